This design comes from an exercise in tuning for small area on the open sky130 flow, not from production work.
In this exercise RTL edits were held to simulation tests only and were not proved equivalent to the original.
Runs are listed by start time; runs that overlapped did not see each other's results, and the first one shown may already differ from the original design.
Not every run is shown, and edits may drop behaviour that the tests do not exercise.
No driver is modelled on the clock port, so clocking that relies on it looks cheaper here than on a real chip.
Power is estimated from default activity; no workload was simulated.

<file path="design/flow/config.mk">
export PLATFORM = sky130hd
export DESIGN_NAME = cpu
export DESIGN_NICKNAME = cpu
export VERILOG_FILES = /design/flow/design.v
export SDC_FILE = /design/flow/constraint.sdc
export NUM_CORES = 8
export LEC_CHECK = 0
export ABC_CLOCK_PERIOD_IN_PS = 10000
export CAP_MARGIN = 20
export CORE_MARGIN = 2
export CORE_UTILIZATION = 40
export SLEW_MARGIN = 20
</file>
<file path="design/flow/constraint.sdc">
create_clock -name core_clock -period 20.0 [get_ports {clk}]
set_input_delay 4.0000 -clock core_clock [delete_from_list [all_inputs] [get_ports {clk}]]
set_output_delay 4.0000 -clock core_clock [all_outputs]
set_load 0.01 [all_outputs]
</file>
<file path="design/flow/design.v">
module gnrl_dfflrs #(
    parameter DW = 32 
) (
    input lden,
    input [DW-1:0] dnxt,
    output [DW-1:0] qout,
    input clk,
    input rst_n
);
reg [DW-1: 0] qout_r;
always @(posedge clk or negedge rst_n) begin
    if (rst_n == 1'b0) begin
        qout_r <= {DW{1'b1}};
    end
    else if (lden == 1'b1) begin
        qout_r  <= dnxt;
    end
end
assign qout = qout_r;
endmodule
module gnrl_dfflr #(
    parameter DW = 32 
) (
    input lden,
    input [DW-1:0] dnxt,
    output [DW-1:0] qout,
    input clk,
    input rst_n
);
reg [DW-1: 0] qout_r;
always @(posedge clk or negedge rst_n) begin
    if (rst_n == 1'b0) begin
        qout_r <= {DW{1'b0}};
    end
    else if (lden == 1'b1) begin
        qout_r  <= dnxt;
    end
end
assign qout = qout_r;
endmodule
module gnrl_dffl #(
    parameter DW = 32 
) (
    input lden,
    input [DW-1:0] dnxt,
    output [DW-1:0] qout,
    input clk
);
reg [DW-1: 0] qout_r;
always @(posedge clk) begin
    if (lden == 1'b1) begin
        qout_r  <= dnxt;
    end
end
assign qout = qout_r;
endmodule
module gnrl_dffrs #(
    parameter DW = 32 
) (
    input [DW-1:0] dnxt,
    output [DW-1:0] qout,
    input clk,
    input rst_n
);
reg [DW-1: 0] qout_r;
always @(posedge clk or negedge rst_n) begin
    if (rst_n == 1'b0) begin
        qout_r <= {DW{1'b1}};
    end
    else begin
        qout_r  <= dnxt;
    end
end
assign qout = qout_r;
endmodule
module gnrl_dffr #(
    parameter DW = 32 
) (
    input [DW-1:0] dnxt,
    output [DW-1:0] qout,
    input clk,
    input rst_n
);
reg [DW-1: 0] qout_r;
always @(posedge clk or negedge rst_n) begin
    if (rst_n == 1'b0) begin
        qout_r <= {DW{1'b0}};
    end
    else begin
        qout_r  <= dnxt;
    end
end
assign qout = qout_r;
endmodule
module gnrl_pipe_stage #(
    parameter DP = 1,
    parameter DW = 32
)(
    input           i_vld, 
    output          i_rdy, 
    input  [DW-1:0] i_dat,
    output          o_vld, 
    input           o_rdy, 
    output [DW-1:0] o_dat,
    input           clk,
    input           rst_n
);
    wire vld_set;
    wire vld_clr;
    wire vld_ena;
    wire vld_r;
    wire vld_nxt;
    assign vld_set = i_vld & i_rdy;
    assign vld_clr = o_vld & o_rdy;
    assign vld_ena = vld_set | vld_clr;
    assign vld_nxt = vld_set | (~ vld_clr);
    gnrl_dfflr #(1) vld_dfflr(vld_ena, vld_nxt, vld_r, clk, rst_n);
    gnrl_dfflr #(DW) dat_dfflr(vld_set, i_dat, o_dat, clk, rst_n);
    assign o_vld = vld_r;
    assign i_rdy = (~vld_r) | vld_clr;
endmodule
module exu_decode (
    input[32-1: 0] i_instr,
    input[32-1:0] i_pc,
    input i_prdt_taken,
    output dec_rs1en,
    output dec_rs2en,
    output dec_rdwen,
    output [5-1:0] dec_rs1idx,
    output [5-1:0] dec_rs2idx,
    output [5-1:0] dec_rdidx,
    output [0+2 - 1+1+1+1+1+1+1+1+1+1+1+1+1+1+1+1-1:0] dec_info,
    output [32-1:0] dec_imm,
    output [32-1:0] dec_pc,
    output dec_illegal,
    output dec_bjp,
    output dec_jal,
    output dec_jalr,
    output dec_bxx,
    output [5-1:0] dec_jalr_rs1idx,
    output [32-1:0] dec_bjp_imm
);
wire opcode_1_0_00 = i_instr[1:0] == 2'b00;
wire opcode_1_0_11 = i_instr[1:0] == 2'b11;
wire opcode_4_2_000 = i_instr[4:2] == 3'b000;
wire opcode_4_2_001 = i_instr[4:2] == 3'b001;
wire opcode_4_2_011 = i_instr[4:2] == 3'b011;
wire opcode_4_2_100 = i_instr[4:2] == 3'b100;
wire opcode_4_2_101 = i_instr[4:2] == 3'b101;
wire opcode_4_2_111 = i_instr[4:2] == 3'b111;
wire opcode_6_5_00 = i_instr[6:5] == 2'b00;
wire opcode_6_5_01 = i_instr[6:5] == 2'b01;
wire opcode_6_5_11 = i_instr[6:5] == 2'b11;
wire func3_000 = i_instr[14:12] == 3'b000;
wire func3_001 = i_instr[14:12] == 3'b001;
wire func3_010 = i_instr[14:12] == 3'b010;
wire func3_011 = i_instr[14:12] == 3'b011;
wire func3_100 = i_instr[14:12] == 3'b100;
wire func3_101 = i_instr[14:12] == 3'b101;
wire func3_110 = i_instr[14:12] == 3'b110;
wire func3_111 = i_instr[14:12] == 3'b111;
wire func7_0000000 = i_instr[31:25] == 7'b000_0000;
wire func7_0000001 = i_instr[31:25] == 7'b000_0001;
wire func7_0100000 = i_instr[31:25] == 7'b010_0000;
wire func7_1111111 = i_instr[31:25] == 7'b111_1111;
wire rv32_lui = opcode_4_2_101 & opcode_6_5_01;
wire rv32_auipc = opcode_4_2_101 & opcode_6_5_00;
wire rv32_jal = opcode_4_2_011 & opcode_6_5_11;
wire rv32_jalr = opcode_4_2_001 & opcode_6_5_11;
wire rv32_branch = opcode_4_2_000 & opcode_6_5_11;
wire rv32_load = opcode_4_2_000 & opcode_6_5_00 & opcode_1_0_11;
wire rv32_store = opcode_4_2_000 & opcode_6_5_01;
wire rv32_op_imm = opcode_4_2_100 & opcode_6_5_00;
wire rv32_op = opcode_4_2_100 & opcode_6_5_01; 
wire need_rs1 = ~(rv32_lui | rv32_auipc | rv32_jal) ;
wire need_rs2 = rv32_branch | rv32_store | rv32_op;
wire need_rd = ~(rv32_branch | rv32_store);
wire[5-1:0] rs1_idx = i_instr[19:15];
wire[5-1:0] rs2_idx = i_instr[24:20];
wire[5-1:0] rd_idx = i_instr[11:7];
wire rs1_x0 = rs1_idx == {5{1'b0}};
wire rd_x0 = rd_idx == {5{1'b0}};
wire rs1_x31 = rs1_idx == {5{1'b1}};
wire rs2_x31 = rs1_idx == {5{1'b1}};
wire rd_x31 = rd_idx == {5{1'b1}};
wire rv32_beq = rv32_branch & func3_000;
wire rv32_bne = rv32_branch & func3_001;
wire rv32_blt = rv32_branch & func3_100;
wire rv32_bge = rv32_branch & func3_101;
wire rv32_bltu = rv32_branch & func3_110;
wire rv32_bgeu = rv32_branch & func3_111;
wire bjp_op = rv32_branch | rv32_jal | rv32_jalr;
wire [0+2 - 1+1+1+1+1+1+1+1+1+1+1-1:0] bjp_info_bus;
assign bjp_info_bus[0+2 - 1:0] = 2'd1;  
assign bjp_info_bus[0+2 - 1+1] = rv32_jal | rv32_jalr;
assign bjp_info_bus[0+2 - 1+1+1] = i_prdt_taken;
assign bjp_info_bus[0+2 - 1+1+1+1] = rv32_beq;
assign bjp_info_bus[0+2 - 1+1+1+1+1] = rv32_bne;
assign bjp_info_bus[0+2 - 1+1+1+1+1+1] = rv32_blt;
assign bjp_info_bus[0+2 - 1+1+1+1+1+1+1] = rv32_bge;
assign bjp_info_bus[0+2 - 1+1+1+1+1+1+1+1] = rv32_bltu;
assign bjp_info_bus[0+2 - 1+1+1+1+1+1+1+1+1] = rv32_bgeu;
assign bjp_info_bus[0+2 - 1+1+1+1+1+1+1+1+1+1] = rv32_branch;
wire rv32_addi = rv32_op_imm & func3_000;
wire rv32_slti = rv32_op_imm & func3_010;
wire rv32_sltiu = rv32_op_imm & func3_011;
wire rv32_xori = rv32_op_imm & func3_100;
wire rv32_ori = rv32_op_imm & func3_110;
wire rv32_andi = rv32_op_imm & func3_111;
wire rv32_slli = rv32_op_imm & func3_001 & func7_0000000;
wire rv32_srli = rv32_op_imm & func3_101 & func7_0000000;
wire rv32_srai = rv32_op_imm & func3_101 &func7_0100000;
wire rv32_op_imm_sxxi  = rv32_slli | rv32_srli | rv32_srai;
wire rv32_nop = rv32_addi & rs1_x0 & rd_x0 & (~(|i_instr[31:20])); 
wire rv32_add = rv32_op & func3_000 & func7_0000000;
wire rv32_sub = rv32_op & func3_000 & func7_0100000;
wire rv32_sll = rv32_op & func3_001 & func7_0000000;
wire rv32_slt = rv32_op & func3_010 & func7_0000000;
wire rv32_sltu = rv32_op & func3_011 & func7_0000000;
wire rv32_xor = rv32_op & func3_100 & func7_0000000;
wire rv32_srl = rv32_op & func3_101 & func7_0000000;
wire rv32_sra = rv32_op & func3_101 & func7_0100000;
wire rv32_or = rv32_op & func3_110 & func7_0000000;
wire rv32_and = rv32_op & func3_111 & func7_0000000;
wire rv32_mul = rv32_op & func3_000 & func7_0000001;
wire rv32_mulh = rv32_op & func3_001 & func7_0000001;
wire rv32_mulhsu = rv32_op & func3_010 & func7_0000001;
wire rv32_mulhu = rv32_op & func3_011 & func7_0000001;
wire rv32_div = rv32_op & func3_100 & func7_0000001;
wire rv32_divu = rv32_op & func3_101 & func7_0000001;
wire rv32_rem = rv32_op & func3_110 & func7_0000001;
wire rv32_remu = rv32_op & func3_111 & func7_0000001;
wire alu_op =  
                (rv32_lui
                | rv32_auipc
                | rv32_op_imm
                | (rv32_op & ~func7_0000001)  
                );
wire need_imm;
wire [0+2 - 1+1+1+1+1+1+1+1+1+1+1+1+1+1+1+1-1:0] alu_info_bus;
assign alu_info_bus[0+2 - 1:0] = 2'd0;
assign alu_info_bus[0+2 - 1+1] = rv32_add | rv32_addi | rv32_auipc;
assign alu_info_bus[0+2 - 1+1+1] = rv32_sub; 
assign alu_info_bus[0+2 - 1+1+1+1] = rv32_slt | rv32_slti;
assign alu_info_bus[0+2 - 1+1+1+1+1] = rv32_sltu | rv32_sltiu;
assign alu_info_bus[0+2 - 1+1+1+1+1+1] = rv32_xor | rv32_xori;
assign alu_info_bus[0+2 - 1+1+1+1+1+1+1] = rv32_or | rv32_ori;
assign alu_info_bus[0+2 - 1+1+1+1+1+1+1+1] = rv32_and | rv32_andi;
assign alu_info_bus[0+2 - 1+1+1+1+1+1+1+1+1] = rv32_sll | rv32_slli;
assign alu_info_bus[0+2 - 1+1+1+1+1+1+1+1+1+1] = rv32_srl | rv32_srli;
assign alu_info_bus[0+2 - 1+1+1+1+1+1+1+1+1+1+1] = rv32_sra | rv32_srai;
assign alu_info_bus[0+2 - 1+1+1+1+1+1+1+1+1+1+1+1] = rv32_lui;
assign alu_info_bus[0+2 - 1+1+1+1+1+1+1+1+1+1+1+1+1] = need_imm;
assign alu_info_bus[0+2 - 1+1+1+1+1+1+1+1+1+1+1+1+1+1] =rv32_auipc;
assign alu_info_bus[0+2 - 1+1+1+1+1+1+1+1+1+1+1+1+1+1+1] = rv32_nop;
wire muldiv_op = rv32_op & func7_0000001;
wire [0+2 - 1+1+1+1+1+1+1+1+1+1-1:0] muldiv_info_bus;
assign muldiv_info_bus[0+2 - 1:0] = 2'd2;
assign muldiv_info_bus[0+2 - 1+1] = rv32_mul;
assign muldiv_info_bus[0+2 - 1+1+1] = rv32_mulh;
assign muldiv_info_bus[0+2 - 1+1+1+1] = rv32_mulhsu;
assign muldiv_info_bus[0+2 - 1+1+1+1+1] = rv32_mulhu;
assign muldiv_info_bus[0+2 - 1+1+1+1+1+1] = rv32_div;
assign muldiv_info_bus[0+2 - 1+1+1+1+1+1+1] = rv32_divu;
assign muldiv_info_bus[0+2 - 1+1+1+1+1+1+1+1] = rv32_rem;
assign muldiv_info_bus[0+2 - 1+1+1+1+1+1+1+1+1] = rv32_remu;
wire rv32_lb = rv32_load & func3_000;
wire rv32_lh = rv32_load & func3_001;
wire rv32_lw = rv32_load & func3_010;
wire rv32_lbu = rv32_load & func3_100;
wire rv32_lhu = rv32_load & func3_101;
wire rv32_sb = rv32_store & func3_000;
wire rv32_sh = rv32_store & func3_001;
wire rv32_sw = rv32_store & func3_010;
wire ls_op = rv32_load | rv32_store;
wire [1:0] lsu_info_size = i_instr[13:12];
wire lsu_info_usign = i_instr[14];
wire [0+2 - 1+1+1+2+1+1+1-1:0] agu_info_bus;
assign agu_info_bus[0+2 - 1:0] = 2'd3;
assign agu_info_bus[0+2 - 1+1] = rv32_load;
assign agu_info_bus[0+2 - 1+1+1] = rv32_store;
assign agu_info_bus[0+2 - 1+1+1+2:0+2 - 1+1+1+1] = lsu_info_size; 
assign agu_info_bus[0+2 - 1+1+1+2+1] = lsu_info_usign;
assign agu_info_bus[0+2 - 1+1+1+2+1+1] = need_imm;
wire rv32_imm_sel_i = rv32_jalr | rv32_op_imm | rv32_load;
wire rv32_imm_sel_s = rv32_store;
wire rv32_imm_sel_b = rv32_branch;
wire rv32_imm_sel_u = rv32_lui | rv32_auipc;
wire rv32_imm_sel_j = rv32_jal;
assign need_imm = ~rv32_op;
wire[32-1:0] rv32_i_imm =  {{20{i_instr[31]}},i_instr[31:20]};
wire[32-1:0] rv32_s_imm = {{20{i_instr[31]}},i_instr[31], i_instr[30:25],i_instr[11:8], i_instr[7]};
wire[32-1:0] rv32_b_imm = {{20{i_instr[31]}},
                                                 i_instr[7], 
                                                 i_instr[30:25], 
                                                 i_instr[11:8], 
                                                 1'b0};
wire[32-1:0] rv32_u_imm ={i_instr[31:12],
                                                12'b0};
wire[32-1:0] rv32_j_imm = {{11{i_instr[31]}},
                                                i_instr[31],
                                                i_instr[19:12],
                                                i_instr[20],
                                                i_instr[30:25],
                                                i_instr[24:21],
                                                1'b0};
wire all_zeros_illegal = opcode_1_0_00 
                                    & opcode_4_2_000 
                                    & opcode_6_5_00
                                    & rd_x0
                                    & func3_000
                                    & i_instr[15] == 1'b0;
wire all_ones_illegal = opcode_1_0_11
                                    & opcode_4_2_111
                                    & opcode_6_5_11
                                    & rd_x31
                                    & func3_111
                                    & rs1_x31
                                    & rs2_x31
                                    & func7_1111111;
wire rv32_legal_ops = alu_op | muldiv_op | ls_op | bjp_op;
assign dec_rs1idx = rs1_idx;
assign dec_rs2idx = rs2_idx;
assign dec_rs1en = need_rs1;
assign dec_rs2en = need_rs2;
assign dec_rdidx = rd_idx;
assign dec_rdwen = need_rd & (~dec_illegal);
assign dec_jalr_rs1idx = rs1_idx;
assign dec_pc = i_pc;
assign dec_imm = ({32{rv32_imm_sel_i}} & rv32_i_imm)
                            | ({32{rv32_imm_sel_s}} & rv32_s_imm)
                            | ({32{rv32_imm_sel_b}} & rv32_b_imm)
                            | ({32{rv32_imm_sel_u}} & rv32_u_imm)
                            | ({32{rv32_imm_sel_j}} & rv32_j_imm);
assign dec_illegal = all_ones_illegal
                                | all_zeros_illegal
                                | ~rv32_legal_ops;
assign dec_jal = rv32_jal;
assign dec_jalr = rv32_jalr;
assign dec_bjp = bjp_op;
assign dec_bjp_imm =({32{rv32_jalr}} & rv32_i_imm)
                            | ({32{rv32_branch}} & rv32_b_imm)
                            | ({32{rv32_jal}} & rv32_j_imm);
assign dec_bxx = rv32_branch;
assign dec_info = {{0+2 - 1+1+1+1+1+1+1+1+1+1+1+1+1+1+1+1{bjp_op}}&
                            {{0+2 - 1+1+1+1+1+1+1+1+1+1+1+1+1+1+1+1-0+2 - 1+1+1+1+1+1+1+1+1+1+1{1'b0}},bjp_info_bus}}
                            | ({0+2 - 1+1+1+1+1+1+1+1+1+1+1+1+1+1+1+1{alu_op}} & 
                            {{0+2 - 1+1+1+1+1+1+1+1+1+1+1+1+1+1+1+1-0+2 - 1+1+1+1+1+1+1+1+1+1+1+1+1+1+1+1{1'b0}},
                            alu_info_bus})
                            | ({0+2 - 1+1+1+1+1+1+1+1+1+1+1+1+1+1+1+1{muldiv_op}} & 
                            {{0+2 - 1+1+1+1+1+1+1+1+1+1+1+1+1+1+1+1-0+2 - 1+1+1+1+1+1+1+1+1+1{1'b0}},
                            muldiv_info_bus})
                            |({0+2 - 1+1+1+1+1+1+1+1+1+1+1+1+1+1+1+1{ls_op}} & 
                            {{0+2 - 1+1+1+1+1+1+1+1+1+1+1+1+1+1+1+1-0+2 - 1+1+1+2+1+1+1{1'b0}},
                            agu_info_bus});
endmodule
module ifu_minidec(
  input  [32-1:0] instr,
  output dec_rs1en,
  output dec_rs2en,
  output [5-1:0] dec_rs1idx,
  output [5-1:0] dec_rs2idx,
  output dec_bjp,  
  output dec_jal,
  output dec_jalr,
  output dec_bxx,  
  output [5-1:0] dec_jalr_rs1idx,
  output [32-1:0] dec_bjp_imm 
  );
  exu_decode u_exu_decode(
  .i_instr(instr),
  .i_pc(32'b0),
  .i_prdt_taken(1'b0), 
  .dec_illegal(),
  .dec_rs1en(dec_rs1en),
  .dec_rs2en(dec_rs2en),
  .dec_rdwen(),
  .dec_rs1idx(dec_rs1idx),
  .dec_rs2idx(dec_rs2idx),
  .dec_rdidx(),
  .dec_info(),  
  .dec_imm(),
  .dec_pc(),
  .dec_bjp (dec_bjp ),
  .dec_jal (dec_jal ),
  .dec_jalr(dec_jalr),
  .dec_bxx (dec_bxx ),
  .dec_jalr_rs1idx(dec_jalr_rs1idx),
  .dec_bjp_imm    (dec_bjp_imm    )  
  );
endmodule
module ifu_bpu(
  input  [32-1:0] pc,
  input  dec_jal,  
  input  dec_jalr,
  input  dec_bxx,   
  input  [32-1:0] dec_bjp_imm,  
  input  [5-1:0] dec_jalr_rs1idx,
  input  oitf_empty,  
  input  ir_rs1en,
  input  jalr_rs1idx_match_irrdidx,
  output bpu_wait,  
  output prdt_taken,   
  output [32-1:0] prdt_pc_add_op1,  
  output [32-1:0] prdt_pc_add_op2,
  input  dec_i_valid,
  input  ir_nop_instr,
  input  [32-1:0] rf2bpu_x1,
  input  [32-1:0] rf2bpu_rs1,
  input  clk,
  input  rst_n
);
  assign prdt_taken   = (dec_jal | dec_jalr | (dec_bxx & dec_bjp_imm[32-1]));  
  wire dec_jalr_rs1x0 = (dec_jalr_rs1idx == 5'd0);     
  wire dec_jalr_rs1x1 = (dec_jalr_rs1idx == 5'd1);     
  wire dec_jalr_rs1xn = (~dec_jalr_rs1x0) & (~dec_jalr_rs1x1);    
  wire jalr_rs1x1_dep = dec_i_valid & dec_jalr & dec_jalr_rs1x1 & ((~oitf_empty) | (jalr_rs1idx_match_irrdidx));
  wire jalr_rs1xn_dep = dec_i_valid & dec_jalr & dec_jalr_rs1xn & ((~oitf_empty) | (~ir_nop_instr));
  assign bpu_wait = jalr_rs1x1_dep | jalr_rs1xn_dep;
  assign prdt_pc_add_op1 = (dec_bxx | dec_jal) ? pc[32-1:0]                        
                         : (dec_jalr & dec_jalr_rs1x0) ? 32'b0                     
                         : (dec_jalr & dec_jalr_rs1x1) ? rf2bpu_x1[32-1:0]         
                         : rf2bpu_rs1[32-1:0];                                     
  assign prdt_pc_add_op2 = dec_bjp_imm[32-1:0];  
endmodule
module ifu_ifetch(
   input  [32-1:0] pc_rtvec,               
   output ifu_req_valid, 
   input  ifu_req_ready,
   output [32-1:0] ifu_req_pc,
   input  ifu_rsp_valid, 
   output ifu_rsp_ready, 
   input  [32-1:0] ifu_rsp_instr, 
   output [32-1:0] ifu_o_ir,            
   output [32-1:0] ifu_o_pc,
   output [5-1:0] ifu_o_rs1idx,
   output [5-1:0] ifu_o_rs2idx,
   output ifu_o_prdt_taken,                      
   output ifu_o_valid,                           
   input  ifu_o_ready,
   output  pipe_flush_ack,                       
   input   pipe_flush_req,                       
   input   [32-1:0] pipe_flush_add_op1,  
   input   [32-1:0] pipe_flush_add_op2,
   input  oitf_empty,
   input  [32-1:0] rf2ifu_x1,
   input  [32-1:0] rf2ifu_rs1,
   input  dec2ifu_rs1en,
   input  dec2ifu_rden,
   input  [5-1:0] dec2ifu_rdidx,
   input  clk,
   input  rst_n
);
   wire [32-1:0] pc_r;
   wire prdt_taken;
   wire ir_nop_instr_r;
   wire minidec_bjp;
   wire minidec_jal;
   wire minidec_jalr;
   wire minidec_bxx;
   wire [32-1:0] minidec_bjp_imm;
   wire [5-1:0] minidec_jalr_rs1idx;
   wire minidec_rs1en;  
   wire minidec_rs2en;
   wire [5-1:0] minidec_rs1idx;
   wire [5-1:0] minidec_rs2idx;
   ifu_minidec u_ifu_minidec (
      .instr       (ifu_rsp_instr         ),
      .dec_rs1en   (minidec_rs1en      ),
      .dec_rs2en   (minidec_rs2en      ),
      .dec_rs1idx  (minidec_rs1idx     ),
      .dec_rs2idx  (minidec_rs2idx     ),
      .dec_bjp     (minidec_bjp        ),
      .dec_jal     (minidec_jal        ),
      .dec_jalr    (minidec_jalr       ),
      .dec_bxx     (minidec_bxx        ),
      .dec_jalr_rs1idx (minidec_jalr_rs1idx),
      .dec_bjp_imm (minidec_bjp_imm)
   );
   wire bpu_wait;
   wire [32-1:0] prdt_pc_add_op1;  
   wire [32-1:0] prdt_pc_add_op2;
   wire jalr_rs1idx_match_irrdidx = dec2ifu_rden & (minidec_jalr_rs1idx == dec2ifu_rdidx);
   ifu_bpu u_ifu_bpu(
      .pc                           (pc_r),
      .dec_jal                      (minidec_jal  ),
      .dec_jalr                     (minidec_jalr ),
      .dec_bxx                      (minidec_bxx  ),
      .dec_bjp_imm                  (minidec_bjp_imm  ),
      .dec_jalr_rs1idx              (minidec_jalr_rs1idx  ),
      .dec_i_valid                  (ifu_rsp_valid),
      .oitf_empty                   (oitf_empty),
      .ir_rs1en                     (dec2ifu_rs1en  ),
      .jalr_rs1idx_match_irrdidx    (jalr_rs1idx_match_irrdidx),
      .bpu_wait                     (bpu_wait       ),  
      .prdt_taken                   (prdt_taken     ),  
      .prdt_pc_add_op1              (prdt_pc_add_op1),  
      .prdt_pc_add_op2              (prdt_pc_add_op2),
      .ir_nop_instr                 (ir_nop_instr_r),
      .rf2bpu_x1                    (rf2ifu_x1    ),
      .rf2bpu_rs1                   (rf2ifu_rs1   ),
      .clk                          (clk  ) ,
      .rst_n                        (rst_n )                 
   );
   wire reset_flag_r;
   wire ifu_o_hsked = (ifu_o_valid & ifu_o_ready);              
   assign ifu_req_valid = ~reset_flag_r;
   wire ifu_req_hsked  = (ifu_req_valid & ifu_req_ready);
   wire ifu_rsp_hsked  = (ifu_rsp_valid & ifu_rsp_ready);
   assign pipe_flush_ack = 1'b1;                                
  gnrl_dffrs #(1) reset_flag_dffrs (1'b0, reset_flag_r, clk, rst_n);
  wire reset_req_r;
  wire reset_req_set = (~reset_req_r) & reset_flag_r;
  wire reset_req_clr = reset_req_r & ifu_req_hsked;
  wire reset_req_ena = reset_req_set | reset_req_clr;
  wire reset_req_nxt = reset_req_set | (~reset_req_clr);
  gnrl_dfflr #(1) reset_req_dfflr (reset_req_ena, reset_req_nxt, reset_req_r, clk, rst_n);
  wire ifu_reset_req = reset_req_r;
   wire pc_hold_req = (~ifu_o_hsked) | bpu_wait;                                 
   wire [32-1:0] ifu_ir_r;
   wire instr_nop_req = (bpu_wait & ifu_o_hsked) | pipe_flush_req;
   wire [32-1:0] ifu_ir_nxt = instr_nop_req ? 32'b0000000_00000_00000_000_00000_001_0011:ifu_rsp_instr; 
   wire [32-1:0] ifu_pc_nxt = pc_r;
   wire [32-1:0] ifu_pc_r;
   wire [5-1:0] ir_rs1idx_r;
   wire [5-1:0] ir_rs2idx_r;
   wire ifu_prdt_taken_r;
   wire ifu_exu_ena = ifu_o_hsked;
   gnrl_dfflr #(32) ifu_pc_dfflr (ifu_exu_ena, ifu_pc_nxt,  ifu_pc_r, clk, rst_n);
   gnrl_dfflr #(5) ifu_rs1idx_dfflr (ifu_exu_ena, minidec_rs1idx,  ir_rs1idx_r, clk, rst_n);
   gnrl_dfflr #(5) ifu_rs2idx_dfflr (ifu_exu_ena, minidec_rs2idx,  ir_rs2idx_r, clk, rst_n);
   gnrl_dfflr #(1) ifu_prdt_taken_dfflr (ifu_exu_ena, prdt_taken, ifu_prdt_taken_r, clk, rst_n);
   gnrl_dfflr #(32) ifu_ir_dfflr (ifu_exu_ena, ifu_ir_nxt, ifu_ir_r, clk, rst_n);
   assign ifu_o_ir  = ifu_ir_r;            
   assign ifu_o_pc  = ifu_pc_r;            
   wire ir_nop_instr_set = bpu_wait & ifu_o_hsked & (~pipe_flush_req);
   wire ir_nop_instr_clr = ir_nop_instr_r;
   wire ir_nop_instr_ena = ir_nop_instr_set | ir_nop_instr_clr;
   wire ir_nop_instr_nxt = ir_nop_instr_set | (~ir_nop_instr_clr);
   gnrl_dfflr #(1) ir_nop_instr_dfflr (ir_nop_instr_ena, ir_nop_instr_nxt, ir_nop_instr_r, clk, rst_n);
   assign ifu_o_rs1idx = ir_rs1idx_r;
   assign ifu_o_rs2idx = ir_rs2idx_r;
   assign ifu_o_prdt_taken = ifu_prdt_taken_r;
   assign ifu_o_valid  = ~reset_flag_r;
   wire bjp_req = minidec_bjp & prdt_taken;
   wire [32-1:0] pc_add_op1 = 
                                 reset_req_r ? pc_rtvec:
                                 pipe_flush_req  ? pipe_flush_add_op1 :
                                 pc_hold_req   ? pc_r :
                                 bjp_req ? prdt_pc_add_op1    :
                                                   pc_r;
   wire [32-1:0] pc_add_op2 =  
                                 reset_req_r ? 32'b0:
                                 pipe_flush_req  ? pipe_flush_add_op2 :
                                 pc_hold_req   ? 32'b0 :
                                 bjp_req ? prdt_pc_add_op2    :
                                  32'd4 ;
   wire [32-1:0] pc_nxt_pre = pc_add_op1 + pc_add_op2;
   wire [32-1:0] pc_nxt = {pc_nxt_pre[32-1:2],2'b00};
   gnrl_dfflr #(32) pc_dfflr (1'b1, pc_nxt, pc_r, clk, rst_n);
   assign ifu_rsp_ready = 1'b1;
   assign ifu_req_pc = pc_nxt;
   endmodule
module ifu_ifu2itcm(
  input  ifu_req_valid,  
  output ifu_req_ready,  
  input  [32-1:0] ifu_req_pc,  
  output ifu_rsp_valid,  
  input  ifu_rsp_ready,  
  output [32-1:0] ifu_rsp_instr,  
  output ifu2itcm_cmd_valid,  
  input  ifu2itcm_cmd_ready,  
  output [16-1:0]   ifu2itcm_cmd_addr,  
  input  ifu2itcm_rsp_valid,  
  output ifu2itcm_rsp_ready,  
  input  [32-1:0] ifu2itcm_rsp_rdata
);
  assign ifu2itcm_cmd_valid = ifu_req_valid;
  assign ifu_req_ready = ifu2itcm_cmd_ready;
  assign ifu2itcm_cmd_addr = ifu_req_pc[16-1:0]; 
  assign ifu_rsp_valid = ifu2itcm_rsp_valid;
  assign ifu2itcm_rsp_ready = ifu_rsp_ready;
  assign ifu_rsp_instr = ifu2itcm_rsp_rdata;
endmodule
module ifu (
   input [32-1:0] pc_rtvec,
  output [32-1:0] ifu_o_ir, 
  output [32-1:0] ifu_o_pc,    
  output [5-1:0] ifu_o_rs1idx,
  output [5-1:0] ifu_o_rs2idx,
  output ifu_o_prdt_taken,                
  output ifu_o_valid,  
  input  ifu_o_ready,
  output  pipe_flush_ack,
  input   pipe_flush_req,
  input   [32-1:0] pipe_flush_add_op1,  
  input   [32-1:0] pipe_flush_add_op2,
  output ifu2itcm_cmd_valid,  
  input  ifu2itcm_cmd_ready,  
  output [16-1:0]   ifu2itcm_cmd_addr,  
  input  ifu2itcm_rsp_valid,  
  output ifu2itcm_rsp_ready,  
  input  [32-1:0] ifu2itcm_rsp_rdata, 
  input  oitf_empty,
  input  [32-1:0] rf2ifu_x1,
  input  [32-1:0] rf2ifu_rs1,
  input  dec2ifu_rden,
  input  dec2ifu_rs1en,
  input  [5-1:0] dec2ifu_rdidx,
  input  clk,
  input  rst_n
);
  wire ifu_req_valid; 
  wire ifu_req_ready; 
  wire [32-1:0]   ifu_req_pc; 
  wire ifu_rsp_valid; 
  wire ifu_rsp_ready; 
  wire [32-1:0] ifu_rsp_instr; 
  ifu_ifetch u_ifu_ifetch(
    .pc_rtvec      (pc_rtvec),  
    .ifu_req_valid (ifu_req_valid),
    .ifu_req_ready (ifu_req_ready),
    .ifu_req_pc    (ifu_req_pc   ),
    .ifu_rsp_valid (ifu_rsp_valid),
    .ifu_rsp_ready (ifu_rsp_ready),
    .ifu_rsp_instr (ifu_rsp_instr),
    .ifu_o_ir      (ifu_o_ir     ),
    .ifu_o_pc      (ifu_o_pc     ),
    .ifu_o_rs1idx  (ifu_o_rs1idx),
    .ifu_o_rs2idx  (ifu_o_rs2idx),
    .ifu_o_prdt_taken(ifu_o_prdt_taken),
    .ifu_o_valid   (ifu_o_valid  ),
    .ifu_o_ready   (ifu_o_ready  ),
    .pipe_flush_ack (pipe_flush_ack),
    .pipe_flush_req     (pipe_flush_req),
    .pipe_flush_add_op1 (pipe_flush_add_op1),     
    .pipe_flush_add_op2 (pipe_flush_add_op2), 
    .oitf_empty    (oitf_empty   ),
    .rf2ifu_x1     (rf2ifu_x1    ),
    .rf2ifu_rs1    (rf2ifu_rs1   ),
    .dec2ifu_rden  (dec2ifu_rden ),
    .dec2ifu_rs1en (dec2ifu_rs1en),
    .dec2ifu_rdidx (dec2ifu_rdidx),
    .clk           (clk),
    .rst_n         (rst_n) 
  );
  ifu_ifu2itcm u_ifu_ifu2itcm (
    .ifu_req_valid (ifu_req_valid),
    .ifu_req_ready (ifu_req_ready),
    .ifu_req_pc    (ifu_req_pc),
    .ifu_rsp_valid (ifu_rsp_valid),
    .ifu_rsp_ready (ifu_rsp_ready),
    .ifu_rsp_instr (ifu_rsp_instr),
    .ifu2itcm_cmd_valid(ifu2itcm_cmd_valid),
    .ifu2itcm_cmd_ready(ifu2itcm_cmd_ready),
    .ifu2itcm_cmd_addr(ifu2itcm_cmd_addr),
    .ifu2itcm_rsp_valid(ifu2itcm_rsp_valid),
    .ifu2itcm_rsp_ready(ifu2itcm_rsp_ready),
    .ifu2itcm_rsp_rdata(ifu2itcm_rsp_rdata)
  );
endmodule
module exu_regfile (
    input [5-1:0] read_src1_idx,
    input [5-1:0] read_src2_idx,
    output [32-1:0] read_src1_data,
    output [32-1:0] read_src2_data,
    input [5-1:0] wbck_dest_idx,
    input [32-1:0] wbck_dest_data,
    input wbck_dest_ena,
    output [32-1:0] x1_data,
    input clk,
    input rst_n
);
wire [32-1:0] rf_r[32-1:0];
wire [32-1:0] rf_wen;
genvar i;
generate
    for(i=0; i<32; i=i+1) begin:regfile
        if(i==0) begin:x0
            assign rf_wen[i] = 1'b0;
            assign rf_r[i] = 32'b0;          
        end        
        else begin:not_x0
            assign rf_wen[i] = wbck_dest_ena & (wbck_dest_idx == i);
            gnrl_dfflr #(32) rf_dfflr(rf_wen[i], wbck_dest_data, rf_r[i], clk, rst_n);
        end
    end
endgenerate
assign read_src1_data = rf_r[read_src1_idx];
assign read_src2_data = rf_r[read_src2_idx];
assign x1_data = rf_r[1]; 
endmodule
module exu_disp (
    input oitf_empty,
    input disp_i_valid,          
    output disp_i_ready,      
    input disp_i_rs1en,
    input disp_i_rs2en,
    input disp_i_rdwen,
    input [5-1:0] disp_i_rs1idx,
    input [5-1:0] disp_i_rs2idx,
    input [5-1:0] disp_i_rdidx,
    input [32-1:0] disp_i_rs1,
    input [32-1:0] disp_i_rs2,
    input [0+2 - 1+1+1+1+1+1+1+1+1+1+1+1+1+1+1+1-1:0] disp_i_info,
    input [32-1:0] disp_i_imm,
    input [32-1:0] disp_i_pc,
    input disp_ilegl,
    output disp_o_alu_valid,
    input disp_o_alu_ready,
    input disp_o_alu_longpipe,  
    output [32-1:0] disp_o_alu_rs1,
    output [32-1:0] disp_o_alu_rs2,
    output disp_o_alu_rdwen,
    output [5-1:0] disp_o_alu_rdidx,
    output [0+2 - 1+1+1+1+1+1+1+1+1+1+1+1+1+1+1+1-1:0] disp_o_alu_info,
    output [32-1:0] disp_o_alu_imm,
    output [32-1:0] disp_o_alu_pc,
    output [1-1:0] disp_o_alu_itag,  
    output disp_o_alu_ilegl,
    input oitfrd_match_disprs1,  
    input oitfrd_match_disprs2,  
    input oitfrd_match_disprd,   
    input [1-1:0] disp_oitf_ptr, 
    output disp_oitf_ena,
    input disp_oitf_ready,
    output  disp_oitf_rs1en,
    output disp_oitf_rs2en,
    output disp_oitf_rdwen,
    output [5-1:0] disp_oitf_rs1idx,
    output [5-1:0] disp_oitf_rs2idx,
    output [5-1:0] disp_oitf_rdidx
);
wire raw_dep = oitfrd_match_disprs1 | oitfrd_match_disprs2;
wire waw_dep = oitfrd_match_disprd;
wire dep = raw_dep | waw_dep;
wire disp_condition = (~dep)
                                    & (disp_o_alu_longpipe ? disp_oitf_ready: 1'b1);
wire disp_i_valid_pos = disp_condition & disp_i_valid;
assign disp_i_ready = disp_condition & disp_o_alu_ready;
assign disp_o_alu_valid = disp_i_valid_pos;
assign disp_o_alu_rs1 = disp_i_rs1;
assign disp_o_alu_rs2 = disp_i_rs2;
assign disp_o_alu_rdwen = disp_i_rdwen;
assign disp_o_alu_rdidx = disp_i_rdidx;
assign disp_o_alu_info = disp_i_info;
assign disp_oitf_ena = disp_o_alu_valid & disp_o_alu_ready & disp_o_alu_longpipe;
assign disp_o_alu_imm = disp_i_imm;
assign disp_o_alu_pc = disp_i_pc;
assign disp_o_alu_itag = disp_oitf_ptr; 
assign disp_o_alu_ilegl = disp_ilegl;
assign disp_oitf_rs1en = disp_i_rs1en;
assign disp_oitf_rs2en = disp_i_rs2en;
assign disp_oitf_rdwen = disp_i_rdwen;
assign disp_oitf_rs1idx = disp_i_rs1idx;
assign disp_oitf_rs2idx = disp_i_rs2idx;
assign disp_oitf_rdidx = disp_i_rdidx;
endmodule
module exu_alu_dpath(
  input  alu_req_alu,
  input  alu_req_alu_add ,
  input  alu_req_alu_sub ,
  input  alu_req_alu_xor ,
  input  alu_req_alu_sll ,
  input  alu_req_alu_srl ,
  input  alu_req_alu_sra ,
  input  alu_req_alu_or  ,
  input  alu_req_alu_and ,
  input  alu_req_alu_slt ,
  input  alu_req_alu_sltu,
  input  alu_req_alu_lui ,
  input  [32-1:0] alu_req_alu_op1,
  input  [32-1:0] alu_req_alu_op2,
  output [32-1:0] alu_req_alu_res,
  input  bjp_req_alu,
  input  [32-1:0] bjp_req_alu_op1,
  input  [32-1:0] bjp_req_alu_op2,
  input  bjp_req_alu_cmp_eq ,
  input  bjp_req_alu_cmp_ne ,
  input  bjp_req_alu_cmp_lt ,
  input  bjp_req_alu_cmp_ge ,
  input  bjp_req_alu_cmp_ltu,
  input  bjp_req_alu_cmp_geu,
  input  bjp_req_alu_add,
  output bjp_req_alu_cmp_res,
  output [32-1:0] bjp_req_alu_add_res,
  input  agu_req_alu,
  input  [32-1:0] agu_req_alu_op1,
  input  [32-1:0] agu_req_alu_op2,
  input  agu_req_alu_swap,
  input  agu_req_alu_add ,
  input  agu_req_alu_and ,
  input  agu_req_alu_or  ,
  input  agu_req_alu_xor ,
  input  agu_req_alu_max ,
  input  agu_req_alu_min ,
  input  agu_req_alu_maxu,
  input  agu_req_alu_minu,
  output [32-1:0] agu_req_alu_res,
  input  agu_sbf_0_ena,
  input  [32-1:0] agu_sbf_0_nxt,
  output [32-1:0] agu_sbf_0_r,
  input  agu_sbf_1_ena,
  input  [32-1:0] agu_sbf_1_nxt,
  output [32-1:0] agu_sbf_1_r,
  input  muldiv_req_alu,
  input  [32+1-1:0] muldiv_req_alu_op1,
  input  [32+1-1:0] muldiv_req_alu_op2,
  input                         muldiv_req_alu_add,
  input                         muldiv_req_alu_sub,
  output [32+1-1:0] muldiv_req_alu_res,
  input           muldiv_sbf_0_ena,
  input  [33-1:0] muldiv_sbf_0_nxt,
  output [33-1:0] muldiv_sbf_0_r,
  input           muldiv_sbf_1_ena,
  input  [33-1:0] muldiv_sbf_1_nxt,
  output [33-1:0] muldiv_sbf_1_r,
  input  clk,
  input  rst_n
  );
  wire [32-1:0] mux_op1;
  wire [32-1:0] mux_op2;
  wire [32-1:0] misc_op1 = mux_op1[32-1:0];
  wire [32-1:0] misc_op2 = mux_op2[32-1:0];
  wire [32-1:0] shifter_op1 = alu_req_alu_op1[32-1:0];
  wire [32-1:0] shifter_op2 = alu_req_alu_op2[32-1:0];
  wire op_max;  
  wire op_min; 
  wire op_maxu;
  wire op_minu;
  wire op_add;
  wire op_sub;
  wire op_addsub = op_add | op_sub; 
  wire op_or;
  wire op_xor;
  wire op_and;
  wire op_sll;
  wire op_srl;
  wire op_sra;
  wire op_slt;
  wire op_sltu;
  wire op_mvop2;
  wire op_cmp_eq ;
  wire op_cmp_ne ;
  wire op_cmp_lt ;
  wire op_cmp_gt ;
  wire op_cmp_ltu;
  wire op_cmp_gtu;
  wire cmp_res;
  wire sbf_0_ena;
  wire [33-1:0] sbf_0_nxt;
  wire [33-1:0] sbf_0_r;
  wire sbf_1_ena;
  wire [33-1:0] sbf_1_nxt;
  wire [33-1:0] sbf_1_r;
  wire [32-1:0] shifter_in1;
  wire [4:0] shifter_in2;
  wire [32-1:0] shifter_res;
  wire op_shift = op_sra | op_sll | op_srl; 
  assign shifter_in1 = {32{op_shift}} &
           ((op_sra | op_srl) ? 
                 {
                    shifter_op1[00],shifter_op1[01],shifter_op1[02],shifter_op1[03],
                    shifter_op1[04],shifter_op1[05],shifter_op1[06],shifter_op1[07],
                    shifter_op1[08],shifter_op1[09],shifter_op1[10],shifter_op1[11],
                    shifter_op1[12],shifter_op1[13],shifter_op1[14],shifter_op1[15],
                    shifter_op1[16],shifter_op1[17],shifter_op1[18],shifter_op1[19],
                    shifter_op1[20],shifter_op1[21],shifter_op1[22],shifter_op1[23],
                    shifter_op1[24],shifter_op1[25],shifter_op1[26],shifter_op1[27],
                    shifter_op1[28],shifter_op1[29],shifter_op1[30],shifter_op1[31]
                 } : shifter_op1
           );
  assign shifter_in2 = {5{op_shift}} & shifter_op2[4:0];
  assign shifter_res = (shifter_in1 << shifter_in2);
  wire [32-1:0] sll_res = shifter_res;
  wire [32-1:0] srl_res =  
                 {
                    shifter_res[00],shifter_res[01],shifter_res[02],shifter_res[03],
                    shifter_res[04],shifter_res[05],shifter_res[06],shifter_res[07],
                    shifter_res[08],shifter_res[09],shifter_res[10],shifter_res[11],
                    shifter_res[12],shifter_res[13],shifter_res[14],shifter_res[15],
                    shifter_res[16],shifter_res[17],shifter_res[18],shifter_res[19],
                    shifter_res[20],shifter_res[21],shifter_res[22],shifter_res[23],
                    shifter_res[24],shifter_res[25],shifter_res[26],shifter_res[27],
                    shifter_res[28],shifter_res[29],shifter_res[30],shifter_res[31]
                 };
  wire [32-1:0] eff_mask = (~(32'b0)) >> shifter_in2;
  wire [32-1:0] sra_res = (srl_res & eff_mask) | ({32{shifter_op1[31]}} & (~eff_mask));
  wire op_unsigned = op_sltu | op_cmp_ltu | op_cmp_gtu | op_maxu | op_minu;
  wire [32+1-1:0] misc_adder_op1 =
      {{32+1-32{(~op_unsigned) & misc_op1[32-1]}},misc_op1};
  wire [32+1-1:0] misc_adder_op2 =
      {{32+1-32{(~op_unsigned) & misc_op2[32-1]}},misc_op2};
  wire [32+1-1:0] adder_op1 =  misc_adder_op1;
  wire [32+1-1:0] adder_op2 =  misc_adder_op2;
  wire adder_cin;
  wire [32+1-1:0] adder_in1;
  wire [32+1-1:0] adder_in2;
  wire [32+1-1:0] adder_res;
  wire adder_add;
  wire adder_sub;
  assign adder_add = op_add; 
  assign adder_sub = (
                      (op_sub) 
                    | (op_cmp_lt | op_cmp_gt  | 
                      op_cmp_ltu | op_cmp_gtu |
                      op_max     | op_maxu    |
                      op_min     | op_minu    |
                      op_slt     | op_sltu 
                    ));
  wire adder_addsub = adder_add | adder_sub; 
  assign adder_in1 = {32+1{adder_addsub}} & (adder_op1);
  assign adder_in2 = {32+1{adder_addsub}} & (adder_sub ? (~adder_op2) : adder_op2);
  assign adder_cin = adder_addsub & adder_sub;
  assign adder_res = adder_in1 + adder_in2 + adder_cin;
  wire [32-1:0] xorer_in1;
  wire [32-1:0] xorer_in2;
  wire xorer_op = op_xor | (op_cmp_eq | op_cmp_ne); 
  assign xorer_in1 = {32{xorer_op}} & misc_op1;
  assign xorer_in2 = {32{xorer_op}} & misc_op2;
  wire [32-1:0] xorer_res = xorer_in1 ^ xorer_in2;
  wire [32-1:0] orer_res  = misc_op1 | misc_op2; 
  wire [32-1:0] ander_res = misc_op1 & misc_op2; 
  wire neq  = (|xorer_res); 
  wire cmp_res_ne  = (op_cmp_ne & neq);
  wire cmp_res_eq  = op_cmp_eq  & (~neq);
  wire cmp_res_lt  = op_cmp_lt  & adder_res[32];
  wire cmp_res_ltu = op_cmp_ltu & adder_res[32];
  wire op1_gt_op2  = (~adder_res[32]);
  wire cmp_res_gt  = op_cmp_gt  & op1_gt_op2;
  wire cmp_res_gtu = op_cmp_gtu & op1_gt_op2;
  assign cmp_res = cmp_res_eq 
                 | cmp_res_ne 
                 | cmp_res_lt 
                 | cmp_res_gt  
                 | cmp_res_ltu 
                 | cmp_res_gtu; 
  wire [32-1:0] mvop2_res = misc_op2;
  wire op_slttu = (op_slt | op_sltu);
  wire slttu_cmp_lt = op_slttu & adder_res[32];
  wire [32-1:0] slttu_res = slttu_cmp_lt ? 32'b1 : 32'b0;
  wire maxmin_sel_op1 =  ((op_max | op_maxu) &   op1_gt_op2) 
                      |  ((op_min | op_minu) & (~op1_gt_op2));
  wire [32-1:0] maxmin_res  = maxmin_sel_op1 ? misc_op1 : misc_op2;  
  wire [32-1:0] alu_dpath_res = 
                                   ({32{op_or       }} & orer_res )
                                 | ({32{op_and      }} & ander_res)
                                 | ({32{op_xor      }} & xorer_res)
                                 | ({32{op_addsub   }} & adder_res[32-1:0])
                                 | ({32{op_srl      }} & srl_res)
                                 | ({32{op_sll      }} & sll_res)
                                 | ({32{op_sra      }} & sra_res)
                                 | ({32{op_mvop2    }} & mvop2_res)
                                 | ({32{op_slttu    }} & slttu_res)
                                 | ({32{op_max | op_maxu | op_min | op_minu}} & maxmin_res)
                                  ;
  gnrl_dffl #(33) sbf_0_dffl (sbf_0_ena, sbf_0_nxt, sbf_0_r, clk);
  gnrl_dffl #(33) sbf_1_dffl (sbf_1_ena, sbf_1_nxt, sbf_1_r, clk);
  localparam DPATH_MUX_WIDTH = ((32*2) + 21);
  assign  {
             mux_op1
            ,mux_op2
            ,op_max  
            ,op_min  
            ,op_maxu 
            ,op_minu 
            ,op_add
            ,op_sub
            ,op_or
            ,op_xor
            ,op_and
            ,op_sll
            ,op_srl
            ,op_sra
            ,op_slt
            ,op_sltu
            ,op_mvop2
            ,op_cmp_eq 
            ,op_cmp_ne 
            ,op_cmp_lt 
            ,op_cmp_gt 
            ,op_cmp_ltu
            ,op_cmp_gtu
            }
            = 
        ({DPATH_MUX_WIDTH{alu_req_alu}} & {
             alu_req_alu_op1
            ,alu_req_alu_op2
            ,1'b0
            ,1'b0
            ,1'b0
            ,1'b0
            ,alu_req_alu_add
            ,alu_req_alu_sub
            ,alu_req_alu_or
            ,alu_req_alu_xor
            ,alu_req_alu_and
            ,alu_req_alu_sll
            ,alu_req_alu_srl
            ,alu_req_alu_sra
            ,alu_req_alu_slt
            ,alu_req_alu_sltu
            ,alu_req_alu_lui 
            ,1'b0
            ,1'b0
            ,1'b0
            ,1'b0
            ,1'b0
            ,1'b0
        })
      | ({DPATH_MUX_WIDTH{bjp_req_alu}} & {
             bjp_req_alu_op1
            ,bjp_req_alu_op2
            ,1'b0
            ,1'b0
            ,1'b0
            ,1'b0
            ,bjp_req_alu_add
            ,1'b0
            ,1'b0
            ,1'b0
            ,1'b0
            ,1'b0
            ,1'b0
            ,1'b0
            ,1'b0
            ,1'b0
            ,1'b0
            ,bjp_req_alu_cmp_eq 
            ,bjp_req_alu_cmp_ne 
            ,bjp_req_alu_cmp_lt 
            ,bjp_req_alu_cmp_ge 
            ,bjp_req_alu_cmp_ltu
            ,bjp_req_alu_cmp_geu
        })
      | ({DPATH_MUX_WIDTH{agu_req_alu}} & {
             agu_req_alu_op1
            ,agu_req_alu_op2
            ,agu_req_alu_max  
            ,agu_req_alu_min  
            ,agu_req_alu_maxu 
            ,agu_req_alu_minu 
            ,agu_req_alu_add
            ,1'b0
            ,agu_req_alu_or
            ,agu_req_alu_xor
            ,agu_req_alu_and
            ,1'b0
            ,1'b0
            ,1'b0
            ,1'b0
            ,1'b0
            ,agu_req_alu_swap 
            ,1'b0
            ,1'b0
            ,1'b0
            ,1'b0
            ,1'b0
            ,1'b0
        })
        ;
  assign alu_req_alu_res     = alu_dpath_res[32-1:0];
  assign agu_req_alu_res     = alu_dpath_res[32-1:0];
  assign bjp_req_alu_add_res = alu_dpath_res[32-1:0];
  assign bjp_req_alu_cmp_res = cmp_res;
  assign muldiv_req_alu_res  = adder_res;
  assign sbf_0_ena = muldiv_req_alu ? muldiv_sbf_0_ena : agu_sbf_0_ena;
  assign sbf_1_ena = muldiv_req_alu ? muldiv_sbf_1_ena : agu_sbf_1_ena;
  assign sbf_0_nxt = muldiv_req_alu ? muldiv_sbf_0_nxt : {1'b0,agu_sbf_0_nxt};
  assign sbf_1_nxt = muldiv_req_alu ? muldiv_sbf_1_nxt : {1'b0,agu_sbf_1_nxt};
  assign agu_sbf_0_r = sbf_0_r[32-1:0];
  assign agu_sbf_1_r = sbf_1_r[32-1:0];
  assign muldiv_sbf_0_r = sbf_0_r;
  assign muldiv_sbf_1_r = sbf_1_r;
endmodule                                      
module exu_alu_rglr(
  input  alu_i_valid,  
  output alu_i_ready,  
  input  [32-1:0] alu_i_rs1,
  input  [32-1:0] alu_i_rs2,
  input  [32-1:0] alu_i_imm,
  input  [32-1:0] alu_i_pc,
  input  [0+2 - 1+1+1+1+1+1+1+1+1+1+1+1+1+1+1+1-1:0] alu_i_info,  
  output alu_o_valid,                          
  input  alu_o_ready,                          
  output [32-1:0] alu_o_wbck_wdat,
  output alu_req_alu_add ,
  output alu_req_alu_sub ,
  output alu_req_alu_xor ,
  output alu_req_alu_sll ,
  output alu_req_alu_srl ,
  output alu_req_alu_sra ,
  output alu_req_alu_or  ,
  output alu_req_alu_and ,
  output alu_req_alu_slt ,
  output alu_req_alu_sltu,
  output alu_req_alu_lui ,
  output [32-1:0] alu_req_alu_op1,
  output [32-1:0] alu_req_alu_op2,
  input  [32-1:0] alu_req_alu_res,
  input  clk,
  input  rst_n
  );
  wire op2imm  = alu_i_info [0+2 - 1+1+1+1+1+1+1+1+1+1+1+1+1];                   
  wire op1pc   = alu_i_info [0+2 - 1+1+1+1+1+1+1+1+1+1+1+1+1+1 ];                   
  assign alu_req_alu_op1  = op1pc  ? alu_i_pc  : alu_i_rs1;
  assign alu_req_alu_op2  = op2imm ? alu_i_imm : alu_i_rs2;  
  wire nop    = alu_i_info [0+2 - 1+1+1+1+1+1+1+1+1+1+1+1+1+1+1 ] ;                      
  assign alu_req_alu_add  = alu_i_info [0+2 - 1+1 ] & (~nop);  
  assign alu_req_alu_sub  = alu_i_info [0+2 - 1+1+1 ];           
  assign alu_req_alu_slt  = alu_i_info [0+2 - 1+1+1+1 ];           
  assign alu_req_alu_sltu = alu_i_info [0+2 - 1+1+1+1+1];           
  assign alu_req_alu_xor  = alu_i_info [0+2 - 1+1+1+1+1+1 ];           
  assign alu_req_alu_or   = alu_i_info [0+2 - 1+1+1+1+1+1+1  ];           
  assign alu_req_alu_and  = alu_i_info [0+2 - 1+1+1+1+1+1+1+1 ];           
  assign alu_req_alu_sll  = alu_i_info [0+2 - 1+1+1+1+1+1+1+1+1 ];           
  assign alu_req_alu_srl  = alu_i_info [0+2 - 1+1+1+1+1+1+1+1+1+1 ];           
  assign alu_req_alu_sra  = alu_i_info [0+2 - 1+1+1+1+1+1+1+1+1+1+1 ];           
  assign alu_req_alu_lui  = alu_i_info [0+2 - 1+1+1+1+1+1+1+1+1+1+1+1 ];           
  assign alu_o_valid = alu_i_valid;
  assign alu_i_ready = alu_o_ready;
  assign alu_o_wbck_wdat = alu_req_alu_res;
endmodule
module exu_alu_bjp(
  input  bjp_i_valid,        
  output bjp_i_ready,        
  input  [32-1:0] bjp_i_rs1,
  input  [32-1:0] bjp_i_rs2,
  input  [32-1:0] bjp_i_imm,
  input  [32-1:0] bjp_i_pc,
  input  [0+2 - 1+1+1+1+1+1+1+1+1+1+1-1:0] bjp_i_info,  
  output bjp_o_valid,        
  input  bjp_o_ready,        
  output [32-1:0] bjp_o_wbck_wdat,
  output bjp_o_wbck_err,
  output bjp_o_cmt_bjp,
  output bjp_o_cmt_prdt,     
  output bjp_o_cmt_rslv,     
  output [32-1:0] bjp_req_alu_op1,
  output [32-1:0] bjp_req_alu_op2,
  output bjp_req_alu_cmp_eq ,   
  output bjp_req_alu_cmp_ne ,  
  output bjp_req_alu_cmp_lt ,   
  output bjp_req_alu_cmp_ge ,    
  output bjp_req_alu_cmp_ltu,
  output bjp_req_alu_cmp_geu,
  output bjp_req_alu_add,
  input  bjp_req_alu_cmp_res,
  input  [32-1:0] bjp_req_alu_add_res,
  input  clk,
  input  rst_n
  );
  wire bxx   = bjp_i_info [0+2 - 1+1+1+1+1+1+1+1+1+1 ];    
  wire jump  = bjp_i_info [0+2 - 1+1 ];   
  wire wbck_link = jump;
  wire bjp_i_bprdt = bjp_i_info [0+2 - 1+1+1];
  assign bjp_req_alu_op1 = wbck_link ? bjp_i_pc : bjp_i_rs1;
  assign bjp_req_alu_op2 = wbck_link ? 32'd4 : bjp_i_rs2;
  assign bjp_o_cmt_bjp = bxx | jump;
  assign bjp_req_alu_cmp_eq  = bjp_i_info [0+2 - 1+1+1+1  ];   
  assign bjp_req_alu_cmp_ne  = bjp_i_info [0+2 - 1+1+1+1+1  ];   
  assign bjp_req_alu_cmp_lt  = bjp_i_info [0+2 - 1+1+1+1+1+1  ];   
  assign bjp_req_alu_cmp_ge  = bjp_i_info [0+2 - 1+1+1+1+1+1+1  ];   
  assign bjp_req_alu_cmp_ltu = bjp_i_info [0+2 - 1+1+1+1+1+1+1+1 ];   
  assign bjp_req_alu_cmp_geu = bjp_i_info [0+2 - 1+1+1+1+1+1+1+1+1 ];   
  assign bjp_req_alu_add  = wbck_link;
  assign bjp_o_valid     = bjp_i_valid;
  assign bjp_i_ready     = bjp_o_ready;
  assign bjp_o_cmt_prdt  = bjp_i_bprdt;
  assign bjp_o_cmt_rslv  = jump ? 1'b1 : bjp_req_alu_cmp_res;
  assign bjp_o_wbck_wdat  = bjp_req_alu_add_res;
  assign bjp_o_wbck_err   = 1'b0;
endmodule
module exu_alu_lsuagu(
  input  agu_i_valid,                                 
  output agu_i_ready,                                 
  input  [32-1:0] agu_i_rs1,
  input  [32-1:0] agu_i_rs2,
  input  [32-1:0] agu_i_imm,
  input  [0+2 - 1+1+1+2+1+1+1-1:0] agu_i_info,        
  input  [1-1:0] agu_i_itag,
  output agu_i_longpipe,
  output agu_o_valid,                                
  input  agu_o_ready,                                
  output [32-1:0] agu_o_wbck_wdat,
  output agu_cmd_usign,
  output [1:0] agu_cmd_size,
  output                  agu_cmd_valid,             
  input                   agu_cmd_ready,             
  output [16-1:0] agu_cmd_addr,              
  output                  agu_cmd_read,              
  output [32-1:0]      agu_cmd_wdata,
  output [32/8-1:0] agu_cmd_wmask,
  output [1-1:0]agu_cmd_itag,
  input                        agu_rsp_valid,        
  output                       agu_rsp_ready,        
  output [32-1:0] agu_req_alu_op1,
  output [32-1:0] agu_req_alu_op2,
  output agu_req_alu_swap,
  output agu_req_alu_add ,
  output agu_req_alu_and ,
  output agu_req_alu_or  ,
  output agu_req_alu_xor ,
  output agu_req_alu_max ,
  output agu_req_alu_min ,
  output agu_req_alu_maxu,
  output agu_req_alu_minu,
  input  [32-1:0] agu_req_alu_res,
  output agu_sbf_0_ena,
  output [32-1:0] agu_sbf_0_nxt,
  input  [32-1:0] agu_sbf_0_r,
  output agu_sbf_1_ena,
  output [32-1:0] agu_sbf_1_nxt,
  input  [32-1:0] agu_sbf_1_r,
  input  clk,
  input  rst_n
  );
  wire       sta_is_idle;                            
wire       agu_i_load    = agu_i_info [0+2 - 1+1   ];
wire       agu_i_store   = agu_i_info [0+2 - 1+1+1  ];
  wire [1:0] agu_i_size    = agu_i_info [0+2 - 1+1+1+2:0+2 - 1+1+1+1   ];
  wire       agu_i_usign   = agu_i_info [0+2 - 1+1+1+2+1  ];
  wire agu_i_size_b  = (agu_i_size == 2'b00);
  wire agu_i_size_hw = (agu_i_size == 2'b01);
  wire agu_i_size_w  = (agu_i_size == 2'b10);
  wire state_last_exit_ena;
  localparam STATE_WIDTH = 1;
  wire state_ena;
  wire [STATE_WIDTH-1:0] state_nxt;
  wire [STATE_WIDTH-1:0] state_r;
  localparam STATE_IDLE = 1'd0;
  assign sta_is_idle    = (state_r == STATE_IDLE);
  assign state_ena = 1'b0;
  assign state_nxt =({STATE_WIDTH{1'b0}});
  gnrl_dfflr #(STATE_WIDTH) state_dfflr (state_ena, state_nxt, state_r, clk, rst_n);
  wire  sta_is_last = 1'b0; 
  assign state_last_exit_ena = 1'b0;
  wire leftover_ena;
  wire [32-1:0] leftover_nxt;
  wire [32-1:0] leftover_r;
  wire leftover_err_nxt;
  wire leftover_err_r;
  wire [32-1:0] leftover_1_r;
  wire leftover_1_ena;
  wire [32-1:0] leftover_1_nxt;
  assign agu_sbf_0_ena = 1'b0;
  assign agu_sbf_0_nxt = {32{1'b0}};
  assign agu_sbf_1_ena = 1'b0;
  assign agu_sbf_1_nxt = {32{1'b0}};
  assign agu_req_alu_add  = 1'b0 | sta_is_idle;
  assign agu_req_alu_op1 =  sta_is_idle ? agu_i_rs1: 32'd0 ;
  wire [32-1:0] agu_addr_gen_op2 = agu_i_imm;
  assign agu_req_alu_op2 =  sta_is_idle   ? agu_addr_gen_op2 : 32'd0 ;
  assign agu_req_alu_swap = 1'b0;
  assign agu_req_alu_and  = 1'b0;
  assign agu_req_alu_or   = 1'b0;
  assign agu_req_alu_xor  = 1'b0;
  assign agu_req_alu_max  = 1'b0;
  assign agu_req_alu_min  = 1'b0;
  assign agu_req_alu_maxu = 1'b0;
  assign agu_req_alu_minu = 1'b0;
  assign agu_i_ready =( 1'b0) ? state_last_exit_ena : (agu_cmd_ready & agu_o_ready) ;
  assign agu_i_longpipe = agu_i_load | agu_i_store;
  assign agu_o_valid =   agu_i_valid & agu_cmd_ready;
  assign agu_o_wbck_wdat = {32{1'b0 }};
  assign agu_rsp_ready = 1'b1;
  assign agu_cmd_valid = agu_i_valid & agu_o_ready ;
  assign agu_cmd_addr = agu_req_alu_res[16-1:0];
  assign agu_cmd_read = agu_i_load;
  wire [32-1:0] algnst_wdata   = 
                                    ({32{agu_i_size_b }} & {4{agu_i_rs2[ 7:0]}})
                                  | ({32{agu_i_size_hw}} & {2{agu_i_rs2[15:0]}})
                                  | ({32{agu_i_size_w }} & {1{agu_i_rs2[31:0]}});
  assign agu_cmd_wmask =             ({32/8{agu_i_size_b }} & (4'b0001 << agu_cmd_addr[1:0]))
          | ({32/8{agu_i_size_hw}} & (4'b0011 << {agu_cmd_addr[1],1'b0}))
          | ({32/8{agu_i_size_w }} & (4'b1111));
  assign agu_cmd_wdata = algnst_wdata;
  assign agu_cmd_itag     = agu_i_itag;
  assign agu_cmd_usign    = agu_i_usign;
  assign agu_cmd_size     = agu_i_size;
endmodule       
module exu_alu(
  input  i_valid, 
  output i_ready, 
  output i_longpipe,                                 
  input  [1-1:0] i_itag,
  input  [32-1:0] i_rs1,
  input  [32-1:0] i_rs2,
  input  [32-1:0] i_imm,
  input  [0+2 - 1+1+1+1+1+1+1+1+1+1+1+1+1+1+1+1-1:0]  i_info,  
  input  [32-1:0] i_pc,
  input  i_pc_vld,
  input  [5-1:0] i_rdidx,
  input  i_rdwen,
  input  i_ilegl,
  output cmt_o_valid,                                
  input  cmt_o_ready,                                
  output cmt_o_pc_vld,  
  output [32-1:0] cmt_o_pc,  
  output [32-1:0]    cmt_o_imm,                  
  output cmt_o_bjp,
  output cmt_o_ifu_misalgn,
  output cmt_o_ifu_ilegl,
  output cmt_o_bjp_prdt,                             
  output cmt_o_bjp_rslv,                             
  output wbck_o_valid,                               
  input  wbck_o_ready,                               
  output [32-1:0] wbck_o_wdat,
  output [5-1:0] wbck_o_rdidx,
  input  mdv_nob2b,
  output                         agu_cmd_valid,      
  input                          agu_cmd_ready,     
  output [16-1:0]        agu_cmd_addr,            
  output                         agu_cmd_read,       
  output [32-1:0]             agu_cmd_wdata, 
  output [32/8-1:0] agu_cmd_wmask,
  output [1:0]                   agu_cmd_size,
  output                          agu_cmd_usign,
  output [1 -1:0]       agu_cmd_itag,
  input                          agu_rsp_valid,      
  output                         agu_rsp_ready,      
  input  [32-1:0]             agu_rsp_rdata,
  input  clk,
  input  rst_n
  );
  wire ifu_excp_op = i_ilegl;
  wire alu_op = (~ifu_excp_op) & (i_info[0+2 - 1:0] == 2'd0); 
  wire agu_op = (~ifu_excp_op) & (i_info[0+2 - 1:0] == 2'd3); 
  wire bjp_op = (~ifu_excp_op) & (i_info[0+2 - 1:0] == 2'd1); 
  wire mdv_op = (~ifu_excp_op) & (i_info[0+2 - 1:0] == 2'd2); 
  wire mdv_i_valid = i_valid & mdv_op;
  wire agu_i_valid = i_valid & agu_op;
  wire alu_i_valid = i_valid & alu_op;
  wire bjp_i_valid = i_valid & bjp_op;
  wire ifu_excp_i_valid = i_valid & ifu_excp_op;
  wire mdv_i_ready;
  wire agu_i_ready;
  wire alu_i_ready;
  wire bjp_i_ready;
  wire ifu_excp_i_ready;
  assign i_ready =   (agu_i_ready & agu_op)
                   | (mdv_i_ready & mdv_op)
                   | (alu_i_ready & alu_op)
                   | (ifu_excp_i_ready & ifu_excp_op)
                   | (bjp_i_ready & bjp_op)
                     ;
  wire agu_i_longpipe;
  assign i_longpipe = (agu_i_longpipe & agu_op)    
                   ;
  wire bjp_o_valid; 
  wire bjp_o_ready; 
  wire [32-1:0] bjp_o_wbck_wdat;
  wire bjp_o_wbck_err;
  wire bjp_o_cmt_bjp;
  wire bjp_o_cmt_prdt;
  wire bjp_o_cmt_rslv;
  wire [32-1:0] bjp_req_alu_op1;
  wire [32-1:0] bjp_req_alu_op2;
  wire bjp_req_alu_cmp_eq ;
  wire bjp_req_alu_cmp_ne ;
  wire bjp_req_alu_cmp_lt ;
  wire bjp_req_alu_cmp_ge ;
  wire bjp_req_alu_cmp_ltu;
  wire bjp_req_alu_cmp_geu;
  wire bjp_req_alu_add;
  wire bjp_req_alu_cmp_res;
  wire [32-1:0] bjp_req_alu_add_res;
  wire  [32-1:0]           bjp_i_rs1  = {32         {bjp_op}} & i_rs1;
  wire  [32-1:0]           bjp_i_rs2  = {32         {bjp_op}} & i_rs2;
  wire  [32-1:0]           bjp_i_imm  = {32         {bjp_op}} & i_imm;
  wire  [0+2 - 1+1+1+1+1+1+1+1+1+1+1+1+1+1+1+1-1:0]  bjp_i_info = {0+2 - 1+1+1+1+1+1+1+1+1+1+1+1+1+1+1+1{bjp_op}} & i_info;  
  wire  [32-1:0]        bjp_i_pc   = {32      {bjp_op}} & i_pc;  
  exu_alu_bjp u_exu_alu_bjp(
      .bjp_i_valid         (bjp_i_valid         ),
      .bjp_i_ready         (bjp_i_ready         ),
      .bjp_i_rs1           (bjp_i_rs1           ),
      .bjp_i_rs2           (bjp_i_rs2           ),
      .bjp_i_info          (bjp_i_info[0+2 - 1+1+1+1+1+1+1+1+1+1+1-1:0]),
      .bjp_i_imm           (bjp_i_imm           ),
      .bjp_i_pc            (bjp_i_pc            ),
      .bjp_o_valid         (bjp_o_valid      ),
      .bjp_o_ready         (bjp_o_ready      ),
      .bjp_o_wbck_wdat     (bjp_o_wbck_wdat  ),
      .bjp_o_wbck_err      (bjp_o_wbck_err   ),
      .bjp_o_cmt_bjp       (bjp_o_cmt_bjp    ),
      .bjp_o_cmt_prdt      (bjp_o_cmt_prdt   ),
      .bjp_o_cmt_rslv      (bjp_o_cmt_rslv   ),
      .bjp_req_alu_op1     (bjp_req_alu_op1       ),
      .bjp_req_alu_op2     (bjp_req_alu_op2       ),
      .bjp_req_alu_cmp_eq  (bjp_req_alu_cmp_eq    ),
      .bjp_req_alu_cmp_ne  (bjp_req_alu_cmp_ne    ),
      .bjp_req_alu_cmp_lt  (bjp_req_alu_cmp_lt    ),
      .bjp_req_alu_cmp_ge  (bjp_req_alu_cmp_ge    ),
      .bjp_req_alu_cmp_ltu (bjp_req_alu_cmp_ltu   ),
      .bjp_req_alu_cmp_geu (bjp_req_alu_cmp_geu   ),
      .bjp_req_alu_add     (bjp_req_alu_add       ),
      .bjp_req_alu_cmp_res (bjp_req_alu_cmp_res   ),
      .bjp_req_alu_add_res (bjp_req_alu_add_res   ),
      .clk                 (clk),
      .rst_n               (rst_n)
  );
  wire agu_o_valid; 
  wire agu_o_ready; 
  wire [32-1:0] agu_o_wbck_wdat;
  wire agu_o_wbck_err;   
  wire [32-1:0] agu_req_alu_op1;
  wire [32-1:0] agu_req_alu_op2;
  wire agu_req_alu_swap;
  wire agu_req_alu_add ;
  wire agu_req_alu_and ;
  wire agu_req_alu_or  ;
  wire agu_req_alu_xor ;
  wire agu_req_alu_max ;
  wire agu_req_alu_min ;
  wire agu_req_alu_maxu;
  wire agu_req_alu_minu;
  wire [32-1:0] agu_req_alu_res;
  wire agu_sbf_0_ena;
  wire [32-1:0] agu_sbf_0_nxt;
  wire [32-1:0] agu_sbf_0_r;
  wire agu_sbf_1_ena;
  wire [32-1:0] agu_sbf_1_nxt;
  wire [32-1:0] agu_sbf_1_r;
  wire  [32-1:0]           agu_i_rs1  = {32         {agu_op}} & i_rs1;
  wire  [32-1:0]           agu_i_rs2  = {32         {agu_op}} & i_rs2;
  wire  [32-1:0]           agu_i_imm  = {32         {agu_op}} & i_imm;
  wire  [0+2 - 1+1+1+1+1+1+1+1+1+1+1+1+1+1+1+1-1:0]  agu_i_info = {0+2 - 1+1+1+1+1+1+1+1+1+1+1+1+1+1+1+1{agu_op}} & i_info;  
  wire  [1-1:0]     agu_i_itag = {1   {agu_op}} & i_itag;  
  exu_alu_lsuagu u_exu_alu_lsuagu(
      .agu_i_valid         (agu_i_valid     ),
      .agu_i_ready         (agu_i_ready     ),
      .agu_i_rs1           (agu_i_rs1       ),
      .agu_i_rs2           (agu_i_rs2       ),
      .agu_i_imm           (agu_i_imm       ),
      .agu_i_info          (agu_i_info[0+2 - 1+1+1+2+1+1+1-1:0]),
      .agu_i_longpipe      (agu_i_longpipe  ),
      .agu_i_itag          (agu_i_itag      ),
      .agu_o_valid         (agu_o_valid         ),
      .agu_o_ready         (agu_o_ready         ),
      .agu_o_wbck_wdat     (agu_o_wbck_wdat     ),
      .agu_cmd_valid   (agu_cmd_valid   ),
      .agu_cmd_ready   (agu_cmd_ready   ),
      .agu_cmd_addr    (agu_cmd_addr    ),
      .agu_cmd_read    (agu_cmd_read    ),
      .agu_cmd_wdata   (agu_cmd_wdata   ),
      .agu_cmd_wmask (agu_cmd_wmask),
      .agu_cmd_size    (agu_cmd_size    ),
      .agu_cmd_usign   (agu_cmd_usign   ),
      .agu_cmd_itag    (agu_cmd_itag    ),
      .agu_rsp_valid   (agu_rsp_valid   ),
      .agu_rsp_ready   (agu_rsp_ready   ),
      .agu_req_alu_op1     (agu_req_alu_op1     ),
      .agu_req_alu_op2     (agu_req_alu_op2     ),
      .agu_req_alu_swap    (agu_req_alu_swap    ),
      .agu_req_alu_add     (agu_req_alu_add     ),
      .agu_req_alu_and     (agu_req_alu_and     ),
      .agu_req_alu_or      (agu_req_alu_or      ),
      .agu_req_alu_xor     (agu_req_alu_xor     ),
      .agu_req_alu_max     (agu_req_alu_max     ),
      .agu_req_alu_min     (agu_req_alu_min     ),
      .agu_req_alu_maxu    (agu_req_alu_maxu    ),
      .agu_req_alu_minu    (agu_req_alu_minu    ),
      .agu_req_alu_res     (agu_req_alu_res     ),
      .agu_sbf_0_ena       (agu_sbf_0_ena       ),
      .agu_sbf_0_nxt       (agu_sbf_0_nxt       ),
      .agu_sbf_0_r         (agu_sbf_0_r         ),
      .agu_sbf_1_ena       (agu_sbf_1_ena       ),
      .agu_sbf_1_nxt       (agu_sbf_1_nxt       ),
      .agu_sbf_1_r         (agu_sbf_1_r         ),
      .clk                 (clk),
      .rst_n               (rst_n)
  );
  wire alu_o_valid; 
  wire alu_o_ready; 
  wire [32-1:0] alu_o_wbck_wdat;
  wire alu_o_wbck_err;   
  wire alu_req_alu_add ;
  wire alu_req_alu_sub ;
  wire alu_req_alu_xor ;
  wire alu_req_alu_sll ;
  wire alu_req_alu_srl ;
  wire alu_req_alu_sra ;
  wire alu_req_alu_or  ;
  wire alu_req_alu_and ;
  wire alu_req_alu_slt ;
  wire alu_req_alu_sltu;
  wire alu_req_alu_lui ;
  wire [32-1:0] alu_req_alu_op1;
  wire [32-1:0] alu_req_alu_op2;
  wire [32-1:0] alu_req_alu_res;
  wire  [32-1:0]           alu_i_rs1  = {32         {alu_op}} & i_rs1;
  wire  [32-1:0]           alu_i_rs2  = {32         {alu_op}} & i_rs2;
  wire  [32-1:0]           alu_i_imm  = {32         {alu_op}} & i_imm;
  wire  [0+2 - 1+1+1+1+1+1+1+1+1+1+1+1+1+1+1+1-1:0]  alu_i_info = {0+2 - 1+1+1+1+1+1+1+1+1+1+1+1+1+1+1+1{alu_op}} & i_info;  
  wire  [32-1:0]        alu_i_pc   = {32      {alu_op}} & i_pc;  
  exu_alu_rglr u_exu_alu_rglr(
      .alu_i_valid         (alu_i_valid     ),
      .alu_i_ready         (alu_i_ready     ),
      .alu_i_rs1           (alu_i_rs1           ),
      .alu_i_rs2           (alu_i_rs2           ),
      .alu_i_info          (alu_i_info[0+2 - 1+1+1+1+1+1+1+1+1+1+1+1+1+1+1+1-1:0]),
      .alu_i_imm           (alu_i_imm           ),
      .alu_i_pc            (alu_i_pc            ),
      .alu_o_valid         (alu_o_valid         ),
      .alu_o_ready         (alu_o_ready         ),
      .alu_o_wbck_wdat     (alu_o_wbck_wdat     ),
      .alu_req_alu_add     (alu_req_alu_add       ),
      .alu_req_alu_sub     (alu_req_alu_sub       ),
      .alu_req_alu_xor     (alu_req_alu_xor       ),
      .alu_req_alu_sll     (alu_req_alu_sll       ),
      .alu_req_alu_srl     (alu_req_alu_srl       ),
      .alu_req_alu_sra     (alu_req_alu_sra       ),
      .alu_req_alu_or      (alu_req_alu_or        ),
      .alu_req_alu_and     (alu_req_alu_and       ),
      .alu_req_alu_slt     (alu_req_alu_slt       ),
      .alu_req_alu_sltu    (alu_req_alu_sltu      ),
      .alu_req_alu_lui     (alu_req_alu_lui       ),
      .alu_req_alu_op1     (alu_req_alu_op1       ),
      .alu_req_alu_op2     (alu_req_alu_op2       ),
      .alu_req_alu_res     (alu_req_alu_res       ),
      .clk                 (clk           ),
      .rst_n               (rst_n         ) 
  );
  wire [32-1:0]           mdv_i_rs1  = {32         {mdv_op}} & i_rs1;
  wire [32-1:0]           mdv_i_rs2  = {32         {mdv_op}} & i_rs2;
  wire [32-1:0]           mdv_i_imm  = {32         {mdv_op}} & i_imm;
  wire [0+2 - 1+1+1+1+1+1+1+1+1+1+1+1+1+1+1+1-1:0]  mdv_i_info = {0+2 - 1+1+1+1+1+1+1+1+1+1+1+1+1+1+1+1{mdv_op}} & i_info;  
  wire  [1-1:0]    mdv_i_itag = {1   {mdv_op}} & i_itag;  
  wire mdv_o_valid; 
  wire mdv_o_ready;
  wire [32-1:0] mdv_o_wbck_wdat;
  wire mdv_o_wbck_err;
  wire [32+1-1:0] muldiv_req_alu_op1;
  wire [32+1-1:0] muldiv_req_alu_op2;
  wire                             muldiv_req_alu_add ;
  wire                             muldiv_req_alu_sub ;
  wire [32+1-1:0] muldiv_req_alu_res;
  wire          muldiv_sbf_0_ena;
  wire [33-1:0] muldiv_sbf_0_nxt;
  wire [33-1:0] muldiv_sbf_0_r;
  wire          muldiv_sbf_1_ena;
  wire [33-1:0] muldiv_sbf_1_nxt;
  wire [33-1:0] muldiv_sbf_1_r;
  assign mdv_i_ready        = mdv_o_ready;
  assign mdv_o_valid        = mdv_i_valid;
  assign mdv_o_wbck_wdat    = 32'b0;
  assign mdv_o_wbck_err     = 1'b0;
  assign muldiv_req_alu_op1 = {32+1{1'b0}};
  assign muldiv_req_alu_op2 = {32+1{1'b0}};
  assign muldiv_req_alu_add = 1'b0;
  assign muldiv_req_alu_sub = 1'b0;
  assign muldiv_sbf_0_ena   = 1'b0;
  assign muldiv_sbf_0_nxt   = 33'b0;
  assign muldiv_sbf_1_ena   = 1'b0;
  assign muldiv_sbf_1_nxt   = 33'b0;
  wire alu_req_alu = alu_op & i_rdwen; 
  wire muldiv_req_alu = mdv_op; 
  wire bjp_req_alu = bjp_op; 
  wire agu_req_alu = agu_op; 
  exu_alu_dpath u_exu_alu_dpath(
      .alu_req_alu         (alu_req_alu           ),    
      .alu_req_alu_add     (alu_req_alu_add       ),
      .alu_req_alu_sub     (alu_req_alu_sub       ),
      .alu_req_alu_xor     (alu_req_alu_xor       ),
      .alu_req_alu_sll     (alu_req_alu_sll       ),
      .alu_req_alu_srl     (alu_req_alu_srl       ),
      .alu_req_alu_sra     (alu_req_alu_sra       ),
      .alu_req_alu_or      (alu_req_alu_or        ),
      .alu_req_alu_and     (alu_req_alu_and       ),
      .alu_req_alu_slt     (alu_req_alu_slt       ),
      .alu_req_alu_sltu    (alu_req_alu_sltu      ),
      .alu_req_alu_lui     (alu_req_alu_lui       ),
      .alu_req_alu_op1     (alu_req_alu_op1       ),
      .alu_req_alu_op2     (alu_req_alu_op2       ),
      .alu_req_alu_res     (alu_req_alu_res       ),
      .bjp_req_alu         (bjp_req_alu           ),
      .bjp_req_alu_op1     (bjp_req_alu_op1       ),
      .bjp_req_alu_op2     (bjp_req_alu_op2       ),
      .bjp_req_alu_cmp_eq  (bjp_req_alu_cmp_eq    ),
      .bjp_req_alu_cmp_ne  (bjp_req_alu_cmp_ne    ),
      .bjp_req_alu_cmp_lt  (bjp_req_alu_cmp_lt    ),
      .bjp_req_alu_cmp_ge  (bjp_req_alu_cmp_ge    ),
      .bjp_req_alu_cmp_ltu (bjp_req_alu_cmp_ltu   ),
      .bjp_req_alu_cmp_geu (bjp_req_alu_cmp_geu   ),
      .bjp_req_alu_add     (bjp_req_alu_add       ),
      .bjp_req_alu_cmp_res (bjp_req_alu_cmp_res   ),
      .bjp_req_alu_add_res (bjp_req_alu_add_res   ),
      .agu_req_alu         (agu_req_alu           ),
      .agu_req_alu_op1     (agu_req_alu_op1       ),
      .agu_req_alu_op2     (agu_req_alu_op2       ),
      .agu_req_alu_swap    (agu_req_alu_swap      ),
      .agu_req_alu_add     (agu_req_alu_add       ),
      .agu_req_alu_and     (agu_req_alu_and       ),
      .agu_req_alu_or      (agu_req_alu_or        ),
      .agu_req_alu_xor     (agu_req_alu_xor       ),
      .agu_req_alu_max     (agu_req_alu_max       ),
      .agu_req_alu_min     (agu_req_alu_min       ),
      .agu_req_alu_maxu    (agu_req_alu_maxu      ),
      .agu_req_alu_minu    (agu_req_alu_minu      ),
      .agu_req_alu_res     (agu_req_alu_res       ),
      .agu_sbf_0_ena       (agu_sbf_0_ena         ),
      .agu_sbf_0_nxt       (agu_sbf_0_nxt         ),
      .agu_sbf_0_r         (agu_sbf_0_r           ),
      .agu_sbf_1_ena       (agu_sbf_1_ena         ),
      .agu_sbf_1_nxt       (agu_sbf_1_nxt         ),
      .agu_sbf_1_r         (agu_sbf_1_r           ),      
      .muldiv_req_alu      (muldiv_req_alu    ),
      .muldiv_req_alu_op1  (muldiv_req_alu_op1),
      .muldiv_req_alu_op2  (muldiv_req_alu_op2),
      .muldiv_req_alu_add  (muldiv_req_alu_add),
      .muldiv_req_alu_sub  (muldiv_req_alu_sub),
      .muldiv_req_alu_res  (muldiv_req_alu_res),
      .muldiv_sbf_0_ena    (muldiv_sbf_0_ena  ),
      .muldiv_sbf_0_nxt    (muldiv_sbf_0_nxt  ),
      .muldiv_sbf_0_r      (muldiv_sbf_0_r    ),
      .muldiv_sbf_1_ena    (muldiv_sbf_1_ena  ),
      .muldiv_sbf_1_nxt    (muldiv_sbf_1_nxt  ),
      .muldiv_sbf_1_r      (muldiv_sbf_1_r    ),
      .clk                 (clk           ),
      .rst_n               (rst_n         ) 
    );
  wire ifu_excp_o_valid;
  wire ifu_excp_o_ready;
  wire [32-1:0] ifu_excp_o_wbck_wdat;
  wire ifu_excp_o_wbck_err;
  assign ifu_excp_i_ready = ifu_excp_o_ready;
  assign ifu_excp_o_valid = ifu_excp_i_valid;
  assign ifu_excp_o_wbck_wdat = 32'b0;
  assign ifu_excp_o_wbck_err  = 1'b1; 
  wire o_valid;
  wire o_ready;
  wire o_sel_ifu_excp = ifu_excp_op;
  wire o_sel_alu = alu_op;
  wire o_sel_bjp = bjp_op;
  wire o_sel_agu = agu_op;
  wire o_sel_mdv = mdv_op;
  assign o_valid =     (o_sel_alu      & alu_o_valid     )
                     | (o_sel_bjp      & bjp_o_valid     )
                     | (o_sel_agu      & agu_o_valid     )
                     | (o_sel_ifu_excp & ifu_excp_o_valid)
                     | (o_sel_mdv      & mdv_o_valid     )
                     ;
  assign ifu_excp_o_ready = o_sel_ifu_excp & o_ready;
  assign alu_o_ready      = o_sel_alu & o_ready;
  assign agu_o_ready      = o_sel_agu & o_ready;
  assign mdv_o_ready      = o_sel_mdv & o_ready;
  assign bjp_o_ready      = o_sel_bjp & o_ready;
  assign wbck_o_wdat = 
                    ({32{o_sel_alu}} & alu_o_wbck_wdat)
                  | ({32{o_sel_bjp}} & bjp_o_wbck_wdat)
                  | ({32{o_sel_agu}} & agu_o_wbck_wdat)
                  | ({32{o_sel_mdv}} & mdv_o_wbck_wdat)
                  | ({32{o_sel_ifu_excp}} & ifu_excp_o_wbck_wdat)
                  ;
  assign wbck_o_rdidx = i_rdidx; 
  wire wbck_o_rdwen = i_rdwen;                  
  wire o_need_wbck = wbck_o_rdwen & (~i_longpipe);
  wire o_need_cmt  = 1'b1;
  assign o_ready = 
           (o_need_cmt  ? cmt_o_ready  : 1'b1)  
         & (o_need_wbck ? wbck_o_ready : 1'b1); 
  assign wbck_o_valid = o_need_wbck & o_valid & (o_need_cmt  ? cmt_o_ready  : 1'b1);
  assign cmt_o_valid  = o_need_cmt  & o_valid & (o_need_wbck ? wbck_o_ready : 1'b1);
  assign cmt_o_pc   = i_pc;  
  assign cmt_o_imm  = i_imm;
  assign cmt_o_pc_vld      = i_pc_vld;
  assign cmt_o_bjp         = o_sel_bjp & bjp_o_cmt_bjp;
  assign cmt_o_bjp_prdt    = o_sel_bjp & bjp_o_cmt_prdt;
  assign cmt_o_bjp_rslv    = o_sel_bjp & bjp_o_cmt_rslv;
  assign cmt_o_ifu_ilegl   = i_ilegl;
  assign cmt_o_ifu_misalgn = 1'b0;
endmodule                                      
module exu_branchslv (
    input cmt_i_valid,
    output cmt_i_ready,
    input cmt_i_bjp,
    input cmt_i_bjp_prdt,  
    input cmt_i_bjp_rslv, 
    input [32-1:0] cmt_i_pc,
    input [32-1:0] cmt_i_imm,
    input brchmis_flush_ack, 
    output brchmis_flush_req,
    output [32-1:0] brchmis_flush_add_op1,
    output [32-1:0] brchmis_flush_add_op2
);
wire brchmis_need_flush = cmt_i_bjp
                                            & (cmt_i_bjp_prdt ^ cmt_i_bjp_rslv);  
assign brchmis_flush_req = cmt_i_valid & brchmis_need_flush;
assign cmt_i_ready = (~cmt_i_bjp) | 
                                   (brchmis_need_flush? brchmis_flush_ack:1'b1);
assign brchmis_flush_add_op1    = cmt_i_pc;
assign brchmis_flush_add_op2 = cmt_i_bjp_prdt? 32'd4:cmt_i_imm[32-1:0];
endmodule 
module exu_commit (
    output nonflush_cmt_ena,
    input alu_cmt_i_valid,
    output alu_cmt_i_ready,
    input [32-1:0] alu_cmt_i_imm,
    input alu_cmt_i_bjp,
    input alu_cmt_i_bjp_prdt, 
    input alu_cmt_i_bjp_rslv, 
    input [32-1:0] alu_cmt_i_pc,
    input alu_cmt_i_ilegl,
    output flush_pulse,
    input pipe_flush_ack,
    output pipe_flush_req,
    output [32-1:0] pipe_flush_add_op1,
    output [32-1:0] pipe_flush_add_op2
);
    wire alu_brchmis_flush_ack = pipe_flush_ack;
    wire [32-1:0] alu_brchmis_add_op1;
    wire [32-1:0] alu_brchmis_add_op2;
    assign pipe_flush_add_op1 = alu_brchmis_add_op1;
    assign pipe_flush_add_op2 = alu_brchmis_add_op2;
    exu_branchslv u_exu_branchslv (
        .cmt_i_valid(alu_cmt_i_valid),
        .cmt_i_ready(alu_cmt_i_ready),
        .cmt_i_bjp(alu_cmt_i_bjp),
        .cmt_i_bjp_prdt(alu_cmt_i_bjp_prdt),
        .cmt_i_bjp_rslv(alu_cmt_i_bjp_rslv),
        .cmt_i_pc(alu_cmt_i_pc),
        .cmt_i_imm(alu_cmt_i_imm),
        .brchmis_flush_ack(alu_brchmis_flush_ack),
        .brchmis_flush_req(pipe_flush_req),
        .brchmis_flush_add_op1(alu_brchmis_add_op1),
        .brchmis_flush_add_op2(alu_brchmis_add_op2)
    );
    assign flush_pulse = pipe_flush_ack & pipe_flush_req;  
    wire cmt_ena = alu_cmt_i_valid & alu_cmt_i_ready;
    assign nonflush_cmt_ena = (~pipe_flush_req) & cmt_ena;
endmodule
module exu_oitf (
    output disp_ready,
    input disp_ena,  
    input ret_ena,       
    output [1-1:0] dis_ptr,
    output [1-1:0] ret_ptr,
    output [5-1:0] ret_rdidx,
    output ret_rdwen,
    input disp_i_rs1en,
    input disp_i_rs2en,
    input disp_i_rdwen,
    input [5-1:0] disp_i_rs1idx,
    input [5-1:0] disp_i_rs2idx,
    input [5-1:0] disp_i_rdidx,
    output oitfrd_match_disprs1,
    output oitfrd_match_disprs2,
    output oitfrd_match_disprd,
    output oitf_empty,
    input clk,
    input rst_n
);
    wire [1-1:0] vld_set;
    wire [1-1:0] vld_clr;
    wire [1-1:0] vld_ena;
    wire [1-1:0] vld_nxt;
    wire [1-1:0] vld_r;
    wire [1-1:0] rdwen_r;
    wire [5-1:0] rdidx_r[1-1:0];
    wire alc_ptr_ena = disp_ena;
    wire ret_ptr_ena = ret_ena;
    wire oitf_full;  
    wire [1-1:0] alc_ptr_r;
    wire [1-1:0] ret_ptr_r;
    generate
        if(1 > 1) begin: depth_gt1
            wire alc_ptr_flg_r;
            wire alc_ptr_flg_nxt = ~alc_ptr_flg_r;
            wire alc_ptr_flg_ena = (alc_ptr_r == ($unsigned(1-1))) & alc_ptr_ena;
            wire [1-1:0] alc_ptr_nxt = alc_ptr_flg_ena ? 1'b0: (alc_ptr_r + 1'b1);
            wire ret_ptr_flg_r;
            wire ret_ptr_flg_nxt = ~ret_ptr_flg_r;
            wire ret_ptr_flg_ena = (ret_ptr_r == ($unsigned(1-1))) & ret_ptr_ena;
            wire [1-1:0] ret_ptr_nxt = ret_ptr_flg_ena? 1'b0:(ret_ptr_r + 1'b1);
            gnrl_dfflr #(1) alc_ptr_flg_dfflr(alc_ptr_flg_ena, alc_ptr_flg_nxt, alc_ptr_flg_r, clk, rst_n);
            gnrl_dfflr #(1) alc_ptr_dfflr(alc_ptr_ena, alc_ptr_nxt, alc_ptr_r, clk, rst_n);
            gnrl_dfflr #(1) ret_ptr_flg_dfflr(ret_ptr_flg_ena, ret_ptr_flg_nxt, ret_ptr_flg_r, clk, rst_n);
            gnrl_dfflr #(1) ret_ptr_dfflr(ret_ptr_ena, ret_ptr_nxt, ret_ptr_r, clk, rst_n);
            assign oitf_empty = (alc_ptr_r == ret_ptr_r) & (ret_ptr_flg_r == alc_ptr_flg_r);
            assign oitf_full = (alc_ptr_r == ret_ptr_r) & (~(ret_ptr_flg_r == alc_ptr_flg_r));
        end
        else begin: depth_eq1
            assign alc_ptr_r = 1'b0;
            assign ret_ptr_r = 1'b0;
            assign oitf_empty = ~vld_r[0];
            assign oitf_full = vld_r[0];
        end
    endgenerate
    assign dis_ptr = alc_ptr_r;
    assign ret_ptr = ret_ptr_r;
    assign disp_ready = ~oitf_full;
    wire [1-1:0] rd_match_rs1idx;
    wire [1-1:0] rd_match_rs2idx;
    wire [1-1:0] rd_match_rdidx;
    genvar i;
    generate
        for(i=0; i<1;i=i+1) begin:oitf_entries
            assign vld_set[i] = alc_ptr_ena & (alc_ptr_r == i);
            assign vld_clr[i] = ret_ptr_ena & (ret_ptr_r == i);
            assign vld_ena[i] = vld_set[i] | vld_clr[i];
            assign vld_nxt[i] = vld_set[i] | (~vld_clr[i]);
            gnrl_dfflr #(1) vld_dfflr(vld_ena[i], vld_nxt[i], vld_r[i], clk, rst_n);
            gnrl_dfflr #(5) rdidx_dffl(vld_set[i], disp_i_rdidx, rdidx_r[i],clk, rst_n);
            gnrl_dfflr #(1) rdwen_dffl(vld_set[i], disp_i_rdwen, rdwen_r[i], clk, rst_n);
            assign rd_match_rs1idx[i] = vld_r[i] & rdwen_r[i] & disp_i_rs1en & (rdidx_r[i] == disp_i_rs1idx);
            assign rd_match_rs2idx[i] = vld_r[i] & rdwen_r[i] & disp_i_rs2en & (rdidx_r[i] == disp_i_rs2idx);
            assign rd_match_rdidx[i] = vld_r[i] & rdwen_r[i] & disp_i_rdwen & (rdidx_r[i] == disp_i_rdidx);
        end
    endgenerate
    assign oitfrd_match_disprs1 = |rd_match_rs1idx;
    assign oitfrd_match_disprs2 = |rd_match_rs2idx;
    assign oitfrd_match_disprd = |rd_match_rdidx;
    assign ret_rdidx = rdidx_r[ret_ptr];
    assign ret_rdwen = rdwen_r[ret_ptr];
endmodule
module exu_longpwbck (
    input lsu_wbck_i_valid,
    output lsu_wbck_i_ready,
    input [32-1:0] lsu_wbck_i_data,
    input [1-1:0] lsu_wbck_i_itag,
    output longp_wbck_o_valid,
    input longp_wbck_o_ready,
    output [32-1:0] longp_wbck_o_data,
    output [5-1:0] longp_wbck_o_rdidx,
    input oitf_empty,
    input [1-1:0] oitf_ret_ptr,
    input oitf_ret_rdwen,
    output oitf_ret_ena,
    input [5-1:0] oitf_ret_rdidx
);
wire wbck_ready4lsu = (lsu_wbck_i_itag == oitf_ret_ptr) & (~oitf_empty);
wire need_wbck = oitf_ret_rdwen;
wire wbck_i_ready = need_wbck? longp_wbck_o_ready:1'b1;
assign lsu_wbck_i_ready = wbck_ready4lsu & wbck_i_ready;
wire wbck_i_valid = lsu_wbck_i_valid;
assign longp_wbck_o_valid = need_wbck & wbck_i_valid;
assign longp_wbck_o_data = lsu_wbck_i_data;
assign longp_wbck_o_rdidx = oitf_ret_rdidx;
assign oitf_ret_ena = wbck_i_valid & wbck_i_ready;
endmodule
module exu_wbck (
    input alu_wbck_i_valid, 
    output alu_wbck_i_ready,
    input [32-1:0] alu_wbck_i_data,
    input [5-1:0] alu_wbck_i_rdidx,
    input longp_wbck_i_valid,
    output longp_wbck_i_ready,
    input [32-1:0] longp_wbck_i_data,
    input [5-1:0] longp_wbck_i_rdidx,
    output rf_wbck_o_ena,
    output [32-1:0] rf_wbck_o_data,
    output [5-1:0] rf_wbck_o_rdidx
);
    wire wbck_ready4alu = (~longp_wbck_i_valid);
    wire wbck_sel_alu = alu_wbck_i_valid & wbck_ready4alu; 
    wire wbck_ready4longp = 1'b1;
    wire wbck_sel_longp = longp_wbck_i_valid & wbck_ready4longp;
    wire wbck_i_ready;
    wire wbck_i_valid;
    wire [32-1:0] wbck_i_data;
    wire [5-1:0] wbck_i_rdidx;
    assign alu_wbck_i_ready = wbck_i_ready & wbck_ready4alu;
    assign longp_wbck_i_ready = wbck_i_ready & wbck_ready4longp;
    assign wbck_i_valid = wbck_sel_alu? alu_wbck_i_valid : longp_wbck_i_valid;
    assign wbck_i_data = wbck_sel_alu? alu_wbck_i_data : longp_wbck_i_data;
    assign wbck_i_rdidx = wbck_sel_alu? alu_wbck_i_rdidx : longp_wbck_i_rdidx;
    wire rf_wbck_o_ready;
    assign rf_wbck_o_ready = 1'b1;  
    assign wbck_i_ready = rf_wbck_o_ready;
    wire rf_wbck_o_valid = wbck_i_valid;
    assign rf_wbck_o_ena = rf_wbck_o_valid & rf_wbck_o_ready;
    assign rf_wbck_o_rdidx = wbck_i_rdidx;
    assign rf_wbck_o_data = wbck_i_data;
endmodule
module exu (
    input i_valid,
    output i_ready,
    input [32-1:0] i_ir,
    input [32-1:0] i_pc,
    input i_prdt_taken, 
    input [5-1:0] i_rs1idx,  
    input [5-1:0] i_rs2idx,  
    input pipe_flush_ack,
    output pipe_flush_req,
    output [32-1:0] pipe_flush_add_op1,
    output [32-1:0] pipe_flush_add_op2,
    input lsu_wbck_i_valid,
    output lsu_wbck_i_ready,
    input [32-1:0] lsu_wbck_i_data,
    input [1-1:0] lsu_wbck_i_itag,
    output oitf_empty,
    output [32-1:0] rf2ifu_x1,
    output [32-1:0] rf2ifu_rs1,
    output dec2ifu_rden,
    output dec2ifu_rs1en,
    output [5-1:0] dec2ifu_rdidx,
    output agu_cmd_valid,
    input agu_cmd_ready,
    output [16-1:0] agu_cmd_addr,
    output agu_cmd_read,
    output [1-1:0] agu_cmd_itag,
    output [1:0] agu_cmd_size,
    output agu_cmd_usign,
    output [32-1:0] agu_cmd_wdata,
    output [32/8-1:0] agu_cmd_wmask,
    input agu_rsp_valid,
    output agu_rsp_ready,
    input [32-1:0] agu_rsp_rdata,
    input clk,
    input rst_n
);
wire [32-1:0] rf_read_src1_data;
wire [32-1:0] rf_read_src2_data;
wire [5-1:0] rf_wbck_o_rdidx;
wire rf_wbck_o_ena;
wire [32-1:0] rf_wbck_o_data;
wire [32-1:0] rf_x1_data;
assign rf2ifu_rs1 = rf_read_src1_data;
exu_regfile u_exu_regfile (
    .read_src1_idx(i_rs1idx),  
    .read_src2_idx(i_rs2idx),  
    .read_src1_data(rf_read_src1_data), 
    .read_src2_data(rf_read_src2_data), 
    .wbck_dest_idx(rf_wbck_o_rdidx), 
    .wbck_dest_data(rf_wbck_o_data), 
    .wbck_dest_ena(rf_wbck_o_ena), 
    .x1_data(rf2ifu_x1),
    .clk(clk),
    .rst_n(rst_n)
);  
wire [0+2 - 1+1+1+1+1+1+1+1+1+1+1+1+1+1+1+1-1:0] dec_info;
wire [32-1:0] dec_imm;
wire dec_rdwen;
wire [32-1:0] dec_pc;
wire dec_illegal;
wire [5-1:0] dec_rs1idx;
wire [5-1:0] dec_rs2idx;
wire [5-1:0] dec_rdidx;
wire dec_rs1en;
wire dec_rs2en;
assign dec2ifu_rden = dec_rdwen;
assign dec2ifu_rs1en = dec_rs1en;
assign dec2ifu_rdidx = dec_rdidx;
exu_decode u_exu_decode (
    .i_instr(i_ir), 
    .i_pc(i_pc), 
    .i_prdt_taken(i_prdt_taken), 
    .dec_rs1en(dec_rs1en), 
    .dec_rs2en(dec_rs2en), 
    .dec_rdwen(dec_rdwen), 
    .dec_rs1idx(),
    .dec_rs2idx(),
    .dec_rdidx(dec_rdidx), 
    .dec_info(dec_info), 
    .dec_imm(dec_imm), 
    .dec_pc(dec_pc), 
    .dec_illegal(dec_illegal), 
    .dec_bjp(),
    .dec_jal(),
    .dec_jalr(),
    .dec_bxx(),
    .dec_jalr_rs1idx(),
    .dec_bjp_imm()
);
wire disp_oitf_ena;
wire disp_oitf_rs1en;
wire disp_oitf_rs2en;
wire disp_oitf_rdwen;
wire [5-1:0] disp_oitf_rs1idx;
wire [5-1:0] disp_oitf_rs2idx;
wire [5-1:0] disp_oitf_rdidx;
wire disp_o_alu_valid;
wire [32-1:0] disp_o_alu_rs1;
wire [32-1:0] disp_o_alu_rs2;
wire disp_o_alu_rdwen;
wire [5-1:0] disp_o_alu_rdidx;
wire [0+2 - 1+1+1+1+1+1+1+1+1+1+1+1+1+1+1+1-1:0] disp_o_alu_info;
wire [32-1:0] disp_o_alu_imm;
wire [32-1:0] disp_o_alu_pc;
wire [1-1:0] disp_o_alu_itag;
wire disp_o_alu_ilegl;
wire oitfrd_match_disprs1;
wire oitfrd_match_disprs2;
wire oitfrd_match_disprd;
wire disp_oitf_ready;
wire [1-1:0] disp_oitf_ptr;
wire disp_o_alu_ready;
wire disp_o_alu_longpipe;
exu_disp u_exu_disp (
    .oitf_empty(oitf_empty), 
    .disp_i_valid(i_valid), 
    .disp_i_ready(i_ready), 
    .disp_i_rs1idx(i_rs1idx), 
    .disp_i_rs2idx(i_rs2idx), 
    .disp_i_rs1en(dec_rs1en), 
    .disp_i_rs2en(dec_rs2en), 
    .disp_i_rdwen(dec_rdwen), 
    .disp_i_rdidx(dec_rdidx),  
    .disp_i_rs1(rf_read_src1_data), 
    .disp_i_rs2(rf_read_src2_data), 
    .disp_i_info(dec_info), 
    .disp_i_imm(dec_imm), 
    .disp_i_pc(dec_pc), 
    .disp_ilegl(dec_illegal), 
    .disp_o_alu_valid(disp_o_alu_valid), 
    .disp_o_alu_ready(disp_o_alu_ready), 
    .disp_o_alu_longpipe(disp_o_alu_longpipe), 
    .disp_o_alu_rs1(disp_o_alu_rs1), 
    .disp_o_alu_rs2(disp_o_alu_rs2), 
    .disp_o_alu_rdwen(disp_o_alu_rdwen), 
    .disp_o_alu_rdidx(disp_o_alu_rdidx), 
    .disp_o_alu_info(disp_o_alu_info), 
    .disp_o_alu_imm(disp_o_alu_imm), 
    .disp_o_alu_pc(disp_o_alu_pc), 
    .disp_o_alu_itag(disp_o_alu_itag), 
    .disp_o_alu_ilegl(disp_o_alu_ilegl), 
    .oitfrd_match_disprs1(oitfrd_match_disprs1), 
    .oitfrd_match_disprs2(oitfrd_match_disprs2), 
    .oitfrd_match_disprd(oitfrd_match_disprd), 
    .disp_oitf_ptr(disp_oitf_ptr), 
    .disp_oitf_ena(disp_oitf_ena), 
    .disp_oitf_ready(disp_oitf_ready), 
    .disp_oitf_rs1en(disp_oitf_rs1en), 
    .disp_oitf_rs2en(disp_oitf_rs2en), 
    .disp_oitf_rdwen(disp_oitf_rdwen), 
    .disp_oitf_rs1idx(disp_oitf_rs1idx), 
    .disp_oitf_rs2idx(disp_oitf_rs2idx), 
    .disp_oitf_rdidx(disp_oitf_rdidx) 
);
wire alu_cmt_i_valid;
wire [32-1:0] alu_cmt_i_imm;
wire alu_cmt_i_bjp;
wire alu_cmt_i_ilegl;
wire alu_cmt_i_bjp_prdt;
wire alu_cmt_i_bjp_rslv;
wire alu_wbck_i_valid;
wire [32-1:0] alu_wbck_i_data;
wire [5-1:0] alu_wbck_i_rdidx;
wire alu_cmt_i_ready;
wire alu_wbck_i_ready;
wire [32-1:0] alu_cmt_i_pc;
exu_alu u_exu_alu (
    .i_valid(disp_o_alu_valid), 
    .i_ready(disp_o_alu_ready), 
    .i_longpipe(disp_o_alu_longpipe), 
    .i_itag(disp_o_alu_itag), 
    .i_rs1(disp_o_alu_rs1), 
    .i_rs2(disp_o_alu_rs2), 
    .i_imm(disp_o_alu_imm), 
    .i_info(disp_o_alu_info), 
    .i_pc(disp_o_alu_pc), 
    .i_pc_vld(), 
    .i_rdidx(disp_o_alu_rdidx), 
    .i_rdwen(disp_o_alu_rdwen), 
    .i_ilegl(disp_o_alu_ilegl), 
    .cmt_o_valid(alu_cmt_i_valid), 
    .cmt_o_ready(alu_cmt_i_ready), 
    .cmt_o_pc(alu_cmt_i_pc), 
    .cmt_o_imm(alu_cmt_i_imm), 
    .cmt_o_bjp(alu_cmt_i_bjp), 
    .cmt_o_ifu_ilegl(alu_cmt_i_ilegl), 
    .cmt_o_bjp_prdt(alu_cmt_i_bjp_prdt), 
    .cmt_o_bjp_rslv(alu_cmt_i_bjp_rslv), 
    .wbck_o_valid(alu_wbck_i_valid), 
    .wbck_o_ready(alu_wbck_i_ready), 
    .wbck_o_wdat(alu_wbck_i_data), 
    .wbck_o_rdidx(alu_wbck_i_rdidx), 
    .mdv_nob2b(),
    .agu_cmd_valid(agu_cmd_valid), 
    .agu_cmd_ready(agu_cmd_ready), 
    .agu_cmd_addr(agu_cmd_addr), 
    .agu_cmd_read(agu_cmd_read), 
    .agu_cmd_wdata(agu_cmd_wdata), 
    .agu_cmd_wmask(agu_cmd_wmask), 
    .agu_cmd_size(agu_cmd_size),
    .agu_cmd_usign(agu_cmd_usign),
    .agu_cmd_itag(agu_cmd_itag), 
    .agu_rsp_valid(agu_rsp_valid), 
    .agu_rsp_ready(agu_rsp_ready), 
    .agu_rsp_rdata(agu_rsp_rdata), 
    .clk(clk),
    .rst_n(rst_n)
);
exu_commit u_exu_commit (
    .nonflush_cmt_ena(),
    .alu_cmt_i_valid(alu_cmt_i_valid), 
    .alu_cmt_i_ready(alu_cmt_i_ready), 
    .alu_cmt_i_imm(alu_cmt_i_imm), 
    .alu_cmt_i_bjp(alu_cmt_i_bjp), 
    .alu_cmt_i_bjp_prdt(alu_cmt_i_bjp_prdt), 
    .alu_cmt_i_bjp_rslv(alu_cmt_i_bjp_rslv), 
    .alu_cmt_i_pc(alu_cmt_i_pc), 
    .alu_cmt_i_ilegl(alu_cmt_i_ilegl), 
    .pipe_flush_ack(pipe_flush_ack), 
    .pipe_flush_req(pipe_flush_req), 
    .pipe_flush_add_op1(pipe_flush_add_op1), 
    .pipe_flush_add_op2(pipe_flush_add_op2) 
);
wire [1-1:0] oitf_ret_ptr;
wire oitf_ret_ena;
wire [5-1:0] oitf_ret_rdidx;
wire oitf_ret_rdwen;
exu_oitf u_exu_oitf (
    .disp_ready(disp_oitf_ready), 
    .disp_ena(disp_oitf_ena), 
    .dis_ptr(disp_oitf_ptr), 
    .ret_ena(oitf_ret_ena), 
    .ret_ptr(oitf_ret_ptr), 
    .ret_rdidx(oitf_ret_rdidx), 
    .ret_rdwen(oitf_ret_rdwen), 
    .disp_i_rs1en(disp_oitf_rs1en), 
    .disp_i_rs2en(disp_oitf_rs2en), 
    .disp_i_rdwen(disp_oitf_rdwen), 
    .disp_i_rs1idx(disp_oitf_rs1idx), 
    .disp_i_rs2idx(disp_oitf_rs2idx), 
    .disp_i_rdidx(disp_oitf_rdidx), 
    .oitfrd_match_disprs1(oitfrd_match_disprs1), 
    .oitfrd_match_disprs2(oitfrd_match_disprs2), 
    .oitfrd_match_disprd(oitfrd_match_disprd), 
    .oitf_empty(oitf_empty),  
    .clk(clk),
    .rst_n(rst_n)
);
wire longp_wbck_o_valid;
wire [32-1:0] longp_wbck_o_data;
wire [5-1:0] longp_wbck_o_rdidx;
wire longp_wbck_o_ready;
exu_longpwbck u_exu_longpwbck (
    .lsu_wbck_i_valid(lsu_wbck_i_valid), 
    .lsu_wbck_i_ready(lsu_wbck_i_ready), 
    .lsu_wbck_i_data(lsu_wbck_i_data), 
    .lsu_wbck_i_itag(lsu_wbck_i_itag), 
    .longp_wbck_o_valid(longp_wbck_o_valid), 
    .longp_wbck_o_ready(longp_wbck_o_ready), 
    .longp_wbck_o_data(longp_wbck_o_data), 
    .longp_wbck_o_rdidx(longp_wbck_o_rdidx), 
    .oitf_empty(oitf_empty), 
    .oitf_ret_ptr(oitf_ret_ptr), 
    .oitf_ret_rdwen(oitf_ret_rdwen), 
    .oitf_ret_ena(oitf_ret_ena), 
    .oitf_ret_rdidx(oitf_ret_rdidx) 
);
exu_wbck u_exu_wbck (
    .alu_wbck_i_valid(alu_wbck_i_valid), 
    .alu_wbck_i_ready(alu_wbck_i_ready), 
    .alu_wbck_i_data(alu_wbck_i_data), 
    .alu_wbck_i_rdidx(alu_wbck_i_rdidx), 
    .longp_wbck_i_valid(longp_wbck_o_valid), 
    .longp_wbck_i_ready(longp_wbck_o_ready), 
    .longp_wbck_i_data(longp_wbck_o_data), 
    .longp_wbck_i_rdidx(longp_wbck_o_rdidx), 
    .rf_wbck_o_ena(rf_wbck_o_ena), 
    .rf_wbck_o_data(rf_wbck_o_data), 
    .rf_wbck_o_rdidx(rf_wbck_o_rdidx) 
);
endmodule
module lsu_ctrl (
    output lsu_o_valid,
    input lsu_o_ready,
    output [32-1:0] lsu_o_wbck_data,
    output [1-1:0] lsu_o_wbck_itag,
    input agu_cmd_valid,
    output agu_cmd_ready,
    input agu_cmd_read,
    input [16-1:0] agu_cmd_addr,
    input [32-1:0] agu_cmd_wdata,
    input [32/8-1:0] agu_cmd_wmask,
    input [1-1:0] agu_cmd_itag,
    input agu_cmd_usign,       
    input [1:0] agu_cmd_size,  
    output agu_rsp_valid,
    input agu_rsp_ready,
    output dtcm_cmd_valid,
    input dtcm_cmd_ready,
    output dtcm_cmd_read,
    output [16-1:0] dtcm_cmd_addr,
    output [32-1:0] dtcm_cmd_wdata,
    output [32/8-1:0] dtcm_cmd_wmask,
    input dtcm_rsp_valid,
    output dtcm_rsp_ready,
    input [32-1:0] dtcm_rsp_rdata,
    input clk,
    input rst_n
);
   wire wbck_hsked = dtcm_rsp_ready & dtcm_rsp_valid;
    assign lsu_o_valid = wbck_hsked;
    wire fifo_i_ready;
    assign agu_cmd_ready = fifo_i_ready;  
    assign agu_rsp_valid = wbck_hsked;
    assign dtcm_cmd_valid = agu_cmd_valid;
    assign dtcm_cmd_read = agu_cmd_read;
    assign dtcm_cmd_addr = agu_cmd_addr;
    assign dtcm_cmd_wdata = agu_cmd_wdata;
    assign dtcm_cmd_wmask = agu_cmd_wmask;
    assign dtcm_rsp_ready = 1'b1;  
    wire [1:0] agu_cmd_addr_align_shift = agu_cmd_addr[1:0];
    wire [1+6-1:0] agu_cmd_fifo_data = 
                                                {agu_cmd_itag, 
                                                agu_cmd_read, 
                                                agu_cmd_usign, 
                                                agu_cmd_size,
                                                agu_cmd_addr_align_shift};
    wire fifo_i_valid = agu_cmd_valid;
    wire fifo_o_valid;
    wire fifo_o_ready = 1'b1;
    wire [1+6-1:0] agu_cmd_fifo_data_o;
    assign lsu_o_wbck_itag= {1{wbck_hsked}} & agu_cmd_fifo_data_o;
    wire [1-1:0] agu_cmd_itag_o;
    wire agu_cmd_read_o;
    wire [1:0] agu_cmd_size_o;
    wire agu_cmd_usign_o;
    wire [1:0] agu_cmd_cmd_align_shift_o;
    assign {agu_cmd_itag_o,
            agu_cmd_read_o,
            agu_cmd_usign_o,
            agu_cmd_size_o,
            agu_cmd_cmd_align_shift_o} = agu_cmd_fifo_data_o;
    wire [2-1:0]     pre_agu_rsp_size;
    wire rsp_lb   = (agu_cmd_size_o == 2'b00) & (agu_cmd_usign_o  == 1'b0);
    wire rsp_lh   = (agu_cmd_size_o == 2'b01) & (agu_cmd_usign_o  == 1'b0);
    wire rsp_lw   = (agu_cmd_size_o == 2'b10);
    wire rsp_lbu  = (agu_cmd_size_o == 2'b00) & (agu_cmd_usign_o  == 1'b1);
    wire rsp_lhu  = (agu_cmd_size_o == 2'b01) & (agu_cmd_usign_o  == 1'b1);
    wire [16-1:0]   pre_agu_rsp_addr;
    assign   pre_agu_rsp_addr = dtcm_cmd_addr;
    wire [32-1:0] pre_agu_rsp_rdata;
    assign pre_agu_rsp_rdata = dtcm_rsp_rdata;
    wire [32-1:0] rdata_algn= 
      (pre_agu_rsp_rdata >> {agu_cmd_cmd_align_shift_o,3'b0});
    assign lsu_o_wbck_data   =  {(({32{rsp_lb }} & {{24{rdata_algn[7]}}, rdata_algn[ 7:0]})
                                | ({32{rsp_lh }} & {{16{rdata_algn[15]}}, rdata_algn[15:0]}) 
                                | ({32{rsp_lw }} & rdata_algn[31:0])) 
                                |({32{rsp_lbu }} & {{24'b0}, rdata_algn[ 7:0]})
                                | ({32{rsp_lhu }} & {{16'b0}, rdata_algn[15:0]})};
    gnrl_pipe_stage #(
        .DW(1+6),
        .DP(1)
    ) u_lsu_pipe_stage (
        .i_vld(fifo_i_valid),
        .i_rdy(fifo_i_ready),
        .i_dat(agu_cmd_fifo_data),
        .o_vld(fifo_o_valid),  
        .o_rdy(fifo_o_ready),
        .o_dat(agu_cmd_fifo_data_o),
        .clk(clk),
        .rst_n(rst_n)
    );
endmodule
module lsu (
    output lsu_o_valid,
    input lsu_o_ready,
    output [32-1:0] lsu_o_wbck_data,
    output [1-1:0] lsu_o_wbck_itag,
    input agu_cmd_valid,
    output agu_cmd_ready,
    input agu_cmd_read,
    input [16-1:0] agu_cmd_addr,
    input [32-1:0] agu_cmd_wdata,
    input [32/8-1:0] agu_cmd_wmask,
    input [1-1:0] agu_cmd_itag,
    input agu_cmd_usign,
    input [1:0] agu_cmd_size,
    output agu_rsp_valid,
    input agu_rsp_ready,
    output dtcm_cmd_valid,
    input dtcm_cmd_ready,
    output dtcm_cmd_read,
    output [16-1:0] dtcm_cmd_addr,
    output [32-1:0] dtcm_cmd_wdata,
    output [32/8-1:0] dtcm_cmd_wmask,
    input dtcm_rsp_valid,
    output dtcm_rsp_ready,
    input [32-1:0] dtcm_rsp_rdata,
    input clk,
    input rst_n
);
lsu_ctrl u_lsu_ctrl (
    .lsu_o_valid(lsu_o_valid),
    .lsu_o_ready(lsu_o_ready),
    .lsu_o_wbck_data(lsu_o_wbck_data),
    .lsu_o_wbck_itag(lsu_o_wbck_itag),
    .agu_cmd_valid(agu_cmd_valid),
    .agu_cmd_ready(agu_cmd_ready),
    .agu_cmd_read(agu_cmd_read),
    .agu_cmd_addr(agu_cmd_addr),
    .agu_cmd_wdata(agu_cmd_wdata),
    .agu_cmd_wmask(agu_cmd_wmask),
    .agu_cmd_itag(agu_cmd_itag),
     .agu_cmd_usign(agu_cmd_usign),
    .agu_cmd_size(agu_cmd_size),
    .agu_rsp_valid(agu_rsp_valid),
    .agu_rsp_ready(agu_rsp_ready),
    .dtcm_cmd_valid(dtcm_cmd_valid),
    .dtcm_cmd_ready(dtcm_cmd_ready),
    .dtcm_cmd_read(dtcm_cmd_read),
    .dtcm_cmd_addr(dtcm_cmd_addr),
    .dtcm_cmd_wdata(dtcm_cmd_wdata),
    .dtcm_cmd_wmask(dtcm_cmd_wmask),
    .dtcm_rsp_valid(dtcm_rsp_valid),
    .dtcm_rsp_ready(dtcm_rsp_ready),
    .dtcm_rsp_rdata(dtcm_rsp_rdata),
    .clk(clk),
    .rst_n(rst_n)
);
endmodule
module core (
    input [32-1:0] pc_rtvec,     
    output ifu2itcm_cmd_valid,    
    input ifu2itcm_cmd_ready,
    output [16-1:0] ifu2itcm_cmd_addr,
    input ifu2itcm_rsp_valid,
    output ifu2itcm_rsp_ready,
    input [32-1:0] ifu2itcm_rsp_rdata,
    output lsu2dtcm_cmd_valid,
    input lsu2dtcm_cmd_ready,
    output lsu2dtcm_cmd_read,
    output [16-1:0] lsu2dtcm_cmd_addr,
    output [32-1:0] lsu2dtcm_cmd_wdata,
    output [32/8-1:0] lsu2dtcm_cmd_wmask,
    input lsu2dtcm_rsp_valid,
    output lsu2dtcm_rsp_ready,
    input [32-1:0] lsu2dtcm_rsp_rdata,
    input clk,
    input rst_n
);
wire ifu_exu_valid;
wire [32-1:0] ifu_o_ir;
wire [32-1:0] ifu_o_pc;
wire [5-1:0]ifu_o_rs1idx;
wire [5-1:0]ifu_o_rs2idx;
wire ifu_o_prdt_taken;
wire ifu_exu_ready;
wire oitf_empty;
wire pipe_flush_ack;
wire pipe_flush_req;
wire [32-1:0] pipe_flush_add_op1;
wire [32-1:0] pipe_flush_add_op2;
wire [32-1:0] rf2ifu_x1;
wire [32-1:0] rf2ifu_rs1;
wire dec2ifu_rden;
wire dec2ifu_rs1en;
wire [5-1:0] dec2ifu_rdidx;
ifu u_ifu (
    .pc_rtvec(pc_rtvec),                         
    .ifu_o_ir(ifu_o_ir),                         
    .ifu_o_pc(ifu_o_pc),                         
    .ifu_o_rs1idx(ifu_o_rs1idx),                 
    .ifu_o_rs2idx(ifu_o_rs2idx),                 
    .ifu_o_prdt_taken(ifu_o_prdt_taken),         
    .ifu_o_valid(ifu_exu_valid),                 
    .ifu_o_ready(ifu_exu_ready),                 
    .pipe_flush_ack(pipe_flush_ack),             
    .pipe_flush_req(pipe_flush_req),             
    .pipe_flush_add_op1(pipe_flush_add_op1),     
    .pipe_flush_add_op2(pipe_flush_add_op2),     
    .ifu2itcm_cmd_valid(ifu2itcm_cmd_valid),     
    .ifu2itcm_cmd_ready(ifu2itcm_cmd_ready),     
    .ifu2itcm_cmd_addr(ifu2itcm_cmd_addr),       
    .ifu2itcm_rsp_valid(ifu2itcm_rsp_valid),     
    .ifu2itcm_rsp_ready(ifu2itcm_rsp_ready),     
    .ifu2itcm_rsp_rdata(ifu2itcm_rsp_rdata),     
    .oitf_empty(oitf_empty),                     
    .rf2ifu_x1(rf2ifu_x1),                       
    .rf2ifu_rs1(rf2ifu_rs1),                     
    .dec2ifu_rden(dec2ifu_rden),                 
    .dec2ifu_rs1en(dec2ifu_rs1en),               
    .dec2ifu_rdidx(dec2ifu_rdidx),               
    .clk(clk),
    .rst_n(rst_n)
);
wire agu_cmd_ready;
wire agu_cmd_usign;
wire agu_cmd_valid;
wire agu_cmd_read;
wire agu_rsp_valid;
wire agu_rsp_ready;
wire [1:0] agu_cmd_size;
wire [16-1:0] agu_cmd_addr;
wire [1-1:0] agu_cmd_itag;
wire [32-1:0] agu_cmd_wdata;
wire [32/8-1:0] agu_cmd_wmask;
wire lsu_o_valid;
wire lsu_o_ready;
wire [32-1:0] lsu_o_wbck_data;
wire [1-1:0] lsu_o_wbck_itag;
exu u_exu (
    .i_valid(ifu_exu_valid),                     
    .i_ready(ifu_exu_ready),                     
    .i_ir(ifu_o_ir),                             
    .i_pc(ifu_o_pc),                             
    .i_prdt_taken(ifu_o_prdt_taken),             
    .i_rs1idx(ifu_o_rs1idx),                     
    .i_rs2idx(ifu_o_rs2idx),                     
    .pipe_flush_ack(pipe_flush_ack),             
    .pipe_flush_req(pipe_flush_req),             
    .pipe_flush_add_op1(pipe_flush_add_op1),     
    .pipe_flush_add_op2(pipe_flush_add_op2),     
    .lsu_wbck_i_valid(lsu_o_valid),              
    .lsu_wbck_i_ready(lsu_o_ready),              
    .lsu_wbck_i_data(lsu_o_wbck_data),           
    .lsu_wbck_i_itag(lsu_o_wbck_itag),           
    .oitf_empty(oitf_empty),                     
    .rf2ifu_x1(rf2ifu_x1),                       
    .rf2ifu_rs1(rf2ifu_rs1),                     
    .dec2ifu_rden(dec2ifu_rden),                 
    .dec2ifu_rs1en(dec2ifu_rs1en),               
    .dec2ifu_rdidx(dec2ifu_rdidx),               
    .agu_cmd_valid(agu_cmd_valid),               
    .agu_cmd_ready(agu_cmd_ready),               
    .agu_cmd_addr(agu_cmd_addr),                 
    .agu_cmd_read(agu_cmd_read),                 
    .agu_cmd_itag(agu_cmd_itag),                 
     .agu_cmd_usign(agu_cmd_usign),              
    .agu_cmd_size(agu_cmd_size),                 
    .agu_cmd_wdata(agu_cmd_wdata),               
    .agu_cmd_wmask(agu_cmd_wmask),               
    .agu_rsp_valid(agu_rsp_valid),               
    .agu_rsp_ready(agu_rsp_ready),               
    .clk(clk),
    .rst_n(rst_n)
);
lsu u_lsu (
    .lsu_o_valid(lsu_o_valid),                   
    .lsu_o_ready(lsu_o_ready),                   
    .lsu_o_wbck_data(lsu_o_wbck_data),           
    .lsu_o_wbck_itag(lsu_o_wbck_itag),           
    .agu_cmd_valid(agu_cmd_valid),               
    .agu_cmd_ready(agu_cmd_ready),               
    .agu_cmd_read(agu_cmd_read),                 
    .agu_cmd_addr(agu_cmd_addr),                 
    .agu_cmd_wdata(agu_cmd_wdata),               
    .agu_cmd_wmask(agu_cmd_wmask),               
    .agu_cmd_itag(agu_cmd_itag),                 
    .agu_cmd_usign(agu_cmd_usign),               
    .agu_cmd_size(agu_cmd_size),                 
    .agu_rsp_valid(agu_rsp_valid),               
    .agu_rsp_ready(agu_rsp_ready),               
    .dtcm_cmd_valid(lsu2dtcm_cmd_valid),         
    .dtcm_cmd_ready(lsu2dtcm_cmd_ready),         
    .dtcm_cmd_read(lsu2dtcm_cmd_read),           
    .dtcm_cmd_addr(lsu2dtcm_cmd_addr),           
    .dtcm_cmd_wdata(lsu2dtcm_cmd_wdata),         
    .dtcm_cmd_wmask(lsu2dtcm_cmd_wmask),         
    .dtcm_rsp_valid(lsu2dtcm_rsp_valid),         
    .dtcm_rsp_ready(lsu2dtcm_rsp_ready),         
    .dtcm_rsp_rdata(lsu2dtcm_rsp_rdata),         
    .clk(clk),
    .rst_n(rst_n)
);
endmodule
module itcm_ctrl (
    input ifu2itcm_cmd_valid,
    output ifu2itcm_cmd_ready,
    input [16-1:0] ifu2itcm_cmd_addr,
    output ifu2itcm_rsp_valid,
    input ifu2itcm_rsp_ready,
    output [32-1:0] ifu2itcm_rsp_rdata,
    output [16-2-1:0] itcm_ram_addr,
    input [32-1:0] itcm_ram_dout,
    input clk,
    input rst_n
);
    assign ifu2itcm_cmd_ready = 1; 
    wire ifu2itcm_rsp_hdskd = ifu2itcm_rsp_valid & ifu2itcm_rsp_ready;
    assign ifu2itcm_rsp_rdata = {32{ifu2itcm_rsp_hdskd}} & itcm_ram_dout;
    assign itcm_ram_addr = ifu2itcm_cmd_addr[16-1:2];
    wire ifu2itcm_rsp_valid_set = ifu2itcm_cmd_valid;
    wire ifu2itcm_rsp_valid_clr = ifu2itcm_rsp_valid;
    wire ifu2itcm_rsp_valid_nxt = ifu2itcm_rsp_valid_set | (~ifu2itcm_rsp_valid_clr);
    wire ifu2itcm_rsp_valid_ena = ifu2itcm_rsp_valid_set | ifu2itcm_rsp_valid_clr;
    gnrl_dfflr #(1) ifu2itcm_rsp_valid_dfflr(ifu2itcm_rsp_valid_ena, ifu2itcm_rsp_valid_nxt, ifu2itcm_rsp_valid, clk, rst_n);
endmodule
module dtcm_ctrl (
    input lsu2dtcm_cmd_valid,
    output lsu2dtcm_cmd_ready,
    input lsu2dtcm_cmd_read,
    input [16-1:0] lsu2dtcm_cmd_addr,
    input [4-1:0] lsu2dtcm_cmd_wmask,
    input [32-1:0] lsu2dtcm_cmd_wdata,
    output lsu2dtcm_rsp_valid,
    input lsu2dtcm_rsp_ready,
    output [32-1:0] lsu2dtcm_rsp_rdata,
    output dtcm_ram_we,
    output [16-2-1:0] dtcm_ram_addr,
    output [4-1:0] dtcm_ram_wem,
    output [32-1:0] dtcm_ram_din,
    input [32-1:0] dtcm_ram_dout,
    input clk,
    input rst_n
);
    wire lsu2dtcm_rsp_valid_r;
    assign lsu2dtcm_cmd_ready = 1; 
    assign lsu2dtcm_rsp_valid = lsu2dtcm_rsp_valid_r;
    assign lsu2dtcm_rsp_rdata = dtcm_ram_dout;
    assign dtcm_ram_we = ~lsu2dtcm_cmd_read & lsu2dtcm_cmd_valid;
    assign dtcm_ram_addr = lsu2dtcm_cmd_addr[16-1:2];
    assign dtcm_ram_wem = lsu2dtcm_cmd_wmask;
    assign dtcm_ram_din = lsu2dtcm_cmd_wdata;
    wire lsu2dtcm_rsp_valid_set = lsu2dtcm_cmd_valid;
    wire lsu2dtcm_rsp_valid_clr = lsu2dtcm_rsp_valid_r;
    wire lsu2dtcm_rsp_valid_nxt = lsu2dtcm_rsp_valid_set | (~lsu2dtcm_rsp_valid_clr);
    wire lsu2dtcm_rsp_valid_ena = lsu2dtcm_rsp_valid_set | lsu2dtcm_rsp_valid_clr;
    gnrl_dfflr #(1) lsu2dtcm_rsp_valid_dfflr(lsu2dtcm_rsp_valid_ena, lsu2dtcm_rsp_valid_nxt, lsu2dtcm_rsp_valid_r, clk, rst_n);
endmodule
module cpu (
    input [32-1:0] pc_rtvec,
    output [16-2-1:0] itcm_ram_addr,
    input [32-1:0] itcm_ram_dout,
    output dtcm_ram_we,
    output [16-2-1:0] dtcm_ram_addr,
    output [32-1:0] dtcm_ram_din,
    output [4-1:0] dtcm_ram_wem,
    input [32-1:0] dtcm_ram_dout,
    input clk, 
    input rst_n 
);
wire ifu2itcm_cmd_valid;
wire ifu2itcm_cmd_ready;
wire [16-1:0] ifu2itcm_cmd_addr;
wire ifu2itcm_rsp_valid;
wire ifu2itcm_rsp_ready;
wire [32-1:0] ifu2itcm_rsp_rdata;
wire lsu2dtcm_cmd_valid;
wire lsu2dtcm_cmd_ready;
wire lsu2dtcm_cmd_read;
wire [16-1:0] lsu2dtcm_cmd_addr;
wire [32-1:0] lsu2dtcm_cmd_wdata;
wire [4-1:0] lsu2dtcm_cmd_wmask;
wire lsu2dtcm_rsp_valid;
wire lsu2dtcm_rsp_ready;
wire [32-1:0] lsu2dtcm_rsp_rdata;
core u_core (
    .pc_rtvec(pc_rtvec),
    .ifu2itcm_cmd_valid(ifu2itcm_cmd_valid),
    .ifu2itcm_cmd_ready(ifu2itcm_cmd_ready),
    .ifu2itcm_cmd_addr(ifu2itcm_cmd_addr),
    .ifu2itcm_rsp_valid(ifu2itcm_rsp_valid),
    .ifu2itcm_rsp_ready(ifu2itcm_rsp_ready),
    .ifu2itcm_rsp_rdata(ifu2itcm_rsp_rdata),
    .lsu2dtcm_cmd_valid(lsu2dtcm_cmd_valid),
    .lsu2dtcm_cmd_ready(lsu2dtcm_cmd_ready),
    .lsu2dtcm_cmd_read(lsu2dtcm_cmd_read),
    .lsu2dtcm_cmd_addr(lsu2dtcm_cmd_addr),
    .lsu2dtcm_cmd_wdata(lsu2dtcm_cmd_wdata),
    .lsu2dtcm_cmd_wmask(lsu2dtcm_cmd_wmask),
    .lsu2dtcm_rsp_valid(lsu2dtcm_rsp_valid),
    .lsu2dtcm_rsp_ready(lsu2dtcm_rsp_ready),
    .lsu2dtcm_rsp_rdata(lsu2dtcm_rsp_rdata),
    .clk(clk),
    .rst_n(rst_n)
);
itcm_ctrl u_itcm_ctrl (
    .ifu2itcm_cmd_valid(ifu2itcm_cmd_valid),
    .ifu2itcm_cmd_ready(ifu2itcm_cmd_ready),
    .ifu2itcm_cmd_addr(ifu2itcm_cmd_addr),
    .ifu2itcm_rsp_valid(ifu2itcm_rsp_valid),
    .ifu2itcm_rsp_ready(ifu2itcm_rsp_ready),
    .ifu2itcm_rsp_rdata(ifu2itcm_rsp_rdata),
    .itcm_ram_addr(itcm_ram_addr),
    .itcm_ram_dout(itcm_ram_dout),
    .clk(clk),
    .rst_n(rst_n)
);
dtcm_ctrl u_dtcm_ctrl (
    .lsu2dtcm_cmd_valid(lsu2dtcm_cmd_valid),
    .lsu2dtcm_cmd_ready(lsu2dtcm_cmd_ready),
    .lsu2dtcm_cmd_read(lsu2dtcm_cmd_read),
    .lsu2dtcm_cmd_addr(lsu2dtcm_cmd_addr),
    .lsu2dtcm_cmd_wmask(lsu2dtcm_cmd_wmask),
    .lsu2dtcm_cmd_wdata(lsu2dtcm_cmd_wdata),
    .lsu2dtcm_rsp_valid(lsu2dtcm_rsp_valid),
    .lsu2dtcm_rsp_ready(lsu2dtcm_rsp_ready),
    .lsu2dtcm_rsp_rdata(lsu2dtcm_rsp_rdata),
    .dtcm_ram_we(dtcm_ram_we),
    .dtcm_ram_addr(dtcm_ram_addr),
    .dtcm_ram_wem(dtcm_ram_wem),
    .dtcm_ram_din(dtcm_ram_din),
    .dtcm_ram_dout(dtcm_ram_dout),
    .clk(clk),
    .rst_n(rst_n)
);
endmodule
</file>
<file path="design/flow/run.sh">
#!/bin/bash
# synth_recipe.tcl (not shown) runs the flow's synth.tcl, then flattens the netlist and writes it again
# the make line also repeats each setting of config.mk as NAME=value (left out here)
make -C /OpenROAD-flow-scripts/flow DESIGN_CONFIG=/design/flow/config.mk WORK_HOME=/design/flow/orfs CLKGATE_MAP_FILE= SYNTH_SCRIPT=/design/flow/synth_recipe.tcl finish
</file>
==> results of run 1 <==
==> Yosys cell counts, types with 58 or more instances <==
| cell | instances |
|---|---|
| a221oi_1 | 119 |
| o21ai_1 | 89 |
| o21ai_0 | 1147 |
| clkbuf_1 | 583 |
| mux2i_1 | 116 |
| nand2_1 | 1411 |
| nand3_1 | 154 |
| a22oi_1 | 399 |
| and3_1 | 659 |
| mux2_2 | 83 |
| xnor2_1 | 58 |
| nor2_1 | 289 |
| buf_2 | 101 |
| ha_1 | 62 |
| a2111oi_0 | 212 |
| dfrtp_1 | 1111 |
| a21oi_1 | 276 |
| nand4_1 | 126 |
==> worst register-to-register path: cells and delay by family (launching register included) <==
family / cells / cell delay [ns]
flops: 1 / 1.00
compound gates: 25 / 6.91
xor+xnor: 1 / 0.23
simple gates: 12 / 4.85
fa+ha+maj: 2 / 0.72
buf+inv: 2 / 0.86
==> cell type report <==
cell class,instances,share of cell area [%]
clock inverters,57,1.289
multi-input cells,6096,48.05
diodes,70,0.2284
clock buffers,180,4.856
inverters,49,0.2398
flip-flops and latches,1112,36.29
well taps,2204,3.595
repair buffers,485,5.452
==> logic make-up after synthesis <==
kind of cell,synth area share [%]
AO/OA/AOI/OAI,25.48
XOR/XNOR,1.376
adder cells (fa/ha/maj),1.211
buffers and inverters,5.254
flip-flops,41.30
multiplexers,3.178
other,0.005566
AND/OR/NAND/NOR,22.19
==> worst min-delay path by stage <==
stage	endpoint	cells past startpoint	from
after global routing	u_itcm_ctrl.ifu2itcm_rsp_valid_dfflr.qout_r	1	u_core.u_ifu.u_ifu_ifetch.reset_flag_dffrs.qout_r
after global placement	u_itcm_ctrl.ifu2itcm_rsp_valid_dfflr.qout_r	1	u_core.u_ifu.u_ifu_ifetch.reset_flag_dffrs.qout_r
after floorplan	u_itcm_ctrl.ifu2itcm_rsp_valid_dfflr.qout_r	1	u_core.u_ifu.u_ifu_ifetch.reset_flag_dffrs.qout_r
after detailed placement	u_itcm_ctrl.ifu2itcm_rsp_valid_dfflr.qout_r	1	u_core.u_ifu.u_ifu_ifetch.reset_flag_dffrs.qout_r
final	u_itcm_ctrl.ifu2itcm_rsp_valid_dfflr.qout_r	1	u_core.u_ifu.u_ifu_ifetch.reset_flag_dffrs.qout_r
after CTS	u_itcm_ctrl.ifu2itcm_rsp_valid_dfflr.qout_r	1	u_core.u_ifu.u_ifu_ifetch.reset_flag_dffrs.qout_r
==> state kept, by name, indices dropped and copies added (netlist names) <==
name and flops:
u_core.u_ifu.u_ifu_ifetch.ifu_rs1idx_dfflr.qout_r 5, u_core.u_ifu.u_ifu_ifetch.ifu_rs2idx_dfflr.qout_r 5, u_core.u_ifu.u_ifu_ifetch.ifu_ir_dfflr.qout_r 32, u_core.u_exu.u_exu_oitf.oitf_entries.rdidx_dffl.qout_r 5
u_core.u_ifu.u_ifu_ifetch.reset_flag_dffrs.qout_r 1, u_core.u_exu.u_exu_oitf.oitf_entries.vld_dfflr.qout_r 1, u_itcm_ctrl.ifu2itcm_rsp_valid_dfflr.qout_r 1, u_core.u_ifu.u_ifu_ifetch.ifu_prdt_taken_dfflr.qout_r 1
u_core.u_ifu.u_ifu_ifetch.pc_dfflr.qout_r 30, u_core.u_ifu.u_ifu_ifetch.reset_req_dfflr.qout_r 1, u_core.u_ifu.u_ifu_ifetch.ifu_pc_dfflr.qout_r 30, u_core.u_ifu.u_ifu_ifetch.ir_nop_instr_dfflr.qout_r 1
u_dtcm_ctrl.lsu2dtcm_rsp_valid_dfflr.qout_r 1, u_core.u_lsu.u_lsu_ctrl.u_lsu_pipe_stage.dat_dfflr.qout_r 5, u_core.u_exu.u_exu_oitf.oitf_entries.rdwen_dffl.qout_r 1, u_core.u_exu.u_exu_regfile.regfile.not_x0.rf_dfflr.qout_r 992
==> routing by layer <==
metal	wire [um]	vias up	share of wire, %
met2	160800	7199	40
met1	142000	35505	35
met5	767	-	0.19
li1	-	29300	-
met4	42150	25	10
met3	61270	2296	15
==> per-stage QoR <==
stage          utilization (%)  worst slack [ns]  power [W]  instances
3_5_place_dp             42.92             2.930   0.006918       9945
2_1_floorplan                -             6.850   0.004846       8036
5_1_grt                  45.77             1.117    0.01003      10190
3_3_place_gp             42.89             2.957   0.006875       9942
4_1_cts                  45.74             2.015   0.009549      10182
6_report                 45.87             1.396   0.009917      10253
==> where the power goes <==
part / internal [W] / leakage (nW) / switching (W)
clock: 0.00156 / 2.29 / 0.00111
combinational: 0.00106 / 22.6 / 0.00290
sequential: 0.00269 / 10.5 / 0.000599
total: 0.00531 / 35.4 / 0.00461
==> cell usage in the layout (no fill, tap or decap), types with 83 or more instances in the layout <==
cell	count
mux2i_1	116
buf_4	309
a21oi_1	261
nand4_1	126
mux2_2	83
and3_1	657
nand2_1	1379
clkdlybuf4s50_1	160
clkbuf_16	133
a22oi_1	392
a2111oi_0	201
nor2_1	240
o21ai_1	88
a221oi_1	119
nand3_1	154
dfrtp_1	1103
o21ai_0	1144
==> results by group, run 1 <==
Place
  • Port Buffers: 161
  • GP Congestion: 1.041
  • Area post-placement: 71770 um^2
  • Post-DP HPWL: 264200 um

Synth
  • Syn Inst Count: 8036
  • Avg Cell Area, Syn: 8.384 um^2
  • Yosys top cell by area: dfrtp_1
  • Seq/Total Area, Yosys: 41.30%
  • Mapped Nets: 8198
  • Yosys warning total: 8
  • Mapped Area: 67370 um^2
  • Top FF cell, synth: dfrtp_1
  • Count of different cell masters after synthesis: 116
  • Async set-reset flop share out of synthesis: 100.0%
  • Top cell type's share of synthesized area: 41.27%
  • Yosys reg bits: 1112
  • Number of flops mapped to enable cells by yosys: 0
  • Main area contributors after synthesis: dfrtp_1, o21ai_0, nand2_1

Critical path
  • Max stage delay cell, worst path: nor4_1
  • Crit path capture: itcm_ram_addr[12]
  • Worst setup SP type: flop
  • R2r endpoint: u_core.u_ifu.u_ifu_ifetch.pc_dfflr.qout_r[30]
  • Reg2Reg Depth: 42
  • Buffers and inverters on the worst path: 3
  • Max Fanout on Critical Path: 53
  • Endpoint class of the critical path: output port
  • Crit path depth: 38
  • Top cell family by delay on the critical path: compound AO/OA/AOI/OAI gates
  • CP Class: flop to output port
  • Crit path largest cell delay: 1.17 ns
  • Reg2reg setup slack: 5.33 ns
  • Cell repeated most along the worst path: a21o_1
  • Critical Path AT: 14.60 ns
  • CP required: 16.00 ns

GRT
  • First-pass GRT wire length: 553700 um
  • GRT met2 Usage: 63.11%
  • Met1 global-route usage: 54.18%
  • Number of global-route vias before repair: 67705
  • Grt met3 use: 21.04%
  • GRT Total Usage: 45.68%
  • Total gr overflow: 0
  • Pin count of the biggest net entering global routing: 175
  • Initial antenna violation count: 43
  • GR peak layer: met2

Die
  • Core box area: 167200 um^2
  • Starting Density: 40.29%
  • Die ar.: 171700 um^2
  • Die Span Y: 414.4 um
  • # IOs: 163
  • Horiz. Die Dim: 414.4 um
  • Row count: 150

Pwr
  • P_leak: 35.40 nW
  • Total power divided by cell area: 129.3 nW/um^2
  • VDD IR max: 0.09525 mV

STA
  • RSZ-0062 raised after global routing: no
  • Fmax: 53.75 MHz
  • Skew final: 0.07628 ns
  • Final setup fails: 0
  • Tmin final: 18.60 ns
  • Final Hold Vio Count: 0
  • Hold slack: 0.4632 ns
  • Final Cycle Share: 93.02%
  • Fin Setup TNS: 0 ns
  • Relative slew slack: 7.517%
  • Least-Margin Pin Slew: 1.375 ns
  • Final Max Tran Viols: 0

CTS
  • H-tree levels: 4
  • Clock root buffer: clkbuf_16
  • CTS tree: yes
  • Hold buffers post-CTS: 0
  • Clock insertion delay at the later pin of the skew report: 0.86 ns
  • # resized after CTS: 0
  • Postcts setup bufs: 0
  • CTS sink cnt: 1112
  • CTS Buf Count: 132
  • Clock Tree Buf Depth: 3
  • Clk pin slew, worst setup/hold paths: 0.07 ns

Drt
  • # DRC: 0
  • Number of vias per cell: 7.249
  • Initial drt markers: 14761
  • DRT Pass-1 Iters: 19
  • Routed wire length: 407000 um
  • WL/cell: 39.70 um
  • Post-route ant nets: 0
  • Via count of the routed design: 74325

Run status
  • Status: no timing/DRC/antenna violations

Cells and area
  • P&R area growth vs syn: 13.85%
  • Reg area: 27840 um^2
  • Number of fillers in the final layout: 16483
  • Final nets: 8038
  • Non-Filler Cell Area, Final: 76700 um^2
  • Layout cells sized above 1: 11.19%
  • Multi-input gate area: 36850 um^2

Job
  • Max_cap viols: 0

Hold path
  • Min-Delay Path Class: flop to flop
==> inputs of run 2 (changes only) <==
==> design/flow/design.v (replaced) <==
module cpu (
    input  [31:0] pc_rtvec,
    output [13:0] itcm_ram_addr,
    input  [31:0] itcm_ram_dout,
    output        dtcm_ram_we,
    output [13:0] dtcm_ram_addr,
    output [31:0] dtcm_ram_din,
    output [3:0]  dtcm_ram_wem,
    input  [31:0] dtcm_ram_dout,
    input         clk,
    input         rst_n
);
    wire [31:0] ins = itcm_ram_dout;
    reg  [2:0] ph;       
    reg        pass2;    
    reg        init;     
    wire ph0 = (ph == 3'd0);
    wire ph7 = (ph == 3'd7);
    wire o6 = ins[6], o5 = ins[5], o4 = ins[4], o3 = ins[3], o2 = ins[2];
    wire [2:0] f3 = ins[14:12];
    wire is_bxx   = o6 & ~o2;
    wire is_jal   = o6 & o3;
    wire is_jalr  = o6 & o2 & ~o3;
    wire is_load  = ~o6 & ~o5 & ~o4;
    wire is_store = ~o6 & o5 & ~o4;
    wire is_alu   = ~o6 & o4 & ~o2;      
    wire is_op    = is_alu & o5;
    wire is_u     = ~o6 & o4 & o2;       
    wire is_lui   = is_u & o5;
    wire is_auipc = is_u & ~o5;
    wire is_shift = is_alu & (f3[1:0] == 2'b01);
    wire is_slt   = is_alu & (f3[2:1] == 2'b01);
    wire two_pass = is_bxx | is_load | is_store | is_shift | is_slt;
    wire last = ph7 & (init | pass2 | ~two_pass);
    always @(posedge clk or negedge rst_n)
        if (!rst_n) begin
            ph    <= 3'd0;
            pass2 <= 1'b0;
            init  <= 1'b1;
        end else begin
            ph <= ph + 3'd1;
            if (ph7) begin
                init  <= 1'b0;
                pass2 <= ~pass2 & two_pass & ~init;
            end
        end
    wire [4:0] rs1 = ins[19:15];
    wire [4:0] rs2 = ins[24:20];
    wire [4:0] rd  = ins[11:7];
    wire       rd_we;
    wire [3:0] rd_wd;
    wire [3:0] rf_head [0:31];
    assign rf_head[0] = 4'd0;
    genvar g;
    generate
        for (g = 1; g < 32; g = g + 1) begin : rf
            reg  [31:0] r;
            wire        wen = rd_we & (rd == g);
            always @(posedge clk)
                r <= {(wen ? rd_wd : r[3:0]), r[31:4]};
            assign rf_head[g] = r[3:0];
        end
    endgenerate
    wire [3:0] ra = rf_head[rs1];
    wire [3:0] rb = rf_head[rs2];
    reg  [31:0] pcr;
    wire [3:0]  pch = pcr[3:0];
    reg [31:0] imm;
    always @* begin
        if (is_bxx)
            imm = {{20{ins[31]}}, ins[7], ins[30:25], ins[11:8], 1'b0};
        else if (is_jal)
            imm = {{12{ins[31]}}, ins[19:12], ins[20], ins[30:21], 1'b0};
        else if (is_u)
            imm = {ins[31:12], 12'd0};
        else if (is_store)
            imm = {{21{ins[31]}}, ins[30:25], ins[11:7]};
        else
            imm = {{21{ins[31]}}, ins[30:20]};
    end
    wire [3:0] imm_nib = imm[{ph, 2'b00} +: 4];
    reg        cy;       
    reg        zacc;     
    reg        cmp;      
    wire a_pc   = is_jal | is_auipc | (is_bxx & pass2);
    wire a_zero = is_lui | is_shift;
    wire b_reg  = is_op | (is_bxx & ~pass2);
    wire sub    = (is_op & (f3 == 3'b000) & ins[30]) | is_slt | (is_bxx & ~pass2);
    wire [3:0] opa = a_pc ? pch : (a_zero ? 4'd0 : ra);
    wire [3:0] opb = b_reg ? rb : imm_nib;
    wire [3:0] opbx = opb ^ {4{sub}};
    wire       cin = ph0 ? sub : cy;
    wire [4:0] sum = {1'b0, opa} + {1'b0, opbx} + {4'd0, cin};
    wire [3:0] alu_res = (is_alu & f3[2]) ?
                         (f3[1] ? (f3[0] ? (opa & opb) : (opa | opb)) : (opa ^ opb)) :
                         sum[3:0];
    wire eq   = (ph0 | zacc) & (sum[3:0] == 4'd0);
    wire ltu  = ~sum[4];
    wire lts  = (opa[3] ^ opb[3]) ? opa[3] : ~sum[4];
    wire uns  = is_bxx ? f3[1] : f3[0];
    wire lres = uns ? ltu : lts;
    wire cmpres = is_bxx ? ((f3[2] ? lres : eq) ^ f3[0]) : lres;
    always @(posedge clk) begin
        cy   <= sum[4];
        zacc <= eq;
        if (ph7 & ~pass2) cmp <= cmpres;
    end
    reg        ci;
    wire [4:0] inc = {1'b0, pch} + (ph0 ? 5'd4 : {4'd0, ci});
    always @(posedge clk) ci <= inc[4];
    reg [15:0] dreg;
    always @(posedge clk)
        if (~pass2 & ~ph[2]) dreg <= {sum[3:0], dreg[15:4]};
    wire [1:0] off = dreg[1:0];
    reg [31:0] sreg;
    always @(posedge clk)
        sreg <= {(o4 ? ra : rb), sreg[31:4]};
    reg sgn;
    wire [2:0] li = ph + {off, 1'b0};
    wire [3:0] ldnib = dtcm_ram_dout[{li, 2'b00} +: 4];
    wire sgn_ld = pass2 & is_load & ((ph == 3'd1 & f3[1:0] == 2'b00) | (ph == 3'd3 & f3[1:0] == 2'b01));
    always @(posedge clk)
        if ((ph7 & ~pass2) | sgn_ld) sgn <= pass2 ? ldnib[3] : ra[3];
    wire lfill = (f3[1:0] == 2'b00 & ph >= 3'd2) | (f3[1:0] == 2'b01 & ph >= 3'd4);
    wire [3:0] ldres = lfill ? {4{sgn & ~f3[2]}} : ldnib;
    wire [4:0] shamt = dreg[4:0];
    wire       sright = f3[2];
    wire [4:0] rot = sright ? shamt : (5'd0 - shamt);
    wire       fillb = sright & ins[30] & sgn;
    reg  [3:0] shres;
    integer i;
    always @* begin
        for (i = 0; i < 4; i = i + 1) begin : sh
            reg [4:0] pos;
            reg [5:0] pe;
            reg [4:0] idx;
            pos = {ph, 2'b00} + i;
            pe  = {1'b0, pos} + {1'b0, shamt};
            idx = rot + i;
            if (sright)
                shres[i] = pe[5] ? fillb : sreg[idx];
            else
                shres[i] = (pos < shamt) ? 1'b0 : sreg[idx];
        end
    end
    wire wr1 = (is_alu & ~is_shift & ~is_slt) | is_u | is_jal | is_jalr;
    wire wr2 = is_slt | is_shift | is_load;
    assign rd_we = ~init & (rd != 5'd0) & (pass2 ? wr2 : wr1);
    assign rd_wd = pass2 ? (is_load  ? ldres :
                            is_shift ? shres :
                                       {3'd0, cmp & ph0}) :
                           (o6 ? inc[3:0] : alu_res);
    wire [3:0] vec_nib = pc_rtvec[{ph, 2'b00} +: 4];
    wire [3:0] tgt = {sum[3:1], sum[0] & ~(is_jalr & ph0)};
    wire [3:0] pc_in = init  ? vec_nib :
                       pass2 ? (is_bxx ? (cmp ? tgt : inc[3:0]) : pch) :
                               (is_bxx ? pch : (o6 ? tgt : inc[3:0]));
    always @(posedge clk)
        pcr <= {pc_in, pcr[31:4]};
    reg [13:0] areg;
    assign itcm_ram_addr = last ? pcr[19:6] : areg;
    always @(posedge clk)
        areg <= itcm_ram_addr;
    wire [2:0] wph = 3'd0 - {off, 1'b0};
    assign dtcm_ram_we   = ~init & pass2 & is_store & (ph == wph);
    assign dtcm_ram_addr = dreg[15:2];
    assign dtcm_ram_din  = sreg;
    assign dtcm_ram_wem  = f3[1] ? 4'b1111 :
                           f3[0] ? (off[1] ? 4'b1100 : 4'b0011) :
                                   (4'b0001 << off);
endmodule
==> results by group, run 2 <==
Run status
  • Status: no timing/DRC/antenna violations (unchanged)

Die
  • Die ar.: 80040 um^2 (was 171700 um^2)
  • Die Span Y: 282.9 um (was 414.4 um)
  • Horiz. Die Dim: 282.9 um (was 414.4 um)
  • Row count: 102 (was 150)
  • Core box area: 77210 um^2 (was 167200 um^2)
  • Starting Density: 40.30% (was 40.29%)
  • # IOs: 163 (unchanged)

Pwr
  • Total power divided by cell area: 126.0 nW/um^2 (was 129.3 nW/um^2)
  • P_leak: 14.60 nW (was 35.40 nW)
  • Clock Power Share: 40.3% (was 26.9%)
  • Net Sw Frac: 23.80% (was 46.48%)
  • Pint: 0.003558 W (was 0.005308 W)
  • Register share of total power: 50.9% (was 33.1%)
  • Logic pwr share: 8.9% (was 39.9%)
  • NetSw: 0.001112 W (was 0.004609 W)
  • Total power draw: 0.004670 W (was 0.009917 W)
  • VDD IR max: 0.09078 mV (was 0.09525 mV)

Critical path
  • Reg2reg setup slack: 14.20 ns (was 5.33 ns)
  • Worst setup SP type: primary input (was flop)
  • Endpoint class of the critical path: output port (unchanged)
  • Worst Setup SP: itcm_ram_dout[12]
  • Max Fanout on Critical Path: 22 (was 53)
  • R2r startpoint: pass2
  • CP required: 16.00 ns (about the same)
  • Critical Path AT: 7.09 ns (was 14.60 ns)
  • Reg2Reg Depth: 18 (was 42)
  • Crit path capture: itcm_ram_addr[3] (was itcm_ram_addr[12])
  • CP Class: primary input to output port (was flop to output port)
  • R2r endpoint: rf[4].r[30] (was u_core.u_ifu.u_ifu_ifetch.pc_dfflr.qout_r[30])

Cells and area
  • Multi-input gate area: 8274 um^2 (was 36850 um^2)
  • Number of fillers in the final layout: 6641 (was 16483)
  • Max FFs per register: 992 (unchanged)
  • Antenna fix cells: 0 (was 70)
  • Largest regs: rf.r: 992 flops, pcr: 32 flops, sreg: 32 flops (was u_core.u_exu.u_exu_regfile.regfile.not_x0.rf_dfflr.qout_r: 992 flops, u_core.u_ifu.u_ifu_ifetch.ifu_ir_dfflr.qout_r: 32 flops)
  • Non-filler cells, final: 3550 (was 10253)
  • Reg with most FFs: rf.r (was u_core.u_exu.u_exu_regfile.regfile.not_x0.rf_dfflr.qout_r)
  • Reg area: 22150 um^2 (was 27840 um^2)
  • P&R area growth vs syn: 19.08% (was 13.85%)
  • Non-Filler Cell Area, Final: 37050 um^2 (was 76700 um^2)
  • Final nets: 2564 (was 8038)
  • Layout cells sized above 1: 17.49% (was 11.19%)
  • Most frequent cells in the layout: dfxtp_1, mux2_2, clkdlybuf4s50_1 (was nand2_1, o21ai_0, dfrtp_1)
  • Commonest non-fill, non-tap cell in the layout: dfxtp_1 (was nand2_1)

CTS
  • H-tree levels: 3 (was 4)
  • # resized after CTS: 0 (unchanged)
  • Clock root buffer: clkbuf_16 (unchanged)
  • CTS tree: yes (unchanged)
  • Clock Tree Buf Depth: 3 (unchanged)
  • Clock insertion delay at the later pin of the skew report: 0.68 ns (was 0.86 ns)
  • CTS Buf Count: 100 (was 132)
  • Hold buffers post-CTS: 0 (unchanged)
  • Postcts setup bufs: 0 (unchanged)
  • CTS sink cnt: 1096 (was 1112)
  • Clk pin slew, worst setup/hold paths: 0.06 ns (was 0.07 ns)

GRT
  • Initial antenna violation count: 2 (was 43)
  • Total gr overflow: 0 (unchanged)
  • Number of global-route vias before repair: 17641 (was 67705)
  • GRT Total Usage: 19.76% (was 45.68%)
  • Pin count of the biggest net entering global routing: 42 (was 175)
  • First-pass GRT wire length: 117800 um (was 553700 um)

Synth
  • Yosys warning total: 1 (was 8)
  • Async set-reset flop share out of synthesis: 0.4562% (was 100.0%)
  • Avg Cell Area, Syn: 13.82 um^2 (was 8.384 um^2)
  • Yosys top cell by area: dfxtp_1 (was dfrtp_1)
  • Main area contributors after synthesis: dfxtp_1, mux2_2, mux4_2 (was dfrtp_1, o21ai_0, nand2_1)
  • Mapped Area: 31120 um^2 (was 67370 um^2)
  • Syn Inst Count: 2252 (was 8036)
  • Mapped Nets: 2387 (was 8198)
  • Yosys reg bits: 1096 (was 1112)
  • Top FF cell, synth: dfxtp_1 (was dfrtp_1)
  • Seq/Total Area, Yosys: 71.17% (was 41.30%)
  • Count of different cell masters after synthesis: 81 (was 116)
  • Top cell type's share of synthesized area: 69.03% (was 41.27%)
  • Most frequent cell after synthesis: dfxtp_1 (was nand2_1)
  • Number of flops mapped to enable cells by yosys: 18 (was 0)
  • Commonest cells in the synthesized netlist: dfxtp_1, mux2_2, nor2_1, nand2_1, a21oi_1 (was nand2_1, o21ai_0, dfrtp_1, and3_1, clkbuf_1)

Drt
  • Number of vias per cell: 4.955 (was 7.249)
  • # DRC: 0 (unchanged)
  • Post-route ant nets: 0 (unchanged)
  • WL/cell: 22.50 um (was 39.70 um)
  • Initial drt markers: 1255 (was 14761)
  • Routed wire length: 79860 um (was 407000 um)
  • Via count of the routed design: 17590 (was 74325)
  • DRT Pass-1 Iters: 6 (was 19)

STA
  • RSZ-0062 raised after global routing: no (unchanged)
  • Final setup fails: 0 (unchanged)
  • Fin Setup TNS: 0 ns (unchanged)
  • Relative slew slack: 27.15% (was 7.517%)
  • Final Cycle Share: 55.43% (was 93.02%)
  • Final Max Tran Viols: 0 (unchanged)
  • Tmin final: 11.09 ns (was 18.60 ns)
  • Skew final: 0.03369 ns (was 0.07628 ns)
  • Least-Margin Pin Slew: 1.093 ns (was 1.375 ns)
  • Fmax: 90.21 MHz (was 53.75 MHz)
  • Final Hold Vio Count: 0 (unchanged)
  • Hold slack: 0.3035 ns (was 0.4632 ns)

Place
  • Post-DP HPWL: 55160 um (was 264200 um)
  • Placed insts: 3367 (was 9945)
  • Port Buffers: 160 (was 161)
  • GP Congestion: 0.9263 (was 1.041)
  • Area post-placement: 33690 um^2 (was 71770 um^2)

Hold path
  • Min-Delay Path Class: flop to flop (unchanged)

Job
  • Max_cap viols: 0 (unchanged)
[run 2: changes by cell type after synthesis, moves of 536 or more]
cell | previous run | this run
dfxtp_1 | 0 | 1073
nand2_1 | 1411 | 78
clkbuf_1 | 583 | 47
and3_1 | 659 | 18
dfrtp_1 | 1111 | 4
o21ai_0 | 1147 | 58
[run 2: how the worst min path moves through the flow]
stage,from,endpoint,slack [ns],cells past startpoint
after floorplan,pcr[4],pcr[0],0.31,0
after global placement,rf[12].r[8],rf[12].r[4],0.31,0
after detailed placement,pcr[5],pcr[1],0.31,0
after CTS,rf[7].r[10],rf[7].r[6],0.29,0
after global routing,rf[15].r[23],rf[15].r[19],0.30,0
final,rf[7].r[10],rf[7].r[6],0.30,0
[run 2: layout make-up]
type,count,area share (%)
multi-input combinational,1003,22.33
tap,1040,3.512
timing repair buffer,190,4.917
clock inverter,47,1.449
clock buffer,136,7.632
sequential,1096,59.78
inverter,38,0.3850
[run 2: power by group through the flow]
stage | Clock [W] | Combinational, W | Sequential [W]
floorplan | 0 | 0.000240 | 0.00240
global placement | 0 | 0.000412 | 0.00242
detailed placement | 0 | 0.000412 | 0.00242
CTS | 0.00193 | 0.000415 | 0.00238
global route | 0.00202 | 0.000439 | 0.00239
finish | 0.00188 | 0.000414 | 0.00238
[run 2: through the flow]
stage | setup WS (ns) | util (%)
2_1_floorplan | 9.977 | -
5_1_grt | 8.817 | 47.99
3_5_place_dp | 8.962 | 43.63
4_1_cts | 8.950 | 47.99
3_3_place_gp | 8.986 | 43.62
6_report | 8.915 | 47.99
[run 2: critical path, cell delays in order]
cell	delay, ns
clkdlybuf4s50_1	1.08
o21ai_0	0.35
a21oi_1	0.22
nor2_1	0.09
o31ai_2	0.18
buf_4	0.27
mux2_2	0.37
clkdlybuf4s50_1	0.51
[run 2: metal layers]
layer  part of all wire, %  global-route usage [%]
met5                 0.020                       0
met4                   3.5                   7.380
met3                   5.7                   4.179
met2                    46                   31.57
met1                    45                   26.39
[run 2: kinds of logic (layout without fill, tap and decap cells)]
group | count (synthesis) | in the layout | synth area share [%]
buffers and inverters | 153 | 411 | 2.312
adder cells (fa/ha/maj) | 37 | 37 | 1.512
AND/OR/NAND/NOR | 361 | 361 | 5.863
multiplexers | 262 | 262 | 11.46
AO/OA/AOI/OAI | 321 | 321 | 6.892
XOR/XNOR | 22 | 22 | 0.7921
flip-flops | 1096 | 1096 | 71.17
==> inputs of run 3 (changes only) <==
--- a/design/flow/design.v
+++ b/design/flow/design.v
@@ -123,26 +123,21 @@
         if ((ph7 & ~pass2) | sgn_ld) sgn <= pass2 ? ldnib[3] : ra[3];
     wire lfill = (f3[1:0] == 2'b00 & ph >= 3'd2) | (f3[1:0] == 2'b01 & ph >= 3'd4);
     wire [3:0] ldres = lfill ? {4{sgn & ~f3[2]}} : ldnib;
-    wire [4:0] shamt = dreg[4:0];
-    wire       sright = f3[2];
-    wire [4:0] rot = sright ? shamt : (5'd0 - shamt);
-    wire       fillb = sright & ins[30] & sgn;
-    reg  [3:0] shres;
-    integer i;
-    always @* begin
-        for (i = 0; i < 4; i = i + 1) begin : sh
-            reg [4:0] pos;
-            reg [5:0] pe;
-            reg [4:0] idx;
-            pos = {ph, 2'b00} + i;
-            pe  = {1'b0, pos} + {1'b0, shamt};
-            idx = rot + i;
-            if (sright)
-                shres[i] = pe[5] ? fillb : sreg[idx];
-            else
-                shres[i] = (pos < shamt) ? 1'b0 : sreg[idx];
-        end
-    end
+    wire [4:0] shamt  = dreg[4:0];
+    wire       s_zero = (shamt == 5'd0);
+    wire       shr    = f3[2] | s_zero;
+    wire [4:0] rot    = shr ? shamt : (5'd0 - shamt);
+    wire [2:0] ta     = rot[4:2];
+    wire [1:0] tb     = rot[1:0];
+    wire [35:0] taps  = {ra, sreg[31:4]};
+    wire [3:0] tap    = taps[{ta, 2'b00} +: 4];
+    wire       wrapped = pass2 & (ta >= ~ph);
+    wire       fillb  = f3[2] & ins[30] & sgn;
+    wire [3:0] tapm   = (shr ? wrapped : ~wrapped) ? {4{fillb}} : tap;
+    reg  [3:0] sp;
+    always @(posedge clk) sp <= tapm;
+    wire [7:0] funnel = {tapm, sp};
+    wire [3:0] shres  = funnel[tb +: 4];
     wire wr1 = (is_alu & ~is_shift & ~is_slt) | is_u | is_jal | is_jalr;
     wire wr2 = is_slt | is_shift | is_load;
     assign rd_we = ~init & (rd != 5'd0) & (pass2 ? wr2 : wr1);
==> design/flow/flow/run.sh (new file) <==
#!/bin/bash
# Layout flow: the standard ORFS flow (standard.sh) with three changes
#  - synthesis maps logic with an area-oriented ABC script (flow/abc.script);
#    everything else in synthesis is ORFS's own synth.tcl, unchanged
#  - every port gets the smallest buffer (buf_1)
#  - the clock tree uses clkbuf_8 and no dummy loads
# Each ORFS step writes its full log under orfs/logs/; make's output is in flow.log.
set -euo pipefail
HERE=$(pwd)
export FLOW_FLOW_DIR=$HERE/flow
export BUFFER_PORTS_ARGS="-buffer_cell sky130_fd_sc_hd__buf_1"
export CTS_ARGS="-sink_clustering_enable -repair_clock_nets -dont_use_dummy_load -buf_list ${CTS_BUFS:-sky130_fd_sc_hd__clkbuf_8} -sink_clustering_size ${CTS_SIZE:-20} -sink_clustering_max_diameter ${CTS_DIAM:-60}"
bash standard.sh SYNTH_SCRIPT=$HERE/flow/synth.tcl finish > flow.log 2>&1
==> design/flow/flow/abc.script (new file) <==
strash
dc2
dch
amap -F 20 -A 40
topo
==> design/flow/flow/synth.tcl (new file) <==
# synth_recipe.tcl with one change: ABC runs flow/abc.script instead of ORFS's.
proc synth {args} { yosys synth -nofsm -noshare {*}$args }
set f [open $::env(SCRIPTS_DIR)/synth.tcl]
set txt [read $f]
close $f
set old {log_cmd abc {*}$abc_args}
if {[string first $old $txt] < 0} { error "synth.tcl: abc call not found" }
set new "log_cmd abc -script $::env(FLOW_FLOW_DIR)/abc.script {*}\[lrange \$abc_args 2 end\]"
eval [string map [list $old $new] $txt]
# left out here: clear keep_hierarchy, flatten, clean up, hide names made inside functions, write 1_2_yosys.v
==> design/flow/standard.sh (new file) <==
#!/bin/bash
# synth_recipe.tcl (not shown) runs the flow's synth.tcl, then flattens the netlist and writes it again
# the make line also repeats each setting of config.mk as NAME=value (left out here)
make -C /OpenROAD-flow-scripts/flow DESIGN_CONFIG=/design/flow/config.mk WORK_HOME=/design/flow/orfs CLKGATE_MAP_FILE= SYNTH_SCRIPT=/design/flow/synth_recipe.tcl "${@:-finish}"
removed: design/flow/run.sh
==> results by group, run 3 <==
Run status
  • Status: no timing/DRC/antenna violations (unchanged)

Cells and area
  • Largest regs: rf.r: 992 flops, pcr: 32 flops, sreg: 32 flops (unchanged)
  • Max FFs per register: 992 (unchanged)
  • Most frequent cells in the layout: dfxtp_1, nor2_1, buf_1 (was dfxtp_1, mux2_2, clkdlybuf4s50_1)
  • Reg with most FFs: rf.r (unchanged)
  • Commonest non-fill, non-tap cell in the layout: dfxtp_1 (unchanged)
  • Layout cells sized above 1: 4.282% (was 17.49%)
  • Final nets: 2443 (was 2564)
  • Non-filler cells, final: 3261 (was 3550)
  • P&R area growth vs syn: 10.10% (was 19.08%)

CTS
  • Postcts setup bufs: 0 (unchanged)
  • Hold buffers post-CTS: 0 (unchanged)
  • CTS tree: yes (unchanged)
  • Clock Tree Buf Depth: 3 (unchanged)
  • CTS Buf Count: 69 (was 100)
  • CTS sink cnt: 1100 (was 1096)
  • H-tree levels: 3 (unchanged)
  • Clock root buffer: clkbuf_8 (was clkbuf_16)
  • # resized after CTS: 0 (unchanged)
  • Clk pin slew, worst setup/hold paths: 0.11 ns (was 0.06 ns)
  • Clock insertion delay at the later pin of the skew report: 0.71 ns (was 0.68 ns)

Drt
  • Routed wire length: 74590 um (was 79860 um)
  • Number of vias per cell: 5.111 (was 4.955)
  • WL/cell: 22.87 um (was 22.50 um)
  • Initial drt markers: 1697 (was 1255)
  • Post-route ant nets: 0 (unchanged)
  • # DRC: 0 (unchanged)
  • DRT Pass-1 Iters: 8 (was 6)
  • Via count of the routed design: 16668 (was 17590)

Synth
  • Yosys warning total: 1 (unchanged)
  • Async set-reset flop share out of synthesis: 0.4545% (was 0.4562%)
  • Number of flops mapped to enable cells by yosys: 18 (unchanged)
  • Commonest cells in the synthesized netlist: dfxtp_1, nor2_1, clkinv_1, o22a_1, a21oi_1 (was dfxtp_1, mux2_2, nor2_1, nand2_1, a21oi_1)
  • Most frequent cell after synthesis: dfxtp_1 (unchanged)
  • Top FF cell, synth: dfxtp_1 (unchanged)
  • Mapped Area: 28250 um^2 (was 31120 um^2)
  • Yosys top cell by area: dfxtp_1 (unchanged)
  • Syn Inst Count: 2073 (was 2252)
  • Avg Cell Area, Syn: 13.63 um^2 (was 13.82 um^2)
  • Count of different cell masters after synthesis: 45 (was 81)
  • Yosys reg bits: 1100 (was 1096)
  • Top cell type's share of synthesized area: 76.33% (was 69.03%)
  • Seq/Total Area, Yosys: 78.69% (was 71.17%)
  • Mapped Nets: 2202 (was 2387)
  • Main area contributors after synthesis: dfxtp_1, o22a_1, nor2_1 (was dfxtp_1, mux2_2, mux4_2)

GRT
  • Number of global-route vias before repair: 16067 (was 17641)
  • Pin count of the biggest net entering global routing: 39 (was 42)
  • GRT Total Usage: 20.21% (was 19.76%)
  • First-pass GRT wire length: 107900 um (was 117800 um)
  • Initial antenna violation count: 5 (was 2)
  • Total gr overflow: 0 (unchanged)

STA
  • RSZ-0062 raised after global routing: no (unchanged)
  • Final Cycle Share: 55.24% (was 55.43%)
  • Tmin final: 11.05 ns (was 11.09 ns)
  • Least-Margin Pin Slew: 0.9735 ns (was 1.093 ns)
  • Final Hold Vio Count: 0 (unchanged)
  • Skew final: 0.1008 ns (was 0.03369 ns)
  • Relative slew slack: 34.60% (was 27.15%)
  • Final setup fails: 0 (unchanged)
  • Final Max Tran Viols: 0 (unchanged)
  • Fin Setup TNS: 0 ns (unchanged)
  • Fmax: 90.52 MHz (was 90.21 MHz)

Die
  • Row count: 97 (was 102)
  • Starting Density: 40.33% (was 40.30%)
  • Die Span Y: 269.7 um (was 282.9 um)
  • # IOs: 163 (unchanged)
  • Core box area: 70030 um^2 (was 77210 um^2)
  • Die ar.: 72760 um^2 (was 80040 um^2)
  • Horiz. Die Dim: 269.7 um (was 282.9 um)

Critical path
  • CP required: 16.00 ns (about the same)
  • Worst setup SP type: primary input (unchanged)
  • CP Class: primary input to output port (unchanged)
  • Max Fanout on Critical Path: 15 (was 22)
  • Endpoint class of the critical path: output port (unchanged)
  • Critical Path AT: 7.05 ns (was 7.09 ns)

Hold path
  • Min-Delay Path Class: flop to flop (unchanged)

Pwr
  • VDD IR max: 0.09484 mV (was 0.09078 mV)
  • Total power divided by cell area: 117.3 nW/um^2 (was 126.0 nW/um^2)
  • Total power draw: 0.003647 W (was 0.004670 W)
  • P_leak: 11.67 nW (was 14.60 nW)

Place
  • Post-DP HPWL: 54800 um (was 55160 um)
  • GP Congestion: 0.9500 (was 0.9263)
  • Port Buffers: 160 (unchanged)
  • Placed insts: 3183 (was 3367)

Job
  • Max_cap viols: 0 (unchanged)
[run 3: per-stage QoR]
stage | utilization, % | hold WS [ns] | cell area [um^2] | setup slack [ns]
4_1_cts | 44.37 | 0.2557 | 31070 | 8.950
5_1_grt | 44.40 | 0.2648 | 31090 | 8.721
2_1_floorplan | - | 0.3096 | 28250 | 9.164
3_5_place_dp | 43.02 | 0.3121 | 30130 | 8.972
3_3_place_gp | 43.02 | 0.3097 | 30130 | 9.035
6_report | 44.41 | 0.2634 | 31100 | 8.952
[run 3: worst max-delay path, stage by stage]
cell	delay [ns]
buf_1	0.30
clkinv_1	0.46
nand2_1	0.21
clkinv_1	0.16
nand2_1	0.19
nor3_1	0.10
or2_0	0.26
nor3_1	0.37
o31ai_2	0.09
buf_4	0.20
clkinv_1	0.29
o22a_1	0.20
buf_1	0.19
[run 3: final timing paths]
| kind | startpoint | endpoint | slack, ns | cells past startpoint |
|---|---|---|---|---|
| worst max register to register | dreg[0] | rf[27].r[31] | 13.77 | 25 |
| min in group asynchronous | rst_n | ph[1] | 3.19 | 1 |
| worst min register to register | rf[4].r[22] | rf[4].r[18] | 0.26 | 0 |
| worst max-delay path | itcm_ram_dout[6] | itcm_ram_addr[3] | 8.95 | 13 |
| worst min-delay path | rf[4].r[22] | rf[4].r[18] | 0.26 | 0 |
| max in group asynchronous | rst_n | init | 16.53 | 1 |
[run 3: cell type report]
cell class                 count  area, um^2
tap                          940        1176
fill                        6454       38930
inverter                     121       454.2
timing repair buffer         184       780.7
sequential                  1100       22230
multi-input combinational    838        5487
clock buffer                  69       949.7
antenna                        9       22.52
[run 3: kinds of logic after synthesis]
group | synth area share (%)
buffers and inverters | 1.980
AND/OR/NAND/NOR | 5.289
flip-flops | 78.69
adder cells (fa/ha/maj) | 1.426
AO/OA/AOI/OAI | 12.61
[run 3: layer usage]
metal  up-vias  part of all wire (%)  GRT usage (%)  wire (um)
li1       7854                     -              -          -
met1      8099                    47          28.42      35270
met2       583                    44          31.21      32560
met3       128                   5.5          3.749       4093
met4         4                   3.5          7.120       2645
met5         -                 0.028              0         21
[run 3: power by group]
group / internal, W / switching (W) / total [W]
clock network: 0.000313 / 0.000599 / 0.000912
registers: 0.00238 / 0.0000786 / 0.00246
logic: 0.0000837 / 0.000194 / 0.000278
total: 0.00277 / 0.000872 / 0.00365
==> inputs of run 4 (changes only) <==
--- a/design/flow/design.v
+++ b/design/flow/design.v
@@ -85,7 +85,8 @@
     wire a_pc   = is_jal | is_auipc | (is_bxx & pass2);
     wire a_zero = is_lui | is_shift;
     wire b_reg  = is_op | (is_bxx & ~pass2);
-    wire sub    = (is_op & (f3 == 3'b000) & ins[30]) | is_slt | (is_bxx & ~pass2);
+    wire sub    = (is_op & (f3 == 3'b000) & ins[30]) | is_slt | (is_bxx & ~pass2) |
+                      (is_shift & ~f3[2]);
     wire [3:0] opa = a_pc ? pch : (a_zero ? 4'd0 : ra);
     wire [3:0] opb = b_reg ? rb : imm_nib;
     wire [3:0] opbx = opb ^ {4{sub}};
@@ -123,10 +124,8 @@
         if ((ph7 & ~pass2) | sgn_ld) sgn <= pass2 ? ldnib[3] : ra[3];
     wire lfill = (f3[1:0] == 2'b00 & ph >= 3'd2) | (f3[1:0] == 2'b01 & ph >= 3'd4);
     wire [3:0] ldres = lfill ? {4{sgn & ~f3[2]}} : ldnib;
-    wire [4:0] shamt  = dreg[4:0];
-    wire       s_zero = (shamt == 5'd0);
-    wire       shr    = f3[2] | s_zero;
-    wire [4:0] rot    = shr ? shamt : (5'd0 - shamt);
+    wire [4:0] rot    = dreg[4:0];
+    wire       shr    = f3[2] | (rot == 5'd0);
     wire [2:0] ta     = rot[4:2];
     wire [1:0] tb     = rot[1:0];
     wire [35:0] taps  = {ra, sreg[31:4]};
==> design/flow/flow/run.sh (replaced) <==
#!/bin/bash
# Layout flow: the standard ORFS flow (standard.sh) with these changes
#  - synthesis: ORFS's own synth.tcl, but logic is mapped by an area-oriented
#    ABC script; the flow synthesizes with each flow/abc*.script (in cand/N)
#    and keeps the one with the smallest cell area. Full/half-adder cell
#    extraction and the Kogge-Stone adder map are off (ripple logic is smaller).
#    Registers are mapped exactly as in the standard synthesis (ABC only maps
#    combinational logic).
#  - every port gets the smallest buffer (buf_1)
#  - the clock tree uses clkbuf_8 leaves in clusters of 20 and no dummy loads
# Each ORFS step writes its full log under orfs/logs/ (cand/N/logs/ for the
# trial syntheses); make's output is in flow.log and synth_N.log.
set -euo pipefail
HERE=$(pwd)
export FLOW_FLOW_DIR=$HERE/flow
export BUFFER_PORTS_ARGS="-buffer_cell sky130_fd_sc_hd__buf_1"
export CTS_ARGS="-sink_clustering_enable -repair_clock_nets -dont_use_dummy_load -buf_list ${CTS_BUFS:-sky130_fd_sc_hd__clkbuf_8} -sink_clustering_size ${CTS_SIZE:-20} -sink_clustering_max_diameter ${CTS_DIAM:-60}"
SYN="SYNTH_SCRIPT=$HERE/flow/synth.tcl ADDER_MAP_FILE= SYNTH_OPERATIONS_ARGS=-noshare"

best=""; best_area=""
for s in flow/abc*.script; do
  n=$(basename $s .script)
  export FLOW_ABC_SCRIPT=$HERE/$s
  if bash standard.sh $SYN WORK_HOME=$HERE/cand/$n synth > synth_$n.log 2>&1; then
    a=$(grep -m1 "Chip area for module" cand/$n/reports/*/cpu/base/synth_stat.txt | awk '{print $NF}')
    echo "$n $a" >> synth_areas.txt
    if [[ -z "$best" ]] || awk -v a=$a -v b=$best_area 'BEGIN{exit !(a<b)}'; then best=$n; best_area=$a; fi
  fi
done
echo "best $best $best_area" >> synth_areas.txt
export FLOW_ABC_SCRIPT=$HERE/flow/$best.script
bash standard.sh $SYN finish > flow.log 2>&1
==> design/flow/flow/abc1.script (new file) <==
strash
dc2
dch
amap -F 20 -A 40
topo
==> design/flow/flow/abc2.script (new file) <==
strash
refactor
rewrite
dc2
dch
amap -F 20 -A 40
topo
==> design/flow/flow/abc3.script (new file) <==
strash
dc2
dch -f
amap -F 20 -A 40
topo
==> design/flow/flow/abc4.script (new file) <==
strash
ifraig
dc2
strash
dch
amap -F 20 -A 40
topo
==> design/flow/flow/abc5.script (new file) <==
strash
dc2
strash
balance
rewrite
refactor
balance
rewrite
rewrite -z
balance
refactor -z
rewrite -z
balance
strash
dch
amap -F 20 -A 40
topo
==> design/flow/flow/abc6.script (new file) <==
strash
dch
amap -F 20 -A 40
topo
==> design/flow/flow/synth.tcl (replaced) <==
# synth_recipe.tcl with one change: ABC runs the script named by FLOW_ABC_SCRIPT
# (one of flow/abc*.script) instead of ORFS's.
proc synth {args} { yosys synth -nofsm -noshare {*}$args }
set f [open $::env(SCRIPTS_DIR)/synth.tcl]
set txt [read $f]
close $f
set old {log_cmd abc {*}$abc_args}
if {[string first $old $txt] < 0} { error "synth.tcl: abc call not found" }
set new "log_cmd abc -script $::env(FLOW_ABC_SCRIPT) {*}\[lrange \$abc_args 2 end\]"
eval [string map [list $old $new] $txt]
# left out here: clear keep_hierarchy, flatten, clean up, hide names made inside functions, write 1_2_yosys.v
removed: design/flow/flow/abc.script
==> results by group, run 4 <==
Run status
  • Status: no timing/DRC/antenna violations (unchanged)

Cells and area
  • Reg area: 22230 um^2 (unchanged)
  • Largest regs: rf.r: 992 flops, pcr: 32 flops, sreg: 32 flops (unchanged)
  • Final nets: 2344 (was 2443)
  • Max FFs per register: 992 (unchanged)
  • Number of fillers in the final layout: 6261 (was 6454)
  • Non-Filler Cell Area, Final: 30540 um^2 (was 31100 um^2)
  • Reg with most FFs: rf.r (unchanged)
  • Most frequent cells in the layout: dfxtp_1, buf_1, nor2_1 (was dfxtp_1, nor2_1, buf_1)
  • Commonest non-fill, non-tap cell in the layout: dfxtp_1 (unchanged)
  • Multi-input gate area: 5021 um^2 (was 5487 um^2)
  • P&R area growth vs syn: 9.937% (was 10.10%)
  • Layout cells sized above 1: 3.922% (was 4.282%)
  • Final core utilization: 44.44% (was 44.41%)

Pwr
  • Clock Power Share: 25.1% (was 25.0%)
  • P_leak: 11.33 nW (was 11.67 nW)
  • Logic pwr share: 7.3% (was 7.6%)
  • Total power divided by cell area: 118.8 nW/um^2 (was 117.3 nW/um^2)
  • Net Sw Frac: 23.85% (was 23.91%)
  • Register share of total power: 67.6% (was 67.4%)
  • VDD IR max: 0.06410 mV (was 0.09484 mV)
  • Pint: 0.002762 W (was 0.002775 W)
  • NetSw: 0.0008650 W (was 0.0008718 W)

Synth
  • Yosys warning total: 1 (unchanged)
  • Async set-reset flop share out of synthesis: 0.4545% (unchanged)
  • Yosys top cell by area: dfxtp_1 (unchanged)
  • Commonest cells in the synthesized netlist: dfxtp_1, nor2_1, o22a_1, clkinv_1, a222oi_1 (was dfxtp_1, nor2_1, clkinv_1, o22a_1, a21oi_1)
  • Post-synthesis mux area share: 0% (unchanged)
  • Xor and xnor fraction of the mapped netlist area: 0% (unchanged)
  • Largest family of logic cells by synthesized area: compound AO/OA/AOI/OAI gates (unchanged)
  • Top FF cell, synth: dfxtp_1 (unchanged)
  • Compound-gate portion of the synthesized area: 13.01% (was 12.61%)
  • Main area contributors after synthesis: dfxtp_1, o22a_1, a222oi_1 (was dfxtp_1, o22a_1, nor2_1)
  • Yosys reg bits: 1100 (unchanged)
  • Number of flops mapped to enable cells by yosys: 18 (unchanged)
  • Mapped Area: 27780 um^2 (was 28250 um^2)
  • Syn Inst Count: 2016 (was 2073)
  • Top cell type's share of synthesized area: 77.63% (was 76.33%)
  • Synth Area in Adders: 0% (was 1.426%)
  • Most frequent cell after synthesis: dfxtp_1 (unchanged)
  • Seq/Total Area, Yosys: 80.03% (was 78.69%)
  • Mapped Nets: 2114 (was 2202)
  • Simple-Gate Fraction of Synth Area: 4.897% (was 5.289%)
  • Avg Cell Area, Syn: 13.78 um^2 (was 13.63 um^2)
  • Count of different cell masters after synthesis: 48 (was 45)

Drt
  • WL/cell: 22.91 um (was 22.87 um)
  • Number of vias per cell: 5.152 (was 5.111)
  • Initial drt markers: 1477 (was 1697)
  • Routed wire length: 72790 um (was 74590 um)
  • DRT Pass-1 Iters: 9 (was 8)
  • Via count of the routed design: 16367 (was 16668)
  • # DRC: 0 (unchanged)
  • Post-route ant nets: 0 (unchanged)

Die
  • Die Span Y: 267.5 um (was 269.7 um)
  • Die ar.: 71560 um^2 (was 72760 um^2)
  • Starting Density: 40.43% (was 40.33%)
  • Core box area: 68710 um^2 (was 70030 um^2)
  • Row count: 96 (was 97)
  • Horiz. Die Dim: 267.5 um (was 269.7 um)
  • # IOs: 163 (unchanged)

GRT
  • Pin count of the biggest net entering global routing: 32 (was 39)
  • Initial antenna violation count: 3 (was 5)
  • GRT Total Usage: 20.03% (was 20.21%)
  • GRT met2 Usage: 32.76% (was 31.21%)
  • Grt met3 use: 3.604% (was 3.749%)
  • Total gr overflow: 0 (unchanged)
  • GR peak layer: met2 (unchanged)
  • First-pass GRT wire length: 103500 um (was 107900 um)
  • Met1 global-route usage: 25.79% (was 28.42%)
  • Number of global-route vias before repair: 15753 (was 16067)

STA
  • Final Hold Vio Count: 0 (unchanged)
  • RSZ-0062 raised after global routing: no (unchanged)
  • Final setup margin: 8.462 ns (was 8.952 ns)
  • Final setup fails: 0 (unchanged)
  • Fin Setup TNS: 0 ns (unchanged)
  • Tmin final: 11.54 ns (was 11.05 ns)
  • Final Max Tran Viols: 0 (unchanged)
  • Skew final: 0.1036 ns (was 0.1008 ns)
  • Final Cycle Share: 57.69% (was 55.24%)
  • Relative slew slack: 26.73% (was 34.60%)
  • Least-Margin Pin Slew: 1.099 ns (was 0.9735 ns)
  • Fmax: 86.67 MHz (was 90.52 MHz)
  • Hold slack: 0.2480 ns (was 0.2634 ns)

Critical path
  • Max stage delay cell, worst path: o31ai_1 (was clkinv_1)
  • Cells along the critical path: buf_1, clkinv_1, nor3_1, clkinv_1, o31ai_1, a211oi_1, o31ai_2, buf_4, clkinv_1, o22a_1, buf_1 (was buf_1, clkinv_1, nand2_1, clkinv_1, nand2_1, nor3_1, or2_0, nor3_1, o31ai_2, buf_4, clkinv_1, o22a_1, buf_1)
  • CP Class: primary input to output port (unchanged)
  • Buffers and inverters on the worst path: 6 (unchanged)
  • Worst setup SP type: primary input (unchanged)
  • Max Fanout on Critical Path: 15 (unchanged)
  • Top cell family by delay on the critical path: buffers and inverters (unchanged)
  • CP required: 16.00 ns (about the same)
  • Cell repeated most along the worst path: clkinv_1 (unchanged)
  • Endpoint class of the critical path: output port (unchanged)
  • Reg2reg setup slack: 13.39 ns (was 13.77 ns)
  • Critical Path AT: 7.54 ns (was 7.05 ns)
  • Crit path largest cell delay: 0.51 ns (was 0.46 ns)

CTS
  • Clock Tree Buf Depth: 3 (unchanged)
  • # resized after CTS: 0 (unchanged)
  • CTS tree: yes (unchanged)
  • Postcts setup bufs: 0 (unchanged)
  • CTS sink cnt: 1100 (unchanged)
  • Hold buffers post-CTS: 0 (unchanged)
  • Clk pin slew, worst setup/hold paths: 0.10 ns (was 0.11 ns)
  • CTS Buf Count: 69 (unchanged)
  • H-tree levels: 3 (unchanged)
  • Clock insertion delay at the later pin of the skew report: 0.71 ns (about the same)
  • Clock root buffer: clkbuf_8 (unchanged)

Place
  • Post-placement setup slack: 8.572 ns (was 8.972 ns)
  • Port Buffers: 160 (unchanged)
  • Area post-placement: 29580 um^2 (was 30130 um^2)
  • GP Congestion: 0.9646 (was 0.9500)
  • Post-DP HPWL: 53290 um (was 54800 um)

Hold path
  • Min-Delay Path Class: flop to flop (unchanged)

Job
  • Max_cap viols: 0 (unchanged)
[run 4: cells by family (layout without fill, tap and decap cells)]
family	Yosys count	count (layout)
DFF	1100	1100
buffers and inverters	139	367
other	0	2
and+or+nand+nor	309	309
AOI/OAI and AO/OA	468	468
[run 4: final timing paths]
check,start,to,cells after the start
min in group asynchronous,rst_n,pass2,1
max in group asynchronous,rst_n,init,1
min reg2reg,rf[24].r[16],rf[24].r[12],0
max reg2reg,ph[0],rf[20].r[30],22
min,rf[24].r[16],rf[24].r[12],0
max,itcm_ram_dout[4],itcm_ram_addr[8],11
[run 4: metrics by stage]
| step | std cells | total power (W) |
|---|---|---|
| 2_1_floorplan | 2016 | 0.002603 |
| 3_5_place_dp | 3106 | 0.002766 |
| 5_1_grt | 3177 | 0.003776 |
| 3_3_place_gp | 3106 | 0.002760 |
| 6_report | 3177 | 0.003627 |
| 4_1_cts | 3175 | 0.003671 |
[run 4: worst register-to-register path, stage by stage (launching register included)]
cell      delay, ns
dfrtp_1        0.66
clkinv_1       0.49
nor2_1         0.84
clkinv_1       0.55
o22ai_1        0.31
a21oi_1        0.09
o2111a_1       0.24
o22ai_1        0.36
a21oi_1        0.17
nor2_1         0.17
a21o_1         0.12
nor2_1         0.06
nor2_1         0.14
nor2_1         0.08
nor2_1         0.18
nor2_1         0.08
a21oi_1        0.60
nand2_1        0.08
o21ai_0        0.17
o221ai_1       0.24
o221ai_4       0.11
buf_4          0.54
o22a_1         0.34
[run 4: routing by layer]
metal / share of wire [%] / vias up
met3: 6.5 / 160
met2: 45 / 668
met1: 44 / 7933
met5: 0.029 / -
met4: 4.3 / 4
li1: - / 7602
[run 4: layout make-up]
cell class / count / share of cell area [%]
Tap cell: 931 / 3.815
Clock buffer: 69 / 3.110
Antenna cell: 2 / 0.01639
Multi-Input combinational cell: 777 / 16.44
Sequential cell: 1100 / 72.79
Inverter: 125 / 1.537
Timing Repair Buffer: 173 / 2.286
[run 4: power groups by stage]
stage               clock network [W]  registers (W)  logic, W
global placement                    0        0.00250  0.000264
finish                       0.000912        0.00245  0.000264
CTS                          0.000952        0.00245  0.000265
detailed placement                  0        0.00250  0.000264
global route                  0.00102        0.00247  0.000282
floorplan                           0        0.00247  0.000137
==> inputs of run 5 (changes only) <==
--- a/design/flow/design.v
+++ b/design/flow/design.v
@@ -65,20 +65,22 @@
     wire [3:0] rb = rf_head[rs2];
     reg  [31:0] pcr;
     wire [3:0]  pch = pcr[3:0];
-    reg [31:0] imm;
+    wire fsb = is_store | is_bxx;
+    wire sgn31 = ins[31];
+    reg [3:0] imm_nib;
     always @* begin
-        if (is_bxx)
-            imm = {{20{ins[31]}}, ins[7], ins[30:25], ins[11:8], 1'b0};
-        else if (is_jal)
-            imm = {{12{ins[31]}}, ins[19:12], ins[20], ins[30:21], 1'b0};
-        else if (is_u)
-            imm = {ins[31:12], 12'd0};
-        else if (is_store)
-            imm = {{21{ins[31]}}, ins[30:25], ins[11:7]};
-        else
-            imm = {{21{ins[31]}}, ins[30:20]};
+        case (ph)
+            3'd0: imm_nib = is_u ? 4'd0 : {(fsb ? ins[10:8] : ins[23:21]),
+                                           (is_store ? ins[7] : (ins[20] & ~is_bxx & ~is_jal))};
+            3'd1: imm_nib = is_u ? 4'd0 : {ins[27:25], (fsb ? ins[11] : ins[24])};
+            3'd2: imm_nib = is_u ? 4'd0 : {(is_bxx ? ins[7] : is_jal ? ins[20] : sgn31), ins[30:28]};
+            3'd3: imm_nib = (is_u | is_jal) ? ins[15:12] : {4{sgn31}};
+            3'd4: imm_nib = (is_u | is_jal) ? ins[19:16] : {4{sgn31}};
+            3'd5: imm_nib = is_u ? ins[23:20] : {4{sgn31}};
+            3'd6: imm_nib = is_u ? ins[27:24] : {4{sgn31}};
+            default: imm_nib = is_u ? ins[31:28] : {4{sgn31}};
+        endcase
     end
-    wire [3:0] imm_nib = imm[{ph, 2'b00} +: 4];
     reg        cy;       
     reg        zacc;     
     reg        cmp;      
==> design/flow/flow/run.sh (replaced) <==
#!/bin/bash
# Layout flow: the standard ORFS flow (standard.sh) with these changes
#  - synthesis: ORFS's own synth.tcl, but logic is mapped by an area-oriented
#    ABC script; the flow synthesizes once with each flow/abc*.script (in
#    cand/NAME, several at a time) and keeps the script whose netlist has the
#    smallest cell area. Full/half-adder cell extraction and the Kogge-Stone
#    adder map are off (plain logic is smaller). Registers are mapped exactly
#    as in the standard synthesis (ABC only maps combinational logic).
#  - every port gets the smallest buffer (buf_1)
#  - the clock tree uses clkbuf_8 leaves in clusters of 20 and no dummy loads
# Each ORFS step writes its full log under orfs/logs/ (cand/NAME/logs/ for the
# trial syntheses); make's output is in flow.log and synth_NAME.log, and the
# trial areas in synth_areas.txt.
set -euo pipefail
HERE=$(pwd)
export HERE
export FLOW_FLOW_DIR=$HERE/flow
export BUFFER_PORTS_ARGS="-buffer_cell sky130_fd_sc_hd__buf_1"
export CTS_ARGS="-sink_clustering_enable -repair_clock_nets -dont_use_dummy_load -buf_list ${CTS_BUFS:-sky130_fd_sc_hd__clkbuf_8} -sink_clustering_size ${CTS_SIZE:-20} -sink_clustering_max_diameter ${CTS_DIAM:-60}"
export SYN="SYNTH_SCRIPT=$HERE/flow/synth.tcl ADDER_MAP_FILE= SYNTH_OPERATIONS_ARGS=-noshare"

trial() {
  local n
  n=$(basename "$1" .script)
  if FLOW_ABC_SCRIPT=$HERE/$1 bash standard.sh $SYN WORK_HOME=$HERE/cand/$n synth > synth_$n.log 2>&1; then
    echo "$n $(grep -m1 'Chip area for module' cand/$n/reports/*/cpu/base/synth_stat.txt | awk '{print $NF}')"
  fi
}
export -f trial
ls flow/abc*.script | xargs -P 4 -I{} bash -c 'trial {}' | sort -k2 -g > synth_areas.txt
best=$(head -1 synth_areas.txt | awk '{print $1}')
echo "best $best" >> synth_areas.txt
export FLOW_ABC_SCRIPT=$HERE/flow/$best.script
bash standard.sh $SYN finish > flow.log 2>&1
==> design/flow/flow/abc01.script (new file) <==
strash
ifraig
dc2
strash
dch
amap -F 20 -A 40
topo
==> design/flow/flow/abc02.script (new file) <==
strash
ifraig
dc2
strash
dch
amap -m -F 40 -A 80
topo
==> design/flow/flow/abc03.script (new file) <==
strash
ifraig
dc2
resub -K 8
strash
dch
amap -m -F 40 -A 80
topo
==> design/flow/flow/abc04.script (new file) <==
strash
fraig
dc2
strash
dch
amap -F 20 -A 40
topo
==> design/flow/flow/abc05.script (new file) <==
strash
ifraig
dc2
refactor -z
strash
dch
amap -F 20 -A 40
topo
==> design/flow/flow/abc06.script (new file) <==
strash
ifraig
dc2
refactor -z
strash
dch
amap -m -F 40 -A 80
topo
==> design/flow/flow/abc07.script (new file) <==
strash
ifraig
dc2
resub -K 8
strash
dch
amap -m -F 20 -A 40 -E 0.01
topo
==> design/flow/flow/abc08.script (new file) <==
strash
ifraig
dc2
ifraig
dc2
strash
dch
amap -m -F 20 -A 40 -E 0.01
topo
==> design/flow/flow/abc09.script (new file) <==
strash
dc2
dch -r
amap -m -F 40 -A 80
topo
==> design/flow/flow/abc10.script (new file) <==
strash
ifraig
refactor -z
rewrite -z
dc2
strash
dch
amap -m -F 40 -A 80
topo
==> design/flow/flow/abc11.script (new file) <==
strash
ifraig
refactor -z
rewrite -z
dc2
strash
dch
amap -F 20 -A 40
topo
==> design/flow/flow/abc12.script (new file) <==
strash
ifraig
dc2
strash
dch -f
amap -F 20 -A 40
topo
==> design/flow/flow/abc13.script (new file) <==
strash
ifraig
dc2
strash
dch -f
amap -m -F 40 -A 80
topo
==> design/flow/flow/abc14.script (new file) <==
strash
dc2
ifraig
dc2
strash
dch -f
amap -m -F 40 -A 80
topo
==> design/flow/flow/abc15.script (new file) <==
strash
dc2
dch -f
amap -m -F 40 -A 80
topo
==> design/flow/flow/abc16.script (new file) <==
strash
ifraig
dc2 -b
strash
dch
amap -F 20 -A 40
topo
--- a/design/flow/config.mk
+++ b/design/flow/config.mk
@@ -8,5 +8,5 @@
 export ABC_CLOCK_PERIOD_IN_PS = 10000
 export CAP_MARGIN = 20
 export CORE_MARGIN = 2
-export CORE_UTILIZATION = 40
+export CORE_UTILIZATION = 50
 export SLEW_MARGIN = 20
removed: design/flow/flow/abc1.script
removed: design/flow/flow/abc2.script
removed: design/flow/flow/abc3.script
removed: design/flow/flow/abc4.script
removed: design/flow/flow/abc5.script
removed: design/flow/flow/abc6.script
==> results by group, run 5 <==
GRT
  • Met1 global-route usage: 34.47% (was 25.79%)
  • First-pass GRT wire length: 103400 um (was 103500 um)
  • GRT Total Usage: 25.15% (was 20.03%)
  • Pin count of the biggest net entering global routing: 32 (unchanged)
  • Total gr overflow: 0 (unchanged)
  • Grt met3 use: 4.365% (was 3.604%)
  • GRT met2 Usage: 38.46% (was 32.76%)
  • GR peak layer: met2 (unchanged)
  • Number of global-route vias before repair: 15816 (was 15753)
  • Initial antenna violation count: 3 (unchanged)

Critical path
  • Critical Path AT: 6.90 ns (was 7.54 ns)
  • Worst setup SP type: primary input (unchanged)
  • R2r startpoint: ph[0] (unchanged)
  • R2r endpoint: rf[10].r[31] (was rf[20].r[30])
  • CP Class: primary input to output port (unchanged)
  • Reg2Reg Depth: 24 (was 22)
  • Endpoint class of the critical path: output port (unchanged)
  • Reg2reg setup slack: 13.58 ns (was 13.39 ns)
  • Max Fanout on Critical Path: 15 (unchanged)
  • CP required: 16.00 ns (about the same)

STA
  • RSZ-0062 raised after global routing: no (unchanged)
  • Relative slew slack: 22.84% (was 26.73%)
  • Final Cycle Share: 54.50% (was 57.69%)
  • Least-Margin Pin Slew: 1.149 ns (was 1.099 ns)
  • Final setup fails: 0 (unchanged)
  • Tmin final: 10.90 ns (was 11.54 ns)
  • Final Max Tran Viols: 0 (unchanged)
  • Final setup margin: 9.101 ns (was 8.462 ns)
  • Fmax: 91.75 MHz (was 86.67 MHz)
  • Fin Setup TNS: 0 ns (unchanged)
  • Final Hold Vio Count: 0 (unchanged)
  • Skew final: 0.1038 ns (was 0.1036 ns)
  • Hold slack: 0.2645 ns (was 0.2480 ns)

Synth
  • Count of different cell masters after synthesis: 42 (was 48)
  • Top cell type's share of synthesized area: 78.03% (was 77.63%)
  • Seq/Total Area, Yosys: 80.44% (was 80.03%)
  • Yosys top cell by area: dfxtp_1 (unchanged)
  • Yosys reg bits: 1100 (unchanged)
  • Most frequent cell after synthesis: dfxtp_1 (unchanged)
  • Top FF cell, synth: dfxtp_1 (unchanged)
  • Commonest cells in the synthesized netlist: dfxtp_1, nor2_1, a21oi_1, clkinv_1, a222oi_1 (was dfxtp_1, nor2_1, o22a_1, clkinv_1, a222oi_1)
  • Syn Inst Count: 2055 (was 2016)
  • Main area contributors after synthesis: dfxtp_1, nor2_1, a222oi_1 (was dfxtp_1, o22a_1, a222oi_1)
  • Mapped Nets: 2153 (was 2114)
  • Number of flops mapped to enable cells by yosys: 18 (unchanged)
  • Avg Cell Area, Syn: 13.45 um^2 (was 13.78 um^2)
  • Mapped Area: 27630 um^2 (was 27780 um^2)
  • Async set-reset flop share out of synthesis: 0.4545% (unchanged)
  • Yosys warning total: 1 (unchanged)

Cells and area
  • Reg with most FFs: rf.r (unchanged)
  • Max FFs per register: 992 (unchanged)
  • P&R area growth vs syn: 8.871% (was 9.937%)
  • Largest regs: rf.r: 992 flops, pcr: 32 flops, sreg: 32 flops (unchanged)
  • Layout cells sized above 1: 3.895% (was 3.922%)
  • Final nets: 2385 (was 2344)
  • Non-Filler Cell Area, Final: 30080 um^2 (was 30540 um^2)
  • Most frequent cells in the layout: dfxtp_1, nor2_1, buf_1 (was dfxtp_1, buf_1, nor2_1)
  • Commonest non-fill, non-tap cell in the layout: dfxtp_1 (unchanged)

Pwr
  • Total power divided by cell area: 119.3 nW/um^2 (was 118.8 nW/um^2)
  • Pint: 0.002748 W (was 0.002762 W)
  • NetSw: 0.0008408 W (was 0.0008650 W)
  • Logic pwr share: 6.7% (was 7.3%)
  • Clock Power Share: 25.1% (about the same)
  • Register share of total power: 68.2% (was 67.6%)
  • Net Sw Frac: 23.42% (was 23.85%)
  • VDD IR max: 0.08601 mV (was 0.06410 mV)
  • Total power draw: 0.003589 W (was 0.003627 W)
  • P_leak: 11.35 nW (was 11.33 nW)

Drt
  • Via count of the routed design: 16515 (was 16367)
  • DRT Pass-1 Iters: 9 (unchanged)
  • WL/cell: 24.06 um (was 22.91 um)
  • Number of vias per cell: 5.522 (was 5.152)
  • Initial drt markers: 1512 (was 1477)
  • # DRC: 0 (unchanged)
  • Post-route ant nets: 0 (unchanged)
  • Routed wire length: 71970 um (was 72790 um)

Die
  • Row count: 86 (was 96)
  • # IOs: 163 (unchanged)
  • Core box area: 54880 um^2 (was 68710 um^2)
  • Horiz. Die Dim: 239.1 um (was 267.5 um)
  • Die Span Y: 239.1 um (was 267.5 um)
  • Starting Density: 50.35% (was 40.43%)
  • Die ar.: 57160 um^2 (was 71560 um^2)

CTS
  • H-tree levels: 3 (unchanged)
  • Hold buffers post-CTS: 0 (unchanged)
  • Clock Tree Buf Depth: 3 (unchanged)
  • Clock root buffer: clkbuf_8 (unchanged)
  • Clock insertion delay at the later pin of the skew report: 0.69 ns (was 0.71 ns)
  • # resized after CTS: 0 (unchanged)
  • Clk pin slew, worst setup/hold paths: 0.10 ns (about the same)
  • CTS tree: yes (unchanged)
  • CTS Buf Count: 68 (was 69)
  • CTS sink cnt: 1100 (unchanged)
  • Postcts setup bufs: 0 (unchanged)

Place
  • Post-DP HPWL: 52380 um (was 53290 um)
  • Area post-placement: 29140 um^2 (was 29580 um^2)
  • GP Congestion: 0.9878 (was 0.9646)
  • Port Buffers: 160 (unchanged)
  • Post-placement setup slack: 8.918 ns (was 8.572 ns)

Hold path
  • Min-Delay Path Class: flop to flop (unchanged)
  • Min-delay src: rf[15].r[26] (was rf[24].r[16])
  • Worst Hold Path Cells: 0 (unchanged)
  • Worst Hold Path EP: rf[15].r[22] (was rf[24].r[12])

Job
  • Max_cap viols: 0 (unchanged)

Run status
  • Status: no timing/DRC/antenna violations (unchanged)
[run 5: cell types whose count changed in the layout (fill, tap and decap cells not counted), moves of 7 or more]
| cell | delta |
|---|---|
| nor2_1 | +94 |
| nand2_1 | -14 |
| nand4_1 | +14 |
| a22oi_1 | +13 |
| clkinv_1 | -45 |
| o22a_1 | -113 |
| a21oi_1 | +75 |
| o32a_1 | +28 |
| o21ai_0 | +7 |
[run 5: through the flow]
stage	util, %	std cells
2_1_floorplan	-	2055
3_3_place_gp	53.10	2921
3_5_place_dp	53.10	2921
4_1_cts	54.81	2989
5_1_grt	54.81	2990
6_report	54.82	2991
[run 5: cell type report]
class                           count  area, um^2
Fill cell                        4674       24800
Sequential cell                  1100       22230
Multi-Input combinational cell    861        5012
Clock buffer                       68       935.9
Tap cell                          704       880.8
Timing Repair Buffer              176       720.7
Inverter                           80       300.3
Antenna cell                        2       5.005
[run 5: worst max path at each step]
| stage | start | to | slack, ns | cells after the start |
|---|---|---|---|---|
| finish | itcm_ram_dout[4] | itcm_ram_addr[9] | 9.10 | 14 |
| detailed placement | itcm_ram_dout[24] | rf[31].r[31] | 8.92 | 25 |
| global route | itcm_ram_dout[4] | itcm_ram_addr[2] | 8.79 | 14 |
| global placement | itcm_ram_dout[24] | rf[30].r[31] | 9.09 | 25 |
| CTS | itcm_ram_dout[4] | itcm_ram_addr[10] | 9.12 | 14 |
| floorplan | itcm_ram_dout[4] | itcm_ram_addr[0] | 9.17 | 10 |
[run 5: metal layers]
layer | part of all wire, % | wire length [um]
met1 | 45 | 32400
met4 | 4.8 | 3468
met2 | 43 | 31240
met3 | 6.7 | 4847
met5 | 0.022 | 16
[run 5: cell families after synthesis]
group	after synthesis	synth area share, %
flops	1100	80.44
buf+inv	94	1.467
simple gates	402	6.262
compound gates	459	11.83
[run 5: worst max-delay path, stage by stage]
cell and delay [ns]:
buf_1 0.07, buf_4 0.17, clkinv_1 0.19, nor3_1 0.29, clkinv_1 0.20, nor3_1 0.33
a31oi_1 0.13, clkinv_1 0.15, nor2_1 0.07, o31ai_2 0.18, buf_4 0.24, clkinv_1 0.38
o22a_1 0.36, buf_1 0.13
[run 5: power groups by stage]
stage | combinational, W | sequential, W | clock [W]
finish | 0.000240 | 0.00245 | 0.000900
global route | 0.000260 | 0.00247 | 0.00102
CTS | 0.000240 | 0.00245 | 0.000937
detailed placement | 0.000239 | 0.00250 | 0
global placement | 0.000238 | 0.00249 | 0
floorplan | 0.000132 | 0.00246 | 0
==> inputs of run 6 (changes only) <==
--- a/design/flow/design.v
+++ b/design/flow/design.v
@@ -30,8 +30,8 @@
     wire is_auipc = is_u & ~o5;
     wire is_shift = is_alu & (f3[1:0] == 2'b01);
     wire is_slt   = is_alu & (f3[2:1] == 2'b01);
-    wire two_pass = is_bxx | is_load | is_store | is_shift | is_slt;
-    wire last = ph7 & (init | pass2 | ~two_pass);
+    wire is_jump  = o6 & o2;             
+    wire last = ph7 & (init | pass2);
     always @(posedge clk or negedge rst_n)
         if (!rst_n) begin
             ph    <= 3'd0;
@@ -41,7 +41,7 @@
             ph <= ph + 3'd1;
             if (ph7) begin
                 init  <= 1'b0;
-                pass2 <= ~pass2 & two_pass & ~init;
+                pass2 <= ~pass2 & ~init;
             end
         end
     wire [4:0] rs1 = ins[19:15];
@@ -82,22 +82,22 @@
         endcase
     end
     reg        cy;       
-    reg        zacc;     
     reg        cmp;      
-    wire a_pc   = is_jal | is_auipc | (is_bxx & pass2);
+    wire a_pc   = pass2 | is_jal | is_auipc;
     wire a_zero = is_lui | is_shift;
-    wire b_reg  = is_op | (is_bxx & ~pass2);
-    wire sub    = (is_op & (f3 == 3'b000) & ins[30]) | is_slt | (is_bxx & ~pass2) |
-                      (is_shift & ~f3[2]);
+    wire b_reg  = ~pass2 & (is_op | is_bxx);
+    wire sub    = ~pass2 & ((is_op & (f3 == 3'b000) & ins[30]) | is_slt | is_bxx |
+                            (is_shift & ~f3[2]));
+    wire b_four = pass2 & ~(is_bxx & cmp);
     wire [3:0] opa = a_pc ? pch : (a_zero ? 4'd0 : ra);
-    wire [3:0] opb = b_reg ? rb : imm_nib;
+    wire [3:0] opb = b_reg ? rb : b_four ? {1'b0, ph0, 2'b00} : imm_nib;
     wire [3:0] opbx = opb ^ {4{sub}};
     wire       cin = ph0 ? sub : cy;
     wire [4:0] sum = {1'b0, opa} + {1'b0, opbx} + {4'd0, cin};
     wire [3:0] alu_res = (is_alu & f3[2]) ?
                          (f3[1] ? (f3[0] ? (opa & opb) : (opa | opb)) : (opa ^ opb)) :
                          sum[3:0];
-    wire eq   = (ph0 | zacc) & (sum[3:0] == 4'd0);
+    wire eq   = (ph0 | cmp) & (sum[3:0] == 4'd0);
     wire ltu  = ~sum[4];
     wire lts  = (opa[3] ^ opb[3]) ? opa[3] : ~sum[4];
     wire uns  = is_bxx ? f3[1] : f3[0];
@@ -105,19 +105,15 @@
     wire cmpres = is_bxx ? ((f3[2] ? lres : eq) ^ f3[0]) : lres;
     always @(posedge clk) begin
         cy   <= sum[4];
-        zacc <= eq;
-        if (ph7 & ~pass2) cmp <= cmpres;
+        if (~pass2) cmp <= ph7 ? cmpres : eq;
     end
-    reg        ci;
-    wire [4:0] inc = {1'b0, pch} + (ph0 ? 5'd4 : {4'd0, ci});
-    always @(posedge clk) ci <= inc[4];
     reg [15:0] dreg;
     always @(posedge clk)
         if (~pass2 & ~ph[2]) dreg <= {sum[3:0], dreg[15:4]};
     wire [1:0] off = dreg[1:0];
     reg [31:0] sreg;
     always @(posedge clk)
-        sreg <= {(o4 ? ra : rb), sreg[31:4]};
+        sreg <= {(o6 ? sum[3:0] : o4 ? ra : rb), sreg[31:4]};
     reg sgn;
     wire [2:0] li = ph + {off, 1'b0};
     wire [3:0] ldnib = dtcm_ram_dout[{li, 2'b00} +: 4];
@@ -139,18 +135,19 @@
     always @(posedge clk) sp <= tapm;
     wire [7:0] funnel = {tapm, sp};
     wire [3:0] shres  = funnel[tb +: 4];
-    wire wr1 = (is_alu & ~is_shift & ~is_slt) | is_u | is_jal | is_jalr;
-    wire wr2 = is_slt | is_shift | is_load;
+    wire wr1 = (is_alu & ~is_shift & ~is_slt) | is_u;
+    wire wr2 = is_slt | is_shift | is_load | is_jump;
     assign rd_we = ~init & (rd != 5'd0) & (pass2 ? wr2 : wr1);
     assign rd_wd = pass2 ? (is_load  ? ldres :
                             is_shift ? shres :
+                            o6       ? sum[3:0] :
                                        {3'd0, cmp & ph0}) :
-                           (o6 ? inc[3:0] : alu_res);
+                           alu_res;
     wire [3:0] vec_nib = pc_rtvec[{ph, 2'b00} +: 4];
-    wire [3:0] tgt = {sum[3:1], sum[0] & ~(is_jalr & ph0)};
+    wire [3:0] tgt = {sreg[3:1], sreg[0] & ~(is_jalr & ph0)};
     wire [3:0] pc_in = init  ? vec_nib :
-                       pass2 ? (is_bxx ? (cmp ? tgt : inc[3:0]) : pch) :
-                               (is_bxx ? pch : (o6 ? tgt : inc[3:0]));
+                       pass2 ? (is_jump ? tgt : sum[3:0]) :
+                               pch;
     always @(posedge clk)
         pcr <= {pc_in, pcr[31:4]};
     reg [13:0] areg;
--- a/design/flow/flow/run.sh
+++ b/design/flow/flow/run.sh
@@ -7,7 +7,10 @@
 #    adder map are off (plain logic is smaller). Registers are mapped exactly
 #    as in the standard synthesis (ABC only maps combinational logic).
 #  - every port gets the smallest buffer (buf_1)
-#  - the clock tree uses clkbuf_8 leaves in clusters of 20 and no dummy loads
+#  - the clock tree uses clkbuf_8 leaves in clusters of 20 and no dummy loads;
+#    after CTS, flow/post_cts.tcl gives each clock buffer the smallest size
+#    that keeps every flip-flop clock-pin slew under 112 ps and the hold slack
+#    over 0.15 ns (estimated)
 # Each ORFS step writes its full log under orfs/logs/ (cand/NAME/logs/ for the
 # trial syntheses); make's output is in flow.log and synth_NAME.log, and the
 # trial areas in synth_areas.txt.
@@ -17,6 +20,8 @@
 export FLOW_FLOW_DIR=$HERE/flow
 export BUFFER_PORTS_ARGS="-buffer_cell sky130_fd_sc_hd__buf_1"
 export CTS_ARGS="-sink_clustering_enable -repair_clock_nets -dont_use_dummy_load -buf_list ${CTS_BUFS:-sky130_fd_sc_hd__clkbuf_8} -sink_clustering_size ${CTS_SIZE:-20} -sink_clustering_max_diameter ${CTS_DIAM:-60}"
+export POST_CTS_TCL=$HERE/flow/post_cts.tcl
+export CLK_SLEW_LIMIT_NS=${CLK_SLEW_LIMIT_NS:-0.112}
 export SYN="SYNTH_SCRIPT=$HERE/flow/synth.tcl ADDER_MAP_FILE= SYNTH_OPERATIONS_ARGS=-noshare"
 
 trial() {
==> design/flow/flow/post_cts.tcl (new file) <==
# Clock buffer downsizing, run after CTS (POST_CTS_TCL): each clock buffer is
# given the smallest clkbuf size that keeps the slew at every flip-flop clock
# pin it drives (directly or through other clock buffers) under a limit, with
# the placement's estimated parasitics, and the worst hold slack above a
# floor. Leaves are sized before the buffers that drive them.
set cbd_limit [expr {[info exists ::env(CLK_SLEW_LIMIT_NS)] ? $::env(CLK_SLEW_LIMIT_NS) : 0.110}]
set cbd_hold [expr {[info exists ::env(CLK_HOLD_MIN_NS)] ? $::env(CLK_HOLD_MIN_NS) : 0.15}]
set cbd_sizes {sky130_fd_sc_hd__clkbuf_1 sky130_fd_sc_hd__clkbuf_2 sky130_fd_sc_hd__clkbuf_4 sky130_fd_sc_hd__clkbuf_8 sky130_fd_sc_hd__clkbuf_16}
estimate_parasitics -placement

proc cbd_sinks {inst} {
  set ff {}
  set out [get_pins -of_objects $inst -filter "direction == output"]
  set net [get_nets -of_objects $out]
  foreach p [get_pins -of_objects $net -filter "direction == input"] {
    set c [get_cells -of_objects $p]
    set m [get_property $c ref_name]
    if {[string match "sky130_fd_sc_hd__clkbuf_*" $m]} {
      set ff [concat $ff [cbd_sinks $c]]
    } elseif {[get_property $p name] eq "CLK"} {
      lappend ff $p
    }
  }
  return $ff
}
proc cbd_worst {pins} {
  set w 0
  foreach p $pins {
    foreach a {min max} { foreach e {rise fall} {
      set s [get_property $p slew_${a}_$e]
      if {$s > $w} { set w $s }
    }}
  }
  return $w
}
set cbd_bufs {}
foreach c [get_cells *] {
  if {[string match "sky130_fd_sc_hd__clkbuf_*" [get_property $c ref_name]]} { lappend cbd_bufs $c }
}
# leaves first: order by number of clock buffers downstream
set cbd_order {}
foreach c $cbd_bufs {
  set out [get_pins -of_objects $c -filter "direction == output"]
  set nb 0
  foreach p [get_pins -of_objects [get_nets -of_objects $out] -filter "direction == input"] {
    if {[string match "sky130_fd_sc_hd__clkbuf_*" [get_property [get_cells -of_objects $p] ref_name]]} { incr nb }
  }
  lappend cbd_order [list $nb $c]
}
set cbd_saved 0.0
foreach e [lsort -integer -index 0 $cbd_order] {
  set c [lindex $e 1]
  set pins [cbd_sinks $c]
  if {[llength $pins] == 0} continue
  set cur [get_property $c ref_name]
  set i [lsearch $cbd_sizes $cur]
  if {$i <= 0} continue
  set best $cur
  for {set j [expr {$i - 1}]} {$j >= 0} {incr j -1} {
    set s [lindex $cbd_sizes $j]
    replace_cell $c $s
    if {[cbd_worst $pins] > $cbd_limit || [worst_slack -min] < $cbd_hold} { break }
    set best $s
  }
  replace_cell $c $best
  if {$best ne $cur} {
    set cbd_saved [expr {$cbd_saved + [get_property [get_lib_cells */$cur] area] - [get_property [get_lib_cells */$best] area]}]
  }
}
puts "clock buffer downsizing: saved $cbd_saved um2, worst flop clock slew [cbd_worst [get_pins -hierarchical */CLK]] ns, hold ws [worst_slack -min]"
==> results by group, run 6 <==
GRT
  • Total gr overflow: 0 (unchanged)
  • Initial antenna violation count: 7 (was 3)
  • GRT Total Usage: 25.17% (was 25.15%)
  • Pin count of the biggest net entering global routing: 32 (unchanged)
  • Number of global-route vias before repair: 15368 (was 15816)
  • First-pass GRT wire length: 102700 um (was 103400 um)

Die
  • Die ar.: 56990 um^2 (was 57160 um^2)
  • Die Span Y: 238.7 um (was 239.1 um)
  • Core box area: 54770 um^2 (was 54880 um^2)
  • Starting Density: 50.30% (was 50.35%)
  • Row count: 86 (unchanged)
  • # IOs: 163 (unchanged)
  • Horiz. Die Dim: 238.7 um (was 239.1 um)

Cells and area
  • Final core utilization: 54.73% (was 54.82%)
  • Final nets: 2280 (was 2385)
  • Max FFs per register: 992 (unchanged)
  • Non-filler cells, final: 2887 (was 2991)
  • Commonest non-fill, non-tap cell in the layout: dfxtp_1 (unchanged)
  • Most frequent cells in the layout: dfxtp_1, buf_1, o22a_1 (was dfxtp_1, nor2_1, buf_1)
  • Reg with most FFs: rf.r (unchanged)
  • P&R area growth vs syn: 8.820% (was 8.871%)
  • Non-Filler Cell Area, Final: 29980 um^2 (was 30080 um^2)
  • Layout cells sized above 1: 4.220% (was 3.895%)
  • Largest regs: rf.r: 992 flops, pcr: 32 flops, sreg: 32 flops (unchanged)

Synth
  • Yosys reg bits: 1098 (was 1100)
  • Top FF cell, synth: dfxtp_1 (unchanged)
  • Seq/Total Area, Yosys: 80.54% (was 80.44%)
  • Count of different cell masters after synthesis: 46 (was 42)
  • Avg Cell Area, Syn: 14.14 um^2 (was 13.45 um^2)
  • Syn Inst Count: 1948 (was 2055)
  • Mapped Nets: 2046 (was 2153)
  • Commonest cells in the synthesized netlist: dfxtp_1, o22a_1, nor2_1, clkinv_1, a222oi_1 (was dfxtp_1, nor2_1, a21oi_1, clkinv_1, a222oi_1)
  • Number of flops mapped to enable cells by yosys: 18 (unchanged)
  • Top cell type's share of synthesized area: 78.12% (was 78.03%)
  • Main area contributors after synthesis: dfxtp_1, o22a_1, a222oi_1 (was dfxtp_1, nor2_1, a222oi_1)
  • Mapped Area: 27550 um^2 (was 27630 um^2)
  • Most frequent cell after synthesis: dfxtp_1 (unchanged)
  • Async set-reset flop share out of synthesis: 0.4554% (was 0.4545%)
  • Yosys top cell by area: dfxtp_1 (unchanged)
  • Yosys warning total: 1 (unchanged)

CTS
  • Clk pin slew, worst setup/hold paths: 0.11 ns (was 0.10 ns)
  • CTS tree: yes (unchanged)
  • CTS sink cnt: 1098 (was 1100)
  • Clock insertion delay at the later pin of the skew report: 0.86 ns (was 0.69 ns)

STA
  • Relative slew slack: 35.30% (was 22.84%)
  • Final Max Tran Viols: 0 (unchanged)
  • Least-Margin Pin Slew: 0.9706 ns (was 1.149 ns)
  • Fmax: 104.4 MHz (was 91.75 MHz)
  • RSZ-0062 raised after global routing: no (unchanged)
  • Final Hold Vio Count: 0 (unchanged)
  • Tmin final: 9.583 ns (was 10.90 ns)
  • Fin Setup TNS: 0 ns (unchanged)
  • Final Cycle Share: 47.91% (was 54.50%)
  • Final setup fails: 0 (unchanged)
  • Skew final: 0.2538 ns (was 0.1038 ns)

Critical path
  • CP Class: primary input to flop (was primary input to output port)
  • Endpoint class of the critical path: flop (was output port)
  • CP required: 20.59 ns (was 16.00 ns)
  • Worst setup SP type: primary input (unchanged)
  • Critical Path AT: 10.17 ns (was 6.90 ns)
  • Max Fanout on Critical Path: 31 (was 15)

Hold path
  • Min-Delay Path Class: flop to flop (unchanged)

Drt
  • Initial drt markers: 1502 (was 1512)
  • DRT Pass-1 Iters: 7 (was 9)
  • Via count of the routed design: 16013 (was 16515)
  • Post-route ant nets: 0 (unchanged)
  • Routed wire length: 72330 um (was 71970 um)
  • # DRC: 0 (unchanged)
  • Number of vias per cell: 5.547 (was 5.522)
  • WL/cell: 25.05 um (was 24.06 um)

Place
  • Placed insts: 2815 (was 2921)
  • GP Congestion: 0.9493 (was 0.9878)
  • Post-DP HPWL: 53380 um (was 52380 um)
  • Port Buffers: 160 (unchanged)
  • Area post-placement: 29080 um^2 (was 29140 um^2)

Pwr
  • Total power divided by cell area: 117.3 nW/um^2 (was 119.3 nW/um^2)
  • VDD IR max: 0.08414 mV (was 0.08601 mV)
  • P_leak: 11.23 nW (was 11.35 nW)

Run status
  • Status: no timing/DRC/antenna violations (unchanged)

Job
  • Max_cap viols: 0 (unchanged)
[run 6: cell count changes in the layout (fill, tap and decap cells not counted), moves of 6 or more]
cell	before	now
clkinv_1	80	98
clkbuf_8	68	61
a222oi_1	63	54
o221ai_1	26	33
o32a_1	29	0
o22a_1	18	145
or3_1	5	11
nand2_1	37	51
a21oi_1	121	12
nor3_1	24	16
o21ai_0	58	37
nor2_1	252	132
[run 6: through the flow]
step	hold WS, ns	setup slack (ns)	power [W]
2_1_floorplan	0.3096	11.15	0.002535
3_3_place_gp	0.3096	9.733	0.002679
3_5_place_dp	0.3121	9.878	0.002684
5_1_grt	0.09082	10.20	0.003649
6_report	0.1430	10.42	0.003517
[run 6: power by group]
group / switching [W] / leakage [nW] / internal, W
clock network: 0.000593 / 0.470 / 0.000289
logic: 0.000168 / 1.74 / 0.0000646
registers: 0.0000650 / 9.02 / 0.00234
[run 6: area by class of cell]
cell class | instances | area, um^2
fill | 4602 | 24790
sequential | 1098 | 22190
multi-input combinational | 738 | 4920
clock buffer | 69 | 885.9
tap | 704 | 880.8
timing repair buffer | 177 | 728.2
inverter | 98 | 367.9
antenna | 3 | 7.507
[run 6: per-layer routing]
layer  up-vias  routed length, um  GRT usage, %
met3       148               4045         4.457
met1      7846              32880         34.08
met4         8               2856         9.848
met2       583              32500         40.33
li1       7428                  -             -
met5         -                 54             0
[run 6: path summary, 6_finish.rpt]
| check | slack [ns] | depth (start not counted) | endpoint | start |
|---|---|---|---|---|
| min in group asynchronous | 3.24 | 1 | ph[1] | rst_n |
| max in group asynchronous | 16.45 | 1 | init | rst_n |
| worst max register to register | 13.47 | 21 | rf[23].r[31] | ph[0] |
| worst max-delay path | 10.42 | 19 | rf[23].r[31] | itcm_ram_dout[24] |
| worst min-delay path | 0.14 | 0 | rf[7].r[6] | rf[7].r[10] |
| worst min register to register | 0.14 | 0 | rf[7].r[6] | rf[7].r[10] |
[run 6: critical path: stages]
cell and delay (ns):
buf_1 0.59, clkinv_1 0.57, nand3_1 0.28, nor3_1 0.18, a221oi_1 0.34, nand4_1 0.31, nor4_1 0.69, a21oi_1 0.26
clkinv_1 0.13, o22ai_1 0.10, xnor2_1 0.30, o22a_1 0.23, o22a_1 0.19, o22a_1 0.19, a2bb2oi_1 0.58, o32ai_1 0.23
a32oi_2 0.20, buf_4 0.54, o22a_1 0.22
[run 6: kinds of logic (layout without fill, tap and decap cells)]
family / count (synthesis) / count (layout) / share of synthesized area, %
DFF: 1098 / 1098 / 80.54
xor gates and xnor gates: 4 / 4 / 0.1272
AOI/OAI and AO/OA: 440 / 440 / 12.78
buffers and inverters: 112 / 344 / 1.717
and+or+nand+nor: 294 / 294 / 4.837
other: 0 / 3 / 0
==> inputs of run 7 (changes only) <==
--- a/design/flow/design.v
+++ b/design/flow/design.v
@@ -137,7 +137,7 @@
     wire [3:0] shres  = funnel[tb +: 4];
     wire wr1 = (is_alu & ~is_shift & ~is_slt) | is_u;
     wire wr2 = is_slt | is_shift | is_load | is_jump;
-    assign rd_we = ~init & (rd != 5'd0) & (pass2 ? wr2 : wr1);
+    assign rd_we = ~init & (pass2 ? wr2 : wr1);      
     assign rd_wd = pass2 ? (is_load  ? ldres :
                             is_shift ? shres :
                             o6       ? sum[3:0] :
==> design/flow/flow/abc03.script (replaced) <==
strash
ifraig
dc2
strash
dch -f
amap -F 20 -A 40
topo
==> design/flow/flow/abc04.script (replaced) <==
strash
ifraig
dc2
resub -K 8
strash
dch
amap -m -F 40 -A 80
topo
==> design/flow/flow/abc05.script (replaced) <==
strash
ifraig
dc2
resub -K 8
strash
dch
amap -m -F 20 -A 40 -E 0.01
topo
==> design/flow/flow/abc06.script (replaced) <==
strash
ifraig
dc2
resub -K 8
strash
dch
amap -F 100 -A 200 -C 1000
topo
==> design/flow/flow/abc07.script (replaced) <==
strash
fraig
dc2
strash
dch
amap -F 20 -A 40
topo
==> design/flow/flow/abc08.script (replaced) <==
strash
ifraig
dc2
refactor -z
strash
dch
amap -F 20 -A 40
topo
==> design/flow/flow/abc09.script (replaced) <==
strash
ifraig
dc2
refactor -z
strash
dch
amap -m -F 40 -A 80
topo
==> design/flow/flow/abc10.script (replaced) <==
strash
ifraig
dc2
ifraig
dc2
strash
dch
amap -m -F 20 -A 40 -E 0.01
topo
==> design/flow/flow/abc11.script (replaced) <==
strash
dc2
dch -r
amap -m -F 40 -A 80
topo
==> design/flow/flow/abc12.script (replaced) <==
strash
ifraig
refactor -z
rewrite -z
dc2
strash
dch
amap -m -F 40 -A 80
topo
==> design/flow/flow/abc13.script (replaced) <==
strash
ifraig
refactor -z
rewrite -z
dc2
strash
dch
amap -F 20 -A 40
topo
==> design/flow/flow/abc14.script (replaced) <==
strash
ifraig
refactor -z
rewrite -z
dc2
strash
dch -f
amap -m -F 40 -A 80
topo
==> design/flow/flow/abc15.script (replaced) <==
strash
ifraig
refactor -z
rewrite -z
dc2
strash
dch -f
amap -F 20 -A 40
topo
==> design/flow/flow/abc16.script (replaced) <==
strash
ifraig
dc2
dc2
strash
dch
amap -F 20 -A 40
topo
==> design/flow/flow/abc17.script (new file) <==
strash
ifraig
dc2
dc2
strash
dch
amap -F 100 -A 200 -C 1000
topo
==> design/flow/flow/abc18.script (new file) <==
strash
ifraig
dc2
dc2
strash
dch
amap -m -F 20 -A 40 -E 0.01
topo
==> design/flow/flow/abc19.script (new file) <==
strash
dc2
ifraig
dc2
strash
dch -f
amap -m -F 40 -A 80
topo
==> design/flow/flow/abc20.script (new file) <==
strash
refactor
rewrite
dc2
dch -f
amap -F 20 -A 40
topo
==> design/flow/flow/abc21.script (new file) <==
strash
dc2
dch -f
amap -m -F 40 -A 80
topo
==> design/flow/flow/abc22.script (new file) <==
strash
ifraig
dc2
strash
dch
amap -m -F 20 -A 40 -E 0.01
topo
==> design/flow/flow/abc23.script (new file) <==
strash
ifraig
dc2 -b
strash
dch
amap -F 20 -A 40
topo
==> design/flow/flow/abc24.script (new file) <==
strash
refactor
rewrite
dc2
dch
amap -m -F 40 -A 80
topo
==> design/flow/flow/post_cts.tcl (replaced) <==
# Clock buffer sizing, run after CTS (POST_CTS_TCL). With the placement's
# estimated parasitics, each clock buffer whose flip-flop clock pins (driven
# directly or through other clock buffers) have a slew over the limit is
# upsized; then each clock buffer is given the smallest clkbuf size that keeps
# those slews under the limit and the worst hold slack above a floor. Leaves
# are handled before the buffers that drive them.
set cbd_limit [expr {[info exists ::env(CLK_SLEW_LIMIT_NS)] ? $::env(CLK_SLEW_LIMIT_NS) : 0.110}]
set cbd_hold [expr {[info exists ::env(CLK_HOLD_MIN_NS)] ? $::env(CLK_HOLD_MIN_NS) : 0.15}]
set cbd_sizes {sky130_fd_sc_hd__clkbuf_1 sky130_fd_sc_hd__clkbuf_2 sky130_fd_sc_hd__clkbuf_4 sky130_fd_sc_hd__clkbuf_8 sky130_fd_sc_hd__clkbuf_16}
estimate_parasitics -placement

proc cbd_sinks {inst} {
  set ff {}
  set out [get_pins -of_objects $inst -filter "direction == output"]
  set net [get_nets -of_objects $out]
  foreach p [get_pins -of_objects $net -filter "direction == input"] {
    set c [get_cells -of_objects $p]
    set m [get_property $c ref_name]
    if {[string match "sky130_fd_sc_hd__clkbuf_*" $m]} {
      set ff [concat $ff [cbd_sinks $c]]
    } elseif {[get_property $p name] eq "CLK"} {
      lappend ff $p
    }
  }
  return $ff
}
proc cbd_worst {pins} {
  set w 0
  foreach p $pins {
    foreach a {min max} { foreach e {rise fall} {
      set s [get_property $p slew_${a}_$e]
      if {$s > $w} { set w $s }
    }}
  }
  return $w
}
proc cbd_area {m} { return [get_property [get_lib_cells */$m] area] }

set cbd_order {}
foreach c [get_cells *] {
  if {![string match "sky130_fd_sc_hd__clkbuf_*" [get_property $c ref_name]]} continue
  set out [get_pins -of_objects $c -filter "direction == output"]
  set nb 0
  foreach p [get_pins -of_objects [get_nets -of_objects $out] -filter "direction == input"] {
    if {[string match "sky130_fd_sc_hd__clkbuf_*" [get_property [get_cells -of_objects $p] ref_name]]} { incr nb }
  }
  lappend cbd_order [list $nb $c]
}
set cbd_order [lsort -integer -index 0 $cbd_order]

set cbd_delta 0.0
# upsize where the slew is over the limit
foreach e $cbd_order {
  set c [lindex $e 1]
  set pins [cbd_sinks $c]
  if {[llength $pins] == 0} continue
  set cur [get_property $c ref_name]
  set i [lsearch $cbd_sizes $cur]
  while {$i >= 0 && $i < [llength $cbd_sizes] - 1 && [cbd_worst $pins] > $cbd_limit} {
    incr i
    replace_cell $c [lindex $cbd_sizes $i]
  }
  set new [get_property $c ref_name]
  set cbd_delta [expr {$cbd_delta + [cbd_area $new] - [cbd_area $cur]}]
}
# downsize while the slew and hold slack allow
foreach e $cbd_order {
  set c [lindex $e 1]
  set pins [cbd_sinks $c]
  if {[llength $pins] == 0} continue
  set cur [get_property $c ref_name]
  set i [lsearch $cbd_sizes $cur]
  if {$i <= 0} continue
  set best $cur
  for {set j [expr {$i - 1}]} {$j >= 0} {incr j -1} {
    set s [lindex $cbd_sizes $j]
    replace_cell $c $s
    if {[cbd_worst $pins] > $cbd_limit || [worst_slack -min] < $cbd_hold} { break }
    set best $s
  }
  replace_cell $c $best
  set cbd_delta [expr {$cbd_delta + [cbd_area $best] - [cbd_area $cur]}]
}
puts "clock buffer sizing: area change $cbd_delta um2, worst flop clock slew [cbd_worst [get_pins -hierarchical */CLK]] ns, hold ws [worst_slack -min]"
==> results by group, run 7 <==
GRT
  • Met1 global-route usage: 33.27% (was 34.08%)
  • Total gr overflow: 0 (unchanged)
  • Initial antenna violation count: 7 (unchanged)
  • GRT met2 Usage: 40.14% (was 40.33%)
  • GRT Total Usage: 25.07% (was 25.17%)
  • Grt met3 use: 4.685% (was 4.457%)
  • GR peak layer: met2 (unchanged)
  • Number of global-route vias before repair: 15617 (was 15368)
  • First-pass GRT wire length: 102800 um (was 102700 um)
  • Pin count of the biggest net entering global routing: 32 (unchanged)

Pwr
  • Clock Power Share: 26.9% (was 25.1%)
  • Register share of total power: 68.3% (about the same)
  • Logic pwr share: 4.8% (was 6.6%)
  • NetSw: 0.0007550 W (was 0.0008259 W)
  • Net Sw Frac: 22.33% (was 23.48%)
  • P_leak: 11.22 nW (was 11.23 nW)
  • Pint: 0.002627 W (was 0.002691 W)
  • VDD IR max: 0.08345 mV (was 0.08414 mV)
  • Total power divided by cell area: 112.9 nW/um^2 (was 117.3 nW/um^2)

Synth
  • Seq/Total Area, Yosys: 80.85% (was 80.54%)
  • Top FF cell, synth: dfxtp_1 (unchanged)
  • Commonest cells in the synthesized netlist: dfxtp_1, nor2_1, nand2_1, o21ai_0, clkinv_1 (was dfxtp_1, o22a_1, nor2_1, clkinv_1, a222oi_1)
  • Main area contributors after synthesis: dfxtp_1, o21ai_0, nor2_1 (was dfxtp_1, o22a_1, a222oi_1)
  • Syn Inst Count: 2057 (was 1948)
  • Count of different cell masters after synthesis: 41 (was 46)
  • Yosys top cell by area: dfxtp_1 (unchanged)
  • Most frequent cell after synthesis: dfxtp_1 (unchanged)
  • Yosys reg bits: 1098 (unchanged)
  • Mapped Area: 27440 um^2 (was 27550 um^2)
  • Async set-reset flop share out of synthesis: 0.4554% (unchanged)
  • Avg Cell Area, Syn: 13.34 um^2 (was 14.14 um^2)
  • Yosys warning total: 1 (unchanged)
  • Top cell type's share of synthesized area: 78.42% (was 78.12%)
  • Number of flops mapped to enable cells by yosys: 18 (unchanged)
  • Mapped Nets: 2155 (was 2046)

STA
  • Least-Margin Pin Slew: 1.216 ns (was 0.9706 ns)
  • Final setup margin: 10.52 ns (was 10.42 ns)
  • Fmax: 105.5 MHz (was 104.4 MHz)
  • RSZ-0062 raised after global routing: no (unchanged)
  • Fin Setup TNS: 0 ns (unchanged)
  • Relative slew slack: 18.16% (was 35.30%)
  • Final Hold Vio Count: 0 (unchanged)
  • Hold slack: 0.2626 ns (was 0.1430 ns)
  • Final Cycle Share: 47.39% (was 47.91%)
  • Final setup fails: 0 (unchanged)
  • Skew final: 0.1471 ns (was 0.2538 ns)
  • Tmin final: 9.478 ns (was 9.583 ns)
  • Final Max Tran Viols: 0 (unchanged)

Critical path
  • Endpoint class of the critical path: output port (was flop)
  • Critical Path AT: 5.48 ns (was 10.17 ns)
  • Max Fanout on Critical Path: 6 (was 31)
  • Worst setup SP type: primary input (unchanged)
  • CP Class: primary input to output port (was primary input to flop)
  • CP required: 16.00 ns (was 20.59 ns)
  • Reg2Reg Depth: 24 (was 21)

Hold path
  • Worst Hold Path Cells: 0 (unchanged)
  • Min-Delay Path Class: flop to flop (unchanged)

Drt
  • Routed wire length: 71230 um (was 72330 um)
  • Post-route ant nets: 0 (unchanged)
  • Via count of the routed design: 16241 (was 16013)
  • DRT Pass-1 Iters: 9 (was 7)
  • Number of vias per cell: 5.441 (was 5.547)
  • Initial drt markers: 1646 (was 1502)
  • # DRC: 0 (unchanged)
  • WL/cell: 23.86 um (was 25.05 um)

Job
  • Max_cap viols: 0 (unchanged)

CTS
  • Clk pin slew, worst setup/hold paths: 0.11 ns (about the same)
  • Clock insertion delay at the later pin of the skew report: 1.50 ns (was 0.86 ns)
  • CTS sink cnt: 1098 (unchanged)
  • CTS tree: yes (unchanged)

Place
  • GP Congestion: 0.9616 (was 0.9493)
  • Post-DP HPWL: 51990 um (was 53380 um)
  • Post-placement setup slack: 9.622 ns (was 9.878 ns)
  • Area post-placement: 28970 um^2 (was 29080 um^2)
  • Port Buffers: 160 (unchanged)

Cells and area
  • Most frequent cells in the layout: dfxtp_1, nor2_1, buf_1 (was dfxtp_1, buf_1, o22a_1)
  • Non-Filler Cell Area, Final: 29940 um^2 (was 29980 um^2)
  • P&R area growth vs syn: 9.101% (was 8.820%)
  • Max FFs per register: 992 (unchanged)
  • Commonest non-fill, non-tap cell in the layout: dfxtp_1 (unchanged)
  • Layout cells sized above 1: 3.806% (was 4.220%)
  • Final nets: 2386 (was 2280)
  • Largest regs: rf.r: 992 flops, pcr: 32 flops, sreg: 32 flops (unchanged)
  • Reg with most FFs: rf.r (unchanged)

Run status
  • Status: no timing/DRC/antenna violations (unchanged)

Die
  • Row count: 85 (was 86)
  • Die Span Y: 238.3 um (was 238.7 um)
  • Starting Density: 50.79% (was 50.30%)
  • # IOs: 163 (unchanged)
  • Core box area: 54030 um^2 (was 54770 um^2)
  • Die ar.: 56780 um^2 (was 56990 um^2)
  • Horiz. Die Dim: 238.3 um (was 238.7 um)
==> run 7: cell count changes after synthesis, moves of 13 or more <==
cell and change:
a21oi_1 +43, a22o_1 +16, clkinv_1 -13, nand2_1 +96, nand3_1 +14, nand4_1 -19, nor2_1 +30, o21ai_0 +93
o22a_1 -142, or2_0 +13
==> run 7: area by class of cell <==
| type | instances | area, um^2 |
|---|---|---|
| Antenna cell | 3 | 7.507 |
| Clock buffer | 67 | 958.4 |
| Fill cell | 4573 | 24090 |
| Inverter | 85 | 319.1 |
| Multi-Input combinational cell | 860 | 4876 |
| Sequential cell | 1098 | 22190 |
| Tap cell | 696 | 870.8 |
| Timing Repair Buffer | 176 | 720.7 |
==> run 7: worst paths after layout <==
| check | start | end | slack [ns] |
|---|---|---|---|
| max reg2reg | ph[0] | rf[1].r[31] | 13.92 |
| max in group asynchronous | rst_n | init | 17.27 |
| min | rf[3].r[23] | rf[3].r[19] | 0.26 |
| min reg2reg | rf[3].r[23] | rf[3].r[19] | 0.26 |
| max | itcm_ram_dout[6] | dtcm_ram_we | 10.52 |
| min in group asynchronous | rst_n | ph[0] | 2.45 |
==> run 7: logic make-up after synthesis <==
logic type,Yosys count,synth area share (%)
AOI/OAI and AO/OA,440,11.06
buffers and inverters,99,1.546
and+or+nand+nor,420,6.543
DFF,1098,80.85
==> run 7: routing by layer <==
| metal | routed length [um] | vias to the layer above |
|---|---|---|
| li1 | - | 7612 |
| met1 | 31760 | 7809 |
| met2 | 31860 | 638 |
| met3 | 4307 | 174 |
| met4 | 3250 | 8 |
| met5 | 54 | - |
==> run 7: per-stage QoR <==
step           util [%]  std cells  total power, W
2_1_floorplan         -       2057        0.002417
3_5_place_dp      53.63       2915        0.002523
3_3_place_gp      53.63       2915        0.002519
5_1_grt           55.41       2984        0.003513
6_report          55.42       2985        0.003382
==> run 7: power by group through the flow <==
stage	clock [W]	combinational, W	sequential [W]
floorplan	0	0.0000736	0.00234
global placement	0	0.000164	0.00236
detailed placement	0	0.000164	0.00236
global route	0.00102	0.000175	0.00232
finish	0.000910	0.000163	0.00231
==> run 7: worst max-delay path: stages <==
cell	delay, ns
buf_1	0.13
or2_0	0.39
nor2_1	0.30
nand3_1	0.12
nor3_1	0.32
buf_1	0.22
==> inputs of run 8 (changes only) <==
--- a/design/flow/config.mk
+++ b/design/flow/config.mk
@@ -8,5 +8,5 @@
 export ABC_CLOCK_PERIOD_IN_PS = 10000
 export CAP_MARGIN = 20
 export CORE_MARGIN = 2
-export CORE_UTILIZATION = 50
+export CORE_UTILIZATION = 55
 export SLEW_MARGIN = 20
==> results by group, run 8 <==
Run status
  • Status: no timing/DRC/antenna violations (unchanged)

Place
  • GP Congestion: 0.9989 (was 0.9616)
  • Post-DP HPWL: 50560 um (was 51990 um)
  • Port Buffers: 160 (unchanged)
  • Area post-placement: 28910 um^2 (was 28970 um^2)

STA
  • Final Max Tran Viols: 0 (unchanged)
  • Least-Margin Pin Slew: 1.195 ns (was 1.216 ns)
  • Fmax: 108.0 MHz (was 105.5 MHz)
  • Skew final: 0.2110 ns (was 0.1471 ns)
  • Relative slew slack: 19.22% (was 18.16%)
  • Hold slack: 0.2221 ns (was 0.2626 ns)
  • Final Cycle Share: 46.31% (was 47.39%)
  • Final Hold Vio Count: 0 (unchanged)
  • RSZ-0062 raised after global routing: no (unchanged)
  • Final setup fails: 0 (unchanged)
  • Tmin final: 9.262 ns (was 9.478 ns)
  • Fin Setup TNS: 0 ns (unchanged)

Cells and area
  • Commonest non-fill, non-tap cell in the layout: dfxtp_1 (unchanged)
  • Layout cells sized above 1: 3.679% (was 3.806%)
  • Non-Filler Cell Area, Final: 29800 um^2 (was 29940 um^2)
  • Most frequent cells in the layout: dfxtp_1, nor2_1, buf_1 (unchanged)
  • Max FFs per register: 992 (unchanged)
  • Final nets: 2383 (was 2386)
  • P&R area growth vs syn: 8.585% (was 9.101%)
  • Reg with most FFs: rf.r (unchanged)
  • Largest regs: rf.r: 992 flops, pcr: 32 flops, sreg: 32 flops (unchanged)

GRT
  • First-pass GRT wire length: 98710 um (was 102800 um)
  • Initial antenna violation count: 4 (was 7)
  • Total gr overflow: 0 (unchanged)
  • Pin count of the biggest net entering global routing: 32 (unchanged)
  • GRT Total Usage: 26.90% (was 25.07%)
  • Number of global-route vias before repair: 15404 (was 15617)

Drt
  • Via count of the routed design: 16178 (was 16241)
  • WL/cell: 23.61 um (was 23.86 um)
  • DRT Pass-1 Iters: 7 (was 9)
  • Routed wire length: 69700 um (was 71230 um)
  • Post-route ant nets: 0 (unchanged)
  • # DRC: 0 (unchanged)
  • Number of vias per cell: 5.480 (was 5.441)
  • Initial drt markers: 1623 (was 1646)

Synth
  • Yosys top cell by area: dfxtp_1 (unchanged)
  • Number of flops mapped to enable cells by yosys: 18 (unchanged)
  • Top cell type's share of synthesized area: 78.42% (unchanged)
  • Mapped Nets: 2155 (unchanged)
  • Seq/Total Area, Yosys: 80.85% (unchanged)
  • Count of different cell masters after synthesis: 41 (unchanged)
  • Syn Inst Count: 2057 (unchanged)
  • Top FF cell, synth: dfxtp_1 (unchanged)
  • Main area contributors after synthesis: dfxtp_1, o21ai_0, nor2_1 (unchanged)
  • Avg Cell Area, Syn: 13.34 um^2 (unchanged)
  • Async set-reset flop share out of synthesis: 0.4554% (unchanged)
  • Mapped Area: 27440 um^2 (unchanged)
  • Commonest cells in the synthesized netlist: dfxtp_1, nor2_1, nand2_1, o21ai_0, clkinv_1 (unchanged)
  • Most frequent cell after synthesis: dfxtp_1 (unchanged)
  • Yosys reg bits: 1098 (unchanged)
  • Yosys warning total: 1 (unchanged)

Die
  • Die ar.: 51700 um^2 (was 56780 um^2)
  • # IOs: 163 (unchanged)
  • Starting Density: 55.95% (was 50.79%)
  • Core box area: 49050 um^2 (was 54030 um^2)
  • Die Span Y: 227.4 um (was 238.3 um)
  • Row count: 81 (was 85)
  • Horiz. Die Dim: 227.4 um (was 238.3 um)

Hold path
  • Min-Delay Path Class: flop to flop (unchanged)
  • Worst Hold Path Cells: 0 (unchanged)

Pwr
  • VDD IR max: 0.09448 mV (was 0.08345 mV)
  • P_leak: 11.16 nW (was 11.22 nW)
  • Total power draw: 0.003339 W (was 0.003382 W)
  • Total power divided by cell area: 112.1 nW/um^2 (was 112.9 nW/um^2)

Critical path
  • Reg2Reg Depth: 24 (unchanged)
  • CP Class: primary input to output port (unchanged)
  • Critical Path AT: 5.26 ns (was 5.48 ns)
  • Max Fanout on Critical Path: 6 (unchanged)
  • Endpoint class of the critical path: output port (unchanged)
  • Worst setup SP type: primary input (unchanged)
  • CP required: 16.00 ns (about the same)

CTS
  • CTS tree: yes (unchanged)
  • Clock insertion delay at the later pin of the skew report: 1.56 ns (was 1.50 ns)
  • CTS sink cnt: 1098 (unchanged)
  • Clk pin slew, worst setup/hold paths: 0.11 ns (about the same)

Job
  • Max_cap viols: 0 (unchanged)
==> run 8: logic make-up (layout without fill, tap and decap cells) <==
family,after synthesis,after routing,share of synthesized area (%)
AOI/OAI and AO/OA,440,440,11.06
buffers and inverters,99,325,1.546
DFF,1098,1098,80.85
other,0,5,0
and+or+nand+nor,420,420,6.543
==> run 8: final timing paths <==
kind                             startpoint          end  slack, ns
min in group asynchronous             rst_n        ph[2]       2.40
setup reg to reg                      ph[0]  rf[3].r[31]      13.77
hold / removal                  rf[6].r[25]  rf[6].r[21]       0.22
hold reg to reg                 rf[6].r[25]  rf[6].r[21]       0.22
max in group asynchronous             rst_n         init      17.33
setup / recovery           itcm_ram_dout[6]  dtcm_ram_we      10.74
==> run 8: final cells by class <==
class | count | area (um^2)
clock buffers | 67 | 874.6
flip-flops and latches | 1098 | 22190
diodes | 5 | 12.51
multi-input cells | 860 | 4876
well taps | 664 | 830.8
inverters | 85 | 319.1
fillers | 3884 | 19250
repair buffers | 173 | 698.2
==> run 8: per-layer routing <==
| metal | GRT usage (%) | routed length [um] | vias to the layer above |
|---|---|---|---|
| met5 | 0 | 13 | - |
| met4 | 15.50 | 3966 | 2 |
| met3 | 5.408 | 4612 | 194 |
| met2 | 42.55 | 30930 | 680 |
| met1 | 34.60 | 30180 | 7693 |
| li1 | - | - | 7609 |
==> run 8: per-stage QoR <==
| stage | worst slack [ns] | utilization (%) | std cells |
|---|---|---|---|
| floorplan | 11.15 | - | 2057 |
| global placement | 9.613 | 58.94 | 2880 |
| detailed placement | 9.645 | 58.94 | 2880 |
| global route | 10.58 | 60.74 | 2950 |
| finish | 10.74 | 60.75 | 2952 |
==> run 8: where the power goes <==
part	switching [W]	internal, W	leakage (nW)	total [W]
Clock	0.000588	0.000282	0.467	0.000870
Combinational	0.000120	0.0000406	1.73	0.000160
Sequential	0.0000374	0.00227	8.97	0.00231
==> run 8: worst max-delay path, stage by stage <==
cell and delay [ns]:
buf_1 0.11, or2_0 0.37, nor2_1 0.26, nand3_1 0.13
nor3_1 0.21, buf_1 0.18

==> what the ideal ports hide <==
How much do the figures lean on ideal ports? The routed layouts below were timed once more, with nothing changed but the port constraints. Step 1 assumes that a clkbuf_16 drives the clock port and a buf_2 every other input. Step 2 times the ports against the registers' clock, not the clock port: input delays grow and output delays shrink by t, the midpoint of the rising clock arrivals with the driver on. a / b / c = no drivers / after step 1 / after step 2; a / b = the first two.
run	shift t [ns]	slack for setup (ns)	worst data-port slew with drivers (ns)
run 1	0.914	1.396 / 1.302 / 2.217	0.06
run 2	0.726	8.915 / 8.891 / 8.891	0.07
run 3	0.717	8.952 / 8.897 / 8.897	0.09
run 4	0.717	8.462 / 8.437 / 8.437	0.10
run 5	0.697	9.101 / 9.053 / 8.853	0.10
run 6	0.787	10.418 / 10.436 / 9.661	0.10
run 7	1.489	10.522 / 10.481 / 9.426	0.11
run 8	1.518	10.738 / 10.700 / 9.277	0.09
After both steps every run listed still meets setup and hold. For run 8, which loses most, drivers alone change the setup slack by -0.038 ns; drivers and shift together by -1.461 ns.
